Background: an optimization exercise with open tools, aiming at small area. Do not read the settings as production practice. RTL that was checked went through simulation tests only; none was proved equivalent to the original. Runs are listed by start time; runs that overlapped did not see each other's results, and the first one shown may already differ from the original design. Not every run is shown, and edits may drop behaviour that the tests do not exercise. No functional check of the RTL was part of runs 1, 2, 9, 10, 17 and 18. Power figures rest on the tool's default switching activity, not on a simulated workload.

File: run.sh
#!/bin/bash
# synth_recipe.tcl (not shown) runs the flow's synth.tcl, then flattens the netlist and writes it again
# the make line also repeats each setting of config.mk as NAME=value (left out here)
make -C /OpenROAD-flow-scripts/flow DESIGN_CONFIG=/design/flow/config.mk WORK_HOME=/design/flow/orfs CLKGATE_MAP_FILE= SYNTH_SCRIPT=/design/flow/synth_recipe.tcl finish
File: config.mk
export PLATFORM = sky130hd
export DESIGN_NAME = alu
export DESIGN_NICKNAME = alu
export VERILOG_FILES = /design/flow/design.v
export SDC_FILE = /design/flow/constraint.sdc
export NUM_CORES = 4
export LEC_CHECK = 0
export CAP_MARGIN = 20
export CORE_MARGIN = 2
export CORE_UTILIZATION = 40
export SLEW_MARGIN = 20
File: constraint.sdc
create_clock -name core_clock -period 6.0 [get_ports {clk}]
set_input_delay 1.2000 -clock core_clock [delete_from_list [all_inputs] [get_ports {clk}]]
set_output_delay 1.2000 -clock core_clock [all_outputs]
set_load 0.01 [all_outputs]
File: design.v
module black_cell (
    output logic G,        
    output logic P,        
    input  logic Gi,       
    input  logic Pi,       
    input  logic GiPrev,   
    input  logic PiPrev    
);
  wire a;
  and (a, Pi, GiPrev);
  or  (G, a, Gi);
  and (P, PiPrev, Pi);
endmodule
module gray_cell (
    output logic G,   
    input logic Gi,   
    input logic Pi,   
    input logic GiPrev   
);
  wire a;
  and (a, Pi, GiPrev);
  or  (G, a, Gi);
endmodule
module ks_adder #(
    parameter WIDTH = 8
) (
    input  logic [WIDTH-1:0] a,
    input  logic [WIDTH-1:0] b,   
    output logic [WIDTH-1:0] sum,
    output logic             carry,
    input  logic             cin
);
  wire p[7:0],g[7:0],intermediate_p[6:0],intermediate_g[6:0],intermediate2_p[6:0],intermediate2_g[6:0];
  for (genvar i = 0; i < 8; i++) begin
    xor (p[i], a[i], b[i]);
    and (g[i], a[i], b[i]);
  end
  gray_cell DUT0 (
      .Gi(g[0]),
      .Pi(p[0]),
      .GiPrev(cin),
      .G(sum_1_inp)
  );
  for (genvar i = 1; i < 8; i++) begin
    black_cell DUT50 (
        .Gi(g[i]),
        .GiPrev(g[i-1]),
        .Pi(p[i]),
        .PiPrev(p[i-1]),
        .G(intermediate_g[i-1]),
        .P(intermediate_p[i-1])
    );
  end
  gray_cell DUT1 (
      .Gi(intermediate_g[0]),
      .Pi(intermediate_p[0]),
      .GiPrev(cin),
      .G(sum_2_inp)
  );
  gray_cell DUT2 (
      .Gi(intermediate_g[1]),
      .Pi(intermediate_p[1]),
      .GiPrev(sum_1_inp),
      .G(sum_3_inp)
  );
  black_cell DUT3 (
      .Gi(intermediate_g[2]),
      .Pi(intermediate_p[2]),
      .GiPrev(intermediate_g[0]),
      .PiPrev(intermediate_p[0]),
      .G(intermediate2_g[0]),
      .P(intermediate2_p[0])
  );
  black_cell DUT4 (
      .Gi(intermediate_g[3]),
      .Pi(intermediate_p[3]),
      .GiPrev(intermediate_g[1]),
      .PiPrev(intermediate_p[1]),
      .G(intermediate2_g[1]),
      .P(intermediate2_p[1])
  );
  black_cell DUT5 (
      .Gi(intermediate_g[4]),
      .Pi(intermediate_p[4]),
      .GiPrev(intermediate_g[2]),
      .PiPrev(intermediate_p[2]),
      .G(intermediate2_g[2]),
      .P(intermediate2_p[2])
  );
  black_cell DUT6 (
      .Gi(intermediate_g[5]),
      .Pi(intermediate_p[5]),
      .GiPrev(intermediate_g[3]),
      .PiPrev(intermediate_p[3]),
      .G(intermediate2_g[3]),
      .P(intermediate2_p[3])
  );
  black_cell DUT7 (
      .Gi(intermediate_g[6]),
      .Pi(intermediate_p[6]),
      .GiPrev(intermediate_g[4]),
      .PiPrev(intermediate_p[4]),
      .G(intermediate2_g[4]),
      .P(intermediate2_p[4])
  );
  gray_cell DUT8 (
      .Gi(intermediate2_g[0]),
      .Pi(intermediate2_p[0]),
      .GiPrev(cin),
      .G(sum_4_inp)
  );
  gray_cell DUT9 (
      .Gi(intermediate2_g[1]),
      .Pi(intermediate2_p[1]),
      .GiPrev(sum_1_inp),
      .G(sum_5_inp)
  );
  gray_cell DUT10 (
      .Gi(intermediate2_g[2]),
      .Pi(intermediate2_p[2]),
      .GiPrev(sum_2_inp),
      .G(sum_6_inp)
  );
  gray_cell DUT11 (
      .Gi(intermediate2_g[3]),
      .Pi(intermediate2_p[3]),
      .GiPrev(sum_3_inp),
      .G(sum_7_inp)
  );
  black_cell DUT12 (
      .Gi(intermediate2_g[4]),
      .Pi(intermediate2_p[4]),
      .GiPrev(intermediate2_g[0]),
      .PiPrev(intermediate2_p[0]),
      .G(final_g),
      .P(final_p)
  );
  gray_cell DUT13 (
      .Gi(final_g),
      .Pi(final_p),
      .GiPrev(cin),
      .G(carry)
  );
  xor (sum[0], p[0], cin);
  xor (sum[1], p[1], sum_1_inp);
  xor (sum[2], p[2], sum_2_inp);
  xor (sum[3], p[3], sum_3_inp);
  xor (sum[4], p[4], sum_4_inp);
  xor (sum[5], p[5], sum_5_inp);
  xor (sum[6], p[6], sum_6_inp);
  xor (sum[7], p[7], sum_7_inp);
endmodule
module alu #(
    parameter WIDTH     = 8,   
    parameter BITS      = 64,   
    parameter PRECISION = 2   
) (
    input  logic                 clk,rst,        
    input  logic [     BITS-1:0] a,              
    input  logic [     BITS-1:0] b,              
    output logic [     BITS-1:0] result_final,   
    input  logic [PRECISION-1:0] precision,
    input  logic [          3:0] opcode,         
    output logic                 carry           
);
  logic carry_in,carry_in_d;   
  logic sub, sub_d;   
  logic [          6:0] enable;   
  logic [PRECISION-1:0] precision_reg;
  logic [     BITS-1:0] result;   
  logic [     BITS-1:0] result_i;
  logic [     BITS-1:0] xor_out;   
  logic [     BITS-1:0] and_out;   
  logic [     BITS-1:0] or_out;   
  logic [     BITS-1:0] setu_out;   
  logic [     WIDTH-1:0] setu_out_i;   
  logic [     BITS-1:0] setnu_out;   
  logic [     BITS-1:0] avg_add_sub_out;   
  logic [     WIDTH-1:0] setnu_out_i;   
  logic [BITS-1:0] adder_b, b_reg;   
  wire c1, c2, c3, c4, c5, c6, c7, c8, c12, c10, c14;   
  logic [BITS-1:0] a_reg, max_out, min_out;   
  logic [3:0] opcode_reg;   
  assign carry_in_d = sub_d ? 1 : 0;   
  ks_adder DUT1 (
      .a(a_reg[7:0]),
      .b(adder_b[7:0]),
      .cin(carry_in),
      .sum(result[7:0]),
      .carry(c1)
  );
  ks_adder DUT2 (
      .a(a_reg[15:8]),
      .b(adder_b[15:8]),
      .cin(c2),
      .sum(result[15:8]),
      .carry(c3)
  );
  ks_adder DUT3 (
      .a(a_reg[23:16]),
      .b(adder_b[23:16]),
      .cin(c4),
      .sum(result[23:16]),
      .carry(c5)
  );
  ks_adder DUT4 (
      .a(a_reg[31:24]),
      .b(adder_b[31:24]),
      .cin(c6),
      .sum(result[31:24]),
      .carry(c7)
  );
  ks_adder DUT5 (
      .a(a_reg[39:32]),
      .b(adder_b[39:32]),
      .cin(c8),
      .sum(result[39:32]),
      .carry(c9)
  );
  ks_adder DUT6 (
      .a(a_reg[47:40]),
      .b(adder_b[47:40]),
      .cin(c10),
      .sum(result[47:40]),
      .carry(c11)
  );
  ks_adder DUT7 (
      .a(a_reg[55:48]),
      .b(adder_b[55:48]),
      .cin(c12),
      .sum(result[55:48]),
      .carry(c13)
  );
  ks_adder DUT8 (
      .a(a_reg[63:56]),
      .b(adder_b[63:56]),
      .cin(c14),
      .sum(result[63:56]),
      .carry(carry)
  );
  always_comb begin
    unique case (precision_reg)
      2'b00:   enable = '0;
      2'b01:   enable = 7'b1010101;
      2'b10:   enable = 7'b1110111;
      2'b11:   enable = '1;
      default: enable = '0;
    endcase
  end
  assign adder_b = sub ? (~b_reg) : b_reg;
  assign and_out = a_reg & adder_b;
  assign or_out  = a_reg | adder_b;
  assign xor_out = a_reg ^ adder_b;
  assign sub_d = (opcode[2] & opcode[1]) | (opcode[3] & opcode[0] ) | (opcode[3] & opcode[1] );           
  for (genvar i = BITS - 9; i > WIDTH - 2; i = i - 8) begin
    assign avg_add_sub_out[i:i-7] = {enable[(i-7)/8] ? result[i+1] : 1'b0, result[i:i-6]};
  end
  assign avg_add_sub_out[63:56] = {1'b0, result[63:57]};
  assign c2  = enable[0] ? c1  : (sub ? 1 : 0);
  assign c4  = enable[1] ? c3  : (sub ? 1 : 0);
  assign c6  = enable[2] ? c5  : (sub ? 1 : 0);           
  assign c8  = enable[3] ? c7  : (sub ? 1 : 0);
  assign c10 = enable[4] ? c9  : (sub ? 1 : 0);
  assign c12 = enable[5] ? c11 : (sub ? 1 : 0);
  assign c14 = enable[6] ? c13 : (sub ? 1 : 0);
  always_ff @(posedge clk or posedge rst) begin
    if (rst) begin
      a_reg <= 0;
      b_reg <= 0;
      opcode_reg <= 0;
      precision_reg <= 0;
      carry_in <= 0;
      sub <= 0;
    end 
    else begin
      a_reg <= a;
      b_reg <= b;
      opcode_reg <= opcode;
      precision_reg <= precision;
      carry_in <= carry_in_d;
      sub <= sub_d;
    end
  end
  for (genvar i = 0; i < 64; i = i + 8) begin
    assign setu_out_i[i/8] = (xor_out[i+7:i]) ? 1'b0 : 1'b1;
  end
  always_comb begin
    setu_out = '0;
    unique case (precision_reg)
      2'b11: begin
        setu_out[0] = setu_out_i[0] & setu_out_i[1] & setu_out_i[2] & setu_out_i[3]
                      & setu_out_i[4] & setu_out_i[5] & setu_out_i[6] & setu_out_i[7];
      end
      2'b10: begin
        setu_out[0]  = setu_out_i[0] & setu_out_i[1] & setu_out_i[2] & setu_out_i[3];
        setu_out[32] = setu_out_i[4] & setu_out_i[5] & setu_out_i[6] & setu_out_i[7];
      end
      2'b01: begin
        setu_out[0]  = setu_out_i[0] & setu_out_i[1];
        setu_out[16] = setu_out_i[2] & setu_out_i[3];
        setu_out[32] = setu_out_i[4] & setu_out_i[5];
        setu_out[48] = setu_out_i[6] & setu_out_i[7];
      end
      2'b00: begin
        setu_out[0]  = setu_out_i[0];
        setu_out[8]  = setu_out_i[1];
        setu_out[16] = setu_out_i[2];
        setu_out[24] = setu_out_i[3];
        setu_out[32] = setu_out_i[4];
        setu_out[40] = setu_out_i[5];
        setu_out[48] = setu_out_i[6];
        setu_out[56] = setu_out_i[7];
      end
    endcase
  end
  for (genvar i = 0; i < 64; i = i + 8) begin
    assign setnu_out_i[i/8] = (xor_out[i+7:i]) ? 1'b1 : 1'b0;
  end
  always_comb begin
    setnu_out = '0;
    unique case (precision_reg)
      2'b11: begin
        setnu_out[0] = setnu_out_i[0] | setnu_out_i[1] |setnu_out_i[2] | setnu_out_i[3]
                       | setnu_out_i[4] | setnu_out_i[5] | setnu_out_i[6] | setnu_out_i[7];
      end
      2'b10: begin
        setnu_out[0]  = setnu_out_i[0] | setnu_out_i[1] | setnu_out_i[2] | setnu_out_i[3];
        setnu_out[32] = setnu_out_i[4] | setnu_out_i[5] | setnu_out_i[6] | setnu_out_i[7];
      end
      2'b01: begin
        setnu_out[0]  = setnu_out_i[0] | setnu_out_i[1];
        setnu_out[16] = setnu_out_i[2] | setnu_out_i[3];
        setnu_out[32] = setnu_out_i[4] | setnu_out_i[5];
        setnu_out[48] = setnu_out_i[6] | setnu_out_i[7];
      end
      2'b00: begin
        setnu_out[0]  = setnu_out_i[0];
        setnu_out[8]  = setnu_out_i[1];
        setnu_out[16] = setnu_out_i[2];
        setnu_out[24] = setnu_out_i[3];
        setnu_out[32] = setnu_out_i[4];
        setnu_out[40] = setnu_out_i[5];
        setnu_out[48] = setnu_out_i[6];
        setnu_out[56] = setnu_out_i[7];
      end
    endcase
  end
  always @(posedge clk or posedge rst) begin
    if (rst) begin
       result_final <= 0;
    end
    else begin
      result_final <= result_i;
    end
  end
  always_comb begin
    unique case (precision_reg)
      2'b11: begin
        if ((result[63] & adder_b[63]) | (a_reg[63] & adder_b[63]) | (result[63] & a_reg[63])) begin
          max_out = b_reg;
          min_out = a_reg;
        end
        else begin
           max_out = a_reg;
           min_out = b_reg;
        end
      end
      2'b10: begin
        if ((result[63] & adder_b[63]) | (a_reg[63] & adder_b[63]) | (result[63] & a_reg[63])) begin
          max_out[63:32] = b_reg[63:32];
          min_out[63:32] = a_reg[63:32];
        end
        else begin
           max_out[63:32] = a_reg[63:32];
           min_out[63:32] = b_reg[63:32];
        end
        if ((result[31] & adder_b[31]) | (a_reg[31] & adder_b[31]) | (result[31] & a_reg[31])) begin
          max_out[31:0] = b_reg[31:0];
          min_out[31:0] = a_reg[31:0];
        end
        else begin
           max_out[31:0] = a_reg[31:0];
          min_out[31:0] = b_reg[31:0];
        end
      end
      2'b01: begin
        if ((result[63] & adder_b[63]) | (a_reg[63] & adder_b[63]) | (result[63] & a_reg[63])) begin
          max_out[63:48] = b_reg[63:48];
          min_out[63:48] = a_reg[63:48];
        end
        else begin
           max_out[63:48] = a_reg[63:48];
           min_out[63:48] = b_reg[63:48];
        end
        if ((result[47] & adder_b[47]) | (a_reg[47] & adder_b[47]) | (result[47] & a_reg[47])) begin
          max_out[47:32] = b_reg[47:32];
          min_out[47:32] = a_reg[47:32];
        end
        else begin
           max_out[47:32] = a_reg[47:32];
           min_out[47:32] = b_reg[47:32];
        end
        if ((result[31] & adder_b[31]) | (a_reg[31] & adder_b[31]) | (result[31] & a_reg[31])) begin
          max_out[31:16] = b_reg[31:16];
          min_out[31:16] = a_reg[31:16];
        end
        else begin 
          max_out[31:16] = a_reg[31:16];
          min_out[31:16] = b_reg[31:16];
        end
        if ((result[15] & adder_b[15]) | (a_reg[15] & adder_b[15]) | (result[15] & a_reg[15])) begin
          max_out[15:0] = b_reg[15:0];
          min_out[15:0] = a_reg[15:0];
        end
        else begin
           max_out[15:0] = a_reg[15:0];
           min_out[15:0] = b_reg[15:0];
        end
      end
      2'b00: begin
        if ((result[63] & adder_b[63]) | (a_reg[63] & adder_b[63]) | (result[63] & a_reg[63])) begin
          max_out[63:56] = b_reg[63:56];
          min_out[63:56] = a_reg[63:56];
        end
        else begin
           max_out[63:56] = a_reg[63:56];
           min_out[63:56] = b_reg[63:56];
        end
        if ((result[55] & adder_b[55]) | (a_reg[55] & adder_b[55]) | (result[55] & a_reg[55])) begin
          max_out[55:48] = b_reg[55:48];
          min_out[55:48] = a_reg[55:48];
        end
        else begin
           max_out[55:48] = a_reg[55:48];
           min_out[55:48] = b_reg[55:48];
        end
        if ((result[47] & adder_b[47]) | (a_reg[47] & adder_b[47]) | (result[47] & a_reg[47])) begin
          max_out[47:40] = b_reg[47:40];
          min_out[47:40] = a_reg[47:40];
        end
        else begin 
          max_out[47:40] = a_reg[47:40];
          min_out[47:40] = b_reg[47:40];
        end
        if ((result[39] & adder_b[39]) | (a_reg[39] & adder_b[39]) | (result[39] & a_reg[39])) begin
          max_out[39:32] = b_reg[39:32];
          min_out[39:32] = a_reg[39:32];
        end
        else begin 
          max_out[39:32] = a_reg[39:32];
          min_out[39:32] = b_reg[39:32];
        end
        if ((result[31] & adder_b[31]) | (a_reg[31] & adder_b[31]) | (result[31] & a_reg[31])) begin
          max_out[31:24] = b_reg[31:24];
          min_out[31:24] = a_reg[31:24];
        end
        else begin
           max_out[31:24] = a_reg[31:24];
           min_out[31:24] = b_reg[31:24];
        end
        if ((result[23] & adder_b[23]) | (a_reg[23] & adder_b[23]) | (result[23] & a_reg[23])) begin
          max_out[23:16] = b_reg[23:16];
          min_out[23:16] = a_reg[23:16];
        end
        else begin
           max_out[23:16] = a_reg[23:16];
           min_out[23:16] = b_reg[23:16];
        end
        if ((result[15] & adder_b[15]) | (a_reg[15] & adder_b[15]) | (result[15] & a_reg[15])) begin
          max_out[15:8] = b_reg[15:8];
          min_out[15:8] = a_reg[15:8];
        end
        else begin
           max_out[15:8] = a_reg[15:8];
           min_out[15:8] = b_reg[15:8];
        end
        if ((result[7] & adder_b[7]) | (a_reg[7] & adder_b[7]) | (result[7] & a_reg[7])) begin
          max_out[7:0] = b_reg[7:0];
          min_out[7:0] = a_reg[7:0];
        end
        else begin
           max_out[7:0] = a_reg[7:0];
           min_out[7:0] = b_reg[7:0];
        end
      end
    endcase
  end
  always_comb begin
    unique case (opcode_reg)
      4'b0000: result_i = and_out;
      4'b0001: result_i = or_out;
      4'b0010: result_i = xor_out;
      4'b0011: result_i = result;
      4'b0100: result_i = setu_out;
      4'b0101: result_i = setnu_out;
      4'b0110: result_i = result;
      4'b0111: result_i = avg_add_sub_out;
      4'b1000: result_i = avg_add_sub_out;
      4'b1001: result_i = max_out;
      4'b1010: result_i = min_out;
      default: result_i = '0;
    endcase
  end
endmodule
==> flow_summary.ini, run 1 <==
[floorplanning]
dieArea_mm2 = 0.0353
die_h_um = 188
fp-row-count = 67
io_pins = 201
start_util_pct = 40.5
die_w_um = 188
coreArea_mm2 = 0.0334

[sta]
fin_crit_sh_pct = 96.6
period_minus_slack_ns = 5.80
finalSetupTns_ns = 0
finalMaxSlewViolations = 0
worst_pin_slew_ns = 1.07
max_freq_ghz = 0.172
fin_ws_ns = 0.202
rsz0062_at_grt = yes
hold_violations = 0
skew_ns = 0.0144
maxSlewHeadroom_pct = 28.9
setup_viol = 0

[global_route]
grt_pass1_vias = 12800
antenna_found_initial = 0
track_usage_pct = 25.2
grt_overflow_total = 0
grt_pass1_wl_um = 69800
grt_start_max_net_pins = 104

[power]
powerDensity_mw_per_mm2 = 249
p_leak_nw = 8.72
vdd_drop_max_mv = 0.228

[worst_setup_path]
crit_fanout = 9
worstPathRequired_ns = 6.36
path_delay_family = compound AO/OA/AOI/OAI gates
critical-path-slowest-cell = dfrtp_4
crit_type = register to register
arrival_ns = 6.16
slowest_delay_ns = 0.58
crit_top_cell = buf_4
start_kind = register
worstSetupEndpointType = register
cp_num_buf_inv = 8

[cells_and_area]
nFillCells = 2886
n_antenna_cell = 0
layout_common_cells = buf_4, clkdlybuf4s50_1, dfrtp_1, inv_1, ha_1
final_common_cell = buf_4
syn2layout_area_growth_pct = 43.3
instances_no_fill = 2298
drive_gt1_share_pct = 24.2
nNetsFinal = 2116

[clock_network]
clk_latency_ns = 0.47
clockBufferDepth = 2
clk_pin_slew_worst_paths_ns = 0.08
htree_num_levels = 4
cts_root_buf = clkbuf_16
cts_tree = yes
cts_sinks = 199
cts_hold_buf = 0
cts_made_buffers = 17

[run]
drv_cap = 0

[synthesis]
syn_inst = 1444
syn_area_mm2 = 0.0135
ys.flop_type = dfrtp_1
yosysUniqueCellTypes = 81
synth-seq-cells = 199
syn_nets = 1723
synth_edf_count = 0
synth.avg_cell_area_um2 = 9.36
async_reset_ff_share_pct = 100
yosysSeqAreaShare_pct = 36.8
ys_warn_count = 23

[routing]
postRouteAntennaNets = 0
viasPerCell = 5.51
drc_errors = 0
drt_first_pass_iters = 7
vias = 12700
drtIter0Drc = 1036
wirelength_um = 45100
wl_per_cell_um = 19.6

[placed_design]
hpwlAfterDp_um = 31800
io_buffers = 200
pre_cts_ws_ns = -0.416
place_inst = 2241
gp_congestion = 0.898

[min_path]
hp-class = register to register

[outcome]
status = no timing/DRC/antenna violations
[cell type report]
type	count	area, µm²	share of cell area [%]
Inverter	148	559	2.89
Multi-Input combinational cell	1018	8610	44.4
Clock inverter	13	158	0.814
Clock buffer	19	453	2.34
Timing Repair Buffer	453	4060	20.9
Tap cell	448	561	2.89
Sequential cell	199	4980	25.7
[logic make-up (layout without fill, tap and decap cells)]
family	Yosys count	count (layout)	synth area share (%)
compound gates	457	457	24.0
fa+ha+maj	143	143	14.1
simple gates	292	292	10.4
xor+xnor	109	109	7.06
flops	199	199	36.8
buf+inv	227	633	6.42
mux	17	17	1.29
[Yosys cell counts (all sizes together) (7+ instances only)]
cell type / number / share of area [%]
a211oi: 9 / 0.50
a21o: 20 / 1.1
a21oi: 81 / 3.0
a221o: 34 / 2.5
a221oi: 56 / 3.7
a22oi: 42 / 2.4
and2: 7 / 0.32
buf: 12 / 0.45
clkbuf: 67 / 1.9
dfrtp: 199 / 37
fa: 15 / 2.2
ha: 128 / 12
inv: 148 / 4.1
mux2i: 14 / 1.0
nand2: 106 / 2.9
nand2b: 24 / 1.1
nand3: 14 / 0.52
nand4: 9 / 0.46
nor2: 72 / 2.0
nor2b: 17 / 0.79
nor3: 9 / 0.45
nor4: 18 / 0.88
o2111ai: 11 / 0.84
o211ai: 15 / 0.87
o21ai: 124 / 4.6
o21bai: 10 / 0.58
o221ai: 7 / 0.45
xnor2: 25 / 1.6
xor2: 84 / 5.4
[power by group]
group / total [mW] / switching [mW] / internal [mW]
Clock: 1.21 / 0.563 / 0.649
Combinational: 2.04 / 1.02 / 1.02
Sequential: 1.57 / 0.0919 / 1.48
Total: 4.82 / 1.68 / 3.14
[worst reg2reg max path: cells and delay by family (launching register included)]
family / cells / cell delay, ns
AO/OA/AOI/OAI: 11 / 1.91
XOR/XNOR: 1 / 0.22
adder cells (fa/ha/maj): 3 / 0.82
buffers and inverters: 8 / 1.20
flip-flops: 1 / 0.58
multiplexers: 1 / 0.11
AND/OR/NAND/NOR: 5 / 0.85
[repair_timing]
item                                    4_1_cts  5_1_grt
pin swaps                                     6       56
setup buffers                                 6       17
gates cloned                                  0        1
resized for setup                            31      164
endpoints found under the setup margin       55       64
[per-stage QoR]
stage | power, mW | cell area, µm² | util [%] | hold WS [ns]
after floorplan | 2.55 | 13600 | - | 0.468
after global placement | 3.39 | 17500 | 52.6 | 0.527
after detailed placement | 3.40 | 17500 | 52.6 | 0.509
after CTS | 4.66 | 18400 | 55.1 | 0.538
after global routing | 5.08 | 19400 | 58.1 | 0.562
final | 4.82 | 19400 | 58.1 | 0.533
[metal layers]
layer	vias to the layer above	GRT usage, %	part of all wire (%)	routed length [µm]
li1	5909	-	-	-
met1	6224	34.0	45	20200
met2	455	41.1	47	21000
met3	82	5.32	6.3	2850
met4	0	7.06	2.3	1050
met5	-	0	0	0
[final timing paths]
kind                                     startpoint                         end  slack [ns]  cells past startpoint
worst max-delay path             carry_in$_DFF_PP0_  result_final[21]$_DFF_PP0_        0.20                     29
worst min-delay path            b_reg[36]$_DFF_PP0_  result_final[36]$_DFF_PP0_        0.53                      2
worst max register to register   carry_in$_DFF_PP0_  result_final[21]$_DFF_PP0_        0.20                     29
worst min register to register  b_reg[36]$_DFF_PP0_  result_final[36]$_DFF_PP0_        0.53                      2
max in group asynchronous                       rst  result_final[44]$_DFF_PP0_        3.62                      3
min in group asynchronous                       rst         a_reg[22]$_DFF_PP0_        1.19                      2
==> run 2: changes to the inputs <==
==> design.v (replaced) <==
module alu #(
    parameter WIDTH     = 8,
    parameter BITS      = 64,
    parameter PRECISION = 2
) (
    input  logic                 clk, rst,
    input  logic [     BITS-1:0] a,
    input  logic [     BITS-1:0] b,
    output logic [     BITS-1:0] result_final,
    input  logic [PRECISION-1:0] precision,
    input  logic [          3:0] opcode,
    output logic                 carry
);
  logic        sub;
  logic [7:0]  split;      
  logic [63:0] bm;
  logic [71:0] xa, xb;
  logic [72:0] xs;
  logic [63:0] s;
  logic        co;
  logic [63:0] res;
  logic [63:0] res_q;
  logic        co_q;
  assign sub = (opcode[2] & opcode[1]) | (opcode[3] & opcode[0]) | (opcode[3] & opcode[1]);
  always_comb begin
    unique case (precision)
      2'b00:   split = 8'b1111_1111;
      2'b01:   split = 8'b0101_0101;
      2'b10:   split = 8'b0001_0001;
      default: split = 8'b0000_0001;
    endcase
  end
  assign bm = b ^ {64{sub}};
  for (genvar k = 0; k < 8; k++) begin : g_sp
    assign xa[9*k]          = split[k] ? sub : 1'b1;
    assign xb[9*k]          = split[k] ? sub : 1'b0;
    assign xa[9*k+8:9*k+1]  = a[8*k+7:8*k];
    assign xb[9*k+8:9*k+1]  = bm[8*k+7:8*k];
    assign s[8*k+7:8*k]     = xs[9*k+8:9*k+1];
  end
  assign xs = {1'b0, xa} + {1'b0, xb};
  assign co = xs[72];
  logic [7:0] top;
  assign top = {1'b1, split[7:1]};
  logic [7:0] zb, eql;
  for (genvar k = 0; k < 8; k++) begin : g_eq
    assign zb[k] = (a[8*k+7:8*k] == b[8*k+7:8*k]);
  end
  always_comb begin
    unique case (precision)
      2'b00:   eql = zb;
      2'b01:   eql = {1'b0, &zb[7:6], 1'b0, &zb[5:4], 1'b0, &zb[3:2], 1'b0, &zb[1:0]};
      2'b10:   eql = {3'b0, &zb[7:4], 3'b0, &zb[3:0]};
      default: eql = {7'b0, &zb};
    endcase
  end
  logic [7:0] ltb, ltl;
  for (genvar k = 0; k < 8; k++) begin : g_lt
    assign ltb[k] = (s[8*k+7] & bm[8*k+7]) | (a[8*k+7] & bm[8*k+7]) | (s[8*k+7] & a[8*k+7]);
  end
  always_comb begin
    unique case (precision)
      2'b00:   ltl = ltb;
      2'b01:   ltl = {{2{ltb[7]}}, {2{ltb[5]}}, {2{ltb[3]}}, {2{ltb[1]}}};
      2'b10:   ltl = {{4{ltb[7]}}, {4{ltb[3]}}};
      default: ltl = {8{ltb[7]}};
    endcase
  end
  logic [63:0] avg, setu, setnu, maxo, mino;
  for (genvar k = 0; k < 8; k++) begin : g_res
    assign avg[8*k+7:8*k] = {top[k] ? 1'b0 : s[8*k+8 < 64 ? 8*k+8 : 63], s[8*k+7:8*k+1]};
    assign setu[8*k+7:8*k]  = {7'b0,  split[k] & eql[k]};
    assign setnu[8*k+7:8*k] = {7'b0,  split[k] & ~eql[k]};
    assign maxo[8*k+7:8*k] = ltl[k] ? b[8*k+7:8*k] : a[8*k+7:8*k];
    assign mino[8*k+7:8*k] = ltl[k] ? a[8*k+7:8*k] : b[8*k+7:8*k];
  end
  always_comb begin
    unique case (opcode)
      4'b0000: res = a & b;
      4'b0001: res = a | b;
      4'b0010: res = a ^ b;
      4'b0011: res = s;
      4'b0100: res = setu;
      4'b0101: res = setnu;
      4'b0110: res = s;
      4'b0111: res = avg;
      4'b1000: res = avg;
      4'b1001: res = maxo;
      4'b1010: res = mino;
      default: res = '0;
    endcase
  end
  always_ff @(posedge clk or posedge rst) begin
    if (rst) begin
      res_q        <= '0;
      co_q         <= 1'b0;
      result_final <= '0;
    end else begin
      res_q        <= res;
      co_q         <= co;
      result_final <= res_q;
    end
  end
  assign carry = co_q;
endmodule
==> run 2 against run 1 <==
- largest cell class unchanged
- synthesized cell count grew 5.3%
- maximum frequency down 1.6%
- total power is 6.0% lower
- cell count rose by 12%
==> flow_summary.ini, run 2 <==
[clock_network]
cts_sinks = 129
cts_hold_buf = 0
clk_pin_slew_worst_paths_ns = 0.06
cts_made_buffers = 17
cts_tree = yes
cts_root_buf = clkbuf_16
clockBufferDepth = 2
htree_num_levels = 4
clk_latency_ns = 0.46

[placed_design]
io_buffers = 200
placed_area_mm2 = 0.0188
gp_congestion = 0.961
hpwlAfterDp_um = 41600

[sta]
worst_pin_slew_ns = 1.17
period_minus_slack_ns = 5.89
hold_violations = 0
finalMaxSlewViolations = 0
setup_viol = 0
max_freq_ghz = 0.170
fin_crit_sh_pct = 98.2
maxSlewHeadroom_pct = 21.8
skew_ns = 0.0178

[outcome]
status = no timing/DRC/antenna violations

[floorplanning]
coreArea_mm2 = 0.0325
io_pins = 201
start_util_pct = 40.6
dieArea_mm2 = 0.0345
die_w_um = 186
fp-row-count = 66
die_h_um = 186

[power]
p_leak_nw = 9.61
vdd_drop_max_mv = 0.212
power.total_mw = 4.53
powerDensity_mw_per_mm2 = 226

[routing]
drt_first_pass_iters = 5
wl_per_cell_um = 20.7
wirelength_um = 53600
viasPerCell = 5.68
vias = 14700
postRouteAntennaNets = 0
drc_errors = 0
drtIter0Drc = 1099

[global_route]
grt_pass1_vias = 14300
met3_usage_pct = 4.85
track_usage_pct = 30.5
use_met2_pct = 47.2
grt_pass1_wl_um = 79900
grt_use_met1_pct = 42.4
antenna_found_initial = 0
grt_overflow_total = 0
grt_start_max_net_pins = 53
grt_busiest_layer = met2

[min_path]
hold_depth = 0
hp-class = register to register

[cells_and_area]
design_area_mm2 = 0.0200
final_common_cell = buf_4
drive_gt1_share_pct = 26.7
n_antenna_cell = 0
layout_common_cells = buf_4, clkdlybuf4s50_1, ha_1, inv_1, dfrtp_1
syn2layout_area_growth_pct = 51.9
nNetsFinal = 2464

[synthesis]
yosysUniqueCellTypes = 75
syn_inst = 1520
synth_top_area_share_pct = 24.5
async_reset_ff_share_pct = 100
synth.avg_cell_area_um2 = 8.68
synth_commonest_cells = ha_1, inv_1, dfrtp_1
synthTopCellsByArea = dfrtp_1, ha_1, xnor2_1
synth-seq-cells = 129
yosysSeqAreaShare_pct = 24.5
ys_warn_count = 1
synth.largest_area_cell = dfrtp_1
syn_nets = 1856
synth_most_common_cell = ha_1
synth_edf_count = 0
syn_area_mm2 = 0.0132
ys.flop_type = dfrtp_1

[worst_setup_path]
start_kind = input port
crit_fanout = 9
crit_type = input port to register
rr_worst_depth = 0
arrival_ns = 6.17
worstSetupEndpointType = register
worstPathRequired_ns = 6.28

[run]
drv_cap = 0
## run 2: changes by cell type in the layout (fill, tap and decap cells not counted), moves of 25 or more
cell,change
a221o_1,+25
o21ai_0,+32
xnor2_1,+70
dfrtp_1,-69
xor2_1,-30
buf_4,+223
nor2_1,-27
ha_1,+89
## run 2: power by group
group,total [mW],internal (mW),switching [mW],leakage (nW)
Sequential,1.09,1.04,0.0555,1.66
Combinational,2.37,1.18,1.19,7.67
Clock,1.07,0.556,0.511,0.285
## run 2: what timing repair did
item | 4_1_cts | 5_1_grt
pin swaps | 5 | 11
gates resized for setup | 25 | 50
setup buffers | 2 | 22
endpoints found under the setup margin | 64 | 61
hold endpoints to repair | 0 | 0
cloned | 0 | 2
## run 2: stage by stage
step / util (%) / cells / TNS, ns / worst slack, ns / hold slack, ns
CTS: 60.1 / 2559 / 0 / 0.00965 / 0.350
finish: 61.6 / 2583 / 0 / 0.109 / 0.348
global route: 61.6 / 2583 / -0.00492 / -0.00314 / 0.353
detailed placement: 57.9 / 2525 / -58.83 / -1.12 / 0.335
floorplan: - / 1520 / -0.00813 / -0.00406 / 0.331
global placement: 57.9 / 2525 / -51.48 / -1.02 / 0.332
## run 2: worst paths after layout
kind	start	endpoint	slack [ns]
min	res_q[5]$_DFF_PP0_	result_final[5]$_DFF_PP0_	0.35
min in group asynchronous	rst	res_q[2]$_DFF_PP0_	1.08
max in group asynchronous	rst	result_final[21]$_DFF_PP0_	3.93
max reg2reg	res_q[36]$_DFF_PP0_	result_final[36]$_DFF_PP0_	5.44
min reg2reg	res_q[5]$_DFF_PP0_	result_final[5]$_DFF_PP0_	0.35
max	opcode[0]	res_q[5]$_DFF_PP0_	0.11
## run 2: cell families after synthesis
kind of cell / synth area share [%]
xor+xnor: 8.36
buf+inv: 6.59
compound gates: 28.6
fa+ha+maj: 19.4
simple gates: 11.0
flops: 24.5
mux: 1.52
## run 2: layout make-up
| cell class | instances | area, µm² |
|---|---|---|
| Tap cell | 442 | 553 |
| Clock inverter | 15 | 158 |
| Inverter | 149 | 564 |
| Clock buffer | 17 | 425 |
| Multi-Input combinational cell | 1161 | 9450 |
| Sequential cell | 129 | 3230 |
| Fill cell | 2925 | 12500 |
| Timing Repair Buffer | 670 | 5660 |
## run 2: worst max-delay path, cell delays in order
cell and delay (ns):
clkdlybuf4s15_1 0.25, a21oi_4 0.21, nor2_4 0.07, buf_4 0.15, clkbuf_16 0.17, buf_12 0.13, clkbuf_16 0.16, xnor2_1 0.13
ha_1 0.32, nand4_1 0.26, o41ai_4 0.49, a41oi_4 0.08, buf_4 0.19, o21ai_0 0.23, a31oi_1 0.14, fa_1 0.51
nor2_1 0.20, a21oi_2 0.05, a21o_1 0.20, mux2i_2 0.24, buf_4 0.27, a221oi_1 0.30, o221ai_1 0.17
## run 2: routing by layer
layer / share of wire [%] / vias up / wire length [µm]
met5: 0 / - / 0
met4: 2.9 / 0 / 1540
met3: 6.4 / 79 / 3450
met2: 44 / 591 / 23800
met1: 46 / 7126 / 24800
li1: - / 6882 / -
==> run 3: changes to the inputs <==
==> design.v (replaced) <==
module alu #(
    parameter WIDTH     = 8,
    parameter BITS      = 64,
    parameter PRECISION = 2
) (
    input  logic                 clk, rst,
    input  logic [     BITS-1:0] a,
    input  logic [     BITS-1:0] b,
    output logic [     BITS-1:0] result_final,
    input  logic [PRECISION-1:0] precision,
    input  logic [          3:0] opcode,
    output logic                 carry
);
  logic sub;
  assign sub = (opcode[2] & opcode[1]) | (opcode[3] & opcode[0]) | (opcode[3] & opcode[1]);
  logic [7:0] split, top;
  assign split[0] = 1'b1;
  assign split[1] = ~precision[0] & ~precision[1];
  assign split[2] = ~precision[1];
  assign split[3] = ~precision[0] & ~precision[1];
  assign split[4] = ~(precision[0] & precision[1]);
  assign split[5] = ~precision[0] & ~precision[1];
  assign split[6] = ~precision[1];
  assign split[7] = ~precision[0] & ~precision[1];
  assign top = {1'b1, split[7:1]};
  logic op_and, op_or, op_xor, op_sum, op_eq, op_ne, op_avg, op_max, op_min;
  assign op_and = (opcode == 4'b0000);
  assign op_or  = (opcode == 4'b0001);
  assign op_xor = (opcode == 4'b0010);
  assign op_sum = (opcode == 4'b0011) | (opcode == 4'b0110);
  assign op_eq  = (opcode == 4'b0100);
  assign op_ne  = (opcode == 4'b0101);
  assign op_avg = (opcode == 4'b0111) | (opcode == 4'b1000);
  assign op_max = (opcode == 4'b1001);
  assign op_min = (opcode == 4'b1010);
  logic [63:0] bm, p, g;
  assign bm = b ^ {64{sub}};
  assign p  = a ^ bm;
  assign g  = a & bm;
  logic [63:0] G1, P1, G2, P2, G3, P3;
  for (genvar i = 0; i < 64; i++) begin : g_pre
    localparam int j = i % 8;
    if (j % 2 == 1) begin
      assign G1[i] = g[i] | (p[i] & g[i-1]);
      assign P1[i] = p[i] & p[i-1];
    end else begin
      assign G1[i] = g[i];
      assign P1[i] = p[i];
    end
    if (j % 4 >= 2) begin
      assign G2[i] = G1[i] | (P1[i] & G1[i - j % 4 + 1]);
      assign P2[i] = P1[i] & P1[i - j % 4 + 1];
    end else begin
      assign G2[i] = G1[i];
      assign P2[i] = P1[i];
    end
    if (j >= 4) begin
      assign G3[i] = G2[i] | (P2[i] & G2[i - j + 3]);
      assign P3[i] = P2[i] & P2[i - j + 3];
    end else begin
      assign G3[i] = G2[i];
      assign P3[i] = P2[i];
    end
  end
  logic [7:0] gb, pb;    
  logic [8:0] cb;        
  for (genvar k = 0; k < 8; k++) begin : g_byte
    if (k < 7) begin
      assign gb[k] = split[k+1] ? sub : G3[8*k+7];
      assign pb[k] = ~split[k+1] & P3[8*k+7];
    end else begin
      assign gb[k] = G3[63];
      assign pb[k] = P3[63];
    end
  end
  logic [7:0] bg1, bp1, bg2, bp2, bg3, bp3;
  for (genvar k = 0; k < 8; k++) begin : g_bpre
    if (k % 2 == 1) begin
      assign bg1[k] = gb[k] | (pb[k] & gb[k-1]);
      assign bp1[k] = pb[k] & pb[k-1];
    end else begin
      assign bg1[k] = gb[k];
      assign bp1[k] = pb[k];
    end
    if (k % 4 >= 2) begin
      assign bg2[k] = bg1[k] | (bp1[k] & bg1[k - k % 4 + 1]);
      assign bp2[k] = bp1[k] & bp1[k - k % 4 + 1];
    end else begin
      assign bg2[k] = bg1[k];
      assign bp2[k] = bp1[k];
    end
    if (k >= 4) begin
      assign bg3[k] = bg2[k] | (bp2[k] & bg2[3]);
      assign bp3[k] = bp2[k] & bp2[3];
    end else begin
      assign bg3[k] = bg2[k];
      assign bp3[k] = bp2[k];
    end
    assign cb[k+1] = bg3[k] | (bp3[k] & sub);
  end
  assign cb[0] = sub;
  logic [64:0] c;    
  logic [63:0] s;
  for (genvar i = 0; i < 64; i++) begin : g_sum
    if (i % 8 == 0) begin
      assign c[i] = cb[i/8];
    end else begin
      assign c[i] = G3[i-1] | (P3[i-1] & cb[i/8]);
    end
    assign s[i] = p[i] ^ c[i];
  end
  assign c[64] = cb[8];
  logic [7:0] zb, eql, ltb, ltl;
  for (genvar k = 0; k < 8; k++) begin : g_cmp
    assign zb[k]  = ~|p[8*k+7:8*k];    
    assign ltb[k] = (s[8*k+7] & bm[8*k+7]) | (a[8*k+7] & bm[8*k+7]) | (s[8*k+7] & a[8*k+7]);
  end
  always_comb begin
    unique case (precision)
      2'b00:   eql = zb;
      2'b01:   eql = {1'b0, &zb[7:6], 1'b0, &zb[5:4], 1'b0, &zb[3:2], 1'b0, &zb[1:0]};
      2'b10:   eql = {3'b0, &zb[7:4], 3'b0, &zb[3:0]};
      default: eql = {7'b0, &zb};
    endcase
  end
  always_comb begin
    unique case (precision)
      2'b00:   ltl = ltb;
      2'b01:   ltl = {{2{ltb[7]}}, {2{ltb[5]}}, {2{ltb[3]}}, {2{ltb[1]}}};
      2'b10:   ltl = {{4{ltb[7]}}, {4{ltb[3]}}};
      default: ltl = {8{ltb[7]}};
    endcase
  end
  logic kg, kp;
  assign kg = op_and | op_or;    
  assign kp = op_or | op_xor;    
  logic [63:0] res;
  for (genvar k = 0; k < 8; k++) begin : g_res
    logic tb_, ka, kb, kv;
    assign tb_ = ltl[k] ^ op_min;                  
    assign kb  = (op_max | op_min) & tb_;
    assign ka  = (op_max | op_min) & ~tb_;
    for (genvar j = 0; j < 8; j++) begin : g_bit
      localparam int i = 8 * k + j;
      logic sh, eqb;
      if (j == 7) begin
        if (k == 7) assign sh = 1'b0;
        else        assign sh = ~top[k] & s[i+1];
      end else begin
        assign sh = s[i+1];
      end
      if (j == 0) assign eqb = split[k] & ((op_eq & eql[k]) | (op_ne & ~eql[k]));
      else        assign eqb = 1'b0;
      assign res[i] = (kg & g[i]) | (kp & p[i]) | (op_sum & s[i]) | (op_avg & sh)
                    | (ka & a[i]) | (kb & b[i]) | eqb;
    end
  end
  logic [63:0] res_q;
  logic        co_q;
  always_ff @(posedge clk or posedge rst) begin
    if (rst) begin
      res_q        <= '0;
      co_q         <= 1'b0;
      result_final <= '0;
    end else begin
      res_q        <= res;
      co_q         <= c[64];
      result_final <= res_q;
    end
  end
  assign carry = co_q;
endmodule
--- a/config.mk
+++ b/config.mk
@@ -10,2 +10,3 @@
 export CORE_UTILIZATION = 40
+export GPL_TIMING_DRIVEN = 0
 export SLEW_MARGIN = 20
==> run 3 against run 2 <==
- the layout now fails its checks (negative setup slack)
- setup slack worse by 0.23 ns
- sequential share of layout area is 4.8 points higher
- sequential power hardly changed
- via count is 24% lower
- combinational power is 12% lower
- flip-flop and latch count stayed put
- synthesized cell count is 24% lower
- maximum frequency is 3.8% lower
- critical endpoint is now res_q[54]$_DFF_PP0_
- largest cell class unchanged
==> flow_summary.ini, run 3 <==
[cells_and_area]
layout_common_cells = clkdlybuf4s50_1, dfrtp_1, buf_4, xnor2_1, a21oi_1
drive_gt1_share_pct = 20.0
instances_no_fill = 1814
nNetsFinal = 1681
post-route-util_pct = 59.4
final_common_cell = clkdlybuf4s50_1
syn2layout_area_growth_pct = 46.3
n_antenna_cell = 0

[synthesis]
syn_area_mm2 = 0.0105
yosysSeqAreaShare_pct = 30.6
synth_most_common_cell = dfrtp_1
synth.largest_area_cell = dfrtp_1
synth.avg_cell_area_um2 = 9.18
async_reset_ff_share_pct = 100
synthTopCellsByArea = dfrtp_1, xnor2_1, ha_1
synth-seq-cells = 129
synth_edf_count = 0
yosysUniqueCellTypes = 96
syn_nets = 1363
ys.flop_type = dfrtp_1
synth_commonest_cells = dfrtp_1, xnor2_1, a21oi_1
ys_warn_count = 1
syn_inst = 1148
synth_top_area_share_pct = 30.6

[clock_network]
cts_made_buffers = 17
clk_latency_ns = 0.43
cts_sinks = 129
clockBufferDepth = 2
cts_hold_buf = 0
htree_num_levels = 4
clk_pin_slew_worst_paths_ns = 0.06
cts_root_buf = clkbuf_16
cts_tree = yes

[global_route]
grt_start_max_net_pins = 74
track_usage_pct = 30.7
grt_pass1_vias = 10700
antenna_found_initial = 1
grt_pass1_wl_um = 64900
grt_overflow_total = 0

[floorplanning]
die_w_um = 166
io_pins = 201
coreArea_mm2 = 0.0260
die_h_um = 166
start_util_pct = 40.6
fp-row-count = 59
dieArea_mm2 = 0.0277

[routing]
vias = 11200
drtIter0Drc = 1312
wirelength_um = 43900
viasPerCell = 6.16
postRouteAntennaNets = 0
wl_per_cell_um = 24.2
drc_errors = 0
drt_first_pass_iters = 6

[sta]
max_freq_ghz = 0.163
maxSlewHeadroom_pct = 18.6
setup_viol = 27
rsz0062_at_grt = yes
skew_ns = 0.00620
hold_ws_ns = 0.345
period_minus_slack_ns = 6.12
worst_pin_slew_ns = 1.22
fin_crit_sh_pct = 102
hold_violations = 0
finalMaxSlewViolations = 0
fin_ws_ns = -0.125

[worst_setup_path]
slowest_delay_ns = 0.49
start_kind = input port
cp_num_buf_inv = 6
path_delay_family = simple AND/OR/NAND/NOR gates
rr_worst_depth = 0
worstPathRequired_ns = 6.37
crit_fanout = 8
crit_type = input port to register
arrival_ns = 6.50
cp.depth = 27
worstSetupEndpointType = register
critical-path-slowest-cell = or4_4

[outcome]
so_faults = negative setup slack
status = failed layout checks

[min_path]
hp-class = register to register
hold_depth = 0

[power]
powerDensity_mw_per_mm2 = 282
power.total_mw = 4.35
vdd_drop_max_mv = 0.190
p_leak_nw = 6.42

[placed_design]
gp_congestion = 0.965
io_buffers = 200
place_inst = 1684
hpwlAfterDp_um = 30500
pre_cts_ws_ns = -2.07

[run]
drv_cap = 0
[run 3: final timing paths]
kind	startpoint	end	slack [ns]
max in group asynchronous	rst	res_q[49]$_DFF_PP0_	4.08
worst min register to register	res_q[46]$_DFF_PP0_	result_final[46]$_DFF_PP0_	0.35
worst min-delay path	res_q[46]$_DFF_PP0_	result_final[46]$_DFF_PP0_	0.35
worst max-delay path	opcode[3]	res_q[54]$_DFF_PP0_	-0.12
worst max register to register	res_q[32]$_DFF_PP0_	result_final[32]$_DFF_PP0_	5.51
min in group asynchronous	rst	res_q[14]$_DFF_PP0_	1.18
[run 3: routing by layer]
layer	wire length [µm]	part of all wire, %	up-vias	global-route usage, %
met5	12	0.027	-	0
met4	2040	4.6	2	13.3
met3	4120	9.4	124	5.91
met2	19900	45	649	48.5
met1	17900	41	5423	41.3
li1	-	-	4973	-
[run 3: timing repair]
action                                  4_1_cts  5_1_grt
gates cloned                                  2        0
pin swaps                                    40       46
setup buffers                                56       48
gates resized for setup                     125       82
endpoints found under the setup margin       64       60
[run 3: report_power, final]
| part | switching, mW | total [mW] | internal (mW) |
|---|---|---|---|
| Sequential | 0.0491 | 1.11 | 1.06 |
| Clock | 0.453 | 1.17 | 0.714 |
| Combinational | 1.07 | 2.08 | 1.01 |
[run 3: cell type report]
| cell class | count | area, µm² |
|---|---|---|
| sequential | 129 | 3230 |
| tap | 335 | 419 |
| buffer | 69 | 460 |
| clock buffer | 18 | 439 |
| clock inverter | 14 | 204 |
| multi-input combinational | 900 | 7540 |
| fill | 2315 | 10600 |
| inverter | 43 | 166 |
| timing repair buffer | 306 | 2970 |
[run 3: logic make-up after synthesis]
family                   synth area share [%]
XOR/XNOR                                 9.67
AND/OR/NAND/NOR                          12.4
multiplexers                             5.41
adder cells (fa/ha/maj)                  10.4
flip-flops                               30.6
AO/OA/AOI/OAI                            26.8
buffers and inverters                    4.62
[run 3: per-stage QoR]
stage | area [µm²] | setup TNS [ns]
detailed placement | 13100 | -106.71
finish | 15400 | -1.60
global placement | 13100 | -142.58
floorplan | 10600 | 0
CTS | 14800 | -0.0515
global route | 15400 | -10.40
==> run 4: changes to the inputs <==
--- a/config.mk
+++ b/config.mk
@@ -10,3 +10,2 @@
 export CORE_UTILIZATION = 40
-export GPL_TIMING_DRIVEN = 0
 export SLEW_MARGIN = 20
==> run 4 against run 3 <==
- now clean on timing, DRC and antenna
- via count decreased by 2.6%
- first-iteration DRC count down 31%
- clock skew down 0.0014 ns
- die area did not move
- maximum frequency rose by 5.5%
- critical path depth is 1 higher
- area after synthesis unchanged
- flip-flop and latch count stayed put
- count of clock-buffer cells in the layout is 3 higher
- setup slack improved by 0.32 ns
- critical path type unchanged
- highest routed layer unchanged
==> flow_summary.ini, run 4 <==
[worst_setup_path]
start_kind = input port
worstSetupEndpointType = register
worstPathRequired_ns = 6.29
arrival_ns = 6.09
crit_type = input port to register
crit_fanout = 8
rr_worst_depth = 0

[synthesis]
synth.avg_cell_area_um2 = 9.18
syn_inst = 1148
yosysUniqueCellTypes = 96
async_reset_ff_share_pct = 100
synth_commonest_cells = dfrtp_1, xnor2_1, a21oi_1
synth_most_common_cell = dfrtp_1
synth_top_area_share_pct = 30.6
synth_edf_count = 0
synthTopCellsByArea = dfrtp_1, xnor2_1, ha_1
ys.flop_type = dfrtp_1
ys_warn_count = 1
yosysSeqAreaShare_pct = 30.6
syn_nets = 1363
synth-seq-cells = 129
synth.largest_area_cell = dfrtp_1
syn_area_mm2 = 0.0105

[floorplanning]
die_h_um = 166
io_pins = 201
start_util_pct = 40.6
fp-row-count = 59
dieArea_mm2 = 0.0277
die_w_um = 166
coreArea_mm2 = 0.0260

[placed_design]
gp_congestion = 0.902
io_buffers = 200
place_inst = 1856
hpwlAfterDp_um = 27600
placed_area_mm2 = 0.0147

[clock_network]
cts_sinks = 129
cts_made_buffers = 17
cts_hold_buf = 0
cts_root_buf = clkbuf_16
clk_latency_ns = 0.43
clockBufferDepth = 2
clk_pin_slew_worst_paths_ns = 0.06
cts_tree = yes
htree_num_levels = 4

[power]
power_switching_mw = 1.46
power.total_mw = 4.22
vdd_drop_max_mv = 0.155
seqPwrFrac_pct = 26.4
p_int_mw = 2.75
p_comb_share_pct = 49.1
pwr-share-clk_pct = 24.6
p_sw_share_pct = 34.7
p_leak_nw = 6.87
powerDensity_mw_per_mm2 = 269

[sta]
skew_ns = 0.00479
maxSlewHeadroom_pct = 27.7
worst_pin_slew_ns = 1.08
hold_violations = 0
fin_crit_sh_pct = 96.8
max_freq_ghz = 0.172
finalMaxSlewViolations = 0
hold_ws_ns = 0.344
rsz0062_at_grt = no
period_minus_slack_ns = 5.81
setup_viol = 0

[cells_and_area]
instances_no_fill = 1912
drive_gt1_share_pct = 24.5
nNetsFinal = 1781
nFillCells = 2241
design_area_mm2 = 0.0157
layout_common_cells = buf_4, clkdlybuf4s50_1, dfrtp_1, xnor2_1, a21oi_1
final_common_cell = buf_4
n_antenna_cell = 0
syn2layout_area_growth_pct = 48.6

[routing]
drc_errors = 0
postRouteAntennaNets = 0
drtIter0Drc = 905
wirelength_um = 37400
vias = 10900
drt_first_pass_iters = 7
viasPerCell = 5.69
wl_per_cell_um = 19.6

[global_route]
grt_start_max_net_pins = 47
antenna_found_initial = 1
track_usage_pct = 26.5
grt_pass1_vias = 11100
grt_overflow_total = 0
grt_pass1_wl_um = 59000

[min_path]
hp-class = register to register
hold_depth = 0

[outcome]
status = no timing/DRC/antenna violations

[run]
drv_cap = 0
[run 4: cell counts after synthesis]
No cell type changed its count.
[run 4: layer usage]
| metal | vias up | global-route usage, % | routed length (µm) |
|---|---|---|---|
| li1 | 5161 | - | - |
| met1 | 5222 | 35.4 | 16500 |
| met2 | 430 | 44.3 | 17700 |
| met3 | 69 | 4.15 | 2330 |
| met4 | 2 | 8.32 | 942 |
| met5 | - | 0 | 14 |
[run 4: final cells by class]
cell class | count | area (µm²) | area share, %
sequential | 129 | 3230 | 20.6
tap | 335 | 419 | 2.67
clock buffer | 21 | 450 | 2.87
timing repair buffer | 475 | 4190 | 26.7
clock inverter | 9 | 110 | 0.703
multi-input combinational | 900 | 7110 | 45.4
inverter | 43 | 164 | 1.05
[run 4: final timing paths]
kind                                          start                          to  slack, ns
worst max-delay path                      opcode[3]         res_q[53]$_DFF_PP0_       0.19
worst min-delay path            res_q[22]$_DFF_PP0_  result_final[22]$_DFF_PP0_       0.34
worst max register to register  res_q[16]$_DFF_PP0_  result_final[16]$_DFF_PP0_       5.48
worst min register to register  res_q[22]$_DFF_PP0_  result_final[22]$_DFF_PP0_       0.34
max in group asynchronous                       rst         res_q[48]$_DFF_PP0_       3.86
min in group asynchronous                       rst  result_final[15]$_DFF_PP0_       1.17
[run 4: power groups by stage]
stage,clock network (mW),registers [mW],logic (mW)
3_5_place_dp,0,1.13,1.96
6_report,1.04,1.11,2.07
2_1_floorplan,0,1.17,0.999
4_1_cts,1.05,1.12,2.00
5_1_grt,1.09,1.13,2.24
3_3_place_gp,0,1.12,1.95
[run 4: kinds of logic (layout without fill, tap and decap cells)]
family                   Yosys count  in the layout  synth area share, %
AO/OA/AOI/OAI                    392            392                 26.8
XOR/XNOR                         113            113                 9.67
adder cells (fa/ha/maj)           79             79                 10.4
buffers and inverters            119            548                 4.62
flip-flops                       129            129                 30.6
multiplexers                      56             56                 5.41
AND/OR/NAND/NOR                  260            260                 12.4
[run 4: stage by stage]
| stage | setup TNS (ns) | util [%] | setup slack, ns |
|---|---|---|---|
| detailed placement | -27.72 | 56.6 | -0.645 |
| finish | 0 | 60.3 | 0.194 |
| CTS | 0 | 59.4 | 0.115 |
| global route | 0 | 60.3 | 0.0121 |
| global placement | -22.71 | 56.6 | -0.528 |
| floorplan | 0 | - | 0.0135 |
[run 4: worst max-delay path, stage by stage]
cell and delay, ns:
dlygate4sd2_1 0.27, o21a_1 0.22, nor2_4 0.10, buf_6 0.16, buf_12 0.14, buf_4 0.12
xnor2_1 0.12, ha_2 0.34, nand3_2 0.09, a211oi_1 0.05, buf_4 0.15, a32o_2 0.24
o211ai_4 0.23, a311oi_2 0.16, o21ai_2 0.24, a21oi_2 0.10, nand2b_4 0.15, a21o_1 0.18
fa_2 0.42, buf_4 0.17, mux2i_2 0.21, xnor2_2 0.12, nor2b_4 0.18, buf_4 0.17
a22oi_1 0.13, nand2_1 0.10, nor3b_2 0.20, o211ai_1 0.14
[run 4: what timing repair did]
item,4_1_cts,5_1_grt
buffers inserted,8,17
endpoints found under the setup margin,45,53
cloned,1,1
pin swaps,8,29
gates resized for setup,20,35
==> run 5: changes to the inputs <==
==> flow/run.sh (new file) <==
#!/bin/bash
# Standard synthesis and layout; the ports get the smallest buffer (buf_1)
# instead of the delay-cell buffer buffer_ports picks by default.
set -euo pipefail
bash standard.sh synth > synth.log 2>&1
export BUFFER_PORTS_ARGS="-buffer_cell sky130_fd_sc_hd__buf_1"
bash standard.sh > layout.log 2>&1
==> standard.sh (new file) <==
#!/bin/bash
# synth_recipe.tcl (not shown) runs the flow's synth.tcl, then flattens the netlist and writes it again
# the make line also repeats each setting of config.mk as NAME=value (left out here)
make -C /OpenROAD-flow-scripts/flow DESIGN_CONFIG=/design/flow/config.mk WORK_HOME=/design/flow/orfs CLKGATE_MAP_FILE= SYNTH_SCRIPT=/design/flow/synth_recipe.tcl "${@:-finish}"
removed: run.sh
==> run 5 against run 4 <==
- still clean on timing, DRC and antenna
- clock skew is 0.0023 ns higher
- setup slack better by 0.080 ns
- register-to-register slack lost 0.04 ns
- largest cell class unchanged
- largest power group unchanged
==> flow_summary.ini, run 5 <==
[clock_network]
cts_sinks = 129
cts_root_buf = clkbuf_16
cts_hold_buf = 0
cts_made_buffers = 17
htree_num_levels = 4
clk_pin_slew_worst_paths_ns = 0.06
clockBufferDepth = 2
cts_tree = yes
clk_latency_ns = 0.43

[sta]
hold_violations = 0
finalSetupTns_ns = 0
max_freq_ghz = 0.175
period_minus_slack_ns = 5.73
fin_crit_sh_pct = 95.4
maxSlewHeadroom_pct = 49.5
setup_viol = 0
skew_ns = 0.00705
worst_pin_slew_ns = 0.755
finalMaxSlewViolations = 0

[global_route]
grt_pass1_vias = 10700
track_usage_pct = 25.9
grt_pass1_wl_um = 57300
grt_start_max_net_pins = 81
grt_overflow_total = 0
antenna_found_initial = 3

[power]
vdd_drop_max_mv = 0.179
p_leak_nw = 6.15
p_sw_share_pct = 36.7
pwr-share-clk_pct = 26.7
p_comb_share_pct = 45.2
seqPwrFrac_pct = 28.1
power_switching_mw = 1.45
powerDensity_mw_per_mm2 = 281
p_int_mw = 2.50

[placed_design]
gp_congestion = 0.890
hpwlAfterDp_um = 27300
io_buffers = 200
placed_area_mm2 = 0.0132
place_inst = 1827

[synthesis]
syn_nets = 1363
async_reset_ff_share_pct = 100
syn_area_mm2 = 0.0105
synthTopCellsByArea = dfrtp_1, xnor2_1, ha_1
syn_inst = 1148
yosysUniqueCellTypes = 96
synth.avg_cell_area_um2 = 9.18
ys_warn_count = 1
synth_top_area_share_pct = 30.6
synth.largest_area_cell = dfrtp_1
synth_commonest_cells = dfrtp_1, xnor2_1, a21oi_1
synth_edf_count = 0
yosysSeqAreaShare_pct = 30.6
ys.flop_type = dfrtp_1
synth_most_common_cell = dfrtp_1
synth-seq-cells = 129

[worst_setup_path]
r2r-start = res_q[16]$_DFF_PP0_
crit_fanout = 8
critical-path-slowest-cell = fa_2
cp_num_buf_inv = 6
rrSetupSlack_ns = 5.44
crit_top_cell = buf_4
start_kind = input port
slowest_delay_ns = 0.44
path_delay_family = compound AO/OA/AOI/OAI gates
crit_start = opcode[2]
rr_worst_depth = 0
worstSetupEndpointType = register
crit_type = input port to register
worst_r2r_endpoint = result_final[16]$_DFF_PP0_
arrival_ns = 6.04
worstPathRequired_ns = 6.31

[routing]
drc_errors = 0
vias = 10700
postRouteAntennaNets = 0
wirelength_um = 36800
wl_per_cell_um = 19.6
drt_first_pass_iters = 9
drtIter0Drc = 1020
viasPerCell = 5.69

[cells_and_area]
final-seq-area_mm2 = 0.00323
n_antenna_cell = 0
post-route-util_pct = 54.0
syn2layout_area_growth_pct = 33.1
layout_common_cells = buf_4, buf_1, dfrtp_1, xnor2_1, a21oi_1
final_common_cell = buf_4
instances_no_fill = 1876
nNetsFinal = 1744
design_area_mm2 = 0.0140
multi_input_area_mm2 = 0.00702
drive_gt1_share_pct = 21.9
nFillCells = 2445

[floorplanning]
die_w_um = 166
io_pins = 201
coreArea_mm2 = 0.0260
die_h_um = 166
dieArea_mm2 = 0.0277
start_util_pct = 40.6
fp-row-count = 59

[outcome]
status = no timing/DRC/antenna violations

[run]
drv_cap = 0

[min_path]
hp-start = res_q[6]$_DFF_PP0_
hp-class = register to register
hold_depth = 0
hold_end = result_final[6]$_DFF_PP0_
-- run 5: final cells by class --
class	instances	area share [%]
multi-input combinational	900	50.0
inverter	43	1.19
tap	335	2.99
timing repair buffer	438	18.7
sequential	129	23.0
clock buffer	18	3.13
clock inverter	13	0.980
-- run 5: routing by layer --
metal	track usage, %	routed length [µm]
met1	34.5	16300
met2	42.6	17200
met3	4.72	2280
met4	8.70	1020
met5	0	24
-- run 5: cell families (layout without fill, tap and decap cells) --
kind of cell             count (synthesis)  count (layout)  share of synthesized area (%)
adder cells (fa/ha/maj)                 79              79                           10.4
buffers and inverters                  119             512                           4.62
AND/OR/NAND/NOR                        260             260                           12.4
flip-flops                             129             129                           30.6
multiplexers                            56              56                           5.41
AO/OA/AOI/OAI                          392             392                           26.8
XOR/XNOR                               113             113                           9.67
-- run 5: timing repair --
| item | CTS | global route |
|---|---|---|
| setup endpoints to repair | 0 | 19 |
| buffers inserted | 0 | 17 |
| gates resized for setup | 0 | 24 |
-- run 5: how the worst max path moves through the flow --
stage | end | slack, ns | depth (start not counted)
after floorplan | res_q[35]$_DFF_PP0_ | 0.01 | 24
after global placement | res_q[10]$_DFF_PP0_ | -0.15 | 26
after detailed placement | res_q[10]$_DFF_PP0_ | -0.31 | 26
after CTS | res_q[10]$_DFF_PP0_ | 0.11 | 26
after global routing | res_q[53]$_DFF_PP0_ | -0.01 | 27
final | res_q[5]$_DFF_PP0_ | 0.27 | 27
-- run 5: metrics by stage --
stage                     setup slack (ns)  total power [mW]  hold slack (ns)
after CTS                            0.114              3.91            0.343
after floorplan                     0.0135              2.17            0.331
final                                0.274              3.95            0.340
after detailed placement            -0.311              2.84            0.335
after global placement              -0.151              2.83            0.331
after global routing               -0.0102              4.18            0.348
-- run 5: power by group through the flow --
stage               registers [mW]  clock network [mW]  logic (mW)
detailed placement            1.13                   0        1.72
global placement              1.12                   0        1.71
CTS                           1.11                1.07        1.73
finish                        1.11                1.05        1.78
global route                  1.13                1.10        1.95
floorplan                     1.17                   0       0.999
==> run 6: changes to the inputs <==
==> run.sh (new file) <==
#!/bin/bash
# synth_recipe.tcl (not shown) runs the flow's synth.tcl, then flattens the netlist and writes it again
# the make line also repeats each setting of config.mk as NAME=value (left out here)
make -C /OpenROAD-flow-scripts/flow DESIGN_CONFIG=/design/flow/config.mk WORK_HOME=/design/flow/orfs CLKGATE_MAP_FILE= SYNTH_SCRIPT=/design/flow/synth_recipe.tcl finish
--- a/config.mk
+++ b/config.mk
@@ -7,2 +7,3 @@
 export LEC_CHECK = 0
+export ABC_AREA = 1
 export CAP_MARGIN = 20
removed: flow/run.sh
removed: standard.sh
==> run 6 against run 5 <==
- area after synthesis fell by 4.2%
- still clean
- critical endpoint is now res_q[20]$_DFF_PP0_
- flip-flop and latch count did not move
- clock skew rose by 0.0017 ns
- critical path type unchanged
- cell area fell by 1.8%
==> flow_summary.ini, run 6 <==
[outcome]
status = no timing/DRC/antenna violations

[clock_network]
cts_sinks = 129
htree_num_levels = 4
cts_tree = yes
cts_setup_buffers = 0
clk_pin_slew_worst_paths_ns = 0.06
clockBufferDepth = 2
cts_made_buffers = 17
cts_root_buf = clkbuf_16
clk_latency_ns = 0.43

[cells_and_area]
post-route-util_pct = 55.2
drive_gt1_share_pct = 11.0
layout_common_cells = nand2_1, clkdlybuf4s50_1, inv_1, nand3_1, dfrtp_1
nNetsFinal = 1848
n_antenna_cell = 0
final_common_cell = nand2_1
nFillCells = 2422
syn2layout_area_growth_pct = 36.5

[synthesis]
synth_commonest_cells = nand2_1, inv_1, nand3_1
synth.largest_area_cell = dfrtp_1
synth.avg_cell_area_um2 = 7.50
synthTopCellsByArea = dfrtp_1, nand2_1, ha_1
syn_area_mm2 = 0.0101
syn_nets = 1563
synth_most_common_cell = nand2_1
yosysUniqueCellTypes = 51
synth_edf_count = 0
async_reset_ff_share_pct = 100
syn_inst = 1348
synth_top_area_share_pct = 31.9
ys.flop_type = dfrtp_1
ys_warn_count = 1
yosysSeqAreaShare_pct = 31.9
synth-seq-cells = 129

[worst_setup_path]
crit_type = input port to register
crit_top_cell = nand2_1
cp_num_buf_inv = 7
critical-path-slowest-cell = clkdlybuf4s50_1
crit_fanout = 14
rrSetupSlack_ns = 5.50
slowest_delay_ns = 0.55
worstPathRequired_ns = 6.26
worstSetupEndpointType = register
r2r-start = res_q[47]$_DFF_PP0_
arrival_ns = 5.93
worst_r2r_endpoint = result_final[47]$_DFF_PP0_
path_delay_family = simple AND/OR/NAND/NOR gates
start_kind = input port
rr_worst_depth = 0

[min_path]
hold_depth = 0
hp-start = res_q[9]$_DFF_PP0_
hold_end = result_final[9]$_DFF_PP0_
hp-class = register to register

[routing]
wl_per_cell_um = 17.1
wirelength_um = 33800
drc_errors = 0
vias = 10500
postRouteAntennaNets = 0
drt_first_pass_iters = 5
drtIter0Drc = 782
viasPerCell = 5.30

[floorplanning]
die_h_um = 163
io_pins = 201
coreArea_mm2 = 0.0250
die_w_um = 163
dieArea_mm2 = 0.0266
fp-row-count = 58
start_util_pct = 40.5

[global_route]
grt_pass1_vias = 10500
grt_start_max_net_pins = 94
grt_use_met1_pct = 33.7
use_met2_pct = 44.4
grt_busiest_layer = met2
track_usage_pct = 26.1
grt_pass1_wl_um = 54300
met3_usage_pct = 3.85
antenna_found_initial = 0
grt_overflow_total = 0

[sta]
worst_pin_slew_ns = 0.984
maxSlewHeadroom_pct = 34.4
period_minus_slack_ns = 5.67
max_freq_ghz = 0.176
hold_violations = 0
finalSetupTns_ns = 0
rsz0062_at_grt = no
setup_viol = 0
skew_ns = 0.00870
finalMaxSlewViolations = 0
fin_crit_sh_pct = 94.5

[placed_design]
gp_congestion = 0.927
hpwlAfterDp_um = 25500
io_buffers = 200

[power]
powerDensity_mw_per_mm2 = 262
vdd_drop_max_mv = 0.177
p_leak_nw = 6.74
power.total_mw = 3.61

[run]
drv_cap = 0
## run 6: changes by cell type in the layout (fill, tap and decap cells not counted), sizes merged, moves of 86 or more
cell and delta:
inv +144, nand3 +140, clkdlybuf4s50 +200, nand2 +264, buf -334, xnor2 -86
## run 6: final cells by class
cell class                 count  area [µm²]  area share, %
timing repair buffer         301        2830           20.5
clock inverter                14         156           1.13
inverter                     187         707           5.13
multi-input combinational    997        6030           43.7
tap                          330         413           2.99
clock buffer                  18         429           3.11
sequential                   129        3230           23.4
## run 6: routing by layer
layer,vias to the layer above,share of wire [%]
li1,5119,-
met1,4952,43
met2,328,48
met3,68,5.5
met4,0,2.9
met5,-,0
## run 6: how the worst max path moves through the flow
| stage | slack (ns) | to | from | cells past startpoint |
|---|---|---|---|---|
| floorplan | 1.02 | res_q[21]$_DFF_PP0_ | opcode[3] | 32 |
| global placement | 0.05 | res_q[40]$_DFF_PP0_ | opcode[3] | 29 |
| detailed placement | -0.04 | res_q[20]$_DFF_PP0_ | opcode[3] | 33 |
| CTS | 0.38 | res_q[20]$_DFF_PP0_ | opcode[3] | 33 |
| global route | 0.006 | res_q[22]$_DFF_PP0_ | opcode[3] | 31 |
| finish | 0.33 | res_q[20]$_DFF_PP0_ | opcode[3] | 33 |
## run 6: stage by stage
stage                     worst slack [ns]  instances  cell area (µm²)  hold WS [ns]
after global placement              0.0479       1943            13200         0.331
after floorplan                       1.02       1348            10100         0.331
after CTS                            0.376       1975            13800         0.340
after detailed placement           -0.0427       1943            13200         0.335
final                                0.330       1976            13800         0.338
after global routing               0.00645       1976            13800         0.336
## run 6: where the power goes
| part | internal (mW) | leakage, nW | switching [mW] |
|---|---|---|---|
| Clock | 0.618 | 0.279 | 0.444 |
| Combinational | 0.671 | 4.79 | 0.801 |
| Sequential | 1.04 | 1.67 | 0.0455 |
## run 6: cells by family (layout without fill, tap and decap cells)
kind of cell | after synthesis | in the layout | synth area share [%]
xor+xnor | 84 | 84 | 7.28
fa+ha+maj | 79 | 79 | 10.9
compound gates | 221 | 221 | 14.6
buf+inv | 222 | 520 | 8.56
flops | 129 | 129 | 31.9
simple gates | 613 | 613 | 26.7
## run 6: timing repair
action | CTS | global route
setup endpoints to repair | 0 | 4
gates resized for setup | 0 | 2
hold buffers | 0 | 0
==> run 7: changes to the inputs <==
==> flow/run.sh (new file) <==
#!/bin/bash
# Standard synthesis and layout; the ports get the smallest buffer (buf_1)
# instead of the delay-cell buffer buffer_ports picks by default.
set -euo pipefail
bash standard.sh synth > synth.log 2>&1
export BUFFER_PORTS_ARGS="-buffer_cell sky130_fd_sc_hd__buf_1"
bash standard.sh > layout.log 2>&1
==> standard.sh (new file) <==
#!/bin/bash
# synth_recipe.tcl (not shown) runs the flow's synth.tcl, then flattens the netlist and writes it again
# the make line also repeats each setting of config.mk as NAME=value (left out here)
make -C /OpenROAD-flow-scripts/flow DESIGN_CONFIG=/design/flow/config.mk WORK_HOME=/design/flow/orfs CLKGATE_MAP_FILE= SYNTH_SCRIPT=/design/flow/synth_recipe.tcl "${@:-finish}"
--- a/config.mk
+++ b/config.mk
@@ -11,2 +11,3 @@
 export CORE_UTILIZATION = 40
+export GPL_TIMING_DRIVEN = 0
 export SLEW_MARGIN = 20
removed: run.sh
==> run 7 against run 6 <==
- still clean on timing, DRC and antenna
- cell count fell by 3.1%
- total power fell by 7.2%
- via count rose by 0.34%
- area after synthesis did not move
- critical endpoint is now res_q[32]$_DFF_PP0_
- largest power group unchanged
==> flow_summary.ini, run 7 <==
[worst_setup_path]
r2r-start = res_q[4]$_DFF_PP0_
worstPathRequired_ns = 6.29
rr_worst_depth = 0
critical-path-slowest-cell = fa_1
worstSetupEndpointType = register
crit_start = opcode[0]
crit_fanout = 10
start_kind = input port
arrival_ns = 5.95
worst_r2r_endpoint = result_final[4]$_DFF_PP0_
slowest_delay_ns = 0.40
crit_top_cell = nand2_1
rrSetupSlack_ns = 5.51
crit_type = input port to register

[power]
seqPwrFrac_pct = 32.1
p_comb_share_pct = 35.9
p_leak_nw = 5.80
power_switching_mw = 1.27
p_sw_share_pct = 37.9
p_int_mw = 2.08
pwr-share-clk_pct = 32.0
vdd_drop_max_mv = 0.140
powerDensity_mw_per_mm2 = 281

[clock_network]
clk_latency_ns = 0.44
cts_hold_buf = 0
clk_pin_slew_worst_paths_ns = 0.06
htree_num_levels = 4
cts_tree = yes
cts_sinks = 129
clockBufferDepth = 2
cts_made_buffers = 17
cts_setup_buffers = 0
cts_root_buf = clkbuf_16

[min_path]
hp-start = res_q[37]$_DFF_PP0_
hold_end = result_final[37]$_DFF_PP0_
hold_depth = 0
hp-class = register to register

[floorplanning]
io_pins = 201
die_w_um = 163
die_h_um = 163
fp-row-count = 58
coreArea_mm2 = 0.0250
dieArea_mm2 = 0.0266
start_util_pct = 40.5

[outcome]
status = no timing/DRC/antenna violations

[synthesis]
synth_commonest_cells = nand2_1, inv_1, nand3_1
syn_nets = 1563
yosysUniqueCellTypes = 51
yosysSeqAreaShare_pct = 31.9
synth_most_common_cell = nand2_1
syn_area_mm2 = 0.0101
synth.avg_cell_area_um2 = 7.50
synthTopCellsByArea = dfrtp_1, nand2_1, ha_1
syn_inst = 1348
synth-seq-cells = 129
async_reset_ff_share_pct = 100
ys.flop_type = dfrtp_1
synth.largest_area_cell = dfrtp_1
ys_warn_count = 1
synth_top_area_share_pct = 31.9
synth_edf_count = 0

[sta]
finalMaxSlewViolations = 0
setup_viol = 0
period_minus_slack_ns = 5.66
skew_ns = 0.00671
hold_violations = 0
fin_ws_ns = 0.338
max_freq_ghz = 0.177
worst_pin_slew_ns = 1.11
fin_crit_sh_pct = 94.4
maxSlewHeadroom_pct = 26.2

[placed_design]
place_inst = 1879
pre_cts_ws_ns = -0.447
hpwlAfterDp_um = 26800
io_buffers = 200
gp_congestion = 0.936

[cells_and_area]
drive_gt1_share_pct = 6.14
nNetsFinal = 1783
final_common_cell = nand2_1
layout_common_cells = nand2_1, buf_1, inv_1, nand3_1, dfrtp_1
syn2layout_area_growth_pct = 18.2
post-route-util_pct = 47.9
nFillCells = 2597
instances_no_fill = 1914

[routing]
postRouteAntennaNets = 0
drtIter0Drc = 736
viasPerCell = 5.49
drt_first_pass_iters = 5
wl_per_cell_um = 18.7
vias = 10500
routed-wl-met2_um = 16200
top_layer_used = met4
wl_met3_um = 3290
drc_errors = 0
wirelength_um = 35800
routedLengthMet1_um = 14800

[global_route]
grt_pass1_wl_um = 54200
grt_pass1_vias = 9962
grt_start_max_net_pins = 72
track_usage_pct = 27.0
antenna_found_initial = 2
grt_overflow_total = 0

[run]
drv_cap = 0
[run 7: cell counts after synthesis]
Identical to the previous run, type by type.
[run 7: through the flow]
stage | power, mW | hold slack [ns] | area (µm²) | TNS (ns)
final | 3.36 | 0.342 | 11900 | 0
after global routing | 3.56 | 0.345 | 11900 | -0.00241
after CTS | 3.35 | 0.342 | 11900 | 0
after detailed placement | 2.27 | 0.335 | 11300 | -12.00
after global placement | 2.25 | 0.332 | 11300 | -11.35
after floorplan | 1.91 | 0.331 | 10100 | 0
[run 7: routing by layer]
layer,vias to the layer above,GRT usage [%]
met3,113,5.86
met2,508,43.0
met5,-,0
li1,4992,-
met4,0,13.4
met1,4890,34.7
[run 7: kinds of logic after synthesis]
group	Yosys count	share of synthesized area, %
flops	129	31.9
buf+inv	222	8.56
compound gates	221	14.6
xor+xnor	84	7.28
simple gates	613	26.7
fa+ha+maj	79	10.9
[run 7: how the worst max path moves through the flow]
stage	endpoint	slack, ns	cells after the start
6_report	res_q[32]$_DFF_PP0_	0.34	34
4_1_cts	res_q[24]$_DFF_PP0_	0.006	30
2_1_floorplan	res_q[21]$_DFF_PP0_	1.02	32
3_5_place_dp	res_q[24]$_DFF_PP0_	-0.45	30
3_3_place_gp	res_q[24]$_DFF_PP0_	-0.45	30
5_1_grt	res_q[5]$_DFF_PP0_	-0.002	32
[run 7: layout make-up]
class                      count  area, µm²  area share [%]
inverter                     187        707            5.92
clock inverter                11        130            1.09
buffer                        35        199            1.67
multi-input combinational    997       6020            50.4
timing repair buffer         201        778            6.51
tap                          330        413            3.46
sequential                   129       3230            27.0
clock buffer                  21        460            3.85
antenna                        3       7.51          0.0628
[run 7: critical path: cells and delay by family]
kind            cells  cell delay [ns]
compound gates      4             0.85
xor+xnor            2             0.30
fa+ha+maj           2             0.72
buf+inv             6             1.10
simple gates       20             1.76
[run 7: power by group through the flow]
stage	Clock [mW]	Combinational, mW	Sequential, mW
after CTS	1.08	1.18	1.08
after global placement	0	1.16	1.09
after detailed placement	0	1.17	1.09
final	1.08	1.20	1.08
after global routing	1.13	1.34	1.09
after floorplan	0	0.776	1.13
[run 7: what timing repair did]
item	CTS	global route
hold endpoints to repair	0	0
resized for setup	0	23
endpoints found under the setup margin	0	61
==> run 8: changes to the inputs <==
--- a/config.mk
+++ b/config.mk
@@ -11,3 +11,2 @@
 export CORE_UTILIZATION = 40
-export GPL_TIMING_DRIVEN = 0
 export SLEW_MARGIN = 20
==> run 8 against run 7 <==
- largest power group unchanged
- global-route usage shrank 2.3 points
- sequential share of layout area rose by 0.22 points
- clock skew rose by 0.00062 ns
==> flow_summary.ini, run 8 <==
[synthesis]
synthTopCellsByArea = dfrtp_1, nand2_1, ha_1
syn_inst = 1348
synth-seq-cells = 129
syn_nets = 1563
synth_most_common_cell = nand2_1
syn_area_mm2 = 0.0101
synth_edf_count = 0
yosysSeqAreaShare_pct = 31.9
ys_warn_count = 1
async_reset_ff_share_pct = 100
synth_commonest_cells = nand2_1, inv_1, nand3_1
synth.avg_cell_area_um2 = 7.50
synth.largest_area_cell = dfrtp_1
yosysUniqueCellTypes = 51
ys.flop_type = dfrtp_1
synth_top_area_share_pct = 31.9

[placed_design]
placed_area_mm2 = 0.0113
hpwlAfterDp_um = 23700
io_buffers = 200
gp_congestion = 0.927
place_inst = 1858

[worst_setup_path]
start_kind = input port
path_delay_family = simple AND/OR/NAND/NOR gates
cp_num_buf_inv = 6
arrival_ns = 5.82
worstPathRequired_ns = 6.28
slowest_delay_ns = 0.38
critical-path-slowest-cell = fa_1
crit_type = input port to register
worstSetupEndpointType = register
crit_fanout = 25
crit_top_cell = nand2_1

[power]
seqPwrFrac_pct = 32.6
p_leak_nw = 5.78
p_sw_share_pct = 37.6
p_int_mw = 2.07
pwr-share-clk_pct = 31.7
power.total_mw = 3.32
powerDensity_mw_per_mm2 = 280
power_switching_mw = 1.25
vdd_drop_max_mv = 0.134
p_comb_share_pct = 35.6

[global_route]
met3_usage_pct = 4.15
grt_pass1_wl_um = 51200
track_usage_pct = 24.8
grt_busiest_layer = met2
use_met2_pct = 42.1
grt_overflow_total = 0
antenna_found_initial = 0
grt_start_max_net_pins = 77
grt_pass1_vias = 9898
grt_use_met1_pct = 31.6

[floorplanning]
die_h_um = 163
coreArea_mm2 = 0.0250
dieArea_mm2 = 0.0266
die_w_um = 163
io_pins = 201
fp-row-count = 58
start_util_pct = 40.5

[cells_and_area]
drive_gt1_share_pct = 5.96
nNetsFinal = 1762
n_antenna_cell = 0
instances_no_fill = 1890
layout_common_cells = nand2_1, buf_1, inv_1, nand3_1, dfrtp_1
multi_input_area_mm2 = 0.00602
post-route-util_pct = 47.5
syn2layout_area_growth_pct = 17.3
final-seq-area_mm2 = 0.00323
design_area_mm2 = 0.0119
nFillCells = 2592
final_common_cell = nand2_1

[clock_network]
clk_pin_slew_worst_paths_ns = 0.06
cts_setup_buffers = 0
cts_root_buf = clkbuf_16
clk_latency_ns = 0.43
clockBufferDepth = 2
cts_tree = yes
htree_num_levels = 4
cts_resized = 0
cts_sinks = 129
cts_made_buffers = 17
cts_hold_buf = 0

[sta]
rsz0062_at_grt = no
skew_ns = 0.00733
setup_viol = 0
max_freq_ghz = 0.181
fin_crit_sh_pct = 92.3
maxSlewHeadroom_pct = 33.7
period_minus_slack_ns = 5.54
finalSetupTns_ns = 0
hold_violations = 0
finalMaxSlewViolations = 0
worst_pin_slew_ns = 0.994

[routing]
drc_errors = 0
drtIter0Drc = 657
drt_first_pass_iters = 5
wirelength_um = 32300
viasPerCell = 5.32
postRouteAntennaNets = 0
wl_per_cell_um = 17.1
vias = 10100

[run]
drv_cap = 0

[min_path]
hp-class = register to register

[outcome]
status = no timing/DRC/antenna violations
==> run 8: changes by cell type in the layout (fill, tap and decap cells not counted), sizes merged <==
cell    previous run  this run
diode              3         0
clkbuf            37        19
clkinv             4         6
buf              220       215
==> run 8: final timing paths <==
path,startpoint,end,slack [ns],depth (start not counted)
max,opcode[1],res_q[32]$_DFF_PP0_,0.46,31
min,res_q[11]$_DFF_PP0_,result_final[11]$_DFF_PP0_,0.34,0
max reg2reg,res_q[43]$_DFF_PP0_,result_final[43]$_DFF_PP0_,5.48,0
min reg2reg,res_q[11]$_DFF_PP0_,result_final[11]$_DFF_PP0_,0.34,0
max in group asynchronous,rst,result_final[0]$_DFF_PP0_,3.99,3
min in group asynchronous,rst,res_q[33]$_DFF_PP0_,0.88,2
==> run 8: routing by layer <==
metal,up-vias,part of all wire [%]
met5,-,0
met4,0,3.2
met3,68,5.7
met2,341,47
met1,4706,44
li1,4936,-
==> run 8: final cells by class <==
class | count | share of cell area [%]
multi-input cells | 997 | 50.8
flip-flops and latches | 129 | 27.2
repair buffers | 215 | 7.60
inverters | 187 | 5.96
clock buffers | 19 | 3.74
well taps | 330 | 3.48
clock inverters | 13 | 1.15
==> run 8: stage by stage <==
step                hold WS, ns  setup slack (ns)
floorplan                 0.331              1.02
global placement          0.331             0.193
detailed placement        0.335            0.0806
CTS                       0.345             0.481
global route              0.347            0.0662
finish                    0.342             0.463
==> run 8: logic make-up after synthesis <==
logic type / synth area share (%)
AND/OR/NAND/NOR: 26.7
buffers and inverters: 8.56
AO/OA/AOI/OAI: 14.6
XOR/XNOR: 7.28
adder cells (fa/ha/maj): 10.9
flip-flops: 31.9
==> run 8: power groups by stage <==
stage                     registers [mW]  clock network [mW]  logic (mW)
after floorplan                     1.13                   0       0.776
after global placement              1.10                   0        1.16
after detailed placement            1.10                   0        1.17
after CTS                           1.09                1.06        1.18
after global routing                1.10                1.11        1.33
final                               1.08                1.05        1.18
==> run 9: changes to the inputs <==
==> design.v (replaced) <==
module alu #(
    parameter WIDTH     = 8,
    parameter BITS      = 64,
    parameter PRECISION = 2
) (
    input  logic                 clk, rst,
    input  logic [     BITS-1:0] a,
    input  logic [     BITS-1:0] b,
    output logic [     BITS-1:0] result_final,
    input  logic [PRECISION-1:0] precision,
    input  logic [          3:0] opcode,
    output logic                 carry
);
  logic sub;
  assign sub = (opcode[2] & opcode[1]) | (opcode[3] & opcode[0]) | (opcode[3] & opcode[1]);
  logic [7:0] split, top;
  assign split[0] = 1'b1;
  assign split[1] = ~precision[0] & ~precision[1];
  assign split[2] = ~precision[1];
  assign split[3] = ~precision[0] & ~precision[1];
  assign split[4] = ~(precision[0] & precision[1]);
  assign split[5] = ~precision[0] & ~precision[1];
  assign split[6] = ~precision[1];
  assign split[7] = ~precision[0] & ~precision[1];
  assign top = {1'b1, split[7:1]};
  logic op_and, op_or, op_xor, op_sum, op_eq, op_ne, op_avg, op_max, op_min, op_mm;
  assign op_and = (opcode == 4'b0000);
  assign op_or  = (opcode == 4'b0001);
  assign op_xor = (opcode == 4'b0010);
  assign op_sum = (opcode == 4'b0011) | (opcode == 4'b0110);
  assign op_eq  = (opcode == 4'b0100);
  assign op_ne  = (opcode == 4'b0101);
  assign op_avg = (opcode == 4'b0111) | (opcode == 4'b1000);
  assign op_max = (opcode == 4'b1001);
  assign op_min = (opcode == 4'b1010);
  assign op_mm  = op_max | op_min;
  logic [63:0] p, g, s;
  logic [7:0]  ngb, npb, nc7, cb, ncb;
  for (genvar k = 0; k < 8; k++) begin : g_byte
    byte_add u_add (
        .a(a[8*k+7:8*k]), .b(b[8*k+7:8*k]), .sub(sub), .cb(cb[k]), .ncb(ncb[k]),
        .p(p[8*k+7:8*k]), .g(g[8*k+7:8*k]), .s(s[8*k+7:8*k]),
        .ngb(ngb[k]), .npb(npb[k]), .nc7(nc7[k])
    );
  end
  logic [7:0] gb, pb;
  for (genvar k = 0; k < 8; k++) begin : g_bgp
    if (k < 7) begin
      assign gb[k] = split[k+1] ? sub : ~ngb[k];
      assign pb[k] = ~split[k+1] & ~npb[k];
    end else begin
      assign gb[k] = ~ngb[k];
      assign pb[k] = ~npb[k];
    end
  end
  logic [8:0] cbx;
  assign cbx[0] = sub;
  for (genvar k = 0; k < 8; k++) begin : g_bc
    logic [k:0] term;
    always_comb begin
      cbx[k+1] = sub & (&pb[k:0]);
      for (int j = 0; j <= k; j++) begin
        logic t;
        t = gb[j];
        for (int m = j + 1; m <= k; m++) t = t & pb[m];
        cbx[k+1] = cbx[k+1] | t;
      end
    end
  end
  assign cb  = cbx[7:0];
  assign ncb = ~cbx[7:0];
  logic [7:0] zb, eql, ltb, ltl;
  for (genvar k = 0; k < 8; k++) begin : g_cmp
    assign zb[k]  = ~|p[8*k+7:8*k];    
    assign ltb[k] = g[8*k+7] | (p[8*k+7] & nc7[k]);
  end
  always_comb begin
    unique case (precision)
      2'b00:   eql = zb;
      2'b01:   eql = {1'b0, &zb[7:6], 1'b0, &zb[5:4], 1'b0, &zb[3:2], 1'b0, &zb[1:0]};
      2'b10:   eql = {3'b0, &zb[7:4], 3'b0, &zb[3:0]};
      default: eql = {7'b0, &zb};
    endcase
  end
  always_comb begin
    unique case (precision)
      2'b00:   ltl = ltb;
      2'b01:   ltl = {{2{ltb[7]}}, {2{ltb[5]}}, {2{ltb[3]}}, {2{ltb[1]}}};
      2'b10:   ltl = {{4{ltb[7]}}, {4{ltb[3]}}};
      default: ltl = {8{ltb[7]}};
    endcase
  end
  logic [63:0] res;
  for (genvar k = 0; k < 8; k++) begin : g_res
    logic tb_, ka, kb, kv7, neqb;
    assign tb_  = ltl[k] ^ op_min;                  
    assign kb   = op_or | (op_mm & tb_);
    assign ka   = op_or | (op_mm & ~tb_);
    assign kv7  = op_avg & ~top[k];
    assign neqb = ~(split[k] & ((op_eq & eql[k]) | (op_ne & ~eql[k])));
    for (genvar j = 0; j < 8; j++) begin : g_bit
      localparam int i = 8 * k + j;
      logic r0n, r1n;
      c_aoi222 u_r0 (.a1(op_and), .a2(g[i]), .b1(op_xor), .b2(p[i]), .c1(op_sum), .c2(s[i]), .y(r0n));
      if (i == 63) begin
        c_aoi22 u_r1 (.a1(ka), .a2(a[i]), .b1(kb), .b2(b[i]), .y(r1n));
      end else begin
        c_aoi222 u_r1 (.a1(j == 7 ? kv7 : op_avg), .a2(s[i+1]), .b1(ka), .b2(a[i]), .c1(kb), .c2(b[i]), .y(r1n));
      end
      if (j == 0) c_nand3 u_r2 (.a(r0n), .b(r1n), .c(neqb), .y(res[i]));
      else        c_nand2 u_r2 (.a(r0n), .b(r1n), .y(res[i]));
    end
  end
  logic [63:0] res_q;
  logic        co_q;
  always_ff @(posedge clk or posedge rst) begin
    if (rst) begin
      res_q        <= '0;
      co_q         <= 1'b0;
      result_final <= '0;
    end else begin
      res_q        <= res;
      co_q         <= cbx[8];
      result_final <= res_q;
    end
  end
  assign carry = co_q;
endmodule
module byte_add (
    input  logic [7:0] a, b,
    input  logic       sub, cb, ncb,
    output logic [7:0] p, g, s,
    output logic       ngb, npb, nc7
);
  logic [7:0] bm, k;
  logic [7:0] gc;    
  logic [7:0] pc;    
  logic [7:0] c;     
  for (genvar j = 0; j < 8; j++) begin : g_bit
    c_xor2 u_bm (.a(b[j]), .b(sub), .y(bm[j]));
    c_ha   u_ha (.a(a[j]), .b(bm[j]), .s(p[j]), .c(g[j]));
    if (j == 2 || j == 4 || j == 6) c_nor2 u_k (.a(a[j]), .b(bm[j]), .y(k[j]));
    else assign k[j] = 1'b0;
  end
  assign gc[0] = g[0];
  assign pc[0] = p[0];
  for (genvar j = 1; j < 8; j++) begin : g_rip
    if (j % 2 == 1) begin
      c_aoi21 u_g (.a1(p[j]), .a2(gc[j-1]), .b1(g[j]), .y(gc[j]));    
      c_nand2 u_p (.a(p[j]), .b(pc[j-1]), .y(pc[j]));                 
    end else begin
      c_aoi21 u_g (.a1(p[j]), .a2(gc[j-1]), .b1(k[j]), .y(gc[j]));    
      c_nor2b u_p (.a(pc[j-1]), .bn(p[j]), .y(pc[j]));                
    end
  end
  assign ngb = gc[7];
  assign npb = pc[7];
  c_xor2 u_s0 (.a(p[0]), .b(cb), .y(s[0]));
  for (genvar j = 1; j < 8; j++) begin : g_sum
    if ((j - 1) % 2 == 0) begin
      c_aoi21 u_c (.a1(pc[j-1]), .a2(cb), .b1(gc[j-1]), .y(c[j]));
      c_xnor2 u_s (.a(p[j]), .b(c[j]), .y(s[j]));
    end else begin
      c_o21ai u_c (.a1(pc[j-1]), .a2(ncb), .b1(gc[j-1]), .y(c[j]));
      c_xor2  u_s (.a(p[j]), .b(c[j]), .y(s[j]));
    end
  end
  assign c[0] = cb;
  assign nc7 = c[7];    
endmodule
module c_xor2 (input logic a, b, output logic y);
  assign y = a ^ b;
endmodule
module c_xnor2 (input logic a, b, output logic y);
  assign y = ~(a ^ b);
endmodule
module c_ha (input logic a, b, output logic s, c);
  assign s = a ^ b;
  assign c = a & b;
endmodule
module c_nor2 (input logic a, b, output logic y);
  assign y = ~(a | b);
endmodule
module c_nor2b (input logic a, bn, output logic y);
  assign y = ~(a | ~bn);
endmodule
module c_nand2 (input logic a, b, output logic y);
  assign y = ~(a & b);
endmodule
module c_nand3 (input logic a, b, c, output logic y);
  assign y = ~(a & b & c);
endmodule
module c_aoi21 (input logic a1, a2, b1, output logic y);
  assign y = ~((a1 & a2) | b1);
endmodule
module c_o21ai (input logic a1, a2, b1, output logic y);
  assign y = ~((a1 | a2) & b1);
endmodule
module c_aoi22 (input logic a1, a2, b1, b2, output logic y);
  assign y = ~((a1 & a2) | (b1 & b2));
endmodule
module c_aoi222 (input logic a1, a2, b1, b2, c1, c2, output logic y);
  assign y = ~((a1 & a2) | (b1 & b2) | (c1 & c2));
endmodule
==> flow/run.sh (replaced) <==
#!/bin/bash
# Standard synthesis, then every combinational cell is set to its smallest
# drive strength (the layout's repair steps size up what timing needs), then
# the standard layout with the ports buffered by buf_1.
set -euo pipefail
bash standard.sh synth > synth.log 2>&1
openroad -no_init -exit flow/downsize.tcl > downsize.log 2>&1
export BUFFER_PORTS_ARGS="-buffer_cell sky130_fd_sc_hd__buf_1"
bash standard.sh > layout.log 2>&1
==> flow/downsize.tcl (new file) <==
# Swap each combinational cell of the synthesized netlist to the _1 (or _0)
# drive strength of the same cell, when that is smaller.
set odb_file orfs/results/sky130hd/alu/base/1_synth.odb
read_db $odb_file
set db [ord::get_db]
set n 0
foreach inst [[ord::get_db_block] getInsts] {
  set m [$inst getMaster]
  set name [$m getName]
  if { ![regexp {^(sky130_fd_sc_hd__[a-z0-9]+)_([0-9]+)$} $name -> base drive] } { continue }
  if { [regexp {__(df|dl|sdf|edf|conb|tap|fill|decap|clkdlybuf|dlygate|dlymetal)} $base] } { continue }
  set best $m
  foreach d {0 1} {
    set cand [$db findMaster ${base}_$d]
    if { $cand ne "NULL" && [expr {[$cand getWidth] < [[set best] getWidth]}] } { set best $cand }
  }
  if { $best ne $m } {
    $inst swapMaster $best
    incr n
  }
}
puts "downsized $n instances"
write_db $odb_file
--- a/config.mk
+++ b/config.mk
@@ -7,3 +7,2 @@
 export LEC_CHECK = 0
-export ABC_AREA = 1
 export CAP_MARGIN = 20
@@ -12 +11,3 @@
 export SLEW_MARGIN = 20
+export SYNTH_HIERARCHICAL = 1
+export SYNTH_MINIMUM_KEEP_SIZE = 0
==> run 9 against run 8 <==
- still clean on timing, DRC and antenna
- clock power up 8%
- count of clock-buffer cells in the layout unchanged
- cell area down 1.7%
- critical endpoint is now res_q[38]$_DFF_PP0_
- largest cell class unchanged
- highest routed layer is now met5
==> flow_summary.ini, run 9 <==
[outcome]
status = no timing/DRC/antenna violations

[routing]
vias = 9111
wl_per_cell_um = 19.3
drc_errors = 0
drt_first_pass_iters = 6
drtIter0Drc = 1038
wirelength_um = 29100
viasPerCell = 6.03
postRouteAntennaNets = 0

[clock_network]
cts_made_buffers = 17
clk_pin_slew_worst_paths_ns = 0.06
htree_num_levels = 4
cts_tree = yes
cts_root_buf = clkbuf_16
clk_latency_ns = 0.42
clockBufferDepth = 2
cts_sinks = 129

[floorplanning]
dieArea_mm2 = 0.0232
fp-row-count = 54
start_util_pct = 40.5
io_pins = 201
coreArea_mm2 = 0.0217
die_w_um = 152
die_h_um = 152

[worst_setup_path]
slowest_delay_ns = 0.34
crit_type = input port to register
crit_top_cell = a21oi_2
critical-path-slowest-cell = ha_2
arrival_ns = 5.99
start_kind = input port
worstPathRequired_ns = 6.28
worstSetupEndpointType = register
crit_fanout = 8

[global_route]
track_usage_pct = 24.6
grt_pass1_vias = 8998
grt_start_max_net_pins = 67
grt_pass1_wl_um = 46400
antenna_found_initial = 2
grt_overflow_total = 0

[cells_and_area]
layout_common_cells = buf_1, dfrtp_1, a222oi_1, nand2_1, buf_4
design_area_mm2 = 0.0116
nNetsFinal = 1418
final_common_cell = buf_1
drive_gt1_share_pct = 17.1
syn2layout_area_growth_pct = 32.4
nFillCells = 2026

[power]
powerDensity_mw_per_mm2 = 305
seqPwrFrac_pct = 30.9
p_leak_nw = 5.03
p_int_mw = 2.33
power_switching_mw = 1.23
p_comb_share_pct = 37.4
p_sw_share_pct = 34.6
vdd_drop_max_mv = 0.189
pwr-share-clk_pct = 31.8

[synthesis]
syn_area_mm2 = 0.00879
syn_inst = 916
syn_nets = 1116
synth.avg_cell_area_um2 = 9.60
ys_warn_count = 7

[sta]
finalMaxSlewViolations = 0
max_freq_ghz = 0.175
hold_ws_ns = 0.344
finalSetupTns_ns = 0
worst_pin_slew_ns = 0.856
fin_ws_ns = 0.285
period_minus_slack_ns = 5.72
skew_ns = 0.00500
rsz0062_at_grt = no
hold_violations = 0
maxSlewHeadroom_pct = 42.9
setup_viol = 0
fin_crit_sh_pct = 95.3

[run]
drv_cap = 0

[min_path]
hp-class = register to register

[placed_design]
hpwlAfterDp_um = 20700
io_buffers = 200
placed_area_mm2 = 0.0108
gp_congestion = 0.892
pre_cts_ws_ns = -0.266
==> run 9: cell count changes in the layout (fill, tap and decap cells not counted), moves of 38 or more <==
cell      previous run  this run
nand2_1            318       111
a222oi_1             0       127
buf_4               12       109
nand3_1            150         9
nor2_1              77        39
inv_1              177         8
a221oi_1            43         0
==> run 9: repair_timing <==
item                       in CTS  in global routing
setup endpoints to repair       0                 56
hold buffers                    0                  0
gates resized for setup         0                 34
buffers inserted                0                  5
==> run 9: area by class of cell <==
| cell class | count | area (µm²) | share of cell area, % |
|---|---|---|---|
| Multi-Input combinational cell | 749 | 5770 | 49.5 |
| Sequential cell | 129 | 3230 | 27.7 |
| Timing Repair Buffer | 311 | 1620 | 13.9 |
| Clock buffer | 19 | 453 | 3.89 |
| Tap cell | 280 | 350 | 3.01 |
| Clock inverter | 13 | 184 | 1.58 |
| Inverter | 10 | 42.5 | 0.365 |
| Antenna cell | 1 | 2.50 | 0.0215 |
==> run 9: critical path, delay by kind of cell <==
family                     cells  cell delay (ns)
AOI/OAI and AO/OA             16             3.00
and+or+nand+nor                4             0.53
buffers and inverters          5             0.73
xor gates and xnor gates       1             0.18
adders and majority gates      1             0.34
==> run 9: metal layers <==
metal  up-vias  share of wire (%)  GRT usage, %  wire, µm
met5         -               0.10             0        29
met4         4                2.3          9.17       679
met3        49                7.4          5.23      2170
met2       416                 49          41.4     14200
met1      4400                 41          31.2     12000
li1       4242                  -             -         -
==> run 9: metrics by stage <==
step	cells	utilization, %	power, mW
3_3_place_gp	1473	49.8	2.38
6_report	1512	53.7	3.56
3_5_place_dp	1473	49.8	2.39
2_1_floorplan	916	-	1.94
4_1_cts	1505	52.8	3.54
5_1_grt	1511	53.7	3.76
==> run 9: worst paths after layout <==
kind | startpoint | end | slack (ns) | cells after the start
hold reg to reg | res_q[22]$_DFF_PP0_ | result_final[22]$_DFF_PP0_ | 0.34 | 0
min in group asynchronous | rst | result_final[50]$_DFF_PP0_ | 0.85 | 2
setup / recovery | opcode[0] | res_q[38]$_DFF_PP0_ | 0.28 | 27
max in group asynchronous | rst | res_q[47]$_DFF_PP0_ | 3.83 | 3
setup reg to reg | res_q[8]$_DFF_PP0_ | result_final[8]$_DFF_PP0_ | 5.48 | 0
hold / removal | res_q[22]$_DFF_PP0_ | result_final[22]$_DFF_PP0_ | 0.34 | 0
==> run 9: power groups by stage <==
stage	clock [mW]	combinational, mW	sequential, mW
final	1.13	1.33	1.10
after global routing	1.19	1.45	1.11
after global placement	0	1.26	1.11
after floorplan	0	0.794	1.15
after CTS	1.15	1.29	1.10
after detailed placement	0	1.28	1.11
==> run 10: changes to the inputs <==
--- a/config.mk
+++ b/config.mk
@@ -9,3 +9,5 @@
 export CORE_MARGIN = 2
-export CORE_UTILIZATION = 40
+export CORE_UTILIZATION = 60
+export CTS_BUF_LIST = sky130_fd_sc_hd__clkbuf_4 sky130_fd_sc_hd__clkbuf_8
+export GPL_TIMING_DRIVEN = 0
 export SLEW_MARGIN = 20
==> run 10 against run 9 <==
- sequential power is essentially flat
- clock power shrank 31%
- critical path depth is the same
- critical endpoint is now res_q[32]$_DFF_PP0_
- maximum frequency shrank 2.2%
- core utilization grew 23 points
- cell area shrank 5.2%
- count of clock-buffer cells in the layout grew 2
- cell count shrank 9.7%
- area after synthesis is the same
- synthesized cell count is the same
==> flow_summary.ini, run 10 <==
[floorplanning]
coreArea_mm2 = 0.0144
dieArea_mm2 = 0.0156
io_pins = 201
fp-row-count = 44
die_h_um = 125
start_util_pct = 61.0
die_w_um = 125

[sta]
fin_crit_sh_pct = 97.4
setup_viol = 0
worst_pin_slew_ns = 0.885
finalMaxSlewViolations = 0
hold_ws_ns = 0.346
maxSlewHeadroom_pct = 40.4
period_minus_slack_ns = 5.84
hold_violations = 0
max_freq_ghz = 0.171
skew_ns = 0.00951

[routing]
drc_errors = 0
postRouteAntennaNets = 0
wl_per_cell_um = 19.6
wirelength_um = 26700
drtIter0Drc = 1400
viasPerCell = 6.67
vias = 9108
drt_first_pass_iters = 11

[cells_and_area]
multi_input_area_mm2 = 0.00582
layout_common_cells = buf_1, dfrtp_1, a222oi_1, nand2_1, xor2_1
final_common_cell = buf_1
syn2layout_area_growth_pct = 25.6
nNetsFinal = 1369
n_antenna_cell = 0
drive_gt1_share_pct = 13.0
nFillCells = 1080
final-seq-area_mm2 = 0.00323

[outcome]
status = no timing/DRC/antenna violations

[global_route]
track_usage_pct = 33.4
grt_pass1_vias = 8716
grt_pass1_wl_um = 42500
grt_overflow_total = 0
antenna_found_initial = 0
grt_start_max_net_pins = 78

[power]
p_leak_nw = 4.65
power.total_mw = 3.14
vdd_drop_max_mv = 0.167
powerDensity_mw_per_mm2 = 284

[placed_design]
gp_congestion = 0.919
hpwlAfterDp_um = 18500
io_buffers = 198

[clock_network]
clk_latency_ns = 0.47
cts_root_buf = clkbuf_8
cts_made_buffers = 17
cts_sinks = 129
clk_pin_slew_worst_paths_ns = 0.08
cts_tree = yes
htree_num_levels = 4
clockBufferDepth = 2

[worst_setup_path]
critical-path-slowest-cell = a211o_1
start_kind = input port
arrival_ns = 6.17
worstSetupEndpointType = register
crit_type = input port to register
worstPathRequired_ns = 6.33
r2r-start = res_q[24]$_DFF_PP0_
rr_worst_depth = 0
rrSetupSlack_ns = 5.49
crit_top_cell = a21oi_1
crit_fanout = 20
worst_r2r_endpoint = result_final[24]$_DFF_PP0_
slowest_delay_ns = 0.36

[synthesis]
syn_area_mm2 = 0.00879
synth.avg_cell_area_um2 = 9.60
syn_inst = 916
syn_nets = 1116
ys_warn_count = 7

[run]
drv_cap = 0

[min_path]
hold_end = result_final[37]$_DFF_PP0_
hp-start = res_q[37]$_DFF_PP0_
hp-class = register to register
hold_depth = 0
## run 10: changes by cell type in the layout (fill, tap and decap cells not counted), moves of 8 or more
cell | previous run | this run
buf_1 | 199 | 218
buf_4 | 109 | 21
buf_6 | 0 | 8
clkbuf_16 | 18 | 1
clkbuf_8 | 2 | 20
## run 10: routing by layer
metal	part of all wire [%]	vias to the layer above	global-route usage, %	wire (µm)
met5	0	-	0	0
met3	9.3	66	7.62	2500
met4	3.0	0	14.2	811
li1	-	4153	-	-
met1	39	4338	42.7	10500
met2	48	551	54.9	12900
## run 10: layout make-up
cell class                 instances  area share [%]
buffer                            28            1.21
multi-input combinational        749            52.7
inverter                          10           0.419
tap                              184            2.08
clock buffer                      21            2.56
sequential                       129            29.2
clock inverter                    11            1.17
timing repair buffer             234            10.6
## run 10: worst max-delay path, delay by kind of cell
kind	cells	cell delay, ns
AOI/OAI and AO/OA	18	3.35
and+or+nand+nor	4	0.57
buffers and inverters	3	0.49
xor gates and xnor gates	1	0.17
adders and majority gates	1	0.35
## run 10: how the worst max path moves through the flow
stage / start / end / slack (ns) / cells past startpoint
after global routing: opcode[3] / res_q[5]$_DFF_PP0_ / -0.07 / 27
after detailed placement: opcode[3] / res_q[8]$_DFF_PP0_ / -1.20 / 26
final: opcode[3] / res_q[32]$_DFF_PP0_ / 0.16 / 27
after global placement: opcode[3] / res_q[8]$_DFF_PP0_ / -2.62 / 24
after floorplan: opcode[1] / res_q[8]$_DFF_PP0_ / -0.73 / 24
after CTS: opcode[0] / res_q[8]$_DFF_PP0_ / 0.02 / 27
## run 10: what timing repair did
item / CTS / global route
gates resized for setup: 11 / 43
setup buffers: 8 / 11
cloned: 0 / 0
pin swaps: 5 / 20
endpoints found under the setup margin: 64 / 64
hold buffers: 0 / 0
## run 10: power by group
| part | internal, mW | switching (mW) |
|---|---|---|
| clock network | 0.409 | 0.373 |
| registers | 1.04 | 0.0483 |
| logic | 0.508 | 0.759 |
| total | 1.96 | 1.18 |
## run 10: metrics by stage
stage / utilization (%) / setup slack [ns] / setup TNS [ns] / instances / area (µm²)
after detailed placement: 71.3 / -1.20 / -62.67 / 1315 / 10300
after global routing: 76.6 / -0.0748 / -0.385 / 1366 / 11000
after CTS: 75.0 / 0.0180 / 0 / 1355 / 10800
after global placement: 69.3 / -2.62 / -153.03 / 1298 / 9990
after floorplan: - / -0.733 / -39.79 / 916 / 9020
final: 76.6 / 0.156 / 0 / 1366 / 11000
==> run 11: changes to the inputs <==
--- a/design.v
+++ b/design.v
@@ -45,32 +45,48 @@
   end
-  logic [7:0] gb, pb;
-  for (genvar k = 0; k < 8; k++) begin : g_bgp
-    if (k < 7) begin
-      assign gb[k] = split[k+1] ? sub : ~ngb[k];
-      assign pb[k] = ~split[k+1] & ~npb[k];
-    end else begin
-      assign gb[k] = ~ngb[k];
-      assign pb[k] = ~npb[k];
-    end
-  end
-  logic [8:0] cbx;
-  assign cbx[0] = sub;
-  for (genvar k = 0; k < 8; k++) begin : g_bc
-    logic [k:0] term;
-    always_comb begin
-      cbx[k+1] = sub & (&pb[k:0]);
-      for (int j = 0; j <= k; j++) begin
-        logic t;
-        t = gb[j];
-        for (int m = j + 1; m <= k; m++) t = t & pb[m];
-        cbx[k+1] = cbx[k+1] | t;
-      end
-    end
-  end
-  assign cb  = cbx[7:0];
-  assign ncb = ~cbx[7:0];
-  logic [7:0] zb, eql, ltb, ltl;
+  logic nsub;
+  logic [7:0] e1n;                  
+  logic [7:0] eg, ep;               
+  assign nsub = ~sub;
+  for (genvar e = 1; e < 8; e++) begin : g_el
+    assign e1n[e] = ~(split[e] & sub);
+    c_o21ai u_g (.a1(ngb[e-1]), .a2(split[e]), .b1(e1n[e]), .y(eg[e]));
+    c_nor2  u_p (.a(npb[e-1]), .b(split[e]), .y(ep[e]));
+  end
+  logic [7:0] n1g, n1p;
+  c_aoi21 u_l1g1 (.a1(ep[1]), .a2(sub), .b1(eg[1]), .y(n1g[1]));
+  for (genvar e = 2; e < 8; e++) begin : g_l1
+    c_aoi21 u_g (.a1(ep[e]), .a2(eg[e-1]), .b1(eg[e]), .y(n1g[e]));
+    c_nand2 u_p (.a(ep[e]), .b(ep[e-1]), .y(n1p[e]));
+  end
+  logic [7:0] l2g, l2p;
+  c_o21ai u_l2g2 (.a1(n1p[2]), .a2(nsub), .b1(n1g[2]), .y(l2g[2]));
+  for (genvar e = 3; e < 8; e++) begin : g_l2
+    c_o21ai u_g (.a1(n1p[e]), .a2(n1g[e-2]), .b1(n1g[e]), .y(l2g[e]));
+    if (e >= 4) c_nor2 u_p (.a(n1p[e]), .b(n1p[e-2]), .y(l2p[e]));
+  end
+  logic cb1;
+  c_inv u_cb1 (.a(n1g[1]), .y(cb1));
+  logic [7:0] n3g;
+  c_aoi21 u_l3g4 (.a1(l2p[4]), .a2(sub),    .b1(l2g[4]), .y(n3g[4]));
+  c_aoi21 u_l3g5 (.a1(l2p[5]), .a2(cb1),    .b1(l2g[5]), .y(n3g[5]));
+  c_aoi21 u_l3g6 (.a1(l2p[6]), .a2(l2g[2]), .b1(l2g[6]), .y(n3g[6]));
+  c_aoi21 u_l3g7 (.a1(l2p[7]), .a2(l2g[3]), .b1(l2g[7]), .y(n3g[7]));
+  assign cb[0]  = sub;
+  assign ncb[0] = nsub;
+  assign cb[1]  = cb1;
+  assign ncb[1] = n1g[1];
+  assign cb[2]  = l2g[2];
+  c_inv u_ncb2 (.a(l2g[2]), .y(ncb[2]));
+  assign cb[3]  = l2g[3];
+  c_inv u_ncb3 (.a(l2g[3]), .y(ncb[3]));
+  for (genvar e = 4; e < 8; e++) begin : g_cb
+    assign ncb[e] = n3g[e];
+    c_inv u_cb (.a(n3g[e]), .y(cb[e]));
+  end
+  logic co;
+  c_o21ai u_co (.a1(npb[7]), .a2(ncb[7]), .b1(ngb[7]), .y(co));
+  logic [7:0] zb, eql, ltb;
   for (genvar k = 0; k < 8; k++) begin : g_cmp
     assign zb[k]  = ~|p[8*k+7:8*k];    
-    assign ltb[k] = g[8*k+7] | (p[8*k+7] & nc7[k]);
+    c_a21o u_lt (.a1(p[8*k+7]), .a2(nc7[k]), .b1(g[8*k+7]), .y(ltb[k]));
   end
@@ -84,10 +100,25 @@
   end
-  always_comb begin
-    unique case (precision)
-      2'b00:   ltl = ltb;
-      2'b01:   ltl = {{2{ltb[7]}}, {2{ltb[5]}}, {2{ltb[3]}}, {2{ltb[1]}}};
-      2'b10:   ltl = {{4{ltb[7]}}, {4{ltb[3]}}};
-      default: ltl = {8{ltb[7]}};
-    endcase
-  end
+  logic d0, d1, d2, d3;
+  assign d0 = ~precision[1] & ~precision[0];
+  assign d1 = ~precision[1] &  precision[0];
+  assign d2 =  precision[1] & ~precision[0];
+  assign d3 =  precision[1] &  precision[0];
+  logic [7:0] nltl;
+  logic ll0a, ll0b, ll0;
+  c_aoi22  u_ll0a (.a1(d0), .a2(ltb[0]), .b1(d1), .b2(ltb[1]), .y(ll0a));
+  c_aoi22  u_ll0b (.a1(d2), .a2(ltb[3]), .b1(d3), .b2(ltb[7]), .y(ll0b));
+  c_nand2  u_ll0  (.a(ll0a), .b(ll0b), .y(ll0));
+  c_inv    u_nl0  (.a(ll0), .y(nltl[0]));
+  logic d23, d12, d13;
+  assign d23 = precision[1];
+  assign d12 = precision[1] ^ precision[0];
+  assign d13 = precision[0];
+  c_aoi222 u_nl1 (.a1(~precision[0] & ~precision[1] | precision[0] & ~precision[1]), .a2(ltb[1]),
+                  .b1(d2), .b2(ltb[3]), .c1(d3), .c2(ltb[7]), .y(nltl[1]));
+  c_aoi222 u_nl2 (.a1(d0), .a2(ltb[2]), .b1(d1 | d2), .b2(ltb[3]), .c1(d3), .c2(ltb[7]), .y(nltl[2]));
+  c_aoi22  u_nl3 (.a1(~d3), .a2(ltb[3]), .b1(d3), .b2(ltb[7]), .y(nltl[3]));
+  c_aoi222 u_nl4 (.a1(d0), .a2(ltb[4]), .b1(d1), .b2(ltb[5]), .c1(d23), .c2(ltb[7]), .y(nltl[4]));
+  c_aoi22  u_nl5 (.a1(~d23), .a2(ltb[5]), .b1(d23), .b2(ltb[7]), .y(nltl[5]));
+  c_aoi22  u_nl6 (.a1(d0), .a2(ltb[6]), .b1(~d0), .b2(ltb[7]), .y(nltl[6]));
+  assign nltl[7] = ltb[7];    
   logic [63:0] res;
@@ -95,5 +126,14 @@
     logic tb_, ka, kb, kv7, neqb;
-    assign tb_  = ltl[k] ^ op_min;                  
-    assign kb   = op_or | (op_mm & tb_);
-    assign ka   = op_or | (op_mm & ~tb_);
+    logic kbl, kbn, kal, kan;
+    assign kbl = op_or | op_max;
+    assign kbn = op_or | op_min;
+    assign kal = op_or | op_min;
+    assign kan = op_or | op_max;
+    if (k == 7) begin
+      c_mux2 u_kb (.a0(kbn), .a1(kbl), .s(nltl[k]), .y(kb));
+      c_mux2 u_ka (.a0(kan), .a1(kal), .s(nltl[k]), .y(ka));
+    end else begin
+      c_mux2 u_kb (.a0(kbl), .a1(kbn), .s(nltl[k]), .y(kb));
+      c_mux2 u_ka (.a0(kal), .a1(kan), .s(nltl[k]), .y(ka));
+    end
     assign kv7  = op_avg & ~top[k];
@@ -122,3 +162,3 @@
       res_q        <= res;
-      co_q         <= cbx[8];
+      co_q         <= co;
       result_final <= res_q;
@@ -204 +244,10 @@
 endmodule
+module c_inv (input logic a, output logic y);
+  assign y = ~a;
+endmodule
+module c_a21o (input logic a1, a2, b1, output logic y);
+  assign y = (a1 & a2) | b1;
+endmodule
+module c_mux2 (input logic a0, a1, s, output logic y);
+  assign y = s ? a1 : a0;
+endmodule
--- a/config.mk
+++ b/config.mk
@@ -9,4 +9,3 @@
 export CORE_MARGIN = 2
-export CORE_UTILIZATION = 60
-export CTS_BUF_LIST = sky130_fd_sc_hd__clkbuf_4 sky130_fd_sc_hd__clkbuf_8
+export CORE_UTILIZATION = 40
 export GPL_TIMING_DRIVEN = 0
==> run 11 against run 10 <==
- critical endpoint is now res_q[14]$_DFF_PP0_
- via count is 5.0% lower
- still clean on timing, DRC and antenna
- critical path depth decreased by 1
- cell area up 1.3%
==> flow_summary.ini, run 11 <==
[power]
p_sw_share_pct = 35.1
p_int_mw = 2.21
vdd_drop_max_mv = 0.173
seqPwrFrac_pct = 32.7
p_comb_share_pct = 37.4
power_switching_mw = 1.19
p_leak_nw = 4.75
pwr-share-clk_pct = 29.9
powerDensity_mw_per_mm2 = 304

[floorplanning]
start_util_pct = 40.4
io_pins = 201
die_h_um = 152
dieArea_mm2 = 0.0231
die_w_um = 152
coreArea_mm2 = 0.0217
fp-row-count = 54

[clock_network]
clk_latency_ns = 0.41
htree_num_levels = 4
clk_pin_slew_worst_paths_ns = 0.05
cts_sinks = 129
clockBufferDepth = 2
cts_made_buffers = 17
cts_tree = yes
cts_hold_buf = 0
cts_root_buf = clkbuf_16

[sta]
hold_violations = 0
max_freq_ghz = 0.173
setup_viol = 0
maxSlewHeadroom_pct = 23.4
finalMaxSlewViolations = 0
skew_ns = 0.00552
worst_pin_slew_ns = 1.14
period_minus_slack_ns = 5.79
fin_crit_sh_pct = 96.5
fin_ws_ns = 0.209

[worst_setup_path]
worstSetupEndpointType = register
crit_start = opcode[3]
crit_fanout = 16
r2r-start = res_q[8]$_DFF_PP0_
start_kind = input port
rrSetupSlack_ns = 5.49
worstPathRequired_ns = 6.27
arrival_ns = 6.06
crit_type = input port to register

[routing]
drc_errors = 0
vias = 8653
drtIter0Drc = 1019
viasPerCell = 6.03
postRouteAntennaNets = 0
drt_first_pass_iters = 8
wl_per_cell_um = 19.8
wirelength_um = 28400

[global_route]
grt_overflow_total = 0
grt_pass1_wl_um = 45200
track_usage_pct = 24.0
grt_pass1_vias = 8661
grt_start_max_net_pins = 81
antenna_found_initial = 0

[outcome]
status = no timing/DRC/antenna violations

[run]
drv_cap = 0

[placed_design]
gp_congestion = 0.810
hpwlAfterDp_um = 20200
pre_cts_ws_ns = -1.58
io_buffers = 198

[cells_and_area]
post-route-util_pct = 51.6
drive_gt1_share_pct = 11.7
n_antenna_cell = 0
nNetsFinal = 1350
final-seq-area_mm2 = 0.00323
syn2layout_area_growth_pct = 27.7
nFillCells = 2032
final_common_cell = buf_1
multi_input_area_mm2 = 0.00570
layout_common_cells = buf_1, a222oi_1, dfrtp_1, nand2_1, xor2_1

[synthesis]
syn_nets = 1101
synth.avg_cell_area_um2 = 9.78
syn_inst = 896
ys_warn_count = 7
syn_area_mm2 = 0.00876

[min_path]
hp-class = register to register
hp-start = res_q[18]$_DFF_PP0_
-- run 11: timing repair --
| item | 4_1_cts | 5_1_grt |
|---|---|---|
| setup buffers | 2 | 10 |
| resized for setup | 14 | 47 |
| pin swaps | 2 | 12 |
| setup endpoints to repair | 64 | 58 |
-- run 11: per-layer routing --
layer  vias up  GRT usage (%)  share of wire (%)
li1       4033              -                  -
met1      4214           32.6                 44
met2       369           38.7                 47
met3        37           5.11                7.1
met4         0           7.08                1.9
met5         -              0                  0
-- run 11: final timing paths --
kind,end,cells past startpoint
max,res_q[14]$_DFF_PP0_,26
min,result_final[18]$_DFF_PP0_,0
max reg2reg,result_final[8]$_DFF_PP0_,0
min reg2reg,result_final[18]$_DFF_PP0_,0
max in group asynchronous,res_q[39]$_DFF_PP0_,3
min in group asynchronous,result_final[4]$_DFF_PP0_,2
-- run 11: cell type report --
type | count | share of cell area [%]
Buffer | 19 | 0.917
Clock buffer | 23 | 4.27
Clock inverter | 6 | 0.738
Inverter | 15 | 0.604
Multi-Input combinational cell | 733 | 50.9
Sequential cell | 129 | 28.9
Tap cell | 280 | 3.13
Timing Repair Buffer | 230 | 10.6
-- run 11: worst max-delay path: stages --
cell,delay (ns)
clkbuf_4,0.21
a21oi_4,0.08
nor2_4,0.19
buf_16,0.19
buf_16,0.17
xor2_1,0.09
ha_2,0.39
a21oi_2,0.08
a21oi_2,0.17
a21oi_2,0.08
a21oi_2,0.17
a21oi_2,0.09
a21oi_2,0.20
a21oi_2,0.10
o21ai_2,0.24
a21oi_4,0.06
buf_4,0.16
o21ai_4,0.18
a21oi_4,0.10
inv_2,0.12
a21oi_2,0.08
a21o_4,0.26
a222oi_1,0.47
mux2_1,0.52
a222oi_1,0.29
nand2_1,0.14
-- run 11: power by group through the flow --
stage / logic, mW / registers [mW] / clock network [mW]
2_1_floorplan: 0.781 / 1.17 / 0
3_3_place_gp: 1.15 / 1.13 / 0
3_5_place_dp: 1.19 / 1.13 / 0
4_1_cts: 1.21 / 1.12 / 1.04
5_1_grt: 1.40 / 1.13 / 1.08
6_report: 1.27 / 1.11 / 1.02
-- run 11: per-stage QoR --
stage / hold slack, ns / cell area [µm²] / power (mW) / std cells / TNS [ns]
2_1_floorplan: 0.331 / 8850 / 1.95 / 896 / -38.40
3_3_place_gp: 0.332 / 9940 / 2.28 / 1374 / -194.74
3_5_place_dp: 0.335 / 10300 / 2.32 / 1394 / -92.00
4_1_cts: 0.344 / 10900 / 3.37 / 1425 / 0
5_1_grt: 0.350 / 11200 / 3.61 / 1435 / -0.0547
6_report: 0.344 / 11200 / 3.40 / 1435 / 0
==> run 12: changes to the inputs <==
--- a/config.mk
+++ b/config.mk
@@ -9,3 +9,4 @@
 export CORE_MARGIN = 2
-export CORE_UTILIZATION = 40
+export CORE_UTILIZATION = 60
+export CTS_BUF_LIST = sky130_fd_sc_hd__clkbuf_4 sky130_fd_sc_hd__clkbuf_8
 export GPL_TIMING_DRIVEN = 0
==> run 12 against run 11 <==
- critical path depth down 1
- clock power shrank 27%
- core utilization up 23 points
- first-iteration DRC count is 29% higher
- non-clock buffer count fell by 10
- cell count decreased by 7.2%
- via count is 2.0% higher
- synthesized cell count unchanged
- die area shrank 33%
- combinational power is 3% lower
- routed wire length decreased by 10%
==> flow_summary.ini, run 12 <==
[global_route]
grt_overflow_total = 0
grt_pass1_wl_um = 41100
grt_pass1_vias = 8363
grt_start_max_net_pins = 82
antenna_found_initial = 0
track_usage_pct = 32.5

[min_path]
hp-class = register to register

[clock_network]
clk_pin_slew_worst_paths_ns = 0.07
htree_num_levels = 4
cts_hold_buf = 0
cts_sinks = 129
clockBufferDepth = 2
cts_made_buffers = 17
cts_root_buf = clkbuf_8
clk_latency_ns = 0.46
cts_tree = yes

[floorplanning]
coreArea_mm2 = 0.0144
io_pins = 201
fp-row-count = 44
die_w_um = 125
start_util_pct = 60.7
die_h_um = 125
dieArea_mm2 = 0.0156

[cells_and_area]
n_antenna_cell = 0
nNetsFinal = 1340
nFillCells = 1116
multi_input_area_mm2 = 0.00559
drive_gt1_share_pct = 9.23
post-route-util_pct = 74.1
final_common_cell = buf_1
layout_common_cells = buf_1, a222oi_1, dfrtp_1, nand2_1, xor2_1
final-seq-area_mm2 = 0.00323
syn2layout_area_growth_pct = 22.0

[routing]
drc_errors = 0
wl_per_cell_um = 19.1
drt_first_pass_iters = 8
viasPerCell = 6.63
postRouteAntennaNets = 0
vias = 8830
drtIter0Drc = 1314
wirelength_um = 25500

[synthesis]
synth.avg_cell_area_um2 = 9.78
syn_nets = 1101
ys_warn_count = 7
syn_area_mm2 = 0.00876
syn_inst = 896

[sta]
maxSlewHeadroom_pct = 46.8
hold_ws_ns = 0.346
fin_crit_sh_pct = 96.4
hold_violations = 0
setup_viol = 0
finalMaxSlewViolations = 0
period_minus_slack_ns = 5.78
max_freq_ghz = 0.173
skew_ns = 0.00545
worst_pin_slew_ns = 0.795

[worst_setup_path]
worst_r2r_endpoint = result_final[40]$_DFF_PP0_
rrSetupSlack_ns = 5.49
crit_type = input port to register
crit_end = res_q[32]$_DFF_PP0_
arrival_ns = 6.10
rr_worst_depth = 0
r2r-start = res_q[40]$_DFF_PP0_
crit_fanout = 16
worstPathRequired_ns = 6.31
crit_start = opcode[3]
start_kind = input port
worstSetupEndpointType = register

[outcome]
status = no timing/DRC/antenna violations

[power]
vdd_drop_max_mv = 0.249
powerDensity_mw_per_mm2 = 289
p_leak_nw = 4.62

[placed_design]
gp_congestion = 0.931
hpwlAfterDp_um = 18200
io_buffers = 198

[run]
drv_cap = 0
==> run 12: final cells by class <==
class                   instances  area share, %
plain buffers                  19          0.960
clock buffers                  22           2.66
clock inverters                10           1.03
inverters                      15          0.574
multi-input cells             733           52.3
flip-flops and latches        129           30.2
well taps                     184           2.15
repair buffers                220           10.1
==> run 12: where the power goes <==
group	switching, mW	leakage, nW	total [mW]	internal, mW
Clock	0.343	0.207	0.745	0.402
Sequential	0.0534	1.66	1.11	1.06
Combinational	0.741	2.76	1.23	0.488
==> run 12: timing repair <==
item | CTS | global route
setup endpoints to repair | 64 | 64
setup buffers | 3 | 2
gates resized for setup | 6 | 25
pin swaps | 2 | 6
==> run 12: worst min path at each step <==
stage | from | to | depth (start not counted)
CTS | res_q[47]$_DFF_PP0_ | result_final[47]$_DFF_PP0_ | 0
global placement | res_q[26]$_DFF_PP0_ | result_final[26]$_DFF_PP0_ | 0
detailed placement | res_q[18]$_DFF_PP0_ | result_final[18]$_DFF_PP0_ | 0
floorplan | res_q[0]$_DFF_PP0_ | result_final[0]$_DFF_PP0_ | 0
finish | res_q[47]$_DFF_PP0_ | result_final[47]$_DFF_PP0_ | 0
global route | res_q[35]$_DFF_PP0_ | result_final[35]$_DFF_PP0_ | 0
==> run 12: per-layer routing <==
metal / wire length, µm / track usage (%)
met3: 2350 / 7.09
met4: 532 / 10.7
met1: 10600 / 43.9
met5: 0 / 0
met2: 12000 / 52.2
==> run 12: critical path, cell delays in order <==
cell	delay, ns
clkbuf_4	0.18
a21oi_4	0.18
nor2_4	0.06
buf_16	0.16
buf_16	0.16
xor2_1	0.15
ha_1	0.38
a21oi_2	0.08
a21oi_1	0.28
a21oi_2	0.13
a21oi_2	0.19
a21oi_2	0.09
a21oi_2	0.20
a21oi_1	0.11
o21ai_1	0.20
a21oi_2	0.10
o21ai_4	0.20
a21oi_4	0.11
inv_2	0.13
a21oi_2	0.09
a21o_4	0.28
a222oi_1	0.52
mux2_4	0.41
a222oi_1	0.31
nand3_1	0.17
==> run 12: per-stage QoR <==
stage / TNS [ns] / cells / total power, mW / worst slack [ns] / cell area (µm²)
floorplan: -38.40 / 896 / 1.95 / -0.768 / 8850
global placement: -160.57 / 1278 / 2.25 / -2.74 / 9820
global route: -0.522 / 1332 / 3.28 / -0.0844 / 10700
CTS: 0 / 1330 / 3.06 / 0.0838 / 10600
detailed placement: -69.54 / 1295 / 2.30 / -1.23 / 10200
finish: 0 / 1332 / 3.09 / 0.215 / 10700
==> run 13: changes to the inputs <==
--- a/config.mk
+++ b/config.mk
@@ -10,3 +10,4 @@
 export CORE_UTILIZATION = 60
-export CTS_BUF_LIST = sky130_fd_sc_hd__clkbuf_4 sky130_fd_sc_hd__clkbuf_8
+export CTS_BUF_LIST = sky130_fd_sc_hd__clkbuf_2 sky130_fd_sc_hd__clkbuf_4
+export CTS_CLUSTER_SIZE = 30
 export GPL_TIMING_DRIVEN = 0
==> run 13 against run 12 <==
- maximum frequency increased by 1.8%
- first-iteration DRC count decreased by 16%
- combinational power about the same
- area after synthesis unchanged
- clock skew increased by 0.0040 ns
- worst hold slack improved by 0.0024 ns
- global-route usage decreased by 0.42 points
- cell area decreased by 1.6%
- flip-flop and latch count unchanged
- critical endpoint unchanged
- largest cell class unchanged
- highest routed layer unchanged
==> flow_summary.ini, run 13 <==
[outcome]
status = no timing/DRC/antenna violations

[clock_network]
clk_pin_slew_worst_paths_ns = 0.11
cts_hold_buf = 0
cts_tree = yes
htree_num_levels = 4
cts_sinks = 129
clockBufferDepth = 2
cts_made_buffers = 17
clk_latency_ns = 0.55
cts_root_buf = clkbuf_4

[cells_and_area]
layout_common_cells = buf_1, a222oi_1, dfrtp_1, nand2_1, xor2_1
final_common_cell = buf_1
design_area_mm2 = 0.0105
drive_gt1_share_pct = 8.01
nNetsFinal = 1340
syn2layout_area_growth_pct = 20.0
n_antenna_cell = 0

[synthesis]
syn_nets = 1101
synth.avg_cell_area_um2 = 9.78
syn_area_mm2 = 0.00876
ys_warn_count = 7
syn_inst = 896

[floorplanning]
coreArea_mm2 = 0.0144
die_h_um = 125
die_w_um = 125
start_util_pct = 60.7
dieArea_mm2 = 0.0156
fp-row-count = 44
io_pins = 201

[routing]
drtIter0Drc = 1098
wirelength_um = 25100
viasPerCell = 6.51
wl_per_cell_um = 18.8
vias = 8674
drc_errors = 0
drt_first_pass_iters = 8
postRouteAntennaNets = 0

[power]
power.total_mw = 2.90
powerDensity_mw_per_mm2 = 276
vdd_drop_max_mv = 0.231
p_leak_nw = 4.55

[sta]
setup_viol = 0
maxSlewHeadroom_pct = 48.0
skew_ns = 0.00949
max_freq_ghz = 0.176
fin_ws_ns = 0.316
period_minus_slack_ns = 5.68
hold_violations = 0
finalMaxSlewViolations = 0
worst_pin_slew_ns = 0.777
fin_crit_sh_pct = 94.7

[placed_design]
hpwlAfterDp_um = 18200
io_buffers = 198
pre_cts_ws_ns = -1.23
gp_congestion = 0.931
placed_area_mm2 = 0.0102

[global_route]
track_usage_pct = 32.0
grt_start_max_net_pins = 82
grt_overflow_total = 0
grt_pass1_vias = 8311
antenna_found_initial = 0
grt_pass1_wl_um = 40800

[worst_setup_path]
crit_type = input port to register
arrival_ns = 6.10
start_kind = input port
crit_fanout = 13
crit_top_cell = nand2_1
worstSetupEndpointType = register
slowest_delay_ns = 0.51
critical-path-slowest-cell = mux2_1
worstPathRequired_ns = 6.41

[run]
drv_cap = 0

[min_path]
hp-class = register to register
==> run 13: routing by layer <==
layer	global-route usage [%]	vias to the layer above	share of wire [%]
met3	7.86	42	9.1
met2	51.7	412	47
met5	0	-	0
li1	-	4025	-
met1	43.0	4195	42
met4	9.54	0	1.8
==> run 13: where the power goes <==
group	internal, mW	switching (mW)	total (mW)	leakage [nW]
sequential	1.06	0.0527	1.11	1.66
combinational	0.482	0.731	1.21	2.74
clock	0.255	0.321	0.576	0.151
total	1.79	1.10	2.90	4.55
==> run 13: path summary, 6_finish.rpt <==
kind	start	endpoint	slack [ns]	depth (start not counted)
min	res_q[56]$_DFF_PP0_	result_final[56]$_DFF_PP0_	0.35	0
max reg2reg	res_q[40]$_DFF_PP0_	result_final[40]$_DFF_PP0_	5.47	0
max	opcode[3]	res_q[32]$_DFF_PP0_	0.32	26
max in group asynchronous	rst	result_final[40]$_DFF_PP0_	4.59	3
min in group asynchronous	rst	result_final[4]$_DFF_PP0_	0.67	2
min reg2reg	res_q[56]$_DFF_PP0_	result_final[56]$_DFF_PP0_	0.35	0
==> run 13: layout make-up <==
type,instances,area (µm²)
tap,184,230
fill,1154,3910
clock buffer,20,150
inverter,15,61.3
clock inverter,12,118
multi-input combinational,733,5550
buffer,19,103
sequential,129,3230
timing repair buffer,220,1080
==> run 13: timing repair <==
item | CTS | global route
buffers inserted | 2 | 3
pin swaps | 2 | 3
endpoints found under the setup margin | 64 | 64
resized for setup | 6 | 10
cloned | 0 | 0
==> run 13: worst max-delay path: cells and delay by family <==
| kind | cells | cell delay (ns) |
|---|---|---|
| simple gates | 11 | 1.54 |
| buf+inv | 5 | 0.88 |
| xor+xnor | 1 | 0.08 |
| mux | 1 | 0.51 |
| compound gates | 7 | 1.51 |
| fa+ha+maj | 1 | 0.36 |
==> run 13: stage by stage <==
stage / hold slack, ns / util (%) / setup TNS (ns) / cells
2_1_floorplan: 0.331 / - / -38.40 / 896
3_3_place_gp: 0.332 / 68.1 / -160.57 / 1278
3_5_place_dp: 0.335 / 70.4 / -69.54 / 1295
4_1_cts: 0.353 / 72.5 / 0 / 1329
5_1_grt: 0.363 / 72.9 / -0.00630 / 1332
6_report: 0.349 / 72.9 / 0 / 1332
==> run 14: changes to the inputs <==
--- a/config.mk
+++ b/config.mk
@@ -7,5 +7,5 @@
 export LEC_CHECK = 0
-export CAP_MARGIN = 20
+export CAP_MARGIN = 10
 export CORE_MARGIN = 2
-export CORE_UTILIZATION = 60
+export CORE_UTILIZATION = 70
 export CTS_BUF_LIST = sky130_fd_sc_hd__clkbuf_2 sky130_fd_sc_hd__clkbuf_4
@@ -13,3 +13,3 @@
 export GPL_TIMING_DRIVEN = 0
-export SLEW_MARGIN = 20
+export SLEW_MARGIN = 10
 export SYNTH_HIERARCHICAL = 1
==> run 14 against run 13 <==
- still clean on timing, DRC and antenna
- combinational power is 3% higher
- clock skew about the same
- critical path depth stayed put
- cell area hardly changed
- setup slack worse by 0.15 ns
- synthesized cell count stayed put
- routed wire length increased by 4.9%
- area after synthesis is the same
- non-clock buffer count fell by 2
- die area decreased by 14%
- critical endpoint unchanged
- largest power group unchanged
- highest routed layer unchanged
==> flow_summary.ini, run 14 <==
[outcome]
status = no timing/DRC/antenna violations

[routing]
vias = 9029
drt_first_pass_iters = 11
drtIter0Drc = 1814
wl_per_cell_um = 20.0
postRouteAntennaNets = 0
viasPerCell = 6.88
drc_errors = 0
wirelength_um = 26300

[run]
drv_cap = 0

[global_route]
grt_busiest_layer = met2
grt_start_max_net_pins = 89
met3_usage_pct = 8.79
grt_pass1_vias = 8661
use_met2_pct = 64.4
antenna_found_initial = 0
grt_overflow_total = 0
grt_pass1_wl_um = 41100
grt_use_met1_pct = 48.8
track_usage_pct = 38.9

[sta]
setup_viol = 0
rsz0062_at_grt = yes
fin_ws_ns = 0.170
worst_pin_slew_ns = 1.02
hold_ws_ns = 0.344
period_minus_slack_ns = 5.83
hold_violations = 0
finalMaxSlewViolations = 0
maxSlewHeadroom_pct = 31.8
max_freq_ghz = 0.172
skew_ns = 0.00946
fin_crit_sh_pct = 97.2

[clock_network]
cts_made_buffers = 17
clk_pin_slew_worst_paths_ns = 0.11
cts_root_buf = clkbuf_4
clk_latency_ns = 0.57
htree_num_levels = 4
clockBufferDepth = 2
cts_tree = yes
cts_sinks = 129
cts_hold_buf = 0

[synthesis]
syn_area_mm2 = 0.00876
syn_inst = 896
ys_warn_count = 7
synth.avg_cell_area_um2 = 9.78
syn_nets = 1101

[power]
powerDensity_mw_per_mm2 = 286
p_int_mw = 1.87
p_leak_nw = 4.55
power.total_mw = 3.01
pwr-share-clk_pct = 21.4
seqPwrFrac_pct = 37.0
power_switching_mw = 1.14
vdd_drop_max_mv = 0.207
p_sw_share_pct = 37.8
p_comb_share_pct = 41.6

[min_path]
hold_depth = 0
hp-class = register to register

[cells_and_area]
syn2layout_area_growth_pct = 20.1
final_common_cell = buf_1
layout_common_cells = buf_1, a222oi_1, dfrtp_1, nand2_1, xor2_1
nNetsFinal = 1338
multi_input_area_mm2 = 0.00559
n_antenna_cell = 0
final-seq-area_mm2 = 0.00323
design_area_mm2 = 0.0105
drive_gt1_share_pct = 8.65
nFillCells = 674

[worst_setup_path]
worstSetupEndpointType = register
critical-path-slowest-cell = a222oi_1
arrival_ns = 6.26
start_kind = input port
crit_type = input port to register
slowest_delay_ns = 0.42
rr_worst_depth = 0
cp.depth = 26
crit_fanout = 24
worstPathRequired_ns = 6.43
cp_num_buf_inv = 5
path_delay_family = compound AO/OA/AOI/OAI gates

[placed_design]
gp_congestion = 0.970
io_buffers = 198
pre_cts_ws_ns = -1.56
hpwlAfterDp_um = 18000
placed_area_mm2 = 0.0100

[floorplanning]
io_pins = 201
die_w_um = 116
coreArea_mm2 = 0.0121
dieArea_mm2 = 0.0134
fp-row-count = 40
start_util_pct = 72.3
die_h_um = 116
run 14: cell type report:
type                            instances  share of cell area [%]
Clock buffer                           18                    1.28
Buffer                                 19                   0.975
Tap cell                              168                    2.00
Inverter                               15                   0.583
Sequential cell                       129                    30.7
Multi-Input combinational cell        733                    53.2
Clock inverter                         13                    1.61
Timing Repair Buffer                  218                    9.71
run 14: path summary, 6_finish.rpt:
check                                         start                          to  slack [ns]
worst min-delay path            res_q[57]$_DFF_PP0_  result_final[57]$_DFF_PP0_        0.34
worst max register to register  res_q[54]$_DFF_PP0_  result_final[54]$_DFF_PP0_        5.49
max in group asynchronous                       rst  result_final[35]$_DFF_PP0_        4.62
worst min register to register  res_q[57]$_DFF_PP0_  result_final[57]$_DFF_PP0_        0.34
worst max-delay path                      opcode[3]         res_q[32]$_DFF_PP0_        0.17
min in group asynchronous                       rst   result_final[4]$_DFF_PP0_        0.63
run 14: through the flow:
stage / setup TNS (ns) / instances / utilization (%)
5_1_grt: -0.353 / 1313 / 86.8
4_1_cts: 0 / 1306 / 85.7
3_5_place_dp: -91.53 / 1274 / 82.9
3_3_place_gp: -153.09 / 1262 / 80.9
2_1_floorplan: -38.40 / 896 / -
6_report: 0 / 1313 / 86.8
run 14: power groups by stage:
| stage | Clock, mW | Sequential, mW | Combinational (mW) |
|---|---|---|---|
| finish | 0.644 | 1.11 | 1.25 |
| global placement | 0 | 1.12 | 1.11 |
| floorplan | 0 | 1.17 | 0.781 |
| CTS | 0.648 | 1.11 | 1.18 |
| detailed placement | 0 | 1.13 | 1.16 |
| global route | 0.687 | 1.13 | 1.36 |
run 14: layer usage:
layer | up-vias | routed length (µm)
met4 | 0 | 856
li1 | 4021 | -
met5 | - | 0
met2 | 662 | 12400
met1 | 4250 | 10000
met3 | 96 | 3020
run 14: what timing repair did:
item                                    in CTS  in global routing
endpoints found under the setup margin      64                 64
pin swaps                                    2                  7
setup buffers                                1                  7
gates resized for setup                      6                 28
==> run 15: changes to the inputs <==
--- a/config.mk
+++ b/config.mk
@@ -7,9 +7,9 @@
 export LEC_CHECK = 0
-export CAP_MARGIN = 10
+export CAP_MARGIN = 20
 export CORE_MARGIN = 2
-export CORE_UTILIZATION = 70
+export CORE_UTILIZATION = 60
 export CTS_BUF_LIST = sky130_fd_sc_hd__clkbuf_2 sky130_fd_sc_hd__clkbuf_4
-export CTS_CLUSTER_SIZE = 30
+export CTS_CLUSTER_SIZE = 50
 export GPL_TIMING_DRIVEN = 0
-export SLEW_MARGIN = 10
+export SLEW_MARGIN = 20
 export SYNTH_HIERARCHICAL = 1
==> run 15 against run 14 <==
- core utilization shrank 14 points
- worst hold slack gained 0.0047 ns
- clock skew is essentially flat
- total power shrank 3.6%
- via count shrank 3.9%
- cell count grew 1.4%
- critical endpoint unchanged
==> flow_summary.ini, run 15 <==
[placed_design]
hpwlAfterDp_um = 18200
io_buffers = 198
pre_cts_ws_ns = -1.23
place_inst = 1295
gp_congestion = 0.931

[cells_and_area]
syn2layout_area_growth_pct = 20.0
final_common_cell = buf_1
instances_no_fill = 1332
layout_common_cells = buf_1, a222oi_1, dfrtp_1, nand2_1, xor2_1
nNetsFinal = 1340
n_antenna_cell = 0
drive_gt1_share_pct = 8.01

[power]
vdd_drop_max_mv = 0.231
powerDensity_mw_per_mm2 = 276
p_leak_nw = 4.55

[sta]
max_freq_ghz = 0.176
fin_ws_ns = 0.316
fin_crit_sh_pct = 94.7
period_minus_slack_ns = 5.68
worst_pin_slew_ns = 0.777
maxSlewHeadroom_pct = 48.0
skew_ns = 0.00949
finalMaxSlewViolations = 0
hold_violations = 0
setup_viol = 0

[routing]
drc_errors = 0
viasPerCell = 6.51
vias = 8674
postRouteAntennaNets = 0
drt_first_pass_iters = 8
wl_per_cell_um = 18.8
wirelength_um = 25100
drtIter0Drc = 1098

[clock_network]
clockBufferDepth = 2
clk_latency_ns = 0.55
cts_made_buffers = 17
clk_pin_slew_worst_paths_ns = 0.11
cts_root_buf = clkbuf_4
cts_sinks = 129
cts_tree = yes
htree_num_levels = 4

[synthesis]
ys_warn_count = 7
syn_nets = 1101
syn_inst = 896
synth.avg_cell_area_um2 = 9.78
syn_area_mm2 = 0.00876

[outcome]
status = no timing/DRC/antenna violations

[min_path]
hold_end = result_final[56]$_DFF_PP0_
hp-start = res_q[56]$_DFF_PP0_
hp-class = register to register
hold_depth = 0

[floorplanning]
fp-row-count = 44
die_w_um = 125
start_util_pct = 60.7
coreArea_mm2 = 0.0144
dieArea_mm2 = 0.0156
io_pins = 201
die_h_um = 125

[worst_setup_path]
rrSetupSlack_ns = 5.47
crit_top_cell = nand2_1
slowest_delay_ns = 0.51
crit_type = input port to register
rr_worst_depth = 0
r2r-start = res_q[40]$_DFF_PP0_
arrival_ns = 6.10
worst_r2r_endpoint = result_final[40]$_DFF_PP0_
start_kind = input port
path_delay_family = simple AND/OR/NAND/NOR gates
cp_num_buf_inv = 5
critical-path-slowest-cell = mux2_1
worstPathRequired_ns = 6.41
worstSetupEndpointType = register
cp.depth = 26
crit_fanout = 13

[global_route]
antenna_found_initial = 0
grt_pass1_vias = 8311
grt_busiest_layer = met2
track_usage_pct = 32.0
grt_overflow_total = 0
grt_use_met1_pct = 43.0
use_met2_pct = 51.7
grt_pass1_wl_um = 40800
grt_start_max_net_pins = 82
met3_usage_pct = 7.86

[run]
drv_cap = 0
-- run 15: layer usage --
metal | share of wire [%] | vias to the layer above
met1 | 42 | 4195
li1 | - | 4025
met5 | 0 | -
met2 | 47 | 412
met3 | 9.1 | 42
met4 | 1.8 | 0
-- run 15: layout make-up --
cell class                      instances  area [µm²]
Inverter                               15        61.3
Sequential cell                       129        3230
Fill cell                            1154        3910
Clock inverter                         12         118
Clock buffer                           20         150
Tap cell                              184         230
Multi-Input combinational cell        733        5550
Timing Repair Buffer                  220        1080
Buffer                                 19         103
-- run 15: worst max path at each step --
stage                         start                   to
after floorplan           opcode[0]   res_q[8]$_DFF_PP0_
after global placement    opcode[3]  res_q[16]$_DFF_PP0_
after detailed placement  opcode[3]  res_q[16]$_DFF_PP0_
after CTS                 opcode[3]  res_q[16]$_DFF_PP0_
after global routing      opcode[3]  res_q[32]$_DFF_PP0_
final                     opcode[3]  res_q[32]$_DFF_PP0_
-- run 15: stage by stage --
stage | utilization, % | power (mW) | area [µm²] | hold slack, ns | TNS, ns
floorplan | - | 1.95 | 8850 | 0.331 | -38.40
global placement | 68.1 | 2.25 | 9820 | 0.332 | -160.57
detailed placement | 70.4 | 2.30 | 10200 | 0.335 | -69.54
CTS | 72.5 | 2.88 | 10500 | 0.353 | 0
global route | 72.9 | 3.09 | 10500 | 0.363 | -0.00630
finish | 72.9 | 2.90 | 10500 | 0.349 | 0
-- run 15: where the power goes --
| part | internal (mW) | switching (mW) |
|---|---|---|
| combinational | 0.482 | 0.731 |
| sequential | 1.06 | 0.0527 |
| clock | 0.255 | 0.321 |
-- run 15: repair_timing --
action                                 in CTS  in global routing
endpoints found under the hold margin       0                  0
pin swaps                                   2                  3
resized for setup                           6                 10
setup endpoints to repair                  64                 64
gates cloned                                0                  0
buffers inserted                            2                  3
hold buffers                                0                  0
==> run 16: changes to the inputs <==
--- a/config.mk
+++ b/config.mk
@@ -7,3 +7,3 @@
 export LEC_CHECK = 0
-export CAP_MARGIN = 20
+export CAP_MARGIN = 0
 export CORE_MARGIN = 2
@@ -11,5 +11,5 @@
 export CTS_BUF_LIST = sky130_fd_sc_hd__clkbuf_2 sky130_fd_sc_hd__clkbuf_4
-export CTS_CLUSTER_SIZE = 50
+export CTS_CLUSTER_SIZE = 30
 export GPL_TIMING_DRIVEN = 0
-export SLEW_MARGIN = 20
+export SLEW_MARGIN = 0
 export SYNTH_HIERARCHICAL = 1
==> run 16 against run 15 <==
- clock skew up 0.0067 ns
- critical path depth unchanged
- cell count unchanged
- total power down 0.80%
- non-clock buffer count down 1
- via count down 0.37%
- maximum frequency down 1.3%
- global-route usage up 0.49 points
- largest cell class unchanged
- largest power group unchanged
==> flow_summary.ini, run 16 <==
[placed_design]
placed_area_mm2 = 0.0100
pre_cts_ws_ns = -1.86
gp_congestion = 0.931
io_buffers = 198
place_inst = 1290
hpwlAfterDp_um = 17800

[min_path]
hold_depth = 0
hp-class = register to register
hp-start = res_q[5]$_DFF_PP0_
hold_end = result_final[5]$_DFF_PP0_

[floorplanning]
io_pins = 201
start_util_pct = 60.7
dieArea_mm2 = 0.0156
coreArea_mm2 = 0.0144
fp-row-count = 44
die_w_um = 125
die_h_um = 125

[power]
p_sw_share_pct = 39.4
p_int_mw = 1.74
p_comb_share_pct = 42.8
seqPwrFrac_pct = 38.6
pwr-share-clk_pct = 18.7
powerDensity_mw_per_mm2 = 274
p_leak_nw = 4.51
power_switching_mw = 1.13
vdd_drop_max_mv = 0.151

[routing]
wl_per_cell_um = 19.2
wirelength_um = 25600
vias = 8642
drtIter0Drc = 1241
postRouteAntennaNets = 0
drc_errors = 0
drt_first_pass_iters = 10
viasPerCell = 6.49

[cells_and_area]
syn2layout_area_growth_pct = 19.9
final-seq-area_mm2 = 0.00323
nFillCells = 1158
instances_no_fill = 1332
nNetsFinal = 1340
multi_input_area_mm2 = 0.00560
n_antenna_cell = 0
drive_gt1_share_pct = 9.15
final_common_cell = buf_1
design_area_mm2 = 0.0105
layout_common_cells = buf_1, a222oi_1, dfrtp_1, nand2_1, xor2_1

[clock_network]
cts_made_buffers = 17
clk_pin_slew_worst_paths_ns = 0.12
clockBufferDepth = 2
cts_tree = yes
cts_hold_buf = 0
cts_sinks = 129
htree_num_levels = 4
clk_latency_ns = 0.56
cts_root_buf = clkbuf_4

[synthesis]
syn_area_mm2 = 0.00876
syn_inst = 896
ys_warn_count = 7
synth.avg_cell_area_um2 = 9.78
syn_nets = 1101

[global_route]
grt_busiest_layer = met2
grt_pass1_vias = 8382
use_met2_pct = 52.2
track_usage_pct = 32.5
met3_usage_pct = 7.43
antenna_found_initial = 0
grt_overflow_total = 0
grt_use_met1_pct = 44.1
grt_start_max_net_pins = 82
grt_pass1_wl_um = 41500

[sta]
finalMaxSlewViolations = 0
skew_ns = 0.0162
finalSetupTns_ns = 0
maxSlewHeadroom_pct = 29.4
max_freq_ghz = 0.174
fin_crit_sh_pct = 96.0
period_minus_slack_ns = 5.76
fin_ws_ns = 0.240
hold_violations = 0
setup_viol = 0
hold_ws_ns = 0.348
worst_pin_slew_ns = 1.06

[outcome]
status = no timing/DRC/antenna violations

[worst_setup_path]
cp_num_buf_inv = 5
r2r-start = res_q[45]$_DFF_PP0_
crit_fanout = 26
rr_worst_depth = 0
slowest_delay_ns = 0.42
crit_top_cell = a21oi_2
start_kind = input port
worstSetupEndpointType = register
critical-path-slowest-cell = mux2_2
worst_r2r_endpoint = result_final[45]$_DFF_PP0_
arrival_ns = 6.18
rrSetupSlack_ns = 5.48
crit_type = input port to register
path_delay_family = compound AO/OA/AOI/OAI gates
worstPathRequired_ns = 6.42

[run]
drv_cap = 0
run 16: cell types whose count changed in the layout (fill, tap and decap cells not counted), sizes merged:
cell,delta
buf,-3
bufinv,-1
clkbuf,-1
clkinv,-2
clkinvlp,+5
inv,+1
nor2,+1
run 16: cell type report:
cell class | instances | area share (%)
clock inverters | 15 | 1.14
plain buffers | 19 | 0.977
flip-flops and latches | 129 | 30.7
repair buffers | 219 | 9.84
well taps | 184 | 2.19
inverters | 15 | 0.584
multi-input cells | 734 | 53.3
clock buffers | 17 | 1.22
run 16: stage by stage:
| stage | power, mW | util, % |
|---|---|---|
| final | 2.87 | 72.8 |
| after global routing | 3.07 | 72.8 |
| after CTS | 2.84 | 71.7 |
| after detailed placement | 2.28 | 69.7 |
| after global placement | 2.25 | 68.1 |
| after floorplan | 1.95 | - |
run 16: worst max-delay path by stage:
stage	slack, ns	start	cells after the start	to
2_1_floorplan	-0.77	opcode[0]	23	res_q[8]$_DFF_PP0_
3_3_place_gp	-2.74	opcode[3]	23	res_q[16]$_DFF_PP0_
3_5_place_dp	-1.86	opcode[3]	25	res_q[16]$_DFF_PP0_
4_1_cts	0.02	opcode[3]	25	res_q[32]$_DFF_PP0_
5_1_grt	-0.06	opcode[3]	26	res_q[32]$_DFF_PP0_
6_report	0.24	opcode[3]	26	res_q[32]$_DFF_PP0_
run 16: per-layer routing:
layer	routed length [µm]	part of all wire, %	up-vias
met1	10700	42	4139
met3	2420	9.4	47
met2	11900	47	430
met5	0	0	-
li1	-	-	4026
met4	551	2.2	0
run 16: power by group through the flow:
| stage | clock network, mW | logic, mW | registers (mW) |
|---|---|---|---|
| detailed placement | 0 | 1.15 | 1.13 |
| CTS | 0.553 | 1.17 | 1.11 |
| global placement | 0 | 1.13 | 1.13 |
| floorplan | 0 | 0.781 | 1.17 |
| finish | 0.536 | 1.23 | 1.11 |
| global route | 0.591 | 1.35 | 1.13 |
run 16: what timing repair did:
item,CTS,global route
buffers inserted,3,5
gates resized for setup,6,27
gates cloned,1,1
endpoints found under the setup margin,64,64
pin swaps,2,7
==> run 17: changes to the inputs <==
--- a/design.v
+++ b/design.v
@@ -38,5 +38,13 @@
   logic [7:0]  ngb, npb, nc7, cb, ncb;
+  logic [7:0] sub_b, and_b, xor_b, sum_b, avg_b;
+  for (genvar k = 0; k < 8; k++) begin : g_cbuf
+    c_buf u_sub (.a(sub),    .y(sub_b[k]));
+    c_buf u_and (.a(op_and), .y(and_b[k]));
+    c_buf u_xor (.a(op_xor), .y(xor_b[k]));
+    c_buf u_sum (.a(op_sum), .y(sum_b[k]));
+    c_buf u_avg (.a(op_avg), .y(avg_b[k]));
+  end
   for (genvar k = 0; k < 8; k++) begin : g_byte
     byte_add u_add (
-        .a(a[8*k+7:8*k]), .b(b[8*k+7:8*k]), .sub(sub), .cb(cb[k]), .ncb(ncb[k]),
+        .a(a[8*k+7:8*k]), .b(b[8*k+7:8*k]), .sub(sub_b[k]), .cb(cb[k]), .ncb(ncb[k]),
         .p(p[8*k+7:8*k]), .g(g[8*k+7:8*k]), .s(s[8*k+7:8*k]),
@@ -143,3 +151,3 @@
       logic r0n, r1n;
-      c_aoi222 u_r0 (.a1(op_and), .a2(g[i]), .b1(op_xor), .b2(p[i]), .c1(op_sum), .c2(s[i]), .y(r0n));
+      c_aoi222 u_r0 (.a1(and_b[k]), .a2(g[i]), .b1(xor_b[k]), .b2(p[i]), .c1(sum_b[k]), .c2(s[i]), .y(r0n));
       if (i == 63) begin
@@ -147,3 +155,3 @@
       end else begin
-        c_aoi222 u_r1 (.a1(j == 7 ? kv7 : op_avg), .a2(s[i+1]), .b1(ka), .b2(a[i]), .c1(kb), .c2(b[i]), .y(r1n));
+        c_aoi222 u_r1 (.a1(j == 7 ? kv7 : avg_b[k]), .a2(s[i+1]), .b1(ka), .b2(a[i]), .c1(kb), .c2(b[i]), .y(r1n));
       end
@@ -253 +261,4 @@
 endmodule
+module c_buf (input logic a, output logic y);
+  assign y = a;
+endmodule
--- a/config.mk
+++ b/config.mk
@@ -7,3 +7,3 @@
 export LEC_CHECK = 0
-export CAP_MARGIN = 0
+export CAP_MARGIN = 20
 export CORE_MARGIN = 2
@@ -13,3 +13,3 @@
 export GPL_TIMING_DRIVEN = 0
-export SLEW_MARGIN = 0
+export SLEW_MARGIN = 20
 export SYNTH_HIERARCHICAL = 1
==> run 17 against run 16 <==
- total power up 3.7%
- critical path type unchanged
- cell count is 2.5% higher
- non-clock buffer count is 33 higher
- core utilization shrank 0.73 points
- combinational power about the same
- largest power group unchanged
- worst hold slack better by 0.00095 ns
- first-iteration DRC count grew 4.8%
- critical path depth down 1
==> flow_summary.ini, run 17 <==
[placed_design]
io_buffers = 198
placed_area_mm2 = 0.00996
gp_congestion = 0.913
hpwlAfterDp_um = 18400
pre_cts_ws_ns = -1.66

[cells_and_area]
design_area_mm2 = 0.0105
layout_common_cells = buf_1, a222oi_1, dfrtp_1, nand2_1, xor2_1
final_common_cell = buf_1
drive_gt1_share_pct = 7.37
nFillCells = 1185
nNetsFinal = 1372
syn2layout_area_growth_pct = 17.6

[global_route]
grt_start_max_net_pins = 68
grt_pass1_wl_um = 40400
track_usage_pct = 31.7
grt_pass1_vias = 8039
grt_overflow_total = 0
antenna_found_initial = 1

[power]
vdd_drop_max_mv = 0.185
power.total_mw = 2.98
powerDensity_mw_per_mm2 = 285
p_leak_nw = 4.52

[sta]
setup_viol = 0
finalMaxSlewViolations = 0
maxSlewHeadroom_pct = 31.2
max_freq_ghz = 0.173
finalSetupTns_ns = 0
skew_ns = 0.0113
worst_pin_slew_ns = 1.03
fin_ws_ns = 0.213
period_minus_slack_ns = 5.79
hold_violations = 0
fin_crit_sh_pct = 96.4

[clock_network]
clockBufferDepth = 2
clk_pin_slew_worst_paths_ns = 0.11
cts_sinks = 129
cts_hold_buf = 0
cts_made_buffers = 17
cts_tree = yes
clk_latency_ns = 0.55
htree_num_levels = 4
cts_root_buf = clkbuf_4

[synthesis]
ys_warn_count = 7
syn_area_mm2 = 0.00891
syn_nets = 1141
synth.avg_cell_area_um2 = 9.52
syn_inst = 936

[min_path]
hp-class = register to register

[routing]
viasPerCell = 6.55
vias = 8940
drc_errors = 0
wirelength_um = 25500
postRouteAntennaNets = 0
drt_first_pass_iters = 9
wl_per_cell_um = 18.7
drtIter0Drc = 1301

[worst_setup_path]
worstPathRequired_ns = 6.43
arrival_ns = 6.21
crit_fanout = 8
crit_top_cell = a21oi_1
worstSetupEndpointType = register
start_kind = input port
crit_type = input port to register
slowest_delay_ns = 0.49
critical-path-slowest-cell = a222oi_1

[run]
drv_cap = 0

[floorplanning]
die_h_um = 126
start_util_pct = 61.3
coreArea_mm2 = 0.0145
dieArea_mm2 = 0.0158
fp-row-count = 44
die_w_um = 126
io_pins = 201

[outcome]
status = no timing/DRC/antenna violations
run 17: through the flow:
step | util (%) | hold WS (ns) | instances
after floorplan | - | 0.331 | 936
after global placement | 68.1 | 0.331 | 1318
after detailed placement | 68.5 | 0.335 | 1321
after CTS | 71.1 | 0.353 | 1356
after global routing | 72.1 | 0.352 | 1365
final | 72.1 | 0.349 | 1365
run 17: worst paths after layout:
path                                startpoint                         end  slack (ns)  depth (start not counted)
setup reg to reg           res_q[23]$_DFF_PP0_  result_final[23]$_DFF_PP0_        5.48                          0
hold / removal             res_q[22]$_DFF_PP0_  result_final[22]$_DFF_PP0_        0.35                          0
setup / recovery                     opcode[3]         res_q[32]$_DFF_PP0_        0.21                         25
min in group asynchronous                  rst   result_final[4]$_DFF_PP0_        0.73                          2
max in group asynchronous                  rst         res_q[44]$_DFF_PP0_        4.56                          3
hold reg to reg            res_q[22]$_DFF_PP0_  result_final[22]$_DFF_PP0_        0.35                          0
run 17: repair_timing:
action                                  4_1_cts  5_1_grt
pin swaps                                     1       10
buffers inserted                              3        8
endpoints found under the setup margin       64       64
gates resized for setup                      14       32
run 17: report_power, final:
group	switching, mW	leakage [nW]	internal [mW]
Clock	0.331	0.163	0.327
Combinational	0.739	2.71	0.476
Sequential	0.0520	1.66	1.06
Total	1.12	4.52	1.86
run 17: final cells by class:
type	instances	area [µm²]	area share, %
multi-input combinational	733	5520	52.7
sequential	129	3230	30.8
timing repair buffer	212	871	8.31
buffer	59	243	2.32
tap	184	230	2.20
clock inverter	15	191	1.83
clock buffer	17	128	1.22
inverter	15	61.3	0.585
antenna	1	2.50	0.0239
run 17: critical path, delay by kind of cell:
| kind | cells | cell delay [ns] |
|---|---|---|
| adder cells (fa/ha/maj) | 1 | 0.32 |
| AND/OR/NAND/NOR | 2 | 0.26 |
| buffers and inverters | 5 | 0.97 |
| multiplexers | 1 | 0.40 |
| XOR/XNOR | 1 | 0.22 |
| AO/OA/AOI/OAI | 15 | 2.80 |
run 17: metal layers:
metal	up-vias	global-route usage, %	share of wire (%)
met5	-	0	0
met4	0	9.44	1.7
met3	43	6.29	10
met2	506	49.4	46
met1	4292	45.2	42
li1	4099	-	-
==> run 18: changes to the inputs <==
--- a/design.v
+++ b/design.v
@@ -38,13 +38,5 @@
   logic [7:0]  ngb, npb, nc7, cb, ncb;
-  logic [7:0] sub_b, and_b, xor_b, sum_b, avg_b;
-  for (genvar k = 0; k < 8; k++) begin : g_cbuf
-    c_buf u_sub (.a(sub),    .y(sub_b[k]));
-    c_buf u_and (.a(op_and), .y(and_b[k]));
-    c_buf u_xor (.a(op_xor), .y(xor_b[k]));
-    c_buf u_sum (.a(op_sum), .y(sum_b[k]));
-    c_buf u_avg (.a(op_avg), .y(avg_b[k]));
-  end
   for (genvar k = 0; k < 8; k++) begin : g_byte
     byte_add u_add (
-        .a(a[8*k+7:8*k]), .b(b[8*k+7:8*k]), .sub(sub_b[k]), .cb(cb[k]), .ncb(ncb[k]),
+        .a(a[8*k+7:8*k]), .b(b[8*k+7:8*k]), .sub(sub), .cb(cb[k]), .ncb(ncb[k]),
         .p(p[8*k+7:8*k]), .g(g[8*k+7:8*k]), .s(s[8*k+7:8*k]),
@@ -151,3 +143,3 @@
       logic r0n, r1n;
-      c_aoi222 u_r0 (.a1(and_b[k]), .a2(g[i]), .b1(xor_b[k]), .b2(p[i]), .c1(sum_b[k]), .c2(s[i]), .y(r0n));
+      c_aoi222 u_r0 (.a1(op_and), .a2(g[i]), .b1(op_xor), .b2(p[i]), .c1(op_sum), .c2(s[i]), .y(r0n));
       if (i == 63) begin
@@ -155,3 +147,3 @@
       end else begin
-        c_aoi222 u_r1 (.a1(j == 7 ? kv7 : avg_b[k]), .a2(s[i+1]), .b1(ka), .b2(a[i]), .c1(kb), .c2(b[i]), .y(r1n));
+        c_aoi222 u_r1 (.a1(j == 7 ? kv7 : op_avg), .a2(s[i+1]), .b1(ka), .b2(a[i]), .c1(kb), .c2(b[i]), .y(r1n));
       end
@@ -192,6 +184,9 @@
   end
-  assign gc[0] = g[0];
-  assign pc[0] = p[0];
+  assign gc[0] = 1'b0;
+  assign pc[0] = 1'b0;
   for (genvar j = 1; j < 8; j++) begin : g_rip
-    if (j % 2 == 1) begin
+    if (j == 1) begin
+      c_aoi21 u_g (.a1(p[j]), .a2(g[0]), .b1(g[j]), .y(gc[j]));       
+      c_nand2 u_p (.a(p[j]), .b(p[0]), .y(pc[j]));                    
+    end else if (j % 2 == 1) begin
       c_aoi21 u_g (.a1(p[j]), .a2(gc[j-1]), .b1(g[j]), .y(gc[j]));    
@@ -207,3 +202,6 @@
   for (genvar j = 1; j < 8; j++) begin : g_sum
-    if ((j - 1) % 2 == 0) begin
+    if (j == 1) begin
+      c_aoi21 u_c (.a1(p[0]), .a2(cb), .b1(g[0]), .y(c[j]));
+      c_xnor2 u_s (.a(p[j]), .b(c[j]), .y(s[j]));
+    end else if ((j - 1) % 2 == 0) begin
       c_aoi21 u_c (.a1(pc[j-1]), .a2(cb), .b1(gc[j-1]), .y(c[j]));
@@ -261,4 +259 @@
 endmodule
-module c_buf (input logic a, output logic y);
-  assign y = a;
-endmodule
==> run 18 against run 17 <==
- flip-flop and latch count unchanged
- critical path type unchanged
- synthesized cell count down 6.0%
- non-clock buffer count shrank 46
- largest power group unchanged
- still clean on timing, DRC and antenna
- routed wire length decreased by 2.8%
==> flow_summary.ini, run 18 <==
[min_path]
hp-class = register to register
hold_depth = 0

[clock_network]
clk_latency_ns = 0.55
cts_made_buffers = 17
cts_root_buf = clkbuf_4
cts_hold_buf = 0
cts_tree = yes
cts_sinks = 129
clockBufferDepth = 2
htree_num_levels = 4
clk_pin_slew_worst_paths_ns = 0.10

[routing]
drc_errors = 0
drt_first_pass_iters = 10
postRouteAntennaNets = 0
wirelength_um = 24800
vias = 8634
viasPerCell = 6.55
wl_per_cell_um = 18.8
drtIter0Drc = 1368

[power]
p_leak_nw = 4.55
powerDensity_mw_per_mm2 = 278
vdd_drop_max_mv = 0.153

[worst_setup_path]
crit_end = res_q[16]$_DFF_PP0_
worst_r2r_endpoint = result_final[23]$_DFF_PP0_
worstSetupEndpointType = register
worstPathRequired_ns = 6.42
r2r-start = res_q[23]$_DFF_PP0_
rrSetupSlack_ns = 5.47
crit_type = input port to register
crit_start = opcode[3]
rr_worst_depth = 0
start_kind = input port
arrival_ns = 6.13
crit_fanout = 21

[global_route]
grt_pass1_wl_um = 39900
grt_pass1_vias = 8090
track_usage_pct = 31.4
antenna_found_initial = 1
grt_start_max_net_pins = 80
grt_overflow_total = 0

[sta]
skew_ns = 0.00656
finalMaxSlewViolations = 0
worst_pin_slew_ns = 0.769
period_minus_slack_ns = 5.71
hold_violations = 0
max_freq_ghz = 0.175
fin_crit_sh_pct = 95.1
finalSetupTns_ns = 0
setup_viol = 0
maxSlewHeadroom_pct = 48.2

[synthesis]
syn_area_mm2 = 0.00870
syn_nets = 1085
synth.avg_cell_area_um2 = 9.89
ys_warn_count = 7
syn_inst = 880

[floorplanning]
fp-row-count = 44
start_util_pct = 60.5
die_h_um = 124
die_w_um = 124
coreArea_mm2 = 0.0144
io_pins = 201
dieArea_mm2 = 0.0155

[cells_and_area]
drive_gt1_share_pct = 8.29
final_common_cell = buf_1
design_area_mm2 = 0.0105
syn2layout_area_growth_pct = 20.4
nNetsFinal = 1326
layout_common_cells = buf_1, a222oi_1, dfrtp_1, nand2_1, xor2_1

[outcome]
status = no timing/DRC/antenna violations

[placed_design]
gp_congestion = 0.951
hpwlAfterDp_um = 17800
io_buffers = 198
placed_area_mm2 = 0.0101

[run]
drv_cap = 0
## run 18: cell count changes in the layout (fill, tap and decap cells not counted), sizes merged
cell	before	now
buf	264	222
inv	16	15
clkbuf	24	22
clkinvlp	3	1
bufinv	4	3
clkinv	7	9
## run 18: worst min path at each step
stage	startpoint	endpoint	slack [ns]
2_1_floorplan	res_q[0]$_DFF_PP0_	result_final[0]$_DFF_PP0_	0.33
3_3_place_gp	res_q[56]$_DFF_PP0_	result_final[56]$_DFF_PP0_	0.33
4_1_cts	res_q[14]$_DFF_PP0_	result_final[14]$_DFF_PP0_	0.36
5_1_grt	res_q[15]$_DFF_PP0_	result_final[15]$_DFF_PP0_	0.37
6_report	res_q[14]$_DFF_PP0_	result_final[14]$_DFF_PP0_	0.36
3_5_place_dp	res_q[14]$_DFF_PP0_	result_final[14]$_DFF_PP0_	0.33
## run 18: worst max-delay path, cell delays in order
cell	delay, ns
clkbuf_4	0.21
nor2_2	0.07
nor2_4	0.16
buf_16	0.20
buf_12	0.21
buf_16	0.19
xor2_1	0.16
ha_1	0.30
a21oi_1	0.21
a21oi_1	0.11
a21oi_1	0.18
a21oi_1	0.11
a21oi_1	0.18
a21oi_1	0.12
a21oi_1	0.14
o21ai_1	0.10
a21oi_2	0.22
o21ai_4	0.10
a21oi_4	0.20
inv_2	0.10
a21oi_2	0.21
a21o_4	0.23
a222oi_1	0.10
buf_4	0.18
mux2_1	0.44
a222oi_1	0.33
nand3_1	0.12
## run 18: per-stage QoR
step	total power, mW	hold WS, ns	setup WS [ns]	instances	utilization [%]
finish	2.92	0.355	0.291	1319	72.9
global route	3.10	0.366	-0.0232	1319	72.9
CTS	2.90	0.358	0.00534	1313	72.3
detailed placement	2.28	0.335	-1.47	1280	70.2
global placement	2.24	0.332	-2.74	1262	67.9
floorplan	1.94	0.331	-0.768	880	-
## run 18: final cells by class
cell class / instances / area (µm²)
Clock buffer: 19 / 143
Timing Repair Buffer: 222 / 1080
Tap cell: 184 / 230
Clock inverter: 13 / 144
Buffer: 3 / 42.5
Fill cell: 1164 / 3890
Multi-Input combinational cell: 733 / 5550
Antenna cell: 1 / 2.50
Inverter: 15 / 61.3
Sequential cell: 129 / 3230
## run 18: where the power goes
group	switching (mW)	internal, mW
logic	0.724	0.477
clock network	0.315	0.291
registers	0.0510	1.06
total	1.09	1.82
## run 18: routing by layer
metal / vias up / share of wire, % / wire length, µm / track usage (%)
met1: 4124 / 42 / 10500 / 43.5
met5: - / 0 / 0 / 0
met4: 0 / 1.6 / 394 / 8.92
met2: 460 / 46 / 11400 / 49.1
met3: 43 / 10 / 2500 / 7.90
li1: 4007 / - / - / -
## run 18: timing repair
action / 4_1_cts / 5_1_grt
endpoints found under the hold margin: 0 / 0
setup endpoints to repair: 64 / 63
resized for setup: 6 / 11
buffers inserted: 1 / 5
pin swaps: 1 / 6
==> run 19: changes to the inputs <==
--- a/design.v
+++ b/design.v
@@ -38,5 +38,13 @@
   logic [7:0]  ngb, npb, nc7, cb, ncb;
+  logic [7:0] sub_b, and_b, xor_b, sum_b, avg_b;
+  for (genvar k = 0; k < 8; k++) begin : g_cbuf
+    c_buf u_sub (.a(sub),    .y(sub_b[k]));
+    c_buf u_and (.a(op_and), .y(and_b[k]));
+    c_buf u_xor (.a(op_xor), .y(xor_b[k]));
+    c_buf u_sum (.a(op_sum), .y(sum_b[k]));
+    c_buf u_avg (.a(op_avg), .y(avg_b[k]));
+  end
   for (genvar k = 0; k < 8; k++) begin : g_byte
     byte_add u_add (
-        .a(a[8*k+7:8*k]), .b(b[8*k+7:8*k]), .sub(sub), .cb(cb[k]), .ncb(ncb[k]),
+        .a(a[8*k+7:8*k]), .b(b[8*k+7:8*k]), .sub(sub_b[k]), .cb(cb[k]), .ncb(ncb[k]),
         .p(p[8*k+7:8*k]), .g(g[8*k+7:8*k]), .s(s[8*k+7:8*k]),
@@ -143,3 +151,3 @@
       logic r0n, r1n;
-      c_aoi222 u_r0 (.a1(op_and), .a2(g[i]), .b1(op_xor), .b2(p[i]), .c1(op_sum), .c2(s[i]), .y(r0n));
+      c_aoi222 u_r0 (.a1(and_b[k]), .a2(g[i]), .b1(xor_b[k]), .b2(p[i]), .c1(sum_b[k]), .c2(s[i]), .y(r0n));
       if (i == 63) begin
@@ -147,3 +155,3 @@
       end else begin
-        c_aoi222 u_r1 (.a1(j == 7 ? kv7 : op_avg), .a2(s[i+1]), .b1(ka), .b2(a[i]), .c1(kb), .c2(b[i]), .y(r1n));
+        c_aoi222 u_r1 (.a1(j == 7 ? kv7 : avg_b[k]), .a2(s[i+1]), .b1(ka), .b2(a[i]), .c1(kb), .c2(b[i]), .y(r1n));
       end
@@ -259 +267,4 @@
 endmodule
+module c_buf (input logic a, output logic y);
+  assign y = a;
+endmodule
--- a/config.mk
+++ b/config.mk
@@ -10,3 +10,3 @@
 export CORE_UTILIZATION = 60
-export CTS_BUF_LIST = sky130_fd_sc_hd__clkbuf_2 sky130_fd_sc_hd__clkbuf_4
+export CTS_BUF_LIST = sky130_fd_sc_hd__clkbuf_4
 export CTS_CLUSTER_SIZE = 30
==> run 19 against run 18 <==
- area after synthesis rose by 1.7%
- non-clock buffer count rose by 28
- worst hold slack got worse by 0.0084 ns
- die area rose by 1.7%
- critical endpoint is now res_q[8]$_DFF_PP0_
==> flow_summary.ini, run 19 <==
[global_route]
grt_start_max_net_pins = 81
antenna_found_initial = 1
grt_pass1_wl_um = 40000
track_usage_pct = 31.4
grt_pass1_vias = 8152
grt_overflow_total = 0

[power]
power.total_mw = 2.94
p_int_mw = 1.85
p_leak_nw = 4.50
p_comb_share_pct = 40.8
powerDensity_mw_per_mm2 = 284
seqPwrFrac_pct = 37.6
vdd_drop_max_mv = 0.170
power_switching_mw = 1.09
p_sw_share_pct = 37.2
pwr-share-clk_pct = 21.5

[placed_design]
placed_area_mm2 = 0.00990
pre_cts_ws_ns = -1.59
io_buffers = 198
place_inst = 1305
hpwlAfterDp_um = 18500
gp_congestion = 0.944

[worst_setup_path]
path_delay_family = compound AO/OA/AOI/OAI gates
worstPathRequired_ns = 6.39
crit_type = input port to register
worstSetupEndpointType = register
cp_num_buf_inv = 5
arrival_ns = 6.24
crit_top_cell = a21oi_1
crit_fanout = 8
critical-path-slowest-cell = mux2_2
slowest_delay_ns = 0.43
start_kind = input port

[cells_and_area]
instances_no_fill = 1346
syn2layout_area_growth_pct = 17.3
nNetsFinal = 1355
drive_gt1_share_pct = 6.29
design_area_mm2 = 0.0104
post-route-util_pct = 71.7
final_common_cell = buf_1
nFillCells = 1240
layout_common_cells = buf_1, a222oi_1, dfrtp_1, nand2_1, xor2_1

[synthesis]
syn_area_mm2 = 0.00885
synth.avg_cell_area_um2 = 9.62
syn_nets = 1125
ys_warn_count = 7
syn_inst = 920

[routing]
postRouteAntennaNets = 0
drtIter0Drc = 1305
wl_per_cell_um = 18.8
drc_errors = 0
viasPerCell = 6.45
vias = 8684
wirelength_um = 25300
drt_first_pass_iters = 8

[floorplanning]
die_w_um = 125
fp-row-count = 44
die_h_um = 125
io_pins = 201
start_util_pct = 61.1
coreArea_mm2 = 0.0145
dieArea_mm2 = 0.0157

[clock_network]
cts_tree = yes
clk_latency_ns = 0.54
cts_root_buf = clkbuf_4
clockBufferDepth = 2
cts_hold_buf = 0
cts_sinks = 129
clk_pin_slew_worst_paths_ns = 0.11
htree_num_levels = 4
cts_made_buffers = 17

[sta]
setup_viol = 0
finalMaxSlewViolations = 0
fin_crit_sh_pct = 97.4
skew_ns = 0.0136
fin_ws_ns = 0.153
hold_violations = 0
maxSlewHeadroom_pct = 28.8
worst_pin_slew_ns = 1.06
max_freq_ghz = 0.171
finalSetupTns_ns = 0
period_minus_slack_ns = 5.85
hold_ws_ns = 0.347

[min_path]
hp-class = register to register

[run]
drv_cap = 0

[outcome]
status = no timing/DRC/antenna violations
[run 19: power by group through the flow]
stage	clock [mW]	sequential (mW)	combinational (mW)
after floorplan	0	1.17	0.771
after CTS	0.653	1.11	1.16
after global routing	0.700	1.13	1.31
final	0.634	1.11	1.20
after detailed placement	0	1.13	1.14
after global placement	0	1.12	1.12
[run 19: layout make-up]
type,instances,area (µm²),share of cell area [%]
buffer,42,178,1.71
clock inverter,12,168,1.62
multi-input combinational,734,5510,53.1
timing repair buffer,211,863,8.32
inverter,15,61.3,0.591
sequential,129,3230,31.1
clock buffer,18,135,1.30
tap,184,230,2.22
antenna,1,2.50,0.0241
[run 19: worst paths after layout]
check / startpoint / endpoint / slack (ns) / depth (start not counted)
setup / recovery: opcode[2] / res_q[8]$_DFF_PP0_ / 0.15 / 26
hold / removal: res_q[16]$_DFF_PP0_ / result_final[16]$_DFF_PP0_ / 0.35 / 0
setup reg to reg: res_q[23]$_DFF_PP0_ / result_final[23]$_DFF_PP0_ / 5.47 / 0
hold reg to reg: res_q[16]$_DFF_PP0_ / result_final[16]$_DFF_PP0_ / 0.35 / 0
max in group asynchronous: rst / result_final[46]$_DFF_PP0_ / 4.56 / 3
min in group asynchronous: rst / result_final[6]$_DFF_PP0_ / 0.70 / 2
[run 19: per-layer routing]
metal / track usage (%) / part of all wire [%] / up-vias / wire [µm]
met5: 0 / 0 / - / 0
met4: 8.89 / 1.2 / 0 / 313
met3: 8.04 / 9.6 / 28 / 2430
met2: 48.6 / 46 / 427 / 11700
met1: 43.7 / 43 / 4163 / 10800
li1: - / - / 4066 / -
[run 19: what timing repair did]
| action | 4_1_cts | 5_1_grt |
|---|---|---|
| setup buffers | 4 | 6 |
| setup endpoints to repair | 64 | 63 |
| gates resized for setup | 16 | 16 |
| gates cloned | 0 | 1 |
| pin swaps | 2 | 5 |
==> run 20: changes to the inputs <==
--- a/config.mk
+++ b/config.mk
@@ -10,3 +10,3 @@
 export CORE_UTILIZATION = 60
-export CTS_BUF_LIST = sky130_fd_sc_hd__clkbuf_4
+export CTS_BUF_LIST = sky130_fd_sc_hd__clkbuf_2 sky130_fd_sc_hd__clkbuf_4
 export CTS_CLUSTER_SIZE = 30
==> run 20 against run 19 <==
- still clean on timing, DRC and antenna
- non-clock buffer count is the same
- die area is the same
- synthesized cell count is the same
- sequential power is essentially flat
- largest cell class unchanged
==> flow_summary.ini, run 20 <==
[global_route]
grt_pass1_vias = 8152
grt_overflow_total = 0
antenna_found_initial = 1
grt_pass1_wl_um = 40000
grt_start_max_net_pins = 81
track_usage_pct = 31.4

[floorplanning]
coreArea_mm2 = 0.0145
io_pins = 201
die_w_um = 125
start_util_pct = 61.1
dieArea_mm2 = 0.0157
fp-row-count = 44
die_h_um = 125

[cells_and_area]
layout_common_cells = buf_1, a222oi_1, dfrtp_1, nand2_1, xor2_1
nFillCells = 1240
syn2layout_area_growth_pct = 17.3
multi_input_area_mm2 = 0.00551
final_common_cell = buf_1
instances_no_fill = 1346
final-seq-area_mm2 = 0.00323
nNetsFinal = 1355
drive_gt1_share_pct = 6.29

[synthesis]
ys_warn_count = 7
synth.avg_cell_area_um2 = 9.62
syn_area_mm2 = 0.00885
syn_inst = 920
syn_nets = 1125

[clock_network]
cts_made_buffers = 17
clockBufferDepth = 2
clk_pin_slew_worst_paths_ns = 0.11
cts_tree = yes
cts_root_buf = clkbuf_4
clk_latency_ns = 0.54
cts_sinks = 129
htree_num_levels = 4

[routing]
wirelength_um = 25300
vias = 8684
drtIter0Drc = 1305
drt_first_pass_iters = 8
postRouteAntennaNets = 0
drc_errors = 0
viasPerCell = 6.45
wl_per_cell_um = 18.8

[worst_setup_path]
crit_top_cell = a21oi_1
arrival_ns = 6.24
slowest_delay_ns = 0.43
critical-path-slowest-cell = mux2_2
worstPathRequired_ns = 6.39
worstSetupEndpointType = register
crit_type = input port to register
rrSetupSlack_ns = 5.47
start_kind = input port
crit_fanout = 8

[sta]
worst_pin_slew_ns = 1.06
finalMaxSlewViolations = 0
hold_violations = 0
fin_crit_sh_pct = 97.4
setup_viol = 0
skew_ns = 0.0136
maxSlewHeadroom_pct = 28.8
period_minus_slack_ns = 5.85
fin_ws_ns = 0.153
max_freq_ghz = 0.171

[outcome]
status = no timing/DRC/antenna violations

[placed_design]
pre_cts_ws_ns = -1.59
gp_congestion = 0.944
hpwlAfterDp_um = 18500
place_inst = 1305
io_buffers = 198

[min_path]
hp-class = register to register

[run]
drv_cap = 0

[power]
power.total_mw = 2.94
powerDensity_mw_per_mm2 = 284
vdd_drop_max_mv = 0.170
p_leak_nw = 4.50
run 20: where the power goes:
group	switching [mW]	internal, mW	total [mW]
clock	0.308	0.327	0.634
combinational	0.735	0.466	1.20
sequential	0.0508	1.06	1.11
total	1.09	1.85	2.94
run 20: final cells by class:
| type | count | area share [%] |
|---|---|---|
| tap | 184 | 2.22 |
| multi-input combinational | 734 | 53.1 |
| sequential | 129 | 31.1 |
| clock buffer | 18 | 1.30 |
| inverter | 15 | 0.591 |
| antenna | 1 | 0.0241 |
| clock inverter | 12 | 1.62 |
| buffer | 42 | 1.71 |
| timing repair buffer | 211 | 8.32 |
run 20: worst paths after layout:
check                      cells past startpoint                    endpoint                start
max                                           26          res_q[8]$_DFF_PP0_            opcode[2]
max in group asynchronous                      3  result_final[46]$_DFF_PP0_                  rst
min reg2reg                                    0  result_final[16]$_DFF_PP0_  res_q[16]$_DFF_PP0_
max reg2reg                                    0  result_final[23]$_DFF_PP0_  res_q[23]$_DFF_PP0_
min                                            0  result_final[16]$_DFF_PP0_  res_q[16]$_DFF_PP0_
min in group asynchronous                      2   result_final[6]$_DFF_PP0_                  rst
run 20: worst max-delay path, delay by kind of cell:
family,cells,cell delay (ns)
buffers and inverters,5,0.87
adders and majority gates,1,0.37
muxes,1,0.43
AOI/OAI and AO/OA,15,2.73
and+or+nand+nor,3,0.47
xor gates and xnor gates,1,0.19
run 20: routing by layer:
layer	part of all wire (%)	GRT usage (%)	up-vias
met4	1.2	8.89	0
met3	9.6	8.04	28
li1	-	-	4066
met1	43	43.7	4163
met5	0	0	-
met2	46	48.6	427
run 20: through the flow:
step | area (µm²) | util [%] | TNS, ns | hold WS (ns)
after floorplan | 8860 | - | 0 | 0.331
after global placement | 9840 | 67.9 | -91.05 | 0.332
after detailed placement | 9900 | 68.4 | -92.22 | 0.335
after CTS | 10300 | 70.9 | 0 | 0.348
after global routing | 10400 | 71.7 | -0.0271 | 0.349
final | 10400 | 71.7 | 0 | 0.347
run 20: timing repair:
action,4_1_cts,5_1_grt
resized for setup,16,16
cloned,0,1
buffers inserted,4,6
pin swaps,2,5
hold buffers,0,0
endpoints found under the setup margin,64,63
==> run 21: changes to the inputs <==
--- a/flow/run.sh
+++ b/flow/run.sh
@@ -3,3 +3,4 @@
 # drive strength (the layout's repair steps size up what timing needs), then
-# the standard layout with the ports buffered by buf_1.
+# the standard layout with the ports buffered by buf_1 and a clock tree
+# built without dummy loads.
 set -euo pipefail
@@ -8,2 +9,3 @@
 export BUFFER_PORTS_ARGS="-buffer_cell sky130_fd_sc_hd__buf_1"
+export CTS_ARGS="-sink_clustering_enable -repair_clock_nets -sink_clustering_size 30 -buf_list sky130_fd_sc_hd__clkbuf_4 -dont_use_dummy_load"
 bash standard.sh > layout.log 2>&1
--- a/config.mk
+++ b/config.mk
@@ -10,5 +10,6 @@
 export CORE_UTILIZATION = 60
-export CTS_BUF_LIST = sky130_fd_sc_hd__clkbuf_2 sky130_fd_sc_hd__clkbuf_4
+export CTS_BUF_LIST = sky130_fd_sc_hd__clkbuf_4
 export CTS_CLUSTER_SIZE = 30
 export GPL_TIMING_DRIVEN = 0
+export SETUP_SLACK_MARGIN = 0.1
 export SLEW_MARGIN = 20
==> run 21 against run 20 <==
- cell area down 1.1%
- synthesized cell count unchanged
- highest routed layer unchanged
- worst hold slack worse by 0.017 ns
- critical path depth unchanged
- routed wire length up 0.79%
- clock power down 38%
- register-to-register slack about the same
- flip-flop and latch count unchanged
==> flow_summary.ini, run 21 <==
[outcome]
status = no timing/DRC/antenna violations

[floorplanning]
start_util_pct = 61.1
io_pins = 201
coreArea_mm2 = 0.0145
die_w_um = 125
die_h_um = 125
fp-row-count = 44
dieArea_mm2 = 0.0157

[sta]
setup_viol = 0
max_freq_ghz = 0.174
finalMaxSlewViolations = 0
rsz0062_at_grt = no
skew_ns = 0.0437
finalSetupTns_ns = 0
fin_ws_ns = 0.263
maxSlewHeadroom_pct = 31.0
hold_ws_ns = 0.330
worst_pin_slew_ns = 1.03
fin_crit_sh_pct = 95.6
hold_violations = 0
period_minus_slack_ns = 5.74

[routing]
drtIter0Drc = 1390
wirelength_um = 25500
viasPerCell = 6.53
vias = 8738
postRouteAntennaNets = 0
drt_first_pass_iters = 8
wl_per_cell_um = 19.1
drc_errors = 0

[clock_network]
clk_pin_slew_worst_paths_ns = 0.11
cts_tree = yes
clockBufferDepth = 2
cts_made_buffers = 17
cts_sinks = 129
cts_root_buf = clkbuf_4
cts_hold_buf = 0
htree_num_levels = 4
clk_latency_ns = 0.55

[global_route]
antenna_found_initial = 1
track_usage_pct = 31.4
grt_pass1_vias = 8038
grt_start_max_net_pins = 84
grt_overflow_total = 0
grt_pass1_wl_um = 40000

[worst_setup_path]
worst_r2r_endpoint = result_final[2]$_DFF_PP0_
rrSetupSlack_ns = 5.48
slowest_delay_ns = 0.42
r2r-start = res_q[2]$_DFF_PP0_
critical-path-slowest-cell = mux2_2
cp_num_buf_inv = 5
path_delay_family = compound AO/OA/AOI/OAI gates
start_kind = input port
crit_fanout = 8
crit_type = input port to register
crit_top_cell = a21oi_1
worstSetupEndpointType = register
arrival_ns = 6.14
rr_worst_depth = 0
worstPathRequired_ns = 6.40

[cells_and_area]
layout_common_cells = buf_1, a222oi_1, dfrtp_1, nand2_1, xor2_1
syn2layout_area_growth_pct = 15.9
drive_gt1_share_pct = 7.29
design_area_mm2 = 0.0103
nNetsFinal = 1360
final_common_cell = buf_1

[power]
p_leak_nw = 4.44
vdd_drop_max_mv = 0.160
powerDensity_mw_per_mm2 = 265

[min_path]
hold_depth = 0
hold_end = result_final[14]$_DFF_PP0_
hp-start = res_q[14]$_DFF_PP0_
hp-class = register to register

[synthesis]
synth.avg_cell_area_um2 = 9.62
syn_inst = 920
syn_area_mm2 = 0.00885
ys_warn_count = 7
syn_nets = 1125

[placed_design]
pre_cts_ws_ns = -1.43
placed_area_mm2 = 0.00990
io_buffers = 198
hpwlAfterDp_um = 18400
gp_congestion = 0.950

[run]
drv_cap = 0
-- run 21: cell count changes in the layout (fill, tap and decap cells not counted), sizes merged --
cell	previous run	this run
buf	247	251
bufinv	4	0
clkinv	6	0
clkinvlp	2	0
-- run 21: area by class of cell --
| class | instances | area (µm²) |
|---|---|---|
| multi-input combinational | 734 | 5530 |
| tap | 184 | 230 |
| buffer | 42 | 180 |
| sequential | 129 | 3230 |
| inverter | 15 | 61.3 |
| antenna | 1 | 2.50 |
| clock buffer | 17 | 128 |
| fill | 1220 | 4220 |
| timing repair buffer | 216 | 898 |
-- run 21: how the worst max path moves through the flow --
stage | startpoint | to | slack, ns | cells past startpoint
final | opcode[2] | res_q[8]$_DFF_PP0_ | 0.26 | 26
after global routing | opcode[0] | res_q[40]$_DFF_PP0_ | 0.07 | 25
after CTS | opcode[3] | res_q[40]$_DFF_PP0_ | 0.13 | 24
after detailed placement | opcode[3] | res_q[8]$_DFF_PP0_ | -1.43 | 24
after global placement | opcode[0] | res_q[8]$_DFF_PP0_ | -1.27 | 24
after floorplan | opcode[0] | res_q[32]$_DFF_PP0_ | 0.12 | 24
-- run 21: what timing repair did --
item                                    CTS  global route
pin swaps                                 3             6
buffers inserted                          6             9
endpoints found under the setup margin   64            64
resized for setup                        11            35
gates cloned                              0             1
-- run 21: power by group --
group	internal (mW)	total, mW	switching [mW]	leakage, nW
Clock	0.129	0.392	0.263	0.0782
Sequential	1.06	1.11	0.0528	1.66
Combinational	0.476	1.22	0.742	2.70
Total	1.66	2.72	1.06	4.44
-- run 21: through the flow --
stage,power (mW),std cells,utilization [%]
finish,2.72,1338,70.9
global route,2.91,1338,70.9
CTS,2.68,1328,69.7
detailed placement,2.27,1305,68.4
global placement,2.25,1302,68.0
floorplan,1.94,920,-
-- run 21: metal layers --
metal  GRT usage [%]  up-vias  wire [µm]
li1                -     4054          -
met2            48.0      473      11700
met5               0        -          0
met3            6.80       55       2480
met1            44.5     4156      10600
met4            10.8        0        662
==> run 22: changes to the inputs <==
--- a/config.mk
+++ b/config.mk
@@ -12,4 +12,3 @@
 export CTS_CLUSTER_SIZE = 30
-export GPL_TIMING_DRIVEN = 0
-export SETUP_SLACK_MARGIN = 0.1
+export GPL_TIMING_DRIVEN = 1
 export SLEW_MARGIN = 20
==> run 22 against run 21 <==
- still clean on timing, DRC and antenna
- register-to-register slack about the same
- cell count fell by 1.7%
- cell area down 1.4%
- sequential share of layout area increased by 0.44 points
- routed wire length down 2.5%
- sequential power about the same
- maximum frequency increased by 4.5%
- non-clock buffer count is 21 lower
- critical path depth is 2 lower
- total power decreased by 0.80%
- area after synthesis unchanged
==> flow_summary.ini, run 22 <==
[min_path]
hold_depth = 0
hp-class = register to register

[cells_and_area]
post-route-util_pct = 69.9
n_antenna_cell = 0
nNetsFinal = 1338
layout_common_cells = buf_1, a222oi_1, dfrtp_1, nand2_1, a21oi_1
drive_gt1_share_pct = 5.66
syn2layout_area_growth_pct = 14.3
final_common_cell = buf_1
design_area_mm2 = 0.0101

[clock_network]
clk_latency_ns = 0.55
clk_pin_slew_worst_paths_ns = 0.11
htree_num_levels = 4
clockBufferDepth = 2
cts_tree = yes
cts_setup_buffers = 0
cts_root_buf = clkbuf_4
cts_sinks = 129
cts_made_buffers = 17
cts_hold_buf = 0

[synthesis]
syn_nets = 1125
ys_warn_count = 7
syn_inst = 920
synth.avg_cell_area_um2 = 9.62
syn_area_mm2 = 0.00885

[worst_setup_path]
path_delay_family = compound AO/OA/AOI/OAI gates
cp_num_buf_inv = 3
worstSetupEndpointType = register
crit_type = input port to register
slowest_delay_ns = 0.52
worstPathRequired_ns = 6.38
rrSetupSlack_ns = 5.49
cp_cell_sequence = buf_1 > a21oi_1 > nor2_4 > buf_4 > xor2_1 > ha_1 > a21oi_1 > a21oi_1 > a21oi_1 > a21oi_1 > a21oi_1 > a21oi_1 > a21oi_1 > o21ai_1 > a21oi_1 > o21ai_1 > a21oi_1 > inv_1 > a21oi_1 > a21o_2 > a222oi_1 > mux2_1 > a222oi_1 > nand3_1
start_kind = input port
cp.depth = 24
crit_fanout = 12
rr_worst_depth = 0
arrival_ns = 5.87
crit_top_cell = a21oi_1
critical-path-slowest-cell = mux2_1

[routing]
drt_first_pass_iters = 10
wirelength_um = 24900
postRouteAntennaNets = 0
drtIter0Drc = 1563
drc_errors = 0
wl_per_cell_um = 18.9
viasPerCell = 6.57
vias = 8644

[placed_design]
hpwlAfterDp_um = 18100
io_buffers = 200
gp_congestion = 0.925
placed_area_mm2 = 0.00999

[sta]
period_minus_slack_ns = 5.49
worst_pin_slew_ns = 1.02
maxSlewHeadroom_pct = 31.8
skew_ns = 0.0281
hold_ws_ns = 0.332
rsz0062_at_grt = no
max_freq_ghz = 0.182
finalMaxSlewViolations = 0
hold_violations = 0
setup_viol = 0
fin_crit_sh_pct = 91.5

[floorplanning]
io_pins = 201
die_h_um = 125
coreArea_mm2 = 0.0145
die_w_um = 125
start_util_pct = 61.1
fp-row-count = 44
dieArea_mm2 = 0.0157

[power]
power.total_mw = 2.70
p_leak_nw = 4.44
powerDensity_mw_per_mm2 = 267
vdd_drop_max_mv = 0.170

[global_route]
grt_pass1_vias = 8059
antenna_found_initial = 0
grt_start_max_net_pins = 59
track_usage_pct = 31.4
grt_pass1_wl_um = 40400
grt_overflow_total = 0

[run]
drv_cap = 0

[outcome]
status = no timing/DRC/antenna violations
-- run 22: cell types whose count changed in the layout (fill, tap and decap cells not counted), sizes merged --
cell    delta
buf       -14
a21o       -1
clkbuf     -7
diode      -1
-- run 22: power by group --
| part | internal, mW | switching [mW] |
|---|---|---|
| registers | 1.06 | 0.0558 |
| logic | 0.470 | 0.717 |
| clock network | 0.129 | 0.270 |
-- run 22: final cells by class --
class	count	area, µm²
multi-input cells	733	5430
well taps	184	230
flip-flops and latches	129	3230
repair buffers	237	1040
inverters	15	58.8
clock buffers	17	128
fillers	1240	4360
-- run 22: final timing paths --
kind,startpoint,endpoint
max reg2reg,res_q[23]$_DFF_PP0_,result_final[23]$_DFF_PP0_
max in group asynchronous,rst,result_final[32]$_DFF_PP0_
min in group asynchronous,rst,res_q[11]$_DFF_PP0_
min reg2reg,res_q[14]$_DFF_PP0_,result_final[14]$_DFF_PP0_
max,opcode[3],res_q[16]$_DFF_PP0_
min,res_q[14]$_DFF_PP0_,result_final[14]$_DFF_PP0_
-- run 22: repair_timing --
item	4_1_cts	5_1_grt
setup endpoints to repair	0	2
gates resized for setup	0	2
endpoints found under the hold margin	0	0
-- run 22: layer usage --
metal  track usage [%]  wire length (µm)  vias up
li1                  -                 -     4022
met1              44.8             10600     4110
met2              49.8             11400      485
met3              6.20              2510       27
met4              7.39               276        0
met5                 0                 0        -
-- run 22: per-stage QoR --
step / cells / TNS, ns / setup slack (ns)
floorplan: 920 / 0 / 0.00635
CTS: 1315 / 0 / 0.547
global route: 1315 / 0 / 0.0335
detailed placement: 1298 / -0.0265 / -0.0265
global placement: 1298 / 0 / 0.0451
finish: 1315 / 0 / 0.511
==> run 23: changes to the inputs <==
--- a/config.mk
+++ b/config.mk
@@ -9,3 +9,3 @@
 export CORE_MARGIN = 2
-export CORE_UTILIZATION = 60
+export CORE_UTILIZATION = 70
 export CTS_BUF_LIST = sky130_fd_sc_hd__clkbuf_4
==> run 23 against run 22 <==
- core utilization up 11 points
- sequential share of layout area hardly changed
- cell count fell by 0.68%
- critical path type unchanged
- via count up 4.5%
- global-route usage up 6.1 points
==> flow_summary.ini, run 23 <==
[outcome]
status = no timing/DRC/antenna violations

[sta]
period_minus_slack_ns = 5.69
max_freq_ghz = 0.176
maxSlewHeadroom_pct = 36.2
fin_crit_sh_pct = 94.8
hold_ws_ns = 0.334
setup_viol = 0
skew_ns = 0.0242
fin_ws_ns = 0.314
finalMaxSlewViolations = 0
hold_violations = 0
finalSetupTns_ns = 0
worst_pin_slew_ns = 0.957

[power]
p_leak_nw = 4.46
powerDensity_mw_per_mm2 = 270
power.total_mw = 2.73
vdd_drop_max_mv = 0.193

[global_route]
antenna_found_initial = 0
grt_overflow_total = 0
track_usage_pct = 37.5
grt_start_max_net_pins = 79
grt_pass1_vias = 8492
grt_pass1_wl_um = 40200

[cells_and_area]
layout_common_cells = buf_1, a222oi_1, dfrtp_1, nand2_1, a21oi_1
nNetsFinal = 1341
instances_no_fill = 1306
final_common_cell = buf_1
nFillCells = 859
final-seq-area_mm2 = 0.00323
syn2layout_area_growth_pct = 14.4
drive_gt1_share_pct = 5.82
n_antenna_cell = 0
multi_input_area_mm2 = 0.00543

[routing]
postRouteAntennaNets = 0
viasPerCell = 6.92
wl_per_cell_um = 19.7
wirelength_um = 25700
vias = 9037
drt_first_pass_iters = 7
drtIter0Drc = 1714
drc_errors = 0

[clock_network]
cts_sinks = 129
clk_latency_ns = 0.54
cts_hold_buf = 0
clk_pin_slew_worst_paths_ns = 0.11
cts_tree = yes
htree_num_levels = 4
cts_root_buf = clkbuf_4
clockBufferDepth = 2
cts_made_buffers = 17

[floorplanning]
fp-row-count = 41
dieArea_mm2 = 0.0136
die_w_um = 116
die_h_um = 116
start_util_pct = 71.0
io_pins = 201
coreArea_mm2 = 0.0125

[worst_setup_path]
crit_fanout = 24
start_kind = input port
worstSetupEndpointType = register
crit_type = input port to register
arrival_ns = 6.08
worstPathRequired_ns = 6.39

[synthesis]
ys_warn_count = 7
syn_nets = 1125
syn_inst = 920
syn_area_mm2 = 0.00885
synth.avg_cell_area_um2 = 9.62

[run]
drv_cap = 0

[placed_design]
place_inst = 1287
gp_congestion = 0.957
pre_cts_ws_ns = -0.193
hpwlAfterDp_um = 18200
io_buffers = 200

[min_path]
hp-class = register to register
[run 23: final cells by class]
type                       instances  share of cell area (%)
sequential                       129                    31.9
timing repair buffer             240                    10.5
tap                              172                    2.12
inverter                          15                   0.581
multi-input combinational        733                    53.6
clock buffer                      17                    1.26
[run 23: worst paths after layout]
path | startpoint | to | slack [ns] | cells after the start
max | opcode[3] | res_q[0]$_DFF_PP0_ | 0.31 | 26
min reg2reg | res_q[22]$_DFF_PP0_ | result_final[22]$_DFF_PP0_ | 0.33 | 0
max in group asynchronous | rst | result_final[43]$_DFF_PP0_ | 3.93 | 3
min in group asynchronous | rst | res_q[3]$_DFF_PP0_ | 0.85 | 2
max reg2reg | res_q[32]$_DFF_PP0_ | result_final[32]$_DFF_PP0_ | 5.45 | 0
min | res_q[22]$_DFF_PP0_ | result_final[22]$_DFF_PP0_ | 0.33 | 0
[run 23: what timing repair did]
action                                  CTS  global route
endpoints found under the setup margin    0            57
setup buffers                             0             1
resized for setup                         0             2
[run 23: metal layers]
layer / GRT usage, % / routed length (µm)
met3: 8.98 / 3170
met1: 49.4 / 9860
met4: 16.0 / 733
met5: 0 / 0
met2: 59.5 / 12000
[run 23: report_power, final]
| part | leakage [nW] | internal [mW] | switching [mW] | total [mW] |
|---|---|---|---|---|
| Sequential | 1.66 | 1.06 | 0.0613 | 1.12 |
| Combinational | 2.73 | 0.477 | 0.735 | 1.21 |
| Clock | 0.0782 | 0.129 | 0.272 | 0.401 |
| Total | 4.46 | 1.66 | 1.07 | 2.73 |
[run 23: worst max-delay path, cell delays in order]
cell	delay (ns)
buf_1	0.10
a21oi_1	0.25
nor2_4	0.06
buf_12	0.18
xor2_1	0.18
ha_1	0.29
a21oi_1	0.22
a21oi_1	0.12
a21oi_1	0.18
a21oi_1	0.11
a21oi_1	0.19
a21oi_1	0.13
a21oi_1	0.20
o21ai_1	0.10
a21oi_1	0.23
o21ai_2	0.12
a21oi_1	0.26
inv_1	0.11
a21oi_1	0.27
a21o_2	0.32
a22oi_1	0.12
nand2_1	0.08
inv_1	0.06
mux2_1	0.47
a222oi_1	0.40
nand3_1	0.11
[run 23: per-stage QoR]
step | area, µm² | util (%)
finish | 10100 | 81.3
global route | 10100 | 81.3
CTS | 10100 | 81.1
detailed placement | 9980 | 80.1
global placement | 9980 | 80.1
floorplan | 8860 | -
==> run 24: changes to the inputs <==
--- a/flow/run.sh
+++ b/flow/run.sh
@@ -9,3 +9,3 @@
 export BUFFER_PORTS_ARGS="-buffer_cell sky130_fd_sc_hd__buf_1"
-export CTS_ARGS="-sink_clustering_enable -repair_clock_nets -sink_clustering_size 30 -buf_list sky130_fd_sc_hd__clkbuf_4 -dont_use_dummy_load"
+export CTS_ARGS="-sink_clustering_enable -repair_clock_nets -sink_clustering_size 40 -sink_clustering_max_diameter 150 -buf_list sky130_fd_sc_hd__clkbuf_4 -dont_use_dummy_load"
 bash standard.sh > layout.log 2>&1
--- a/config.mk
+++ b/config.mk
@@ -9,3 +9,3 @@
 export CORE_MARGIN = 2
-export CORE_UTILIZATION = 70
+export CORE_UTILIZATION = 60
 export CTS_BUF_LIST = sky130_fd_sc_hd__clkbuf_4
==> run 24 against run 23 <==
- still clean on timing, DRC and antenna
- register-to-register slack better by 0.04 ns
- synthesized cell count did not move
- clock skew increased by 0.0040 ns
- sequential share of layout area about the same
- setup slack improved by 0.20 ns
- sequential power is essentially flat
- core utilization down 11 points
- global-route usage shrank 6.1 points
- via count fell by 4.3%
- first-iteration DRC count fell by 8.8%
- critical path depth fell by 2
- largest cell class unchanged
==> flow_summary.ini, run 24 <==
[global_route]
antenna_found_initial = 0
grt_start_max_net_pins = 59
grt_overflow_total = 0
grt_pass1_vias = 8059
track_usage_pct = 31.4
grt_pass1_wl_um = 40400

[power]
p_comb_share_pct = 44.0
powerDensity_mw_per_mm2 = 267
pwr-share-clk_pct = 14.8
p_int_mw = 1.66
seqPwrFrac_pct = 41.2
power_switching_mw = 1.04
vdd_drop_max_mv = 0.170
p_sw_share_pct = 38.6
power.total_mw = 2.70
p_leak_nw = 4.44

[clock_network]
clockBufferDepth = 2
cts_made_buffers = 17
clk_pin_slew_worst_paths_ns = 0.11
htree_num_levels = 4
cts_setup_buffers = 0
clk_latency_ns = 0.55
cts_sinks = 129
cts_root_buf = clkbuf_4
cts_tree = yes

[routing]
drtIter0Drc = 1563
drc_errors = 0
drt_first_pass_iters = 10
viasPerCell = 6.57
vias = 8644
wirelength_um = 24900
postRouteAntennaNets = 0
wl_per_cell_um = 18.9

[sta]
finalMaxSlewViolations = 0
rsz0062_at_grt = no
max_freq_ghz = 0.182
skew_ns = 0.0281
hold_violations = 0
period_minus_slack_ns = 5.49
maxSlewHeadroom_pct = 31.8
setup_viol = 0
fin_crit_sh_pct = 91.5
worst_pin_slew_ns = 1.02

[worst_setup_path]
worstPathRequired_ns = 6.38
crit_type = input port to register
start_kind = input port
worstSetupEndpointType = register
crit_fanout = 12
arrival_ns = 5.87

[outcome]
status = no timing/DRC/antenna violations

[cells_and_area]
nNetsFinal = 1338
final_common_cell = buf_1
drive_gt1_share_pct = 5.66
layout_common_cells = buf_1, a222oi_1, dfrtp_1, nand2_1, a21oi_1
syn2layout_area_growth_pct = 14.3
n_antenna_cell = 0
instances_no_fill = 1315
multi_input_area_mm2 = 0.00543
final-seq-area_mm2 = 0.00323
nFillCells = 1240

[floorplanning]
die_w_um = 125
dieArea_mm2 = 0.0157
fp-row-count = 44
coreArea_mm2 = 0.0145
start_util_pct = 61.1
io_pins = 201
die_h_um = 125

[placed_design]
io_buffers = 200
gp_congestion = 0.925
place_inst = 1298
hpwlAfterDp_um = 18100

[synthesis]
syn_area_mm2 = 0.00885
syn_inst = 920
syn_nets = 1125
ys_warn_count = 7
synth.avg_cell_area_um2 = 9.62

[min_path]
hp-class = register to register

[run]
drv_cap = 0
run 24: power by group through the flow:
| stage | Sequential [mW] | Combinational (mW) | Clock [mW] |
|---|---|---|---|
| after floorplan | 1.17 | 0.771 | 0 |
| after global placement | 1.13 | 1.15 | 0 |
| after detailed placement | 1.13 | 1.16 | 0 |
| after CTS | 1.11 | 1.17 | 0.414 |
| after global routing | 1.13 | 1.31 | 0.448 |
| final | 1.11 | 1.19 | 0.399 |
run 24: critical path, stage by stage:
cell,delay (ns)
buf_1,0.09
a21oi_1,0.25
nor2_4,0.07
buf_4,0.21
xor2_1,0.18
ha_1,0.37
a21oi_1,0.11
a21oi_1,0.18
a21oi_1,0.10
a21oi_1,0.18
a21oi_1,0.11
a21oi_1,0.20
a21oi_1,0.12
o21ai_1,0.24
a21oi_1,0.13
o21ai_1,0.15
a21oi_1,0.07
inv_1,0.08
a21oi_1,0.08
a21o_2,0.29
a222oi_1,0.41
mux2_1,0.52
a222oi_1,0.37
nand3_1,0.16
run 24: worst paths after layout:
| path | start | end | slack (ns) | cells after the start |
|---|---|---|---|---|
| max | opcode[3] | res_q[16]$_DFF_PP0_ | 0.51 | 24 |
| min | res_q[14]$_DFF_PP0_ | result_final[14]$_DFF_PP0_ | 0.33 | 0 |
| max reg2reg | res_q[23]$_DFF_PP0_ | result_final[23]$_DFF_PP0_ | 5.49 | 0 |
| min reg2reg | res_q[14]$_DFF_PP0_ | result_final[14]$_DFF_PP0_ | 0.33 | 0 |
| max in group asynchronous | rst | result_final[32]$_DFF_PP0_ | 4.18 | 3 |
| min in group asynchronous | rst | res_q[11]$_DFF_PP0_ | 0.74 | 2 |
run 24: cell type report:
class | instances | area share (%)
repair buffers | 237 | 10.3
multi-input cells | 733 | 53.7
well taps | 184 | 2.28
flip-flops and latches | 129 | 31.9
clock buffers | 17 | 1.26
inverters | 15 | 0.581
run 24: per-layer routing:
| layer | track usage [%] | part of all wire [%] | vias up |
|---|---|---|---|
| met3 | 6.20 | 10 | 27 |
| li1 | - | - | 4022 |
| met2 | 49.8 | 46 | 485 |
| met4 | 7.39 | 1.1 | 0 |
| met1 | 44.8 | 43 | 4110 |
| met5 | 0 | 0 | - |
run 24: what timing repair did:
action / CTS / global route
endpoints found under the setup margin: 0 / 2
gates resized for setup: 0 / 2
hold buffers: 0 / 0
run 24: metrics by stage:
stage / instance area (µm²) / util, % / hold slack (ns) / TNS (ns) / worst slack [ns]
floorplan: 8860 / - / 0.331 / 0 / 0.00635
global placement: 9990 / 69.0 / 0.331 / 0 / 0.0451
detailed placement: 9990 / 69.0 / 0.336 / -0.0265 / -0.0265
CTS: 10100 / 69.9 / 0.331 / 0 / 0.547
global route: 10100 / 69.9 / 0.340 / 0 / 0.0335
finish: 10100 / 69.9 / 0.332 / 0 / 0.511

[port drivers added, routing unchanged]
The flow's constraints put no driver on any port. The routed layouts listed below were extracted and timed again, unchanged, in two steps. Step 1 sets driving cells, clkbuf_16 on the clock port and buf_2 on the other inputs (assumed; they add their load-dependent delay and slew). Step 2, shift: input delay + t, output delay - t, t = (earliest + latest rising clock arrival at the registers) / 2. This alone moves slack from input paths to output paths. Three values: ideal, step 1, step 2; two values: the first two.
run | t (ns) | slack for setup (ns) | worst hold slack (ns) | worst slew at a driven data input, ns
run 1 | 0.520 | 0.202 / 0.202 / 0.202 | 0.533 / 0.533 / 0.533 | 0.06
run 2 | 0.505 | 0.109 / 0.135 / -0.370 | 0.348 / 0.348 / 0.348 | 0.06
run 3 | 0.480 | -0.125 / -0.147 / -0.627 | 0.345 / 0.345 / 0.345 | 0.09
run 4 | 0.472 | 0.194 / 0.185 / -0.287 | 0.344 / 0.344 / 0.344 | 0.08
run 5 | 0.479 | 0.274 / 0.272 / -0.207 | 0.340 / 0.340 / 0.340 | 0.08
run 6 | 0.475 | 0.330 / 0.347 / -0.128 | 0.338 / 0.338 / 0.338 | 0.07
run 7 | 0.485 | 0.338 / 0.325 / -0.161 | 0.342 / 0.342 / 0.342 | 0.07
run 8 | 0.477 | 0.463 / 0.489 / 0.011 | 0.342 / 0.342 / 0.342 | 0.06
run 9 | 0.463 | 0.285 / 0.292 / -0.171 | 0.344 / 0.344 / 0.344 | 0.08
run 10 | 0.504 | 0.156 / 0.149 / -0.355 | 0.346 / 0.346 / 0.346 | 0.08
run 11 | 0.457 | 0.209 / 0.213 / -0.244 | 0.344 / 0.344 / 0.344 | 0.07
run 12 | 0.495 | 0.215 / 0.211 / -0.284 | 0.346 / 0.346 / 0.346 | 0.08
run 13 | 0.581 | 0.316 / 0.300 / -0.281 | 0.349 / 0.349 / 0.349 | 0.08
run 14 | 0.599 | 0.170 / 0.160 / -0.438 | 0.344 / 0.344 / 0.344 | 0.07
run 15 | 0.581 | 0.316 / 0.300 / -0.281 | 0.349 / 0.349 / 0.349 | 0.08
run 16 | 0.587 | 0.240 / 0.228 / -0.360 | 0.348 / 0.348 / 0.348 | 0.08
run 17 | 0.583 | 0.213 / 0.197 / -0.387 | 0.349 / 0.349 / 0.349 | 0.07
run 18 | 0.595 | 0.291 / 0.287 / -0.308 | 0.355 / 0.355 / 0.355 | 0.07
run 19 | 0.577 | 0.153 / 0.163 / -0.414 | 0.347 / 0.347 / 0.347 | 0.07
run 20 | 0.577 | 0.153 / 0.163 / -0.414 | 0.347 / 0.347 / 0.347 | 0.07
run 21 | 0.567 | 0.263 / 0.260 / -0.307 | 0.330 / 0.330 / 0.330 | 0.06
run 22 | 0.569 | 0.511 / 0.527 / -0.042 | 0.332 / 0.332 / 0.332 | 0.06
run 23 | 0.567 | 0.314 / 0.329 / -0.237 | 0.334 / 0.334 / 0.334 | 0.07
run 24 | 0.569 | 0.511 / 0.527 / -0.042 | 0.332 / 0.332 / 0.332 | 0.06
Met with ideal ports but missed after step 2: setup timing in 21 of these runs. For run 14, which loses most, drivers alone change the setup slack by -0.010 ns; drivers and shift together by -0.608 ns.
